Context: an optimization exercise on an open-source flow, tuned for small area. The choices shown serve that exercise and are no tape-out recipe. Where RTL was checked, it was by simulation tests only, not by an equivalence proof against the original. Runs are listed by start time; runs that overlapped did not see each other's results, and the first one shown may already differ from the original design. Some runs may be left out. An edit can pass the tests and still lose a function that they never use. No functional check of the RTL was part of run 3.

$ cat flow/run.sh
#!/bin/bash
# synth_recipe.tcl (not shown) runs the flow's synth.tcl, then flattens the netlist and writes it again
# the make line also repeats each setting of config.mk as NAME=value (left out here)
make -C /OpenROAD-flow-scripts/flow DESIGN_CONFIG=/design/flow/config.mk WORK_HOME=/design/flow/orfs CLKGATE_MAP_FILE= SYNTH_SCRIPT=/design/flow/synth_recipe.tcl finish
$ cat flow/config.mk
export PLATFORM = sky130hd
export DESIGN_NAME = calc
export DESIGN_NICKNAME = calc
export VERILOG_FILES = /design/flow/design.v
export SDC_FILE = /design/flow/constraint.sdc
export NUM_CORES = 4
export LEC_CHECK = 0
export CAP_MARGIN = 20
export CORE_MARGIN = 2
export CORE_UTILIZATION = 45
export SLEW_MARGIN = 20
$ cat flow/constraint.sdc
create_clock -name core_clock -period 170.0 [get_ports {clk}]
set_input_delay 34.0000 -clock core_clock [delete_from_list [all_inputs] [get_ports {clk}]]
set_output_delay 34.0000 -clock core_clock [all_outputs]
set_load 0.01 [all_outputs]
$ cat flow/design.v
module alu (
	input [1:0] op,
	input  signed [35:0] A,
	input  signed [35:0] B,
	output reg [35:0] Y,
	output reg error,
	input clk,
	input reset
);
parameter add = 0;
parameter sub = 1;
parameter mult = 2;
parameter div = 3;
always@ (posedge(clk)) begin
	if(reset==1'b1) begin
		Y <= 0;
		error <= 0;
	end
	else begin
        case(op)
            add: begin
                Y <= A+B;
				error <= 0;
            end
            sub: begin
                Y <= A-B;
				error <= 0;
            end
            mult: begin
                Y <= A*B;
				error <= 0;
            end
            div: begin
				if(B == 0)begin
					Y <= 0;
					error <= 1;
				end
				else begin
					Y <= A/B;
					error <= 0;
				end
            end
				default: begin
					Y <= 0;
					error <= 1;
				end
        endcase
	end
end
endmodule
module bcd (
	input [35:0] binary,
	output reg [3:0] ones,
	output reg [3:0] tens,
	output reg [3:0] hundreds,
	output reg [3:0] thousands,
	output reg [3:0] tenthousands,
	output reg [3:0] hundredthousands,
	output reg [3:0] millions,
	output reg [3:0] tenmillions,
	output reg [3:0] hundredmillions,
	output reg [3:0] billions
);
integer i;
always @(binary) begin
	ones = 0;
	tens = 0;
	hundreds = 0;
	thousands = 0;
	tenthousands = 0;
	hundredthousands = 0;
	millions = 0;
	tenmillions = 0;
	hundredmillions = 0;
	billions = 0;
	for(i = 35; i>=0; i = i-1) begin
		if(billions >= 5)
			billions = billions+3;
		if(hundredmillions >= 5)
			 hundredmillions = hundredmillions+3;
		if(tenmillions >= 5)
			tenmillions = tenmillions+3;
		if(millions >= 5)
			millions = millions+3;
		if(hundredthousands >= 5)
			hundredthousands = hundredthousands+3;
		if(tenthousands >= 5)
			tenthousands = tenthousands+3;
		if(thousands >= 5)
			thousands = thousands+3;
		if(hundreds >= 5)
			hundreds = hundreds+3;
		if(tens >= 5)
			tens = tens+3;
		if(ones >= 5)
			ones = ones+3;
		billions = billions << 1;
		billions[0] = hundredmillions[3];
		hundredmillions = hundredmillions << 1;
		hundredmillions[0] = tenmillions[3];
		tenmillions = tenmillions << 1;
		tenmillions[0] = millions[3];
		millions = millions << 1;
		millions[0] = hundredthousands[3];
		hundredthousands = hundredthousands << 1;
		hundredthousands[0] = tenthousands[3];
		tenthousands = tenthousands << 1;
		tenthousands[0] = thousands[3];
		thousands = thousands << 1;
		thousands[0] = hundreds[3];
		hundreds = hundreds << 1;
		hundreds[0] = tens[3];
		tens = tens << 1;
		tens[0] = ones[3];
		ones = ones << 1;
		ones[0] = binary[i];
	end
end
endmodule
module stack #(parameter WIDTH = 36, parameter DEPTH = 10) (
	input signed [WIDTH-1:0] d,
	output reg signed [WIDTH-1:0] q1,
	output reg signed [WIDTH-1:0] q2,
	input push,
	input pop,
	output logic [9:0] ptr,
	input reset,
	input clk
);
parameter SCAN = 2'b00;
parameter PUSH = 2'b01;
parameter POP = 2'b10;
logic [1:0] state;
reg [WIDTH - 1:0] mem [0: DEPTH - 1];
integer i;
always @(posedge clk) begin
	if (reset)begin
		ptr <= 0;
		q1 <= 0;
		q2 <= 0;
		for(i = 0; i < DEPTH; i = i+1)
		begin
			mem[i] <= 0;
		end
	end
	else
		if(push == 1'b1)begin
			mem[ptr+1] <= d;
			ptr <= ptr + 1;
		end
		else if(pop && (ptr > 0))begin
			if(ptr == 1)begin  
				q1 <= mem[ptr];
				q2 <= 0;
				ptr <= 0;
			end
			else begin
				q1 <= mem[ptr];
				q2 <= mem[ptr-1];
				ptr <= ptr - 2;
			end
		end
		else if(pop && (ptr < 1)) begin
			q1 <= 0;
			q2 <= 0;
		end
end
endmodule
module display(
	input clk,
	input signed [35:0] binary,
	input disp_en,
	input div0,
	output reg [6:0] sseg_a,
	output reg [9:0] sseg_c,
	output reg neg,
	input reset
);
wire [3:0] d0;
wire [3:0] d1;
wire [3:0] d2;
wire [3:0] d3;
wire [3:0] d4;
wire [3:0] d5;
wire [3:0] d6;
wire [3:0] d7;
wire [3:0] d8;
wire [3:0] d9;
parameter E = 10;
parameter r = 11;
parameter o = 12;
parameter off = 13;
reg [35:0] unsigned_bin;
always @(binary, reset) begin
	if(reset) begin
		unsigned_bin = 0;
		neg = 0;
	end
	else if(binary[35] == 1'b1) begin 
		unsigned_bin = ~binary;
		unsigned_bin = unsigned_bin + 1;
		neg = 1;
	end
	else begin 
		unsigned_bin = binary;
		neg = 0;
	end
end
bcd convert(
	.binary(unsigned_bin),
	.ones(d0),
	.tens(d1),
	.hundreds(d2),
	.thousands(d3),
	.tenthousands(d4),
	.hundredthousands(d5),
	.millions(d6),
	.tenmillions(d7),
	.hundredmillions(d8),
	.billions(d9)
);
reg [3:0] count;
reg clk_div;
parameter divider = 1;
always @ (posedge clk) begin
	if(reset) begin
		count <= 0;
		clk_div <= 0;
	end
	else begin
		if(count < divider)
			count <= count + 1;
		else begin
			count <= 0;
			clk_div <= ~clk_div;
		end
	end
end
reg [3:0] output_dig;
reg [3:0] sel_count;
wire div_tick = !(count < divider) && !clk_div;
always @(posedge clk or posedge reset)begin
	if(reset) begin
		sseg_c <= 10'b1111111110;
		sel_count <= 0;
	end
	else if(div_tick) begin
		sseg_c = {sseg_c[8:0], sseg_c[9]};
		if(sel_count == 9)
			sel_count <= 0;
		else
			sel_count++;
	end
end
always @(*) begin
	if(div0 == 0)begin
		case(sel_count)
			0:
				output_dig = d0;
			1:
				output_dig = d1;
			2:
				output_dig = d2;
			3:
				output_dig = d3;
			4:
				output_dig = d4;
			5:
				output_dig = d5;
			6:
				output_dig = d6;
			7:
				output_dig = d7;
			8:
				output_dig = d8;
			9:
				output_dig = d9;
			default:
				output_dig = 0;
		endcase
	end
	else begin
		case(sel_count)
			0:
				output_dig = r;
			1:
				output_dig = o;
			2:
				output_dig = r;
			3:
				output_dig = r;
			4:
				output_dig = E;
			5:
				output_dig = off;
			6:
				output_dig = off;
			7:
				output_dig = off;
			8:
				output_dig = off;
			9:
				output_dig = off;
			default:
				output_dig = 0;
		endcase
	end
end
always @(output_dig, disp_en) begin
    if(disp_en == 1)begin
        case(output_dig)
            0:
                sseg_a = 7'b1000000;
            1:
                sseg_a = 7'b1111001;
            2:
                sseg_a = 7'b0100100;
            3:
                sseg_a = 7'b0110000;
            4:
                sseg_a = 7'b0011001;
            5:
                sseg_a = 7'b0010010;
            6:
                sseg_a = 7'b0000010;
            7:
                sseg_a = 7'b1111000;
            8:
                sseg_a = 7'b0000000;
            9:
                sseg_a = 7'b0011000;
            E:
                sseg_a = 7'b0000110;
            r:
                sseg_a = 7'b0101111;
            o:
                sseg_a = 7'b0100011;
						off:
								sseg_a = 7'b1111111;
            default:
								sseg_a = 7'b1000000;
        endcase
    end
    else
        sseg_a = 7'b0000000;
end
endmodule
module input_control(
	output logic [3:0] key_col,
	input logic [3:0] key_row,
	output logic ev,
	output logic [3:0] row_o,
	output logic [3:0] col_o,
	input clk,
	input reset
);
logic count_en;
reg [3:0] count;
logic [2:0] state, next;
parameter SCAN = 0, EVENT = 1, WAIT_FOR_RELEASE = 2;
always @ (posedge(clk)) begin 
	if(reset == 1'b1)begin  
		count <= 4'b0111;
		row_o <= 4'b1111;
	end
	else if(count_en == 1'b0) begin
		count <= count;
		row_o <= key_row;
	end
	else begin  
		count <= {count[2:0], count[3]};  
	end
end
assign key_col = count;
always @(posedge clk or posedge reset) begin
	if(reset) begin
		state <= SCAN;
	end
	else
		state <= next;
end
assign count_en = (&key_row);
always @ (posedge clk or posedge reset) begin
	if(reset == 1'b1)begin
		ev <= 0;
		col_o <= 4'b1111;
	end
	else begin
		case (state)
			SCAN: begin
				ev <= 1'b0;
			end
			EVENT: begin
				ev <= 1'b1;
				col_o <= key_col; 
			end
			WAIT_FOR_RELEASE: begin
				ev <= 1'b0;
			end
		endcase
	end
end
always_comb begin
	case(state)
		SCAN: begin
			if(!(&key_row))
				next = EVENT;
			else
				next = SCAN;
		end
		EVENT: begin
			if(reset)
				next = SCAN;
			else
				next = WAIT_FOR_RELEASE;
		end
		WAIT_FOR_RELEASE: begin
			if(&key_row)
				next = SCAN;
			else
				next = WAIT_FOR_RELEASE;
		end
		default:
			next = SCAN;
	endcase
end
endmodule
module main_control (
	input [3:0] col,
	input [3:0] row,
	input ev,
	output reg disp_en,
	output reg valid,
	output reg [35:0] disp,
	output div0,
	input clk,
	input reset
);
parameter plus = 10, minus = 11, mult = 12, div = 13, enter = 14, clr = 15, no_button = 16;
typedef enum{
	SCAN =  0,
	CLEAR = 1,
	PUSH_DIG = 2,
	PUSH_MEM1 = 3,
	PUSH_MEM2 = 4,
	LOAD = 5,
	STORE = 6,
	POP_MEM = 7,
	PUSH_MEM3 = 8,
	WAIT_POP_MEM = 9,
	LOAD2 = 10,
	STORE2 = 11
} state_type;
logic [11:0] state, next;
reg [1:0] operator;
logic signed [35:0] A;
logic signed [35:0] B;
logic signed [35:0] Y;
reg push_digit;
reg pop_digit;
wire [9:0] dig_ptr;
reg push_mem;
reg pop_mem;
wire [9:0] mem_ptr;
wire [3:0] out_dig1;
wire [3:0] out_dig2;
wire [35:0] out_mem1;
wire [35:0] out_mem2;
reg [35:0] in_mem;
reg stack_reset;
reg [1:0] push_count;
wire [8:0] colrow_i;
wire [3:0] state_check;
reg [31:0] digit_i;
assign colrow_i = {col, row};
always @(colrow_i) begin
	case (colrow_i)
		8'b01110111:
			digit_i = 7;
		8'b10110111:
			digit_i = 8;
		8'b11010111:
			digit_i = 9;
		8'b11100111:
			digit_i = plus;
		8'b01111011:
			digit_i = 4;
		8'b10111011:
			digit_i = 5;
		8'b11011011:
			digit_i = 6;
		8'b11101011:
			digit_i = minus;
		8'b01111101:
			digit_i = 1;
		8'b10111101:
			digit_i = 2;
		8'b11011101:
			digit_i = 3;
		8'b11101101:
			digit_i = mult;
		8'b01111110:
			digit_i = clr;
		8'b10111110:
			digit_i = 0;
		8'b11011110:
			digit_i = enter;
		8'b11101110:
			digit_i = div;
		8'b11111111:
			digit_i = no_button;
		default:
			digit_i = 0;
	endcase
end
always @(posedge clk or posedge reset) begin
	if(reset) begin
		state <= 13'b1;  
	end
	else
		state <= next;
end
always_comb begin
	next = '0;  
	case(1'b1)
		state[SCAN] : begin
			if(ev == 1'b1) begin
				if(digit_i < plus)begin  
					next[PUSH_DIG] = 1'b1;
				end
				else if(digit_i == clr) begin
					next[CLEAR] = 1'b1;
				end
				else if(digit_i == enter) begin
					next[PUSH_MEM1] = 1'b1;
				end
				else  
					next[POP_MEM] = 1'b1;
			end
			else
				next[SCAN] = 1'b1;  
		end
		state[CLEAR]: begin
			next[SCAN] = 1'b1;
		end
		state[PUSH_DIG]: begin
			next[SCAN] = 1'b1;
		end
		state[PUSH_MEM1]: begin
			next[PUSH_MEM2] = 1'b1;
		end
		state[PUSH_MEM2]: begin
			next[PUSH_MEM3] = 1'b1;
		end
		state[PUSH_MEM3]: begin
			next[SCAN] = 1'b1;
		end
		state[POP_MEM]: begin
			next[WAIT_POP_MEM] = 1'b1;
		end
		state[WAIT_POP_MEM]: begin
			next[LOAD] = 1'b1;
		end
		state[LOAD]: begin
			next[LOAD2] = 1'b1;
		end
		state[LOAD2]: begin
			next[STORE] = 1'b1;
		end
		state[STORE]: begin
			next[STORE2] = 1'b1;
		end
		state[STORE2]:begin
			next[SCAN] = 1'b1;
		end
		default:
			next[SCAN] = 1'b1;
	endcase
end
always @ (posedge(clk) or posedge reset)
begin
	if(reset == 1'b1)begin
		disp_en <= 0;
		operator <= 0;
		A <= 0;
		B <= 0;
		pop_digit <= 0;
		push_count <= 0;
		pop_mem <= 0;
		stack_reset <= 1;
		push_digit <= 0;
		in_mem <= 0;
		push_mem <= 0;
		disp <= 0;
		valid <= 0;
	end
	else begin
		disp_en <= 1;
		case(1'b1)
			state[SCAN]: begin
				push_mem <= 0;
				push_digit <= 0;
				pop_digit <= 0;
				pop_mem <= 0;
				stack_reset <= 0;
				valid <= 0;
			end
			state[CLEAR]: begin
				stack_reset <= 1;
				disp <= 0;
				valid <= 0;
			end
			state[PUSH_DIG]: begin
				push_digit <= 1;
			end
			state[PUSH_MEM1]: begin
				pop_digit <= 1;
			end
			state[PUSH_MEM2]: begin
				pop_digit <= 1;
			end
			state[PUSH_MEM3]: begin
				pop_digit <= 0;
				in_mem <= out_dig1 + (out_dig2 * 10);
				push_mem <= 1;
			end
			state[POP_MEM]: begin
				pop_mem <= 1;
				operator <= digit_i -10;
			end
			state[WAIT_POP_MEM]: begin
				pop_mem <= 0;
			end
			state[LOAD]: begin
				B <= out_mem1;
				A <= out_mem2;
			end
			state[LOAD2]: begin
			end
			state[STORE]: begin
				in_mem <= Y;
				disp <= Y;
				valid <= 1;
			end
			state[STORE2]: begin
				push_mem <= 1;
			end
			default: begin
				push_mem <= 0;
				pop_mem <= 0;
				push_digit <= 0;
				pop_digit <= 0;
				stack_reset <= 0;
			end
		endcase
	end
end
alu calc(
	.op(operator),
	.A(A),
	.B(B),
	.Y(Y),
	.error(div0),
	.clk(clk),
	.reset(reset)
);
stack #(.WIDTH(4), .DEPTH(10))digit(
	.d(digit_i[3:0]),
	.q1(out_dig1),
	.q2(out_dig2),
	.push(push_digit),
	.pop(pop_digit),
	.ptr(dig_ptr),
	.clk(clk),
	.reset(stack_reset)
);
stack #(.WIDTH(36), .DEPTH(10))memory(
	.d(in_mem),
	.q1(out_mem1),
	.q2(out_mem2),
	.push(push_mem),
	.pop(pop_mem),
	.ptr(mem_ptr),
	.clk(clk),
	.reset(stack_reset)
);
endmodule
module calc (
	output [3:0] col,
	input [3:0] row,
	output [6:0] sseg_A,
	output [9:0] sseg_C,
	output [35:0] value,
  output valid,
	output neg,
	input clk,
	input reset
);
wire ev;
wire [3:0] row_o;
wire [3:0] col_o;
wire [35:0] disp;
wire div0;
input_control input_controller(
	.key_col(col),
	.key_row(row),
	.ev(ev),
	.row_o(row_o),
	.col_o(col_o),
	.clk(clk),
	.reset(reset));
wire disp_en;
main_control main_controller(
	.col(col_o),
	.row(row_o),
	.ev(ev),
	.disp_en(disp_en),
	.disp(disp),
  .valid(valid),
	.div0(div0),
	.clk(clk),
	.reset(reset)
);
display display_controller(
	.binary(disp),
	.disp_en(disp_en),
	.sseg_a(sseg_A),
	.sseg_c(sseg_C),
	.div0(div0),
	.neg(neg),
	.clk(clk),
	.reset(reset)
);
assign value = disp;
endmodule
==> notes.md, run 1 <==
======================================================================================================
Run status                                                            no timing/DRC/antenna violations
Number of rows created at floorplan                                                                195
Buffer cell driving the clock tree root                                                   sky130_fd_sc_hd__clkbuf_16
Fmax achieved                                                                             0.006313 GHz
Pin count of the biggest net entering global routing                                                95
Dominant delay contributor by cell family on the critical path                            compound AO/OA/AOI/OAI gates
Vias per Instance                                                                                6.042
Number of buffer cells added on primary ports                                                       64
Share of the synthesized area in the top cell type                                              0.1509
Finished Layout Cells                                                                           17,826
First-pass GRT wire length                                                                    604.9 mm
Worst Path Max Fanout                                                                               68
Worst-skew pair later-pin latency                                                              0.76 ns
Initial core utilization                                                                        0.4520
Fill cell count                                                                                 26,616
Source of the worst hold timing path                                                      main_controller.memory.q2[11]
Critical Path Sink                                                                        main_controller.calc.Y[31]
Sequential-to-total area share from yosys stat                                                  0.2124
Die X                                                                                         536.0 µm
Origin of the critical flop-to-flop path                                                  main_controller.B[2]
Critical-path cell with the highest stage delay                                           sky130_fd_sc_hd__or3_1
1st-iter DRT viols                                                                               9,270
Post-detailed-route wirelength per cell                                                       22.05 µm
Max Cap Violations                                                                                   0
Floorplan Core Area                                                                        281,800 µm²
Predominant post-synthesis flop cell                                                      sky130_fd_sc_hd__edfxtp_1
Aggregate negative setup slack                                                                    0 ns
Buf/Inv on CP                                                                                       37
Internal reg-to-reg setup slack                                                               11.60 ns
Final cycle utilization of the critical path                                                    0.9317
Launch point of the worst path                                                            main_controller.B[2]
Cell variety after synth                                                                           181
Share of async-settable or async-resettable flops after synthesis                               0.1890
Hold Worst Slack                                                                             0.4596 ns
Synthesis-to-layout area growth                                                                 7.028%
Vias after detailed routing                                                                    107,711
Worst Setup Path Type                                                                          reg2reg
Number of standard cells after synthesis                                                        14,205
HPWL after detailed placement                                                                 284.2 mm
Via count of the first global-routing pass                                                     101,814
Most prevalent standard cell on the critical path                                         sky130_fd_sc_hd__o21a_1
Fraction of the mapped netlist area in compound gates                                           0.1749
Residual DRC count                                                                                   0
Yosys reg bits                                                                                     984
Final hold violation count                                                                           0
Worst Hold Endpoint                                                                       main_controller.A[11]
Post-synthesis simple-gate area fraction                                                        0.1956
Leading area contributor after synthesis                                                  sky130_fd_sc_hd__edfxtp_1
Destination of the worst register-to-register timing path                                 main_controller.calc.Y[31]
Total global routing track utilization                                                          0.2681
Final setup vio count                                                                                0
Fraction of synthesized area in multiplexers                                                    0.1155
Initial DRT Pass Iterations                                                                          7
Fin nets                                                                                        15,838
Cell area after placement                                                                  132,600 µm²
Area of the die                                                                            287,300 µm²
Post-synth design cell area                                                                127,400 µm²
WP data arrival                                                                              158.98 ns
Crit path capture type                                                                            flop
Slew Viols, Final                                                                                    0
Synthesized net count                                                                           16,053
Time the final worst path needs with I/O delays and setup                                    158.40 ns
Clock skew                                                                                  0.04610 ns
Final routed wirelength across all metal layers                                               393.1 mm
Post-synthesis adder-cell area fraction                                                         0.2125
Xor-xnor portion of the synthesized cell area                                                  0.03568
Tightest Hold Check Type                                                                       reg2reg
Most frequent standard cell in the layout excluding fill and tap cells                    sky130_fd_sc_hd__nand2_1
Clock tree sinks                                                                                   984
Die Y                                                                                         536.0 µm
Total instance count after detailed placement                                                   17,622
Dominant combinational cell family by area after synthesis                                 adder cells
Startpoint class of the critical path                                                             flop
Hold-fix buffers, CTS                                                                                0
Post-route ant nets                                                                                  0
Worst Hold Depth                                                                                     2
CTS tree                                                                                           yes
Fraction of final layout cells sized beyond drive strength 1                                    0.1210
Total overflow reported by the global router                                                         0
Critical path data required time                                                             170.58 ns
EDFF count, synth                                                                                  640
Max_slew headroom                                                                               0.1989
Top library cells by usage in the layout, fill and taps aside                             1,722 x sky130_fd_sc_hd__nand2_1, 1,305 x sky130_fd_sc_hd__ha_1, 1,116 x sky130_fd_sc_hd__inv_1, 1,071 x sky130_fd_sc_hd__nor2_1, 700 x sky130_fd_sc_hd__nor3_1
Boundary Pins                                                                                       65
Buffers from clock root to sink, at most                                                             3
Final Wtd Congestion                                                                            0.9439
Largest cells by area after synthesis                                                     sky130_fd_sc_hd__edfxtp_1 15%, sky130_fd_sc_hd__ha_1 13%, sky130_fd_sc_hd__fa_1 8.4%
CTS H-Tree Depth                                                                                     3
TritonCTS buffer count                                                                             102
Setup repair after global routing missed its margin                                              false
Highest cell delay on the worst timing path                                                    0.62 ns
Post-route cell area                                                                       136,300 µm²
Yosys warning total                                                                                  7
Clock transition at the register clock pins on the worst setup and hold paths after CTS        0.06 ns
Transition time of the tightest slew-check pin                                                1.202 ns
Antenna violations before repair                                                                     4
Number of cells on the critical path                                                               904
Worst reg2reg path depth                                                                           778
Mean instance size in the synthesized netlist                                                8.966 µm²
======================================================================================================
## stage by stage
step | setup WS, ns | util
final | 11.60 | 0.4837
after floorplan | 9.938 | -
after detailed placement | 10.08 | 0.4706
after global routing | 0.07779 | 0.4837
after global placement | 11.62 | 0.4706
after CTS | 9.444 | 0.4832
## Yosys cell counts (88+ instances only)
| cell | n |
|---|---|
| sky130_fd_sc_hd__and2_1 | 337 |
| sky130_fd_sc_hd__clkbuf_1 | 471 |
| sky130_fd_sc_hd__o21a_1 | 603 |
| sky130_fd_sc_hd__a21o_1 | 148 |
| sky130_fd_sc_hd__fa_1 | 536 |
| sky130_fd_sc_hd__nand2_1 | 1729 |
| sky130_fd_sc_hd__nand3_1 | 210 |
| sky130_fd_sc_hd__ha_1 | 1306 |
| sky130_fd_sc_hd__dfxtp_1 | 158 |
| sky130_fd_sc_hd__o21ai_0 | 268 |
| sky130_fd_sc_hd__nand2b_1 | 207 |
| sky130_fd_sc_hd__a21oi_1 | 408 |
| sky130_fd_sc_hd__buf_1 | 96 |
| sky130_fd_sc_hd__nor2_1 | 1082 |
| sky130_fd_sc_hd__mux4_2 | 358 |
| sky130_fd_sc_hd__edfxtp_1 | 640 |
| sky130_fd_sc_hd__or2_2 | 101 |
| sky130_fd_sc_hd__o211ai_1 | 97 |
| sky130_fd_sc_hd__nor2b_1 | 101 |
| sky130_fd_sc_hd__and3_1 | 88 |
| sky130_fd_sc_hd__mux2_2 | 337 |
| sky130_fd_sc_hd__xor2_1 | 207 |
| sky130_fd_sc_hd__xnor2_1 | 264 |
| sky130_fd_sc_hd__inv_1 | 1118 |
| sky130_fd_sc_hd__o31ai_1 | 394 |
| sky130_fd_sc_hd__mux2i_1 | 198 |
| sky130_fd_sc_hd__nor3_1 | 701 |
| sky130_fd_sc_hd__a211oi_1 | 93 |
| sky130_fd_sc_hd__dfrtp_1 | 171 |
## registers in the layout, summed over array words and instances, names as in the netlist, 12 cells and up, named ones only
signal and count:
main_controller.memory.mem 576, main_controller.digit.mem 64, main_controller.A 36, main_controller.B 36, main_controller.calc.Y 36, main_controller.disp 36
main_controller.in_mem 36, main_controller.memory.q1 36, main_controller.memory.q2 36, main_controller.state 12
## routing by layer
| metal | track usage | part of all wire | routed length [µm] |
|---|---|---|---|
| met1 | 0.3650 | 0.43 | 170100 |
| met2 | 0.4324 | 0.45 | 177400 |
| met3 | 0.03596 | 0.073 | 28500 |
| met4 | 0.1015 | 0.044 | 17140 |
| met5 | 0 | 0 | 0 |
## what timing repair did
item / CTS / global route
setup buffers: 0 / 5
endpoints found under the setup margin: 0 / 36
gates resized for setup: 0 / 18
## logic make-up after synthesis
logic type	after synthesis
fa+ha+maj	1842
mux	952
compound gates	2997
xor+xnor	495
other cells	2
simple gates	5159
buf+inv	1774
flops	984
## layout make-up
class | instances | area (µm²) | area share
Multi-Input combinational cell | 11448 | 94320 | 0.6919
Sequential cell | 984 | 27090 | 0.1987
Tap cell | 3743 | 4683 | 0.03436
Inverter | 1185 | 4473 | 0.03281
Clock buffer | 142 | 2895 | 0.02124
Timing Repair Buffer | 268 | 2207 | 0.01619
Clock inverter | 51 | 640.6 | 0.004699
Antenna cell | 4 | 10.01 | 0.00007343
Timing Repair inverter | 1 | 5.005 | 0.00003671
Power of run 1 is not shown: the default activity estimate is doubtful for this run.
==> run 2: changes to the inputs <==
==> flow/design.v (replaced) <==
module calc (
	output [3:0] col,
	input [3:0] row,
	output [6:0] sseg_A,
	output [9:0] sseg_C,
	output [35:0] value,
	output valid,
	output neg,
	input clk,
	input reset
);
reg [1:0] ci;             
wire allhi = &row;
always @(posedge clk)
	if (reset) ci <= 2'd3;
	else if (allhi) ci <= ci + 2'd1;
assign col = ~(4'b0001 << ci);
reg held;                 
wire det = !held && !allhi;
always @(posedge clk or posedge reset)
	if (reset) held <= 1'b0;
	else if (det) held <= 1'b1;
	else if (allhi) held <= 1'b0;
reg [3:0] code;
always @(*) begin
	case ({row, ci})
		6'b0111_11: code = 4'd7;
		6'b0111_10: code = 4'd8;
		6'b0111_01: code = 4'd9;
		6'b0111_00: code = 4'd10;
		6'b1011_11: code = 4'd4;
		6'b1011_10: code = 4'd5;
		6'b1011_01: code = 4'd6;
		6'b1011_00: code = 4'd11;
		6'b1101_11: code = 4'd1;
		6'b1101_10: code = 4'd2;
		6'b1101_01: code = 4'd3;
		6'b1101_00: code = 4'd12;
		6'b1110_11: code = 4'd15;
		6'b1110_10: code = 4'd0;
		6'b1110_01: code = 4'd14;
		6'b1110_00: code = 4'd13;
		default:    code = 4'd0;
	endcase
end
reg [1:0] c4;             
reg [3:0] sel;            
wire tick = (c4 == 2'd1);
wire [3:0] seln = (sel == 4'd9) ? 4'd0 : sel + 4'd1;
always @(posedge clk or posedge reset)
	if (reset) begin
		c4 <= 2'd0;
		sel <= 4'd0;
	end else begin
		c4 <= c4 + 2'd1;
		if (tick) sel <= seln;
	end
assign sseg_C = ~(10'b1 << sel);
localparam IDLE = 4'd0, DIG = 4'd1, ENT = 4'd2, PUSH = 4'd3, CLR = 4'd4,
           OPW = 4'd5, OPB = 4'd6, OPPH = 4'd7, XFER = 4'd8, ITER = 4'd9,
           FIN = 4'd10, PREP = 4'd11, CONV = 4'd12, FIN2 = 4'd13, VAL = 4'd14;
reg [3:0] st;
reg [5:0] cnt;
reg [3:0] key;
reg [3:0] ph;             
reg [3:0] spn, spd;       
reg err, sgn;
wire isdiv = (key == 4'd13);
wire ismul = (key == 4'd12);
wire issub = (key == 4'd11);
wire isadd = (key == 4'd10);
wire addsub = isadd | issub;
wire isop = addsub | ismul | isdiv;
reg [36*9-1:0] nr;
reg [4*9-1:0] dr;
wire [35:0] nend = nr[36*9-1 -: 36];
wire [3:0] dend = dr[4*9-1 -: 4];
wire [3:0] dfirst = dr[3:0];
reg [35:0] V, P, Q;
reg xp, xs, sb, selV, selW, selE, inv, cin, vload;
wire [6:0] e1 = (spd >= 4'd1) ? {3'b0, dend} : 7'd0;
wire [3:0] e2 = (spd >= 4'd2) ? dfirst : 4'd0;
wire [6:0] e7 = {e2, 3'b0} + {2'b0, e2, 1'b0} + e1;
wire [35:0] X = ({36{xp}} & P) | ({36{xs}} & {P[34:0], 1'b0}) | {35'b0, sb};
wire [35:0] Y = ({36{selV}} & V) | ({36{selW}} & nend) | {29'b0, {7{selE}} & e7};
wire [35:0] S = X + (Y ^ {36{inv}}) + {35'b0, cin};
wire topn = (ph == spn) || (spn == 4'd0);
wire topd = (ph == spd) || (spd == 4'd0);
wire pushn = (ph == spn + 4'd1);
wire pushd = (ph == spd + 4'd1);
wire first = (cnt == 6'd0);
wire last = (cnt == 6'd35);
wire B35 = (spn >= 4'd1) & nend[35];
wire A35 = (spn >= 4'd2) & nend[35];
wire phok = (sel == 4'd2) && (c4 == (isdiv ? 2'd0 : 2'd2));
always @(*) begin
	xp = 0; xs = 0; sb = 0; selV = 0; selW = 0; selE = 0; inv = 0; cin = 0; vload = 0;
	case (st)
		ENT: selE = 1;
		PUSH: begin
			xp = !isop;
			selV = isop;
		end
		CLR: vload = 1;
		OPW: begin
			selW = (spn >= 4'd1);
			inv = issub | (isdiv & B35);
			cin = inv;
			vload = 1;
		end
		OPB: begin
			if (cnt == 6'd7) begin
				selW = (spn >= 4'd2);
				inv = isdiv & A35;
				cin = inv;
				xp = addsub;
				vload = addsub;
			end else
				xp = 1;
		end
		OPPH: xp = 1;
		XFER: xs = 1;
		ITER: begin
			xs = !first;
			if (isdiv) begin
				sb = Q[35];
				selV = 1;
				inv = first | ~P[35];
				cin = inv;
			end else
				selV = Q[35];
		end
		FIN: begin
			xp = 1;
			vload = ismul;
		end
		PREP: begin
			selV = 1;
			inv = V[35];
			cin = V[35];
		end
		CONV: begin
			xs = 1;
			sb = isdiv & (Q[35] ^ sgn);
		end
		FIN2: begin
			xp = isdiv & !err;
			cin = isdiv & sgn & !err;
			vload = isdiv;
		end
		default: ;
	endcase
end
always @(posedge clk or posedge reset)
	if (reset) begin
		st <= CLR;
		cnt <= 6'd0;
		key <= 4'd0;
		ph <= 4'd1;
		spn <= 4'd0;
		spd <= 4'd0;
		err <= 1'b0;
		sgn <= 1'b0;
	end else begin
		ph <= (ph == 4'd9) ? 4'd1 : ph + 4'd1;
		cnt <= cnt + 6'd1;
		case (st)
			IDLE: begin
				cnt <= 6'd0;
				if (det) begin
					key <= code;
					if (code < 4'd10) st <= DIG;
					else if (code == 4'd14) st <= ENT;
					else if (code == 4'd15) st <= CLR;
					else st <= OPW;
				end
			end
			DIG: if (pushd) begin
				spd <= spd + 4'd1;
				st <= IDLE;
			end
			ENT: if (topd) begin
				spd <= (spd >= 4'd4) ? spd - 4'd4 : 4'd0;
				st <= PUSH;
			end
			PUSH: if (pushn) begin
				spn <= spn + 4'd1;
				st <= IDLE;
			end
			CLR: begin
				spn <= 4'd0;
				spd <= 4'd0;
				if (cnt == 6'd39) st <= IDLE;
			end
			OPW: begin
				cnt <= 6'd0;
				if (topn) begin
					sgn <= isdiv & B35;
					st <= OPB;
				end
			end
			OPB: if (cnt == 6'd7) begin
				sgn <= sgn ^ (isdiv & A35);
				spn <= (spn >= 4'd2) ? spn - 4'd2 : 4'd0;
				st <= OPPH;
			end
			OPPH: begin
				cnt <= 6'd0;
				if (phok) st <= XFER;
			end
			XFER: if (last) begin
				cnt <= 6'd0;
				st <= ITER;
			end
			ITER: if (last) begin
				cnt <= 6'd0;
				st <= isdiv ? CONV : FIN;
			end
			FIN: st <= PREP;
			PREP: begin
				cnt <= 6'd0;
				st <= CONV;
			end
			CONV: begin
				if (first) err <= isdiv & Q[35] & Q[34];
				if (last) st <= FIN2;
			end
			FIN2: st <= VAL;
			VAL: st <= PUSH;
			default: st <= IDLE;
		endcase
	end
wire wrn = (st == PUSH) && pushn;
wire wrd = (st == DIG) && pushd;
always @(posedge clk) begin
	nr <= {nr[36*8-1:0], wrn ? S : nend};
	dr <= {dr[4*8-1:0], wrd ? key : dend};
	P <= S;
	Q <= {Q[34:0], (st == ITER && isdiv) ? ~S[35] : P[35]};
	if (vload) V <= S;
end
assign value = V;
assign neg = V[35];
assign valid = (st == VAL);
reg [39:0] b;
wire conv = (st == CONV);
wire rot = (st == IDLE) || (st == DIG) || (st == ENT) || (st == PUSH) ||
           (st == FIN2) || (st == VAL);
wire binbit = isdiv ? Q[35] : P[35];
reg [39:0] adj;
integer k;
always @(*) begin
	for (k = 0; k < 10; k = k + 1) begin
		if (conv && (b[4*k+3] || (b[4*k+2] && (b[4*k+1] || b[4*k]))))
			adj[4*k +: 4] = b[4*k +: 4] + 4'd3;
		else
			adj[4*k +: 4] = b[4*k +: 4];
	end
end
always @(posedge clk)
	b <= {adj[38:0], conv ? binbit : (rot & b[39])};
reg [3:0] dig;
reg [3:0] tap;
always @(*) begin
	case (seln)
		4'd0, 4'd5: tap = b[3:0];
		4'd1, 4'd6: tap = b[11:8];
		4'd2, 4'd7: tap = b[19:16];
		4'd3, 4'd8: tap = b[27:24];
		default:    tap = b[35:32];
	endcase
end
reg [3:0] ecode;
always @(*) begin
	case (seln)
		4'd0, 4'd2, 4'd3: ecode = 4'd11;
		4'd1: ecode = 4'd12;
		4'd4: ecode = 4'd10;
		default: ecode = 4'd13;
	endcase
end
always @(posedge clk)
	if (tick) dig <= err ? ecode : tap;
reg [6:0] sa;
always @(*) begin
	case (dig)
		4'd0: sa = 7'b1000000;
		4'd1: sa = 7'b1111001;
		4'd2: sa = 7'b0100100;
		4'd3: sa = 7'b0110000;
		4'd4: sa = 7'b0011001;
		4'd5: sa = 7'b0010010;
		4'd6: sa = 7'b0000010;
		4'd7: sa = 7'b1111000;
		4'd8: sa = 7'b0000000;
		4'd9: sa = 7'b0011000;
		4'd10: sa = 7'b0000110;
		4'd11: sa = 7'b0101111;
		4'd12: sa = 7'b0100011;
		4'd13: sa = 7'b1111111;
		default: sa = 7'b1000000;
	endcase
end
assign sseg_A = sa;
endmodule
==> run 2 against run 1 <==
  * Final cell count decreased by 87%
  * Fmax increased to 4.3 times the previous value
  * Sequential cell count decreased by 435
  * Area after synthesis decreased by 85%
  * Clock skew decreased by 0.020 ns
  * Clock-buffer cell count decreased by 63
==> notes.md, run 2 <==
======================================================================================================
Initial DRT Pass Iterations                                                                          5
Buffer cell driving the clock tree root                                                   sky130_fd_sc_hd__clkbuf_16
Number of standard cells after synthesis                                                         1,672
Xor-xnor portion of the synthesized cell area                                                  0.05104
Clock skew                                                                                  0.02603 ns
First-pass GRT wire length                                                                    58.86 mm
Worst Setup Path Type                                                                          reg2out
Crit path capture type                                                                     output port
Share of the synthesized area in the top cell type                                              0.4982
Top library cells by usage in the layout, fill and taps aside                             474 x sky130_fd_sc_hd__dfxtp_1, 117 x sky130_fd_sc_hd__nand2_1, 110 x sky130_fd_sc_hd__o21ai_0, 90 x sky130_fd_sc_hd__ha_1, 81 x sky130_fd_sc_hd__xnor2_1
Core utilization of the finished layout                                                         0.5248
Vias per Instance                                                                                5.120
Area of the die                                                                             43,990 µm²
Post-synthesis adder-cell area fraction                                                        0.06227
Final hold violation count                                                                           0
Final setup vio count                                                                                0
Via count of the first global-routing pass                                                      11,814
Antenna fix cells                                                                                    0
Fraction of synthesized area in multiplexers                                                   0.03390
Die Y                                                                                         209.7 µm
Registers with the most flip-flops                                                        nr x324, b x40
Number of flip-flops in the largest register                                                       324
Residual DRC count                                                                                   0
Hold-fix buffers, CTS                                                                                0
Critical-path cell with the highest stage delay                                           sky130_fd_sc_hd__dfrtp_1
Cells traversed along the worst timing path                                               clkinv_1 > nand2_1 > nor2_1 > clkdlybuf4s50_1
Clock tree sinks                                                                                   549
Cell variety after synth                                                                            73
WP data arrival                                                                                2.58 ns
Most instantiated cells after synthesis                                                   474 x sky130_fd_sc_hd__dfxtp_1, 117 x sky130_fd_sc_hd__nand2_1, 110 x sky130_fd_sc_hd__o21ai_0
Post-route ant nets                                                                                  0
Leading area contributor after synthesis                                                  sky130_fd_sc_hd__dfxtp_1
Final cycle utilization of the critical path                                                    0.2152
Mean instance size in the synthesized netlist                                                11.39 µm²
TritonCTS buffer count                                                                              52
Largest cells by area after synthesis                                                     sky130_fd_sc_hd__dfxtp_1 50%, sky130_fd_sc_hd__edfxtp_1 6.3%, sky130_fd_sc_hd__ha_1 5.9%
Most numerous cell in the Yosys netlist                                                   sky130_fd_sc_hd__dfxtp_1
Slew Viols, Final                                                                                    0
1st-iter DRT viols                                                                                 783
Total global routing track utilization                                                          0.1631
Max_slew headroom                                                                               0.4976
Fraction of final layout cells sized beyond drive strength 1                                   0.09224
CTS tree                                                                                           yes
Dominant delay contributor by cell family on the critical path                            buffers and inverters
Antenna violations before repair                                                                     0
Vias after detailed routing                                                                     11,862
Post-synth design cell area                                                                 19,050 µm²
HPWL after detailed placement                                                                 23.28 mm
Post-synthesis simple-gate area fraction                                                       0.09000
Startpoint class of the critical path                                                             flop
Post-detailed-route wirelength per cell                                                       15.20 µm
Run status                                                            no timing/DRC/antenna violations
Synthesis-to-layout area growth                                                                 15.31%
Max Cap Violations                                                                                   0
Total overflow reported by the global router                                                         0
Worst Path Max Fanout                                                                               21
Die X                                                                                         209.7 µm
Clock transition at the register clock pins on the worst setup and hold paths after CTS        0.06 ns
Fraction of the mapped netlist area in compound gates                                           0.1267
Aggregate negative setup slack                                                                    0 ns
Tightest Hold Check Type                                                                       reg2reg
Transition time of the tightest slew-check pin                                               0.7537 ns
Floorplan Core Area                                                                         41,850 µm²
Sequential-to-total area share from yosys stat                                                  0.6074
Buf/Inv on CP                                                                                        2
EDFF count, synth                                                                                   40
Final Wtd Congestion                                                                            0.8233
Yosys warning total                                                                                  1
Largest reg by FF count                                                                             nr
Yosys reg bits                                                                                     549
Critical path data required time                                                             136.00 ns
Pin count of the biggest net entering global routing                                                44
Number of rows created at floorplan                                                                 75
Predominant post-synthesis flop cell                                                      sky130_fd_sc_hd__dfxtp_1
Initial core utilization                                                                        0.4551
Total of cells resized after clock tree synthesis                                                    0
Fmax achieved                                                                              0.02734 GHz
Buffers from clock root to sink, at most                                                             3
Final routed wirelength across all metal layers                                               35.22 mm
Post-CTS Repair Setup Buffers                                                                        0
Boundary Pins                                                                                       65
Time the final worst path needs with I/O delays and setup                                     36.58 ns
Dominant combinational cell family by area after synthesis                                compound AO/OA/AOI/OAI gates
Number of buffer cells added on primary ports                                                       64
Worst-skew pair later-pin latency                                                              0.60 ns
Most frequent standard cell in the layout excluding fill and tap cells                    sky130_fd_sc_hd__dfxtp_1
Highest cell delay on the worst timing path                                                    0.73 ns
Setup repair after global routing missed its margin                                              false
Fin nets                                                                                         1,834
Synthesized net count                                                                            1,771
Share of async-settable or async-resettable flops after synthesis                              0.06375
CTS H-Tree Depth                                                                                     2
======================================================================================================
run 2: cell count changes after synthesis, moves of 316 or more:
cell                       delta
sky130_fd_sc_hd__a21oi_1    -335
sky130_fd_sc_hd__and2_1     -332
sky130_fd_sc_hd__clkbuf_1   -421
sky130_fd_sc_hd__dfxtp_1    +316
sky130_fd_sc_hd__edfxtp_1   -600
sky130_fd_sc_hd__fa_1       -533
sky130_fd_sc_hd__ha_1      -1216
sky130_fd_sc_hd__inv_1     -1041
sky130_fd_sc_hd__mux4_2     -357
sky130_fd_sc_hd__nand2_1   -1612
sky130_fd_sc_hd__nor2_1    -1012
sky130_fd_sc_hd__nor3_1     -672
sky130_fd_sc_hd__o21a_1     -598
sky130_fd_sc_hd__o31ai_1    -386
run 2: cells by family (layout without fill, tap and decap cells):
| kind of cell | after synthesis | count (layout) |
|---|---|---|
| mux | 57 | 57 |
| xor+xnor | 111 | 111 |
| fa+ha+maj | 93 | 93 |
| compound gates | 368 | 368 |
| simple gates | 352 | 352 |
| flops | 549 | 549 |
| buf+inv | 142 | 248 |
run 2: area by class of cell:
class | instances | area [µm²]
clock inverters | 18 | 136.4
clock buffers | 79 | 1620
well taps | 539 | 674.4
inverters | 78 | 292.8
fillers | 3696 | 19890
flip-flops and latches | 549 | 11570
repair buffers | 73 | 708.2
multi-input cells | 981 | 6962
run 2: path summary, 6_finish.rpt:
path | end | depth (start not counted) | from | slack (ns)
min reg2reg | nr[134] | 0 | nr[98] | 0.30
min | nr[134] | 0 | nr[98] | 0.30
max reg2reg | nr[32] | 21 | spd[0] | 163.84
max in group asynchronous | ph[0] | 3 | reset | 135.78
min in group asynchronous | sel[2] | 3 | reset | 33.82
max | valid | 4 | st[0] | 133.42
run 2: metal layers:
metal,wire length [µm],GRT usage,up-vias
met2,15980,0.2633,219
met3,1333,0.02589,70
met1,16960,0.2199,5613
met4,935,0.06603,0
li1,-,-,5960
met5,0,0,-
run 2: metrics by stage:
stage | area (µm²) | setup WS [ns] | hold slack (ns) | std cells
3_5_place_dp | 20210 | 133.65 | 0.3121 | 2220
5_1_grt | 21960 | 133.30 | 0.3128 | 2317
4_1_cts | 21960 | 133.40 | 0.3048 | 2317
2_1_floorplan | 19050 | 134.34 | 0.3096 | 1672
6_report | 21960 | 133.42 | 0.3039 | 2317
3_3_place_gp | 20210 | 133.77 | 0.3097 | 2220
Power of run 2 is not shown: the default activity estimate is doubtful for this run.
==> run 3: changes to the inputs <==
--- a/flow/design.v
+++ b/flow/design.v
@@ -11,2 +11,39 @@
 );
+wire det;
+wire [3:0] code;
+keyscan u_scan (.clk(clk), .reset(reset), .row(row), .col(col), .det(det), .code(code));
+wire [3:0] sel;
+wire [1:0] c4;
+wire conv, rot, binbit, err;
+display u_disp (.clk(clk), .reset(reset), .conv(conv), .rot(rot), .binbit(binbit),
+	.err(err), .sel(sel), .c4(c4), .sseg_A(sseg_A), .sseg_C(sseg_C));
+wire wrn, wrd;
+wire [35:0] S, nend;
+wire [3:0] key, dend, dfirst;
+nring u_nring (.clk(clk), .wr(wrn), .d(S), .q(nend));
+dring u_dring (.clk(clk), .wr(wrd), .d(key), .q(dend), .q0(dfirst));
+wire xp, xs, sb, selV, selW, selE, inv, cin, vload, qdiv;
+wire [6:0] e7;
+wire [35:0] V;
+wire P35, Q35, Q34;
+datapath u_dp (.clk(clk), .xp(xp), .xs(xs), .sb(sb), .selV(selV), .selW(selW),
+	.selE(selE), .inv(inv), .cin(cin), .vload(vload), .qdiv(qdiv), .e7(e7),
+	.nend(nend), .S(S), .V(V), .P35(P35), .Q35(Q35), .Q34(Q34));
+control u_ctl (.clk(clk), .reset(reset), .det(det), .code(code), .sel(sel), .c4(c4),
+	.nend35(nend[35]), .dend(dend), .dfirst(dfirst), .P35(P35), .Q35(Q35),
+	.Q34(Q34), .V35(V[35]), .S35(S[35]),
+	.xp(xp), .xs(xs), .sb(sb), .selV(selV), .selW(selW), .selE(selE), .inv(inv),
+	.cin(cin), .vload(vload), .qdiv(qdiv), .e7(e7), .wrn(wrn), .wrd(wrd), .key(key),
+	.conv(conv), .rot(rot), .binbit(binbit), .err(err), .valid(valid));
+assign value = V;
+assign neg = V[35];
+endmodule
+module keyscan (
+	input clk,
+	input reset,
+	input [3:0] row,
+	output [3:0] col,
+	output det,
+	output reg [3:0] code
+);
 reg [1:0] ci;             
@@ -18,3 +55,3 @@
 reg held;                 
-wire det = !held && !allhi;
+assign det = !held && !allhi;
 always @(posedge clk or posedge reset)
@@ -23,3 +60,2 @@
 	else if (allhi) held <= 1'b0;
-reg [3:0] code;
 always @(*) begin
@@ -45,4 +81,15 @@
 end
-reg [1:0] c4;             
-reg [3:0] sel;            
+endmodule
+module display (
+	input clk,
+	input reset,
+	input conv,               
+	input rot,                
+	input binbit,
+	input err,
+	output reg [3:0] sel,
+	output reg [1:0] c4,
+	output [6:0] sseg_A,
+	output [9:0] sseg_C
+);
 wire tick = (c4 == 2'd1);
@@ -58,2 +105,143 @@
 assign sseg_C = ~(10'b1 << sel);
+reg [39:0] b;
+reg [39:0] adj;
+integer k;
+always @(*) begin
+	for (k = 0; k < 10; k = k + 1) begin
+		case ({conv, b[4*k +: 4]})
+			5'h15: adj[4*k +: 4] = 4'd8;
+			5'h16: adj[4*k +: 4] = 4'd9;
+			5'h17: adj[4*k +: 4] = 4'd10;
+			5'h18: adj[4*k +: 4] = 4'd11;
+			5'h19: adj[4*k +: 4] = 4'd12;
+			5'h1a: adj[4*k +: 4] = 4'd13;
+			5'h1b: adj[4*k +: 4] = 4'd14;
+			5'h1c: adj[4*k +: 4] = 4'd15;
+			5'h1d: adj[4*k +: 4] = 4'd0;
+			5'h1e: adj[4*k +: 4] = 4'd1;
+			5'h1f: adj[4*k +: 4] = 4'd2;
+			default: adj[4*k +: 4] = b[4*k +: 4];
+		endcase
+	end
+end
+always @(posedge clk)
+	b <= {adj[38:0], conv ? binbit : (rot & b[39])};
+reg [3:0] dig;
+reg [3:0] tap;
+always @(*) begin
+	case (seln)
+		4'd0, 4'd5: tap = b[3:0];
+		4'd1, 4'd6: tap = b[11:8];
+		4'd2, 4'd7: tap = b[19:16];
+		4'd3, 4'd8: tap = b[27:24];
+		default:    tap = b[35:32];
+	endcase
+end
+reg [3:0] ecode;
+always @(*) begin
+	case (seln)
+		4'd0, 4'd2, 4'd3: ecode = 4'd11;
+		4'd1: ecode = 4'd12;
+		4'd4: ecode = 4'd10;
+		default: ecode = 4'd13;
+	endcase
+end
+always @(posedge clk)
+	if (tick) dig <= err ? ecode : tap;
+reg [6:0] sa;
+always @(*) begin
+	case (dig)
+		4'd0: sa = 7'b1000000;
+		4'd1: sa = 7'b1111001;
+		4'd2: sa = 7'b0100100;
+		4'd3: sa = 7'b0110000;
+		4'd4: sa = 7'b0011001;
+		4'd5: sa = 7'b0010010;
+		4'd6: sa = 7'b0000010;
+		4'd7: sa = 7'b1111000;
+		4'd8: sa = 7'b0000000;
+		4'd9: sa = 7'b0011000;
+		4'd10: sa = 7'b0000110;
+		4'd11: sa = 7'b0101111;
+		4'd12: sa = 7'b0100011;
+		4'd13: sa = 7'b1111111;
+		default: sa = 7'b1000000;
+	endcase
+end
+assign sseg_A = sa;
+endmodule
+module nring (
+	input clk,
+	input wr,
+	input [35:0] d,
+	output [35:0] q
+);
+reg [36*9-1:0] r;
+assign q = r[36*9-1 -: 36];
+always @(posedge clk)
+	r <= {r[36*8-1:0], wr ? d : q};
+endmodule
+module dring (
+	input clk,
+	input wr,
+	input [3:0] d,
+	output [3:0] q,
+	output [3:0] q0
+);
+reg [4*9-1:0] r;
+assign q = r[4*9-1 -: 4];
+assign q0 = r[3:0];
+always @(posedge clk)
+	r <= {r[4*8-1:0], wr ? d : q};
+endmodule
+module datapath (
+	input clk,
+	input xp, xs, sb, selV, selW, selE, inv, cin, vload, qdiv,
+	input [6:0] e7,
+	input [35:0] nend,
+	output [35:0] S,
+	output reg [35:0] V,
+	output P35, Q35, Q34
+);
+reg [35:0] P, Q;
+wire [35:0] X = ({36{xp}} & P) | ({36{xs}} & {P[34:0], 1'b0}) | {35'b0, sb};
+wire [35:0] Y = ({36{selV}} & V) | ({36{selW}} & nend) | {29'b0, {7{selE}} & e7};
+wire [35:0] Yx = Y ^ {36{inv}};
+wire [36:0] cy;
+assign cy[0] = cin;
+genvar gi;
+generate
+	for (gi = 0; gi < 36; gi = gi + 1) begin : rca
+		assign S[gi] = X[gi] ^ Yx[gi] ^ cy[gi];
+		assign cy[gi+1] = (X[gi] & Yx[gi]) | (cy[gi] & (X[gi] ^ Yx[gi]));
+	end
+endgenerate
+always @(posedge clk) begin
+	P <= S;
+	Q <= {Q[34:0], qdiv ? ~S[35] : P[35]};
+	if (vload) V <= S;
+end
+assign P35 = P[35];
+assign Q35 = Q[35];
+assign Q34 = Q[34];
+endmodule
+module control (
+	input clk,
+	input reset,
+	input det,
+	input [3:0] code,
+	input [3:0] sel,
+	input [1:0] c4,
+	input nend35,
+	input [3:0] dend, dfirst,
+	input P35, Q35, Q34, V35, S35,
+	output reg xp, xs, sb, selV, selW, selE, inv, cin, vload,
+	output qdiv,
+	output [6:0] e7,
+	output wrn, wrd,
+	output reg [3:0] key,
+	output conv, rot, binbit,
+	output reg err,
+	output valid
+);
 localparam IDLE = 4'd0, DIG = 4'd1, ENT = 4'd2, PUSH = 4'd3, CLR = 4'd4,
@@ -63,6 +251,5 @@
 reg [5:0] cnt;
-reg [3:0] key;
 reg [3:0] ph;             
 reg [3:0] spn, spd;       
-reg err, sgn;
+reg sgn;
 wire isdiv = (key == 4'd13);
@@ -73,15 +260,5 @@
 wire isop = addsub | ismul | isdiv;
-reg [36*9-1:0] nr;
-reg [4*9-1:0] dr;
-wire [35:0] nend = nr[36*9-1 -: 36];
-wire [3:0] dend = dr[4*9-1 -: 4];
-wire [3:0] dfirst = dr[3:0];
-reg [35:0] V, P, Q;
-reg xp, xs, sb, selV, selW, selE, inv, cin, vload;
 wire [6:0] e1 = (spd >= 4'd1) ? {3'b0, dend} : 7'd0;
 wire [3:0] e2 = (spd >= 4'd2) ? dfirst : 4'd0;
-wire [6:0] e7 = {e2, 3'b0} + {2'b0, e2, 1'b0} + e1;
-wire [35:0] X = ({36{xp}} & P) | ({36{xs}} & {P[34:0], 1'b0}) | {35'b0, sb};
-wire [35:0] Y = ({36{selV}} & V) | ({36{selW}} & nend) | {29'b0, {7{selE}} & e7};
-wire [35:0] S = X + (Y ^ {36{inv}}) + {35'b0, cin};
+assign e7 = {e2, 3'b0} + {2'b0, e2, 1'b0} + e1;
 wire topn = (ph == spn) || (spn == 4'd0);
@@ -92,4 +269,4 @@
 wire last = (cnt == 6'd35);
-wire B35 = (spn >= 4'd1) & nend[35];
-wire A35 = (spn >= 4'd2) & nend[35];
+wire B35 = (spn >= 4'd1) & nend35;
+wire A35 = (spn >= 4'd2) & nend35;
 wire phok = (sel == 4'd2) && (c4 == (isdiv ? 2'd0 : 2'd2));
@@ -125,8 +302,8 @@
 			if (isdiv) begin
-				sb = Q[35];
+				sb = Q35;
 				selV = 1;
-				inv = first | ~P[35];
+				inv = first | ~P35;
 				cin = inv;
 			end else
-				selV = Q[35];
+				selV = Q35;
 		end
@@ -138,4 +315,4 @@
 			selV = 1;
-			inv = V[35];
-			cin = V[35];
+			inv = V35;
+			cin = V35;
 		end
@@ -143,3 +320,3 @@
 			xs = 1;
-			sb = isdiv & (Q[35] ^ sgn);
+			sb = isdiv & (Q35 ^ sgn);
 		end
@@ -224,3 +401,3 @@
 			CONV: begin
-				if (first) err <= isdiv & Q[35] & Q[34];
+				if (first) err <= isdiv & Q35 & Q34;
 				if (last) st <= FIN2;
@@ -232,74 +409,10 @@
 	end
-wire wrn = (st == PUSH) && pushn;
-wire wrd = (st == DIG) && pushd;
-always @(posedge clk) begin
-	nr <= {nr[36*8-1:0], wrn ? S : nend};
-	dr <= {dr[4*8-1:0], wrd ? key : dend};
-	P <= S;
-	Q <= {Q[34:0], (st == ITER && isdiv) ? ~S[35] : P[35]};
-	if (vload) V <= S;
-end
-assign value = V;
-assign neg = V[35];
+assign wrn = (st == PUSH) && pushn;
+assign wrd = (st == DIG) && pushd;
+assign qdiv = (st == ITER) && isdiv;
 assign valid = (st == VAL);
-reg [39:0] b;
-wire conv = (st == CONV);
-wire rot = (st == IDLE) || (st == DIG) || (st == ENT) || (st == PUSH) ||
-           (st == FIN2) || (st == VAL);
-wire binbit = isdiv ? Q[35] : P[35];
-reg [39:0] adj;
-integer k;
-always @(*) begin
-	for (k = 0; k < 10; k = k + 1) begin
-		if (conv && (b[4*k+3] || (b[4*k+2] && (b[4*k+1] || b[4*k]))))
-			adj[4*k +: 4] = b[4*k +: 4] + 4'd3;
-		else
-			adj[4*k +: 4] = b[4*k +: 4];
-	end
-end
-always @(posedge clk)
-	b <= {adj[38:0], conv ? binbit : (rot & b[39])};
-reg [3:0] dig;
-reg [3:0] tap;
-always @(*) begin
-	case (seln)
-		4'd0, 4'd5: tap = b[3:0];
-		4'd1, 4'd6: tap = b[11:8];
-		4'd2, 4'd7: tap = b[19:16];
-		4'd3, 4'd8: tap = b[27:24];
-		default:    tap = b[35:32];
-	endcase
-end
-reg [3:0] ecode;
-always @(*) begin
-	case (seln)
-		4'd0, 4'd2, 4'd3: ecode = 4'd11;
-		4'd1: ecode = 4'd12;
-		4'd4: ecode = 4'd10;
-		default: ecode = 4'd13;
-	endcase
-end
-always @(posedge clk)
-	if (tick) dig <= err ? ecode : tap;
-reg [6:0] sa;
-always @(*) begin
-	case (dig)
-		4'd0: sa = 7'b1000000;
-		4'd1: sa = 7'b1111001;
-		4'd2: sa = 7'b0100100;
-		4'd3: sa = 7'b0110000;
-		4'd4: sa = 7'b0011001;
-		4'd5: sa = 7'b0010010;
-		4'd6: sa = 7'b0000010;
-		4'd7: sa = 7'b1111000;
-		4'd8: sa = 7'b0000000;
-		4'd9: sa = 7'b0011000;
-		4'd10: sa = 7'b0000110;
-		4'd11: sa = 7'b0101111;
-		4'd12: sa = 7'b0100011;
-		4'd13: sa = 7'b1111111;
-		default: sa = 7'b1000000;
-	endcase
-end
-assign sseg_A = sa;
+assign conv = (st == CONV);
+assign rot = (st == IDLE) || (st == DIG) || (st == ENT) || (st == PUSH) ||
+             (st == FIN2) || (st == VAL);
+assign binbit = isdiv ? Q35 : P35;
 endmodule
--- a/flow/config.mk
+++ b/flow/config.mk
@@ -9,3 +9,4 @@
 export CORE_MARGIN = 2
-export CORE_UTILIZATION = 45
+export CORE_UTILIZATION = 70
+export CTS_BUF_LIST = sky130_fd_sc_hd__clkbuf_4
 export SLEW_MARGIN = 20
==> run 3 against run 2 <==
  * Highest routed layer is now met5
  * Synthesized cell count fell by 15%
  * Via count fell by 5.4%
  * Global-route usage rose by 13 points
  * Non-clock buffer count fell by 1
  * Utilization rose by 30 points
==> notes.md, run 3 <==
======================================================================================================
Registers with the most flip-flops                                                        u_nring.r x324, u_disp.b x40
Most instantiated cells after synthesis                                                   474 x sky130_fd_sc_hd__dfxtp_1, 112 x sky130_fd_sc_hd__nand2_1, 69 x sky130_fd_sc_hd__inv_1
Worst Hold Depth                                                                                     0
Vias after detailed routing                                                                     11,218
TritonCTS buffer count                                                                             131
Worst reg2reg path depth                                                                            46
Number of cells on the critical path                                                                 4
Post-CTS Repair Setup Buffers                                                                        0
Final cycle utilization of the critical path                                                    0.2150
WP data arrival                                                                                2.55 ns
Final Wtd Congestion                                                                            0.9022
Cell variety after synth                                                                            76
Antenna violations before repair                                                                     2
Highest cell delay on the worst timing path                                                    0.49 ns
Die X                                                                                         162.1 µm
Crit path capture type                                                                     output port
Buffers from clock root to sink, at most                                                             3
Clock skew                                                                                  0.06384 ns
Predominant post-synthesis flop cell                                                      sky130_fd_sc_hd__dfxtp_1
Run status                                                            no timing/DRC/antenna violations
Largest reg by FF count                                                                      u_nring.r
Launch point of the worst path                                                            u_disp.dig[1]
Worst Hold Endpoint                                                                          u_dp.Q[3]
Number of flip-flops in the largest register                                                       324
Total of cells resized after clock tree synthesis                                                    0
Fraction of final layout cells sized beyond drive strength 1                                    0.1443
Dominant delay contributor by cell family on the critical path                            buffers and inverters
Synthesized net count                                                                            1,504
Post-detailed-route wirelength per cell                                                       18.66 µm
Critical-path cell with the highest stage delay                                           sky130_fd_sc_hd__clkdlybuf4s50_1
Share of async-settable or async-resettable flops after synthesis                              0.06375
Worst-skew pair later-pin latency                                                              0.79 ns
Max Cap Violations                                                                                   0
Vias per Instance                                                                                5.623
Most numerous cell in the Yosys netlist                                                   sky130_fd_sc_hd__dfxtp_1
Total overflow reported by the global router                                                         0
Yosys reg bits                                                                                     549
Number of standard cells after synthesis                                                         1,426
Time the final worst path needs with I/O delays and setup                                     36.55 ns
Aggregate negative setup slack                                                                    0 ns
Leading area contributor after synthesis                                                  sky130_fd_sc_hd__dfxtp_1
Boundary Pins                                                                                       65
CTS H-Tree Depth                                                                                     4
Residual DRC count                                                                                   0
Largest cells by area after synthesis                                                     sky130_fd_sc_hd__dfxtp_1 54%, sky130_fd_sc_hd__edfxtp_1 6.9%, sky130_fd_sc_hd__dfrtp_1 4.7%
Via count of the first global-routing pass                                                      11,777
Post-route ant nets                                                                                  0
Final setup vio count                                                                                0
Floorplan Core Area                                                                         24,390 µm²
Fmax achieved                                                                              0.02736 GHz
Mean instance size in the synthesized netlist                                                12.26 µm²
Buffer cell driving the clock tree root                                                   sky130_fd_sc_hd__clkbuf_4
Buf/Inv on CP                                                                                        2
Origin of the critical flop-to-flop path                                                  u_ctl.key[1]
Area of the die                                                                             26,270 µm²
Tightest Hold Check Type                                                                       reg2reg
HPWL after detailed placement                                                                 21.21 mm
Worst Setup Path Type                                                                          reg2out
Yosys warning total                                                                                  6
Total global routing track utilization                                                          0.2955
Number of buffer cells added on primary ports                                                       64
Sequential-to-total area share from yosys stat                                                  0.6615
Hold-fix buffers, CTS                                                                                0
1st-iter DRT viols                                                                               1,042
Clock transition at the register clock pins on the worst setup and hold paths after CTS        0.07 ns
Initial core utilization                                                                        0.7170
Most frequent standard cell in the layout excluding fill and tap cells                    sky130_fd_sc_hd__dfxtp_1
First-pass GRT wire length                                                                    60.73 mm
Slew Viols, Final                                                                                    0
M3 GR Usage                                                                                    0.07150
Initial DRT Pass Iterations                                                                          6
EDFF count, synth                                                                                   40
Source of the worst hold timing path                                                         u_dp.Q[2]
Destination of the worst register-to-register timing path                                 u_nring.r[35]
Worst Path Max Fanout                                                                                6
Max_slew headroom                                                                               0.2363
Internal reg-to-reg setup slack                                                              152.71 ns
Number of rows created at floorplan                                                                 57
Setup repair after global routing missed its margin                                              false
Fin nets                                                                                         1,650
Die Y                                                                                         162.1 µm
Global-route met2 utilization                                                                   0.5081
Most heavily used metal layer in global routing                                                   met2
Synthesis-to-layout area growth                                                                 15.17%
Final hold violation count                                                                           0
Met1 global-route usage                                                                         0.3601
Startpoint class of the critical path                                                             flop
Pin count of the biggest net entering global routing                                                46
Transition time of the tightest slew-check pin                                                1.146 ns
Final routed wirelength across all metal layers                                               37.22 mm
Share of the synthesized area in the top cell type                                              0.5426
Critical path data required time                                                             136.00 ns
Post-synth design cell area                                                                 17,490 µm²
Top library cells by usage in the layout, fill and taps aside                             474 x sky130_fd_sc_hd__dfxtp_1, 196 x sky130_fd_sc_hd__clkbuf_4, 112 x sky130_fd_sc_hd__nand2_1, 69 x sky130_fd_sc_hd__inv_1, 67 x sky130_fd_sc_hd__xnor2_1
Clock tree sinks                                                                                   549
Cells traversed along the worst timing path                                               inv_1 > ha_1 > mux4_2 > clkdlybuf4s50_1
CTS tree                                                                                           yes
======================================================================================================
## run 3: cell count changes in the layout (fill, tap and decap cells not counted), moves of 34 or more
| cell | before | now |
|---|---|---|
| sky130_fd_sc_hd__clkbuf_16 | 58 | 0 |
| sky130_fd_sc_hd__o21ai_1 | 1 | 43 |
| sky130_fd_sc_hd__clkbuf_4 | 0 | 196 |
| sky130_fd_sc_hd__fa_1 | 3 | 37 |
| sky130_fd_sc_hd__mux2_2 | 50 | 7 |
| sky130_fd_sc_hd__o21ai_0 | 110 | 55 |
| sky130_fd_sc_hd__ha_1 | 90 | 35 |
## run 3: worst register-to-register path, delay by kind of cell (launching register included)
| family | cells | cell delay (ns) |
|---|---|---|
| AO/OA/AOI/OAI | 3 | 0.73 |
| XOR/XNOR | 2 | 0.61 |
| adder cells (fa/ha/maj) | 35 | 13.54 |
| buffers and inverters | 2 | 0.55 |
| flip-flops | 1 | 0.49 |
| multiplexers | 1 | 0.26 |
| AND/OR/NAND/NOR | 3 | 1.01 |
## run 3: stage by stage
stage | cell area (µm²) | std cells | hold slack, ns | util | setup WS, ns
floorplan | 17490 | 1426 | 0.3096 | - | 134.48
global placement | 18400 | 1763 | 0.3097 | 0.7543 | 133.87
detailed placement | 18400 | 1763 | 0.3121 | 0.7543 | 133.80
CTS | 20140 | 1994 | 0.2838 | 0.8257 | 133.40
global route | 20140 | 1995 | 0.2899 | 0.8258 | 133.32
finish | 20140 | 1995 | 0.2955 | 0.8258 | 133.45
## run 3: kinds of logic after synthesis
logic type,share of synthesized area
mux,0.01331
buf+inv,0.02819
simple gates,0.07548
flops,0.6615
compound gates,0.1143
fa+ha+maj,0.06739
xor+xnor,0.03985
## run 3: metal layers
layer / routed length, µm / share of wire
met1: 15150 / 0.41
met3: 2094 / 0.056
met4: 1140 / 0.031
met2: 18820 / 0.51
met5: 13 / 0.00035
## run 3: how the worst max path moves through the flow
| stage | endpoint | slack (ns) |
|---|---|---|
| CTS | sseg_A[0] | 133.40 |
| global placement | u_ctl.st[1] | 133.87 |
| global route | valid | 133.32 |
| finish | sseg_A[0] | 133.45 |
| detailed placement | u_ctl.st[1] | 133.80 |
| floorplan | u_ctl.st[1] | 134.48 |
## run 3: layout make-up
class                           count  area, µm²
Antenna cell                        1      2.502
Clock buffer                      196       1471
Clock inverter                     35      269.0
Fill cell                        1351       4249
Inverter                           70      262.8
Multi-Input combinational cell    748       5461
Sequential cell                   549      11570
Tap cell                          324      405.4
Timing Repair Buffer               72      700.7
Power of run 3 is not shown: the default activity estimate is doubtful for this run.
==> run 4: changes to the inputs <==
==> flow/design.v (replaced) <==
module calc (
	output [3:0] col,
	input [3:0] row,
	output [6:0] sseg_A,
	output [9:0] sseg_C,
	output [35:0] value,
	output valid,
	output neg,
	input clk,
	input reset
);
wire det;
wire [3:0] code;
keyscan u_scan (.clk(clk), .reset(reset), .row(row), .col(col), .det(det), .code(code));
wire [3:0] sel;
wire [1:0] c4;
wire conv, rot, qin, err, setu;
wire Q35, Q34;
display u_disp (.clk(clk), .reset(reset), .conv(conv), .rot(rot), .qin(qin),
	.err(err), .setu(setu), .sel(sel), .c4(c4), .q35(Q35), .q34(Q34),
	.sseg_A(sseg_A), .sseg_C(sseg_C));
wire wrn, wrd;
wire [35:0] S, nend;
wire [3:0] key, dend, dfirst;
nring u_nring (.clk(clk), .wr(wrn), .d(S), .q(nend));
dring u_dring (.clk(clk), .wr(wrd), .d(key), .q(dend), .q0(dfirst));
wire xp, xs, sb, selV, selW, selE, inv, cin, vload;
wire [6:0] e7;
wire [35:0] V;
wire P35;
datapath u_dp (.clk(clk), .xp(xp), .xs(xs), .sb(sb), .selV(selV), .selW(selW),
	.selE(selE), .inv(inv), .cin(cin), .vload(vload), .e7(e7),
	.nend(nend), .S(S), .V(V), .P35(P35));
control u_ctl (.clk(clk), .reset(reset), .det(det), .code(code), .sel(sel), .c4(c4),
	.nend35(nend[35]), .dend(dend), .dfirst(dfirst), .P35(P35), .Q35(Q35),
	.Q34(Q34), .V35(V[35]), .S35(S[35]),
	.xp(xp), .xs(xs), .sb(sb), .selV(selV), .selW(selW), .selE(selE), .inv(inv),
	.cin(cin), .vload(vload), .e7(e7), .wrn(wrn), .wrd(wrd), .key(key),
	.conv(conv), .rot(rot), .qin(qin), .setu(setu), .err(err), .valid(valid));
assign value = V;
assign neg = V[35];
endmodule
module keyscan (
	input clk,
	input reset,
	input [3:0] row,
	output [3:0] col,
	output det,
	output reg [3:0] code
);
reg [1:0] ci;             
wire allhi = &row;
always @(posedge clk)
	if (reset) ci <= 2'd3;
	else if (allhi) ci <= ci + 2'd1;
assign col = ~(4'b0001 << ci);
reg held;                 
assign det = !held && !allhi;
always @(posedge clk)
	if (det) held <= 1'b1;
	else if (allhi) held <= 1'b0;
wire [1:0] ri = {~row[3] | ~row[2], ~row[3] | ~row[1]};
always @(*) begin
	case ({ri, ci})
		4'b11_11: code = 4'd7;
		4'b11_10: code = 4'd8;
		4'b11_01: code = 4'd9;
		4'b11_00: code = 4'd10;
		4'b10_11: code = 4'd4;
		4'b10_10: code = 4'd5;
		4'b10_01: code = 4'd6;
		4'b10_00: code = 4'd11;
		4'b01_11: code = 4'd1;
		4'b01_10: code = 4'd2;
		4'b01_01: code = 4'd3;
		4'b01_00: code = 4'd12;
		4'b00_11: code = 4'd15;
		4'b00_10: code = 4'd0;
		4'b00_01: code = 4'd14;
		default:  code = 4'd13;
	endcase
end
endmodule
module display (
	input clk,
	input reset,
	input conv,               
	input rot,                
	input qin,
	input err,
	input setu,               
	output reg [3:0] sel,
	output reg [1:0] c4,
	output q35, q34,
	output [6:0] sseg_A,
	output [9:0] sseg_C
);
wire tick = ~c4[1] & c4[0];
always @(posedge clk or posedge reset)
	if (reset) begin
		c4 <= 2'd0;
		sel <= 4'd0;
	end else begin
		c4 <= c4 + 2'd1;
		if (tick) sel <= (sel == 4'd9) ? 4'd0 : sel + 4'd1;
	end
wire [3:0] s = sel;
assign sseg_C[0] = ~(~s[3] & ~s[2] & ~s[1] & ~s[0]);
assign sseg_C[1] = ~(~s[3] & ~s[2] & ~s[1] & s[0]);
assign sseg_C[2] = ~(~s[2] & s[1] & ~s[0]);
assign sseg_C[3] = ~(~s[2] & s[1] & s[0]);
assign sseg_C[4] = ~(s[2] & ~s[1] & ~s[0]);
assign sseg_C[5] = ~(s[2] & ~s[1] & s[0]);
assign sseg_C[6] = ~(s[2] & s[1] & ~s[0]);
assign sseg_C[7] = ~(s[2] & s[1] & s[0]);
assign sseg_C[8] = ~(s[3] & ~s[0]);
assign sseg_C[9] = ~(s[3] & s[0]);
reg [39:0] b;
wire [39:0] a;
genvar gk;
generate
	for (gk = 0; gk < 10; gk = gk + 1) begin : adjd
		wire [3:0] d = b[4*gk +: 4];
		wire t = d[1] | d[0];
		wire g = conv & (d[3] | (d[2] & t));
		assign a[4*gk]   = d[0] ^ g;
		assign a[4*gk+1] = d[1] ^ (g & ~d[0]);
		assign a[4*gk+2] = d[2] ^ (g & t);
		if (gk == 9)
			assign a[4*gk+3] = d[3] ^ (g & d[2] & t);
		else
			assign a[4*gk+3] = d[3] | g;
	end
endgenerate
always @(posedge clk)
	b <= {a[38:0], rot ? b[39] : qin};
assign q35 = b[35];
assign q34 = b[34];
reg [2:0] u;
always @(posedge clk)
	if (setu) begin
		case (sel)
			4'd0: u <= 3'd1;
			4'd2: u <= 3'd2;
			4'd4: u <= 3'd3;
			4'd6: u <= 3'd4;
			default: u <= 3'd0;
		endcase
	end else if (tick)
		u <= (u == 3'd4) ? 3'd0 : u + 3'd1;
reg [3:0] dig;
reg [3:0] tap;
always @(*) begin
	case (u)
		3'd0: tap = b[6:3];
		3'd1: tap = b[14:11];
		3'd2: tap = b[22:19];
		3'd3: tap = b[30:27];
		default: tap = b[38:35];
	endcase
end
reg [3:0] ecode;
always @(*) begin
	case (sel)
		4'd9, 4'd1, 4'd2: ecode = 4'd11;
		4'd0: ecode = 4'd12;
		4'd3: ecode = 4'd10;
		default: ecode = 4'd13;
	endcase
end
always @(posedge clk)
	if (tick) dig <= err ? ecode : tap;
reg [6:0] sa;
always @(*) begin
	case (dig)
		4'd0: sa = 7'b1000000;
		4'd1: sa = 7'b1111001;
		4'd2: sa = 7'b0100100;
		4'd3: sa = 7'b0110000;
		4'd4: sa = 7'b0011001;
		4'd5: sa = 7'b0010010;
		4'd6: sa = 7'b0000010;
		4'd7: sa = 7'b1111000;
		4'd8: sa = 7'b0000000;
		4'd9: sa = 7'b0011000;
		4'd10: sa = 7'b0000110;
		4'd11: sa = 7'b0101111;
		4'd12: sa = 7'b0100011;
		4'd13: sa = 7'b1111111;
		default: sa = 7'b1000000;
	endcase
end
assign sseg_A = sa;
endmodule
module nring (
	input clk,
	input wr,
	input [35:0] d,
	output [35:0] q
);
reg [36*9-1:0] r;
assign q = r[36*9-1 -: 36];
always @(posedge clk)
	r <= {r[36*8-1:0], wr ? d : q};
endmodule
module dring (
	input clk,
	input wr,
	input [3:0] d,
	output [3:0] q,
	output [3:0] q0
);
reg [4*9-1:0] r;
assign q = r[4*9-1 -: 4];
assign q0 = r[3:0];
always @(posedge clk)
	r <= {r[4*8-1:0], wr ? d : q};
endmodule
module datapath (
	input clk,
	input xp, xs, sb, selV, selW, selE, inv, cin, vload,
	input [6:0] e7,
	input [35:0] nend,
	output [35:0] S,
	output reg [35:0] V,
	output P35
);
reg [35:0] P;
wire [35:0] X = ({36{xp}} & P) | ({36{xs}} & {P[34:0], 1'b0}) | {35'b0, sb};
wire [35:0] Y = ({36{selV}} & V) | ({36{selW}} & nend) | {29'b0, {7{selE}} & e7};
wire [35:0] Yx = Y ^ {36{inv}};
wire [36:0] cy;
assign cy[0] = cin;
genvar gi;
generate
	for (gi = 0; gi < 36; gi = gi + 1) begin : rca
		assign S[gi] = X[gi] ^ Yx[gi] ^ cy[gi];
		assign cy[gi+1] = (X[gi] & Yx[gi]) | (cy[gi] & (X[gi] ^ Yx[gi]));
	end
endgenerate
always @(posedge clk) begin
	P <= S;
	if (vload) V <= S;
end
assign P35 = P[35];
endmodule
module control (
	input clk,
	input reset,
	input det,
	input [3:0] code,
	input [3:0] sel,
	input [1:0] c4,
	input nend35,
	input [3:0] dend, dfirst,
	input P35, Q35, Q34, V35, S35,
	output reg xp, xs, sb, selV, selW, selE, inv, cin, vload,
	output [6:0] e7,
	output wrn, wrd,
	output reg [3:0] key,
	output conv, rot, qin, setu,
	output reg err,
	output valid
);
localparam IDLE = 4'd0, DIG = 4'd1, ENT = 4'd2, PUSH = 4'd3, CLR = 4'd4,
           OPW = 4'd5, OPB = 4'd6, ALGN = 4'd7, XFER = 4'd8, ITER = 4'd9,
           FIN = 4'd10, PREP = 4'd11, CONV = 4'd12, FIN2 = 4'd13, VAL = 4'd14,
           BACK = 4'd15;
reg [3:0] st;
reg [5:0] cnt;
reg [3:0] ph;             
reg [3:0] spn, spd;       
reg sgn;
wire isdiv = (key == 4'd13);
wire ismul = (key == 4'd12);
wire issub = (key == 4'd11);
wire isadd = (key == 4'd10);
wire addsub = isadd | issub;
wire isop = addsub | ismul | isdiv;
wire [6:0] e1 = (spd >= 4'd1) ? {3'b0, dend} : 7'd0;
wire [3:0] e2 = (spd >= 4'd2) ? dfirst : 4'd0;
assign e7 = {e2, 3'b0} + {2'b0, e2, 1'b0} + e1;
wire zn = (spn == 4'd0);
wire zd = (spd == 4'd0);
wire topn = (ph == {spn[3] | zn, spn[2:1], spn[0] | zn});
wire topd = (ph == {spd[3] | zd, spd[2:1], spd[0] | zd});
reg pushn, pushd;
always @(posedge clk) begin
	pushn <= topn;
	pushd <= topd;
end
wire first = (cnt == 6'd0);
wire last = (cnt == 6'd35);
wire B35 = (spn >= 4'd1) & nend35;
wire A35 = (spn >= 4'd2) & nend35;
wire phok = (c4 == 2'd1) && sel[0] && (cnt >= 6'd2);
always @(*) begin
	xp = 0; xs = 0; sb = 0; selV = 0; selW = 0; selE = 0; inv = 0; cin = 0; vload = 0;
	case (st)
		ENT: selE = 1;
		PUSH: begin
			xp = !isop;
			selV = isop;
		end
		CLR: vload = 1;
		OPW: begin
			selW = (spn >= 4'd1);
			inv = issub | (isdiv & B35);
			cin = inv;
			vload = 1;
		end
		OPB: begin
			if (cnt == 6'd7) begin
				selW = (spn >= 4'd2);
				inv = isdiv & A35;
				cin = inv;
				xp = addsub;
				vload = addsub;
			end else
				xp = 1;
		end
		ALGN: xp = 1;
		XFER: xs = 1;
		ITER: begin
			xs = !first;
			if (isdiv) begin
				sb = Q35;
				selV = 1;
				inv = first | ~P35;
				cin = inv;
			end else
				selV = Q35;
		end
		FIN: begin
			xp = 1;
			vload = ismul;
		end
		PREP: begin
			selV = 1;
			inv = V35;
			cin = V35;
		end
		CONV: xs = 1;
		BACK: begin
			xs = (cnt < 6'd36);
			xp = !xs;
			sb = xs & (Q35 ^ sgn);
		end
		FIN2: begin
			xp = isdiv & !err;
			cin = isdiv & sgn & !err;
			vload = isdiv;
		end
		default: ;
	endcase
end
always @(posedge clk or posedge reset)
	if (reset) begin
		st <= CLR;
		cnt <= 6'd0;
		ph <= 4'd1;
		err <= 1'b0;
	end else begin
		ph <= (ph == 4'd9) ? 4'd1 : ph + 4'd1;
		cnt <= cnt + 6'd1;
		case (st)
			IDLE: begin
				cnt <= 6'd0;
				if (det) begin
					if (code < 4'd10) st <= DIG;
					else if (code == 4'd14) st <= ENT;
					else if (code == 4'd15) st <= CLR;
					else st <= OPW;
				end
			end
			DIG: if (pushd) st <= IDLE;
			ENT: if (topd) st <= PUSH;
			PUSH: if (pushn) st <= IDLE;
			CLR: if (cnt == 6'd39) st <= IDLE;
			OPW: begin
				cnt <= 6'd0;
				if (topn) st <= OPB;
			end
			OPB: if (cnt == 6'd7) begin
				cnt <= 6'd0;
				st <= XFER;
			end
			XFER: if (last) begin
				cnt <= 6'd0;
				st <= ITER;
			end
			ITER: if (last) begin
				cnt <= 6'd0;
				st <= isdiv ? BACK : FIN;
			end
			BACK: begin
				if (first) err <= Q35 & Q34;
				if (cnt == 6'd39) st <= FIN2;
			end
			FIN2: st <= PREP;
			FIN: begin
				err <= 1'b0;
				st <= PREP;
			end
			PREP: begin
				cnt <= 6'd0;
				st <= ALGN;
			end
			ALGN: if (phok) begin
				cnt <= 6'd0;
				st <= CONV;
			end
			CONV: if (last) st <= VAL;
			VAL: st <= PUSH;
			default: st <= IDLE;
		endcase
	end
always @(posedge clk) begin
	if (st == IDLE && det) key <= code;
	if (st == CLR) begin
		spn <= 4'd0;
		spd <= 4'd0;
	end
	if (st == DIG && pushd) spd <= spd + 4'd1;
	if (st == ENT && topd) spd <= (spd >= 4'd4) ? spd - 4'd4 : 4'd0;
	if (st == PUSH && pushn) spn <= spn + 4'd1;
	if (st == OPW && topn) sgn <= isdiv & B35;
	if (st == OPB && cnt == 6'd7) begin
		sgn <= sgn ^ (isdiv & A35);
		spn <= (spn >= 4'd2) ? spn - 4'd2 : 4'd0;
	end
end
assign wrn = (st == PUSH) && pushn;
assign wrd = (st == DIG) && pushd;
assign valid = (st == VAL);
assign conv = (st == CONV);
assign rot = (st == IDLE) || (st == DIG) || (st == ENT) || (st == PUSH) ||
             (st == VAL);
assign qin = (st == CONV || st == XFER) ? P35 :
             (st == ITER && isdiv) ? ~S35 : 1'b0;
assign setu = conv && last;
endmodule
==> flow/flow/run.sh (new file) <==
#!/bin/bash
# Layout flow: the standard flow (standard.sh) with three changes to how the
# layout is built:
#  - ABC maps the logic with an area-oriented script (abc_area.script beside
#    this file) in place of ORFS's; the registers are mapped before ABC runs, so
#    they are the standard synthesis's;
#  - ports are buffered with the smallest buffer;
#  - the clock tree uses small clock buffers in larger sink clusters, without
#    dummy loads.
# The make output goes to standard.log; ORFS keeps each step's log in orfs/logs.
set -euo pipefail
here=$(pwd)
rm -rf "$here/scripts"
cp -r "$FLOW_HOME/scripts" "$here/scripts"
cp "$here/flow/abc_area.script" "$here/scripts/abc_area.script"
bash standard.sh \
	"SCRIPTS_DIR=$here/scripts" \
	"ABC_AREA=1" \
	"CTS_ARGS=-sink_clustering_enable -repair_clock_nets -dont_use_dummy_load -buf_list sky130_fd_sc_hd__clkbuf_4 -sink_clustering_size 10 -sink_clustering_max_diameter 40" \
	"BUFFER_PORTS_ARGS=-buffer_cell sky130_fd_sc_hd__buf_1" \
	finish > standard.log 2>&1
==> flow/flow/abc_area.script (new file) <==
strash
&get -n
&fraig -x
&put
scorr
dc2
strash
&get -n
&dch -f
&nf -R 1000
&put
==> flow/standard.sh (new file) <==
#!/bin/bash
# synth_recipe.tcl (not shown) runs the flow's synth.tcl, then flattens the netlist and writes it again
# the make line also repeats each setting of config.mk as NAME=value (left out here)
make -C /OpenROAD-flow-scripts/flow DESIGN_CONFIG=/design/flow/config.mk WORK_HOME=/design/flow/orfs CLKGATE_MAP_FILE= SYNTH_SCRIPT=/design/flow/synth_recipe.tcl "${@:-finish}"
--- a/flow/config.mk
+++ b/flow/config.mk
@@ -9,4 +9,3 @@
 export CORE_MARGIN = 2
-export CORE_UTILIZATION = 70
-export CTS_BUF_LIST = sky130_fd_sc_hd__clkbuf_4
+export CORE_UTILIZATION = 75
 export SLEW_MARGIN = 20
removed: flow/run.sh
==> run 4 against run 3 <==
  * Largest cell class unchanged
  * Synthesized cell count shrank 10%
  * Non-clock buffer count up 1
  * Fmax is 1.4% higher
  * Area after synthesis down 7.1%
  * Clock-buffer cell count fell by 136
==> notes.md, run 4 <==
======================================================================================================
Run status                                                            no timing/DRC/antenna violations
Worst Path Max Fanout                                                                               15
First-pass GRT wire length                                                                    52.31 mm
Hold-fix buffers, CTS                                                                                0
Worst reg2reg path depth                                                                            47
Number of buffer cells added on primary ports                                                       64
Worst Hold Endpoint                                                                       u_nring.r[217]
Cells traversed along the worst timing path                                               clkinv_1 > nand2_1 > nor2_1 > buf_1
Sequential-to-total area share from yosys stat                                                  0.6793
Yosys warning total                                                                                  6
Aggregate negative setup slack                                                                    0 ns
Destination of the worst register-to-register timing path                                  u_disp.b[0]
Registers with the most flip-flops                                                        u_nring.r x324, u_disp.b x40
Buf/Inv on CP                                                                                        2
1st-iter DRT viols                                                                                 579
Startpoint class of the critical path                                                             flop
Critical path data required time                                                             136.00 ns
Number of rows created at floorplan                                                                 53
CTS H-Tree Depth                                                                                     2
Final Wtd Congestion                                                                            0.9217
Synthesized net count                                                                            1,376
WP data arrival                                                                                2.05 ns
Dominant delay contributor by cell family on the critical path                              flip-flops
Fmax achieved                                                                              0.02774 GHz
Post-route ant nets                                                                                  0
Buffers from clock root to sink, at most                                                             3
Post-synth design cell area                                                                 16,250 µm²
Worst Setup Path Type                                                                          reg2out
Total global routing track utilization                                                          0.2990
Final hold violation count                                                                           0
Area of the die                                                                             22,860 µm²
Most numerous cell in the Yosys netlist                                                   sky130_fd_sc_hd__dfxtp_1
Via count of the first global-routing pass                                                      10,189
Mean instance size in the synthesized netlist                                                12.65 µm²
Setup repair after global routing missed its margin                                              false
Buffer cell driving the clock tree root                                                   sky130_fd_sc_hd__clkbuf_4
Synthesis-to-layout area growth                                                                 6.861%
Total overflow reported by the global router                                                         0
Share of the synthesized area in the top cell type                                              0.5434
Max_slew headroom                                                                               0.4489
Most instantiated cells after synthesis                                                   441 x sky130_fd_sc_hd__dfxtp_1, 104 x sky130_fd_sc_hd__nand2_1, 93 x sky130_fd_sc_hd__clkinv_1
Cell variety after synth                                                                            51
Vias after detailed routing                                                                      9,922
Pin count of the biggest net entering global routing                                                71
Antenna violations before repair                                                                     1
Vias per Instance                                                                                5.864
Source of the worst hold timing path                                                      u_nring.r[181]
Yosys reg bits                                                                                     518
Die X                                                                                         151.2 µm
Final setup vio count                                                                                0
Slew Viols, Final                                                                                    0
Leading area contributor after synthesis                                                  sky130_fd_sc_hd__dfxtp_1
Crit path capture type                                                                     output port
Post-CTS Repair Setup Buffers                                                                        0
Transition time of the tightest slew-check pin                                               0.8191 ns
Origin of the critical flop-to-flop path                                                  u_ctl.cnt[1]
Internal reg-to-reg setup slack                                                              152.40 ns
Time the final worst path needs with I/O delays and setup                                     36.05 ns
HPWL after detailed placement                                                                 21.33 mm
Tightest Hold Check Type                                                                       reg2reg
Top library cells by usage in the layout, fill and taps aside                             441 x sky130_fd_sc_hd__dfxtp_1, 103 x sky130_fd_sc_hd__nand2_1, 93 x sky130_fd_sc_hd__clkinv_1, 66 x sky130_fd_sc_hd__a22oi_1, 66 x sky130_fd_sc_hd__o21ai_0
Number of flip-flops in the largest register                                                       324
Final routed wirelength across all metal layers                                               32.90 mm
Clock transition at the register clock pins on the worst setup and hold paths after CTS        0.10 ns
TritonCTS buffer count                                                                              60
Predominant post-synthesis flop cell                                                      sky130_fd_sc_hd__dfxtp_1
Critical-path cell with the highest stage delay                                           sky130_fd_sc_hd__dfrtp_1
Post-detailed-route wirelength per cell                                                       19.44 µm
Final cycle utilization of the critical path                                                    0.2121
Worst-skew pair later-pin latency                                                              0.77 ns
Boundary Pins                                                                                       65
Initial core utilization                                                                        0.7681
Total of cells resized after clock tree synthesis                                                    0
Most frequent standard cell in the layout excluding fill and tap cells                    sky130_fd_sc_hd__dfxtp_1
Residual DRC count                                                                                   0
Max Cap Violations                                                                                   0
Floorplan Core Area                                                                         21,150 µm²
Worst Setup Slack, final                                                                     133.95 ns
Fin nets                                                                                         1,510
Clock tree sinks                                                                                   518
Initial DRT Pass Iterations                                                                          5
Worst slack at placement                                                                     133.97 ns
Die Y                                                                                         151.2 µm
Clock skew                                                                                   0.1473 ns
EDFF count, synth                                                                                   56
Fraction of final layout cells sized beyond drive strength 1                                   0.05297
Worst Hold Depth                                                                                     0
Highest cell delay on the worst timing path                                                    0.67 ns
Largest cells by area after synthesis                                                     sky130_fd_sc_hd__dfxtp_1 54%, sky130_fd_sc_hd__edfxtp_1 10%, sky130_fd_sc_hd__fa_1 4.6%
CTS tree                                                                                           yes
Largest reg by FF count                                                                      u_nring.r
Share of async-settable or async-resettable flops after synthesis                              0.04054
Number of standard cells after synthesis                                                         1,284
======================================================================================================
## run 4: per-layer routing
metal  vias to the layer above  wire, µm  track usage
met5                         -         0            0
met1                      4809     13550       0.3765
met2                       389     16270       0.5043
met3                        84      1888      0.05602
met4                         0      1194       0.1388
li1                       4640         -            -
## run 4: final cells by class
class,count,area (µm²)
Antenna cell,1,2.502
Multi-Input combinational cell,672,4871
Tap cell,275,344.1
Fill cell,1165,3791
Clock buffer,60,450.4
Inverter,93,349.1
Timing Repair Buffer,73,307.8
Sequential cell,518,11040
## run 4: worst max-delay path by stage
stage          depth (start not counted)          start           to  slack [ns]
5_1_grt                                4  u_disp.dig[0]    sseg_A[3]      133.78
4_1_cts                                4  u_disp.dig[0]    sseg_A[3]      133.91
2_1_floorplan                          8         row[2]  u_ctl.st[3]      134.35
3_3_place_gp                           9         row[2]  u_ctl.st[3]      134.04
3_5_place_dp                           9         row[2]  u_ctl.st[3]      133.97
6_report                               4    u_ctl.st[0]        valid      133.95
## run 4: through the flow
step           hold WS (ns)  instance area, µm²  instances    util
6_report             0.2505               17360       1692  0.8208
5_1_grt              0.2459               17360       1692  0.8208
4_1_cts              0.2489               17360       1691  0.8207
3_5_place_dp         0.3121               16910       1631  0.7994
3_3_place_gp         0.3101               16910       1631  0.7994
2_1_floorplan        0.3096               16250       1284       -
## run 4: kinds of logic after synthesis
family          synth area share
flops                     0.6793
simple gates             0.07993
compound gates           0.09418
buf+inv                  0.02195
fa+ha+maj                0.08332
xor+xnor                 0.03719
mux                     0.004081
## run 4: worst reg2reg max path, delay by kind of cell, from the launching register on
| family | cells | cell delay, ns |
|---|---|---|
| and+or+nand+nor | 4 | 0.97 |
| buffers and inverters | 2 | 0.43 |
| AOI/OAI and AO/OA | 2 | 0.54 |
| DFF | 1 | 0.46 |
| adders and majority gates | 36 | 14.43 |
| xor gates and xnor gates | 3 | 0.69 |
Power of run 4 is not shown: the default activity estimate is doubtful for this run.
==> run 5: changes to the inputs <==
--- a/flow/design.v
+++ b/flow/design.v
@@ -23,5 +23,5 @@
 wire [35:0] S, nend;
-wire [3:0] key, dend, dfirst;
+wire [3:0] dwd, dend, dfirst;
 nring u_nring (.clk(clk), .wr(wrn), .d(S), .q(nend));
-dring u_dring (.clk(clk), .wr(wrd), .d(key), .q(dend), .q0(dfirst));
+dring u_dring (.clk(clk), .wr(wrd), .d(dwd), .q(dend), .q0(dfirst));
 wire xp, xs, sb, selV, selW, selE, inv, cin, vload;
@@ -37,3 +37,3 @@
 	.xp(xp), .xs(xs), .sb(sb), .selV(selV), .selW(selW), .selE(selE), .inv(inv),
-	.cin(cin), .vload(vload), .e7(e7), .wrn(wrn), .wrd(wrd), .key(key),
+	.cin(cin), .vload(vload), .e7(e7), .wrn(wrn), .wrd(wrd), .dwd(dwd),
 	.conv(conv), .rot(rot), .qin(qin), .setu(setu), .err(err), .valid(valid));
@@ -259,3 +259,3 @@
 	output wrn, wrd,
-	output reg [3:0] key,
+	output [3:0] dwd,
 	output conv, rot, qin, setu,
@@ -264,10 +264,9 @@
 );
-localparam IDLE = 4'd0, DIG = 4'd1, ENT = 4'd2, PUSH = 4'd3, CLR = 4'd4,
-           OPW = 4'd5, OPB = 4'd6, ALGN = 4'd7, XFER = 4'd8, ITER = 4'd9,
-           FIN = 4'd10, PREP = 4'd11, CONV = 4'd12, FIN2 = 4'd13, VAL = 4'd14,
-           BACK = 4'd15;
+localparam IDLE = 4'd0, DIG = 4'd1, ENT = 4'd2, ENTZ = 4'd3, PUSH = 4'd4, CLR = 4'd5,
+           OPW = 4'd6, OPB = 4'd7, XFER = 4'd8, ITER = 4'd9, FIN = 4'd10, PREP = 4'd11,
+           BACK = 4'd12, ALGN = 4'd13, CONV = 4'd14, VAL = 4'd15;
 reg [3:0] st;
 reg [5:0] cnt;
-reg [3:0] ph;             
-reg [3:0] spn, spd;       
+reg [3:0] key;
+reg [3:0] rn, rd;
 reg sgn;
@@ -279,19 +278,19 @@
 wire isop = addsub | ismul | isdiv;
-wire [6:0] e1 = (spd >= 4'd1) ? {3'b0, dend} : 7'd0;
-wire [3:0] e2 = (spd >= 4'd2) ? dfirst : 4'd0;
-assign e7 = {e2, 3'b0} + {2'b0, e2, 1'b0} + e1;
-wire zn = (spn == 4'd0);
-wire zd = (spd == 4'd0);
-wire topn = (ph == {spn[3] | zn, spn[2:1], spn[0] | zn});
-wire topd = (ph == {spd[3] | zd, spd[2:1], spd[0] | zd});
-reg pushn, pushd;
-always @(posedge clk) begin
-	pushn <= topn;
-	pushd <= topd;
-end
+assign e7 = {dfirst, 3'b0} + {2'b0, dfirst, 1'b0} + {3'b0, dend};
+wire rn0 = (rn == 4'd0);
+wire rn1 = (rn == 4'd1);
+wire rd0 = (rd == 4'd0);
+wire rd1 = (rd == 4'd1);
 wire first = (cnt == 6'd0);
 wire last = (cnt == 6'd35);
-wire B35 = (spn >= 4'd1) & nend35;
-wire A35 = (spn >= 4'd2) & nend35;
 wire phok = (c4 == 2'd1) && sel[0] && (cnt >= 6'd2);
+wire holdn = (st == PUSH && !isop && rn1) || (st == XFER && cnt < 6'd8);
+wire holdd = (st == DIG && rd1) || (st == ENTZ && cnt < 6'd5);
+always @(posedge clk) begin
+	if (!holdn) rn <= (rn == 4'd8) ? 4'd0 : rn + 4'd1;
+	if (!holdd) rd <= (rd == 4'd8) ? 4'd0 : rd + 4'd1;
+	if (st == IDLE && det) key <= code;
+	if (st == OPW && rn0) sgn <= isdiv & nend35;
+	if (st == OPB && cnt == 6'd7) sgn <= sgn ^ (isdiv & nend35);
+end
 always @(*) begin
@@ -300,5 +299,6 @@
 		ENT: selE = 1;
+		ENTZ: xp = 1;
 		PUSH: begin
 			xp = !isop;
-			selV = isop;
+			selV = isop & rn0;
 		end
@@ -306,4 +306,4 @@
 		OPW: begin
-			selW = (spn >= 4'd1);
-			inv = issub | (isdiv & B35);
+			selW = 1;
+			inv = issub | (isdiv & nend35);
 			cin = inv;
@@ -313,4 +313,4 @@
 			if (cnt == 6'd7) begin
-				selW = (spn >= 4'd2);
-				inv = isdiv & A35;
+				selW = 1;
+				inv = isdiv & nend35;
 				cin = inv;
@@ -334,4 +334,5 @@
 		FIN: begin
-			xp = 1;
-			vload = ismul;
+			xp = !(isdiv & err);
+			cin = isdiv & sgn & !err;
+			vload = ismul | isdiv;
 		end
@@ -344,10 +345,4 @@
 		BACK: begin
-			xs = (cnt < 6'd36);
-			xp = !xs;
-			sb = xs & (Q35 ^ sgn);
-		end
-		FIN2: begin
-			xp = isdiv & !err;
-			cin = isdiv & sgn & !err;
-			vload = isdiv;
+			xs = 1;
+			sb = Q35 ^ sgn;
 		end
@@ -360,6 +355,4 @@
 		cnt <= 6'd0;
-		ph <= 4'd1;
 		err <= 1'b0;
 	end else begin
-		ph <= (ph == 4'd9) ? 4'd1 : ph + 4'd1;
 		cnt <= cnt + 6'd1;
@@ -375,5 +368,9 @@
 			end
-			DIG: if (pushd) st <= IDLE;
-			ENT: if (topd) st <= PUSH;
-			PUSH: if (pushn) st <= IDLE;
+			DIG: if (rd1) st <= IDLE;
+			ENT: begin
+				cnt <= 6'd0;
+				if (rd0) st <= ENTZ;
+			end
+			ENTZ: if (cnt == 6'd7) st <= PUSH;
+			PUSH: if (rn1) st <= IDLE;
 			CLR: if (cnt == 6'd39) st <= IDLE;
@@ -381,3 +378,3 @@
 				cnt <= 6'd0;
-				if (topn) st <= OPB;
+				if (rn0) st <= OPB;
 			end
@@ -393,3 +390,7 @@
 				cnt <= 6'd0;
-				st <= isdiv ? BACK : FIN;
+				if (isdiv) st <= BACK;
+				else begin
+					err <= 1'b0;
+					st <= FIN;
+				end
 			end
@@ -397,9 +398,5 @@
 				if (first) err <= Q35 & Q34;
-				if (cnt == 6'd39) st <= FIN2;
-			end
-			FIN2: st <= PREP;
-			FIN: begin
-				err <= 1'b0;
-				st <= PREP;
+				if (last) st <= FIN;
 			end
+			FIN: st <= PREP;
 			PREP: begin
@@ -413,3 +410,3 @@
 			CONV: if (last) st <= VAL;
-			VAL: st <= PUSH;
+			VAL: if (rn == 4'd8) st <= PUSH;
 			default: st <= IDLE;
@@ -417,23 +414,10 @@
 	end
-always @(posedge clk) begin
-	if (st == IDLE && det) key <= code;
-	if (st == CLR) begin
-		spn <= 4'd0;
-		spd <= 4'd0;
-	end
-	if (st == DIG && pushd) spd <= spd + 4'd1;
-	if (st == ENT && topd) spd <= (spd >= 4'd4) ? spd - 4'd4 : 4'd0;
-	if (st == PUSH && pushn) spn <= spn + 4'd1;
-	if (st == OPW && topn) sgn <= isdiv & B35;
-	if (st == OPB && cnt == 6'd7) begin
-		sgn <= sgn ^ (isdiv & A35);
-		spn <= (spn >= 4'd2) ? spn - 4'd2 : 4'd0;
-	end
-end
-assign wrn = (st == PUSH) && pushn;
-assign wrd = (st == DIG) && pushd;
+assign wrd = (st == DIG && rd1) || (st == ENT && rd0) ||
+             (st == ENTZ && cnt >= 6'd5) || (st == CLR);
+assign dwd = (st == DIG) ? key : 4'd0;
+assign wrn = (st == PUSH && (rn1 || (isop && rn0))) || (st == CLR);
 assign valid = (st == VAL);
 assign conv = (st == CONV);
-assign rot = (st == IDLE) || (st == DIG) || (st == ENT) || (st == PUSH) ||
-             (st == VAL);
+assign rot = (st == IDLE) || (st == DIG) || (st == ENT) || (st == ENTZ) ||
+             (st == PUSH) || (st == VAL);
 assign qin = (st == CONV || st == XFER) ? P35 :
==> run 5 against run 4 <==
  * First-iteration DRC count up 13%
  * Area after synthesis down 3.1%
  * Routed wire length fell by 9.2%
  * Via count is 6.2% lower
  * Utilization fell by 1.1 points
  * Clock skew decreased by 0.052 ns
==> notes.md, run 5 <==
======================================================================================================
Run status                                                            no timing/DRC/antenna violations
Hold-fix buffers, CTS                                                                                0
Aggregate negative setup slack                                                                    0 ns
Final setup vio count                                                                                0
Most numerous cell in the Yosys netlist                                                   sky130_fd_sc_hd__dfxtp_1
Worst-skew pair later-pin latency                                                              0.73 ns
Total global routing track utilization                                                          0.2789
Tightest Hold Check Type                                                                       reg2reg
Most instantiated cells after synthesis                                                   439 x sky130_fd_sc_hd__dfxtp_1, 92 x sky130_fd_sc_hd__clkinv_1, 81 x sky130_fd_sc_hd__nor2_1
Worst slack at placement                                                                     134.12 ns
Yosys warning total                                                                                  6
Max Cap Violations                                                                                   0
Vias per Instance                                                                                5.676
Most frequent standard cell in the layout excluding fill and tap cells                    sky130_fd_sc_hd__dfxtp_1
Top library cells by usage in the layout, fill and taps aside                             439 x sky130_fd_sc_hd__dfxtp_1, 92 x sky130_fd_sc_hd__clkinv_1, 81 x sky130_fd_sc_hd__nor2_1, 75 x sky130_fd_sc_hd__nand2_1, 74 x sky130_fd_sc_hd__a21oi_1
Crit path capture type                                                                     output port
Worst Setup Path Type                                                                          reg2out
Post-route ant nets                                                                                  0
Leading area contributor after synthesis                                                  sky130_fd_sc_hd__dfxtp_1
Floorplan Core Area                                                                         20,820 µm²
Total overflow reported by the global router                                                         0
Final routed wirelength across all metal layers                                               29.86 mm
Fmax achieved                                                                              0.02771 GHz
Transition time of the tightest slew-check pin                                               0.8386 ns
Cell area after placement                                                                   16,410 µm²
1st-iter DRT viols                                                                                 653
Synthesis-to-layout area growth                                                                 7.105%
Post-synth design cell area                                                                 15,740 µm²
Worst Setup Slack, final                                                                     133.92 ns
Time the final worst path needs with I/O delays and setup                                     36.08 ns
Die X                                                                                         148.9 µm
Boundary Pins                                                                                       65
Area of combinational cells with multiple inputs                                              4511 µm²
Pin count of the biggest net entering global routing                                                43
Fraction of final layout cells sized beyond drive strength 1                                   0.05282
Startpoint class of the critical path                                                             flop
Final hold violation count                                                                           0
Largest reg by FF count                                                                      u_nring.r
Die Y                                                                                         148.9 µm
Clock tree sinks                                                                                   512
Slew Viols, Final                                                                                    0
Largest cells by area after synthesis                                                     sky130_fd_sc_hd__dfxtp_1 56%, sky130_fd_sc_hd__edfxtp_1 11%, sky130_fd_sc_hd__fa_1 4.7%
Vias after detailed routing                                                                      9,303
Fill cell count                                                                                  1,162
Final cycle utilization of the critical path                                                    0.2123
Cell variety after synth                                                                            52
Number of buffer cells added on primary ports                                                       64
Synthesized net count                                                                            1,316
Mean instance size in the synthesized netlist                                                12.79 µm²
TritonCTS buffer count                                                                              58
First-pass GRT wire length                                                                    48.59 mm
WP data arrival                                                                                2.08 ns
Post-CTS Repair Setup Buffers                                                                        0
Total of cells resized after clock tree synthesis                                                    0
Initial DRT Pass Iterations                                                                          6
HPWL after detailed placement                                                                 20.16 mm
Yosys reg bits                                                                                     512
Area of the die                                                                             22,170 µm²
Share of the synthesized area in the top cell type                                              0.5582
CTS tree                                                                                           yes
Sequential-to-total area share from yosys stat                                                  0.6922
Area of all sequential standard cells                                                       10,900 µm²
Setup repair after global routing missed its margin                                              false
Via count of the first global-routing pass                                                       9,700
Post-detailed-route wirelength per cell                                                       18.22 µm
CTS H-Tree Depth                                                                                     2
Number of rows created at floorplan                                                                 53
Predominant post-synthesis flop cell                                                      sky130_fd_sc_hd__dfxtp_1
Clock transition at the register clock pins on the worst setup and hold paths after CTS        0.10 ns
Post-route cell area                                                                        16,860 µm²
Buffer cell driving the clock tree root                                                   sky130_fd_sc_hd__clkbuf_4
Clock skew                                                                                  0.09572 ns
Final Wtd Congestion                                                                            0.9268
Worst Path Max Fanout                                                                               14
Buffers from clock root to sink, at most                                                             3
Residual DRC count                                                                                   0
Critical path data required time                                                             136.00 ns
EDFF count, synth                                                                                   56
Initial core utilization                                                                        0.7561
Fin nets                                                                                         1,450
Number of standard cells after synthesis                                                         1,231
Share of async-settable or async-resettable flops after synthesis                              0.03320
Antenna violations before repair                                                                     2
Registers with the most flip-flops                                                        u_nring.r x324, u_disp.b x40
Number of flip-flops in the largest register                                                       324
Max_slew headroom                                                                               0.4409
======================================================================================================
[run 5: changes by cell type in the layout (fill, tap and decap cells not counted), sizes merged, moves of 4 or more]
cell | previous run | this run
nor2b | 12 | 6
xor2 | 23 | 16
o21ai | 68 | 30
and2 | 13 | 2
nor2 | 56 | 81
a21oi | 39 | 74
nor3 | 10 | 14
ha | 49 | 42
dfrtp | 19 | 15
nand2 | 104 | 75
[run 5: path summary, 6_finish.rpt]
kind | startpoint | cells after the start | endpoint | slack [ns]
worst max-delay path | u_ctl.st[0] | 3 | valid | 133.92
worst min-delay path | u_nring.r[250] | 0 | u_nring.r[286] | 0.30
worst max register to register | u_ctl.st[0] | 46 | u_nring.r[35] | 152.57
worst min register to register | u_nring.r[250] | 0 | u_nring.r[286] | 0.30
max in group asynchronous | reset | 2 | u_disp.sel[2] | 136.27
min in group asynchronous | reset | 2 | u_ctl.cnt[0] | 33.31
[run 5: layout make-up]
cell class | count | area share
clock buffers | 58 | 0.02582
diodes | 1 | 0.0001484
repair buffers | 75 | 0.01937
flip-flops and latches | 512 | 0.6463
inverters | 92 | 0.02048
well taps | 275 | 0.02041
multi-input cells | 626 | 0.2675
[run 5: metrics by stage]
| step | instances | hold slack, ns | util |
|---|---|---|---|
| 2_1_floorplan | 1231 | 0.3096 | - |
| 3_3_place_gp | 1579 | 0.3098 | 0.7882 |
| 3_5_place_dp | 1579 | 0.3121 | 0.7882 |
| 4_1_cts | 1637 | 0.3009 | 0.8092 |
| 5_1_grt | 1639 | 0.3001 | 0.8098 |
| 6_report | 1639 | 0.2983 | 0.8098 |
[run 5: cell families after synthesis]
| kind of cell | after synthesis | synth area share |
|---|---|---|
| DFF | 512 | 0.6922 |
| adders and majority gates | 79 | 0.08043 |
| AOI/OAI and AO/OA | 235 | 0.09728 |
| muxes | 2 | 0.001430 |
| buffers and inverters | 93 | 0.02241 |
| and+or+nand+nor | 250 | 0.07288 |
| xor gates and xnor gates | 60 | 0.03338 |
[run 5: per-layer routing]
metal	track usage	vias to the layer above	part of all wire
met5	0	-	0
met4	0.1071	0	0.032
met3	0.05168	90	0.059
met2	0.4719	291	0.49
met1	0.3611	4455	0.42
li1	-	4467	-
[run 5: critical path, stage by stage, from the launching register on]
cell	delay, ns
sky130_fd_sc_hd__dfstp_2	0.68
sky130_fd_sc_hd__nand2_1	0.19
sky130_fd_sc_hd__nor2_1	0.26
sky130_fd_sc_hd__buf_1	0.24
Power of run 5 is not shown: the default activity estimate is doubtful for this run.
==> run 6: changes to the inputs <==
--- a/flow/design.v
+++ b/flow/design.v
@@ -13,3 +13,5 @@
 wire [3:0] code;
-keyscan u_scan (.clk(clk), .reset(reset), .row(row), .col(col), .det(det), .code(code));
+wire idle;
+keyscan u_scan (.clk(clk), .reset(reset), .row(row), .take(idle), .col(col), .det(det),
+	.code(code));
 wire [3:0] sel;
@@ -26,4 +28,5 @@
 dring u_dring (.clk(clk), .wr(wrd), .d(dwd), .q(dend), .q0(dfirst));
-wire xp, xs, sb, selV, selW, selE, inv, cin, vload;
-wire [6:0] e7;
+wire xp, xs, sb, selV, selW, inv, cin, vload;
+wire selE8, selE2, selE1;
+wire [3:0] dend_c, dfirst_c;
 wire [35:0] V;
@@ -31,3 +34,4 @@
 datapath u_dp (.clk(clk), .xp(xp), .xs(xs), .sb(sb), .selV(selV), .selW(selW),
-	.selE(selE), .inv(inv), .cin(cin), .vload(vload), .e7(e7),
+	.selE8(selE8), .selE2(selE2), .selE1(selE1), .dend(dend), .dfirst(dfirst),
+	.inv(inv), .cin(cin), .vload(vload),
 	.nend(nend), .S(S), .V(V), .P35(P35));
@@ -36,5 +40,6 @@
 	.Q34(Q34), .V35(V[35]), .S35(S[35]),
-	.xp(xp), .xs(xs), .sb(sb), .selV(selV), .selW(selW), .selE(selE), .inv(inv),
-	.cin(cin), .vload(vload), .e7(e7), .wrn(wrn), .wrd(wrd), .dwd(dwd),
-	.conv(conv), .rot(rot), .qin(qin), .setu(setu), .err(err), .valid(valid));
+	.xp(xp), .xs(xs), .sb(sb), .selV(selV), .selW(selW), .selE8(selE8), .selE2(selE2),
+	.selE1(selE1), .inv(inv), .cin(cin), .vload(vload), .wrn(wrn), .wrd(wrd), .dwd(dwd),
+	.conv(conv), .rot(rot), .qin(qin), .setu(setu), .err(err), .valid(valid),
+	.idle(idle));
 assign value = V;
@@ -46,2 +51,3 @@
 	input [3:0] row,
+	input take,               
 	output [3:0] col,
@@ -58,4 +64,5 @@
 assign det = !held && !allhi;
-always @(posedge clk)
-	if (det) held <= 1'b1;
+always @(posedge clk or posedge reset)
+	if (reset) held <= 1'b0;
+	else if (det && take) held <= 1'b1;
 	else if (allhi) held <= 1'b0;
@@ -220,4 +227,5 @@
 	input clk,
-	input xp, xs, sb, selV, selW, selE, inv, cin, vload,
-	input [6:0] e7,
+	input xp, xs, sb, selV, selW, inv, cin, vload,
+	input selE8, selE2, selE1,      
+	input [3:0] dend, dfirst,
 	input [35:0] nend,
@@ -229,3 +237,5 @@
 wire [35:0] X = ({36{xp}} & P) | ({36{xs}} & {P[34:0], 1'b0}) | {35'b0, sb};
-wire [35:0] Y = ({36{selV}} & V) | ({36{selW}} & nend) | {29'b0, {7{selE}} & e7};
+wire [6:0] E = ({7{selE8}} & {dend, 3'b0}) | ({7{selE2}} & {2'b0, dfirst, 1'b0}) |
+               ({7{selE1}} & {3'b0, dfirst});
+wire [35:0] Y = ({36{selV}} & V) | ({36{selW}} & nend) | {29'b0, E};
 wire [35:0] Yx = Y ^ {36{inv}};
@@ -256,4 +266,3 @@
 	input P35, Q35, Q34, V35, S35,
-	output reg xp, xs, sb, selV, selW, selE, inv, cin, vload,
-	output [6:0] e7,
+	output reg xp, xs, sb, selV, selW, selE8, selE2, selE1, inv, cin, vload,
 	output wrn, wrd,
@@ -262,3 +271,4 @@
 	output reg err,
-	output valid
+	output valid,
+	output idle
 );
@@ -278,3 +288,2 @@
 wire isop = addsub | ismul | isdiv;
-assign e7 = {dfirst, 3'b0} + {2'b0, dfirst, 1'b0} + {3'b0, dend};
 wire rn0 = (rn == 4'd0);
@@ -282,2 +291,3 @@
 wire rd0 = (rd == 4'd0);
+wire rd8 = (rd == 4'd8);
 wire rd1 = (rd == 4'd1);
@@ -287,3 +297,3 @@
 wire holdn = (st == PUSH && !isop && rn1) || (st == XFER && cnt < 6'd8);
-wire holdd = (st == DIG && rd1) || (st == ENTZ && cnt < 6'd5);
+wire holdd = (st == DIG && rd1) || (st == ENTZ && cnt >= 6'd1 && cnt < 6'd6);
 always @(posedge clk) begin
@@ -296,6 +306,11 @@
 always @(*) begin
-	xp = 0; xs = 0; sb = 0; selV = 0; selW = 0; selE = 0; inv = 0; cin = 0; vload = 0;
+	xp = 0; xs = 0; sb = 0; selV = 0; selW = 0; selE8 = 0; selE2 = 0; selE1 = 0;
+	inv = 0; cin = 0; vload = 0;
 	case (st)
-		ENT: selE = 1;
-		ENTZ: xp = 1;
+		ENT: selE8 = 1;
+		ENTZ: begin
+			xp = 1;
+			selE2 = (cnt == 6'd0);
+			selE1 = (cnt == 6'd1);
+		end
 		PUSH: begin
@@ -354,3 +369,3 @@
 		st <= CLR;
-		cnt <= 6'd0;
+		cnt <= 6'd31;
 		err <= 1'b0;
@@ -371,5 +386,5 @@
 				cnt <= 6'd0;
-				if (rd0) st <= ENTZ;
+				if (rd8) st <= ENTZ;
 			end
-			ENTZ: if (cnt == 6'd7) st <= PUSH;
+			ENTZ: if (cnt == 6'd9) st <= PUSH;
 			PUSH: if (rn1) st <= IDLE;
@@ -414,4 +429,3 @@
 	end
-assign wrd = (st == DIG && rd1) || (st == ENT && rd0) ||
-             (st == ENTZ && cnt >= 6'd5) || (st == CLR);
+assign wrd = (st == DIG && rd1) || (st == ENTZ && cnt >= 6'd6) || (st == CLR);
 assign dwd = (st == DIG) ? key : 4'd0;
@@ -419,5 +433,10 @@
 assign valid = (st == VAL);
+assign idle = (st == IDLE);
 assign conv = (st == CONV);
-assign rot = (st == IDLE) || (st == DIG) || (st == ENT) || (st == ENTZ) ||
-             (st == PUSH) || (st == VAL);
+reg bok;
+always @(posedge clk or posedge reset)
+	if (reset) bok <= 1'b0;
+	else if (sel == 4'd0 && c4 == 2'd3) bok <= 1'b1;
+assign rot = bok && ((st == IDLE) || (st == DIG) || (st == ENT) || (st == ENTZ) ||
+             (st == PUSH) || (st == VAL));
 assign qin = (st == CONV || st == XFER) ? P35 :
==> run 6 against run 5 <==
  * Non-clock buffer count decreased by 1
  * Die area is 0.31% lower
  * Sequential share of layout area up 0.48 points
  * Synthesized cell count decreased by 0.41%
  * Final cell count decreased by 0.67%
  * Via count grew 1.8%
  * Sequential cell count rose by 1
  * Worst setup slack gained 0.081 ns
  * Hold slack improved by 0.010 ns
  * Critical path type unchanged
  * Largest cell class unchanged
  * Highest routed layer unchanged
==> notes.md, run 6 <==
======================================================================================================
Number of standard cells after synthesis                                                         1,226
Top library cells by usage in the layout, fill and taps aside                             438 x sky130_fd_sc_hd__dfxtp_1, 85 x sky130_fd_sc_hd__clkinv_1, 85 x sky130_fd_sc_hd__nor2_1, 77 x sky130_fd_sc_hd__nand2_1, 76 x sky130_fd_sc_hd__a21oi_1
Slew Viols, Final                                                                                    0
Total instance count after detailed placement                                                    1,567
Floorplan Core Area                                                                         20,360 µm²
Predominant post-synthesis flop cell                                                      sky130_fd_sc_hd__dfxtp_1
Number of flip-flops in the largest register                                                       324
Worst-skew pair later-pin latency                                                              0.70 ns
Die Y                                                                                         148.7 µm
Via count of the first global-routing pass                                                       9,782
Setup repair after global routing missed its margin                                              false
Total of cells resized after clock tree synthesis                                                    0
TritonCTS buffer count                                                                              58
Max Cap Violations                                                                                   0
1st-iter DRT viols                                                                                 755
Share of the synthesized area in the top cell type                                              0.5587
Final setup vio count                                                                                0
Boundary Pins                                                                                       65
HPWL after detailed placement                                                                 20.60 mm
Most frequent standard cell in the layout excluding fill and tap cells                    sky130_fd_sc_hd__dfxtp_1
Total global routing track utilization                                                          0.2902
Yosys warning total                                                                                  6
Residual DRC count                                                                                   0
Final hold violation count                                                                           0
Antenna violations before repair                                                                     1
Share of async-settable or async-resettable flops after synthesis                              0.03704
Synthesis-to-layout area growth                                                                 7.016%
Worst Setup Path Type                                                                          reg2out
Hold-fix buffers, CTS                                                                                0
Mean instance size in the synthesized netlist                                                12.80 µm²
Time the final worst path needs with I/O delays and setup                                     36.00 ns
Finished Layout Cells                                                                            1,628
Max_slew headroom                                                                               0.4866
Cells traversed along the worst timing path                                               clkinv_1 > ha_1 > o21bai_1 > a21oi_1 > a21o_1 > buf_1
Number of rows created at floorplan                                                                 52
EDFF count, synth                                                                                   56
Highest cell delay on the worst timing path                                                    0.41 ns
Registers with the most flip-flops                                                        u_nring.r x324, u_disp.b x40
Final cycle utilization of the critical path                                                    0.2118
Critical path data required time                                                             136.00 ns
First-pass GRT wire length                                                                    49.91 mm
Crit path capture type                                                                     output port
Fmax achieved                                                                              0.02778 GHz
Yosys reg bits                                                                                     513
Number of buffer cells added on primary ports                                                       64
Total overflow reported by the global router                                                         0
CTS tree                                                                                           yes
Final Wtd Congestion                                                                            0.9377
Leading area contributor after synthesis                                                  sky130_fd_sc_hd__dfxtp_1
Buffers from clock root to sink, at most                                                             3
Most instantiated cells after synthesis                                                   438 x sky130_fd_sc_hd__dfxtp_1, 85 x sky130_fd_sc_hd__clkinv_1, 85 x sky130_fd_sc_hd__nor2_1
Pin count of the biggest net entering global routing                                                45
Largest cells by area after synthesis                                                     sky130_fd_sc_hd__dfxtp_1 56%, sky130_fd_sc_hd__edfxtp_1 11%, sky130_fd_sc_hd__fa_1 4.5%
Post-synth design cell area                                                                 15,690 µm²
Worst Path Max Fanout                                                                                4
Clock tree sinks                                                                                   513
Post-route ant nets                                                                                  0
Initial core utilization                                                                        0.7706
CTS H-Tree Depth                                                                                     2
Aggregate negative setup slack                                                                    0 ns
Die X                                                                                         148.7 µm
Sequential-to-total area share from yosys stat                                                  0.6967
Clock transition at the register clock pins on the worst setup and hold paths after CTS        0.12 ns
Clock skew                                                                                  0.05808 ns
Final routed wirelength across all metal layers                                               31.01 mm
Area of the die                                                                             22,100 µm²
Critical-path cell with the highest stage delay                                           sky130_fd_sc_hd__edfxtp_1
Startpoint class of the critical path                                                             flop
Transition time of the tightest slew-check pin                                               0.7653 ns
Initial DRT Pass Iterations                                                                          5
Cell variety after synth                                                                            52
Fraction of final layout cells sized beyond drive strength 1                                   0.05748
Tightest Hold Check Type                                                                       reg2reg
WP data arrival                                                                                2.00 ns
Synthesized net count                                                                            1,303
Vias after detailed routing                                                                      9,470
Post-detailed-route wirelength per cell                                                       19.05 µm
Fin nets                                                                                         1,436
Vias per Instance                                                                                5.817
Largest reg by FF count                                                                      u_nring.r
Buffer cell driving the clock tree root                                                   sky130_fd_sc_hd__clkbuf_4
Post-CTS Repair Setup Buffers                                                                        0
Most numerous cell in the Yosys netlist                                                   sky130_fd_sc_hd__dfxtp_1
Run status                                                            no timing/DRC/antenna violations
======================================================================================================
==> run 6: cell count changes after synthesis, moves of 3 or more <==
cell                       before  now
sky130_fd_sc_hd__a21o_1        14   10
sky130_fd_sc_hd__and2_0         2    5
sky130_fd_sc_hd__clkinv_1      92   85
sky130_fd_sc_hd__dfrtp_1       15   12
sky130_fd_sc_hd__dfstp_2        2    7
sky130_fd_sc_hd__ha_1          42   36
sky130_fd_sc_hd__nand3_1       18   14
sky130_fd_sc_hd__nor2_1        81   85
sky130_fd_sc_hd__nor2b_1        6   10
sky130_fd_sc_hd__nor3_1        14   10
sky130_fd_sc_hd__xnor2_1       44   37
sky130_fd_sc_hd__xor2_1        16   22
==> run 6: logic make-up (layout without fill, tap and decap cells) <==
kind of cell,Yosys count,count (layout),synth area share
buf+inv,86,217,0.02081
mux,3,3,0.002152
fa+ha+maj,71,71,0.07335
xor+xnor,59,59,0.03293
flops,513,513,0.6967
compound gates,233,233,0.09639
simple gates,261,261,0.07765
other cells,0,1,0
==> run 6: critical path: cells and delay by family, from the launching register on <==
| kind | cells | cell delay [ns] |
|---|---|---|
| AOI/OAI and AO/OA | 3 | 0.44 |
| DFF | 1 | 0.41 |
| buffers and inverters | 2 | 0.25 |
| adders and majority gates | 1 | 0.23 |
==> run 6: final cells by class <==
class                           instances  area [µm²]
Sequential cell                       513       10930
Multi-Input combinational cell        627        4447
Fill cell                            1118        3570
Clock buffer                           58       435.4
Tap cell                              270       337.8
Timing Repair Buffer                   74       319.1
Inverter                               85       319.1
Antenna cell                            1       2.502
==> run 6: path summary, 6_finish.rpt <==
check	startpoint	slack [ns]	endpoint	cells after the start
worst min-delay path	u_nring.r[228]	0.31	u_nring.r[264]	0
max in group asynchronous	reset	136.20	u_ctl.err	2
worst min register to register	u_nring.r[228]	0.31	u_nring.r[264]	0
min in group asynchronous	reset	33.39	u_scan.held	2
worst max register to register	u_ctl.st[2]	153.22	u_nring.r[35]	46
worst max-delay path	u_disp.dig[1]	134.00	sseg_A[3]	6
==> run 6: layer usage <==
| metal | part of all wire | vias up | track usage |
|---|---|---|---|
| li1 | - | 4449 | - |
| met1 | 0.42 | 4572 | 0.3832 |
| met2 | 0.49 | 363 | 0.4838 |
| met3 | 0.059 | 86 | 0.05429 |
| met4 | 0.031 | 0 | 0.1105 |
| met5 | 0 | - | 0 |
==> run 6: per-stage QoR <==
stage               hold WS [ns]  setup WS, ns  instance area, µm²    util
floorplan                 0.3096        134.74               15690       -
global placement          0.3098        134.47               16340  0.8023
detailed placement        0.3121        134.32               16340  0.8023
CTS                       0.3082        133.97               16770  0.8237
global route              0.3151        133.89               16790  0.8247
finish                    0.3086        134.00               16790  0.8247
Power of run 6 is not shown: the default activity estimate is doubtful for this run.
==> run 7: changes to the inputs <==
--- a/flow/flow/run.sh
+++ b/flow/flow/run.sh
@@ -4,4 +4,5 @@
 #  - ABC maps the logic with an area-oriented script (abc_area.script beside
-#    this file) in place of ORFS's; the registers are mapped before ABC runs, so
-#    they are the standard synthesis's;
+#    this file) in place of ORFS's, and Yosys extracts only full adders before
+#    it (no half adders); the registers are mapped before either runs, so they
+#    are the standard synthesis's;
 #  - ports are buffered with the smallest buffer;
@@ -15,2 +16,5 @@
 cp "$here/flow/abc_area.script" "$here/scripts/abc_area.script"
+# extract only full adders (the ALU's adder); leave other logic to ABC
+sed -i 's/^  extract_fa {\*}\[dont_use_extract_fa_args\]$/  extract_fa -fa/' "$here/scripts/synth.tcl"
+grep -q '^  extract_fa -fa$' "$here/scripts/synth.tcl"
 bash standard.sh \
==> run 7 against run 6 <==
  * Sequential cell count unchanged
  * Via count down 4.0%
  * Critical path type unchanged
  * Register-to-register slack got worse by 0.54 ns
  * Fmax hardly changed
  * Routed wire length decreased by 4.9%
  * Critical path depth decreased by 3
  * Utilization is 1.3 points lower
  * Still clean
  * Hold slack worse by 0.069 ns
  * Clock skew rose by 0.079 ns
  * Highest routed layer unchanged
  * Die area decreased by 2.9%
  * Largest cell class unchanged
  * Final cell count down 3.9%
  * Area after synthesis fell by 3.0%
==> notes.md, run 7 <==
======================================================================================================
Final Wtd Congestion                                                                            0.8997
Startpoint class of the critical path                                                             flop
Share of the synthesized area in the top cell type                                              0.5759
Final routed wirelength across all metal layers                                               29.48 mm
Largest reg by FF count                                                                      u_nring.r
Most heavily used metal layer in global routing                                                   met2
EDFF count, synth                                                                                   56
WP data arrival                                                                                2.00 ns
Predominant post-synthesis flop cell                                                      sky130_fd_sc_hd__dfxtp_1
Origin of the critical flop-to-flop path                                                   u_ctl.st[2]
Synthesis-to-layout area growth                                                                 7.249%
Core utilization of the finished layout                                                         0.8122
Total of cells resized after clock tree synthesis                                                    0
Most instantiated cells after synthesis                                                   438 x sky130_fd_sc_hd__dfxtp_1, 100 x sky130_fd_sc_hd__nor2_1, 73 x sky130_fd_sc_hd__a22oi_1
Residual DRC count                                                                                   0
Registers with the most flip-flops                                                        u_nring.r x324, u_disp.b x40
Post-synth design cell area                                                                 15,220 µm²
Worst Setup Path Type                                                                          reg2out
Cell variety after synth                                                                            54
Slew Viols, Final                                                                                    0
Final hold violation count                                                                           0
Die X                                                                                         146.5 µm
Worst Path Max Fanout                                                                               12
Mean instance size in the synthesized netlist                                                13.12 µm²
Clock skew                                                                                   0.1367 ns
CTS tree                                                                                           yes
Leading area contributor after synthesis                                                  sky130_fd_sc_hd__dfxtp_1
Post-detailed-route wirelength per cell                                                       18.84 µm
Initial DRT Pass Iterations                                                                          5
Most numerous cell in the Yosys netlist                                                   sky130_fd_sc_hd__dfxtp_1
Transition time of the tightest slew-check pin                                               0.8190 ns
Crit path capture type                                                                     output port
Total overflow reported by the global router                                                         0
Area of the die                                                                             21,450 µm²
Antenna violations before repair                                                                     3
First-pass GRT wire length                                                                    47.78 mm
Fmax achieved                                                                              0.02778 GHz
Launch point of the worst path                                                             u_ctl.st[0]
HPWL after detailed placement                                                                 19.13 mm
Global-route met2 utilization                                                                   0.4670
Pin count of the biggest net entering global routing                                                57
Buffers from clock root to sink, at most                                                             3
Max Cap Violations                                                                                   0
Share of async-settable or async-resettable flops after synthesis                              0.03704
Number of buffer cells added on primary ports                                                       64
Worst reg2reg path depth                                                                            48
Number of rows created at floorplan                                                                 52
Met1 global-route usage                                                                         0.3801
Vias after detailed routing                                                                      9,095
Run status                                                            no timing/DRC/antenna violations
Sequential-to-total area share from yosys stat                                                  0.7182
Hold-fix buffers, CTS                                                                                0
1st-iter DRT viols                                                                                 650
Number of standard cells after synthesis                                                         1,160
Final cycle utilization of the critical path                                                    0.2118
Yosys warning total                                                                                  6
Post-CTS Repair Setup Buffers                                                                        0
Clock tree sinks                                                                                   513
Buffer cell driving the clock tree root                                                   sky130_fd_sc_hd__clkbuf_4
Destination of the worst register-to-register timing path                                 u_nring.r[35]
Post-route ant nets                                                                                  0
Number of flip-flops in the largest register                                                       324
Synthesized net count                                                                            1,201
Internal reg-to-reg setup slack                                                              152.68 ns
Die Y                                                                                         146.5 µm
Initial core utilization                                                                        0.7573
Largest cells by area after synthesis                                                     sky130_fd_sc_hd__dfxtp_1 58%, sky130_fd_sc_hd__edfxtp_1 11%, sky130_fd_sc_hd__fa_1 4.6%
Critical Path Sink                                                                               valid
Yosys reg bits                                                                                     513
Final setup vio count                                                                                0
Total global routing track utilization                                                          0.2827
Fin nets                                                                                         1,335
Critical path data required time                                                             136.00 ns
Setup repair after global routing missed its margin                                              false
Time the final worst path needs with I/O delays and setup                                     36.00 ns
Aggregate negative setup slack                                                                    0 ns
Vias per Instance                                                                                5.812
CTS H-Tree Depth                                                                                     2
Tightest Hold Check Type                                                                       reg2reg
Floorplan Core Area                                                                         20,100 µm²
Cell area after placement                                                                   15,880 µm²
Finished Layout Cells                                                                            1,565
Max_slew headroom                                                                               0.4490
Fraction of final layout cells sized beyond drive strength 1                                   0.06037
Most frequent standard cell in the layout excluding fill and tap cells                    sky130_fd_sc_hd__dfxtp_1
Boundary Pins                                                                                       65
Clock transition at the register clock pins on the worst setup and hold paths after CTS        0.10 ns
Top library cells by usage in the layout, fill and taps aside                             438 x sky130_fd_sc_hd__dfxtp_1, 99 x sky130_fd_sc_hd__nor2_1, 73 x sky130_fd_sc_hd__a22oi_1, 65 x sky130_fd_sc_hd__a21oi_1, 64 x sky130_fd_sc_hd__buf_1
Worst-skew pair later-pin latency                                                              0.73 ns
M3 GR Usage                                                                                    0.05250
Via count of the first global-routing pass                                                       9,281
TritonCTS buffer count                                                                              58
Total instance count after detailed placement                                                    1,503
Post-route cell area                                                                        16,330 µm²
======================================================================================================
## run 7: through the flow
| step | hold WS, ns | setup WS, ns |
|---|---|---|
| 6_report | 0.2394 | 134.00 |
| 5_1_grt | 0.2473 | 133.84 |
| 4_1_cts | 0.2616 | 133.95 |
| 3_5_place_dp | 0.3121 | 134.09 |
| 3_3_place_gp | 0.3100 | 134.15 |
| 2_1_floorplan | 0.3096 | 134.47 |
## run 7: how the worst min path moves through the flow
stage,cells after the start,slack [ns],end,start
4_1_cts,0,0.26,u_dring.r[10],u_dring.r[6]
6_report,0,0.24,u_dring.r[10],u_dring.r[6]
3_3_place_gp,0,0.31,u_nring.r[226],u_nring.r[190]
5_1_grt,0,0.25,u_dring.r[10],u_dring.r[6]
2_1_floorplan,0,0.31,u_dring.r[10],u_dring.r[6]
3_5_place_dp,0,0.31,u_nring.r[297],u_nring.r[261]
## run 7: logic make-up (layout without fill, tap and decap cells)
logic type / count (synthesis) / in the layout / synth area share
flops: 513 / 513 / 0.7182
simple gates: 259 / 259 / 0.07890
compound gates: 228 / 228 / 0.09961
xor+xnor: 74 / 74 / 0.04257
buf+inv: 47 / 179 / 0.01183
fa+ha+maj: 35 / 35 / 0.04602
mux: 4 / 4 / 0.002876
other cells: 0 / 3 / 0
## run 7: metal layers
metal / part of all wire / vias up
li1: - / 4282
met1: 0.43 / 4401
met2: 0.48 / 347
met3: 0.066 / 65
met4: 0.024 / 0
met5: 0 / -
## run 7: final cells by class
type	count	area (µm²)
flip-flops and latches	513	10930
multi-input cells	600	4114
fillers	1098	3776
clock buffers	58	435.4
well taps	270	337.8
repair buffers	75	326.6
inverters	46	172.7
diodes	3	7.507
## run 7: worst max-delay path, cell delays in order (launching register included)
cell                      delay [ns]
sky130_fd_sc_hd__dfstp_2        0.66
sky130_fd_sc_hd__nand2_1        0.20
sky130_fd_sc_hd__nor2_1         0.24
sky130_fd_sc_hd__buf_1          0.21
Power of run 7 is not shown: the default activity estimate is doubtful for this run.
==> run 8: changes to the inputs <==
--- a/flow/design.v
+++ b/flow/design.v
@@ -207,6 +207,6 @@
 );
-reg [36*9-1:0] r;
-assign q = r[36*9-1 -: 36];
+reg [36*8-1:0] r;
+assign q = r[36*8-1 -: 36];
 always @(posedge clk)
-	r <= {r[36*8-1:0], wr ? d : q};
+	r <= {r[36*7-1:0], wr ? d : q};
 endmodule
@@ -275,4 +275,4 @@
 localparam IDLE = 4'd0, DIG = 4'd1, ENT = 4'd2, ENTZ = 4'd3, PUSH = 4'd4, CLR = 4'd5,
-           OPW = 4'd6, OPB = 4'd7, XFER = 4'd8, ITER = 4'd9, FIN = 4'd10, PREP = 4'd11,
-           BACK = 4'd12, ALGN = 4'd13, CONV = 4'd14, VAL = 4'd15;
+           OPA = 4'd6, OPW = 4'd7, XFER = 4'd8, ITER = 4'd9, FIN = 4'd10, BACK = 4'd11,
+           ALGN = 4'd12, CONV = 4'd13, VAL = 4'd14, TOS = 4'd15;
 reg [3:0] st;
@@ -280,4 +280,6 @@
 reg [3:0] key;
-reg [3:0] rn, rd;
+reg [2:0] rn;
+reg [3:0] rd;
 reg sgn;
+reg tv;                   
 wire isdiv = (key == 4'd13);
@@ -287,8 +289,7 @@
 wire addsub = isadd | issub;
-wire isop = addsub | ismul | isdiv;
-wire rn0 = (rn == 4'd0);
-wire rn1 = (rn == 4'd1);
+wire rn0 = (rn == 3'd0);
+wire rn1 = (rn == 3'd1);
 wire rd0 = (rd == 4'd0);
-wire rd8 = (rd == 4'd8);
 wire rd1 = (rd == 4'd1);
+wire rd8 = (rd == 4'd8);
 wire first = (cnt == 6'd0);
@@ -296,10 +297,12 @@
 wire phok = (c4 == 2'd1) && sel[0] && (cnt >= 6'd2);
-wire holdn = (st == PUSH && !isop && rn1) || (st == XFER && cnt < 6'd8);
+wire holdn = (st == PUSH && rn1) || (st == XFER && cnt < 6'd7);
 wire holdd = (st == DIG && rd1) || (st == ENTZ && cnt >= 6'd1 && cnt < 6'd6);
 always @(posedge clk) begin
-	if (!holdn) rn <= (rn == 4'd8) ? 4'd0 : rn + 4'd1;
+	if (!holdn) rn <= rn + 3'd1;
 	if (!holdd) rd <= (rd == 4'd8) ? 4'd0 : rd + 4'd1;
 	if (st == IDLE && det) key <= code;
-	if (st == OPW && rn0) sgn <= isdiv & nend35;
-	if (st == OPB && cnt == 6'd7) sgn <= sgn ^ (isdiv & nend35);
+	if (st == OPA && cnt == 6'd1) sgn <= isdiv & V35;
+	if (st == OPW && rn0) sgn <= sgn ^ (isdiv & nend35);
+	if (st == CLR) tv <= 1'b0;
+	if (st == ENT || st == TOS) tv <= 1'b1;
 end
@@ -309,2 +312,3 @@
 	case (st)
+		IDLE, DIG, PUSH, VAL: xp = 1;
 		ENT: selE8 = 1;
@@ -315,15 +319,17 @@
 		end
-		PUSH: begin
-			xp = !isop;
-			selV = isop & rn0;
-		end
 		CLR: vload = 1;
-		OPW: begin
-			selW = 1;
-			inv = issub | (isdiv & nend35);
-			cin = inv;
-			vload = 1;
+		OPA: begin
+			if (first) begin
+				xp = 1;
+				vload = 1;
+			end else if (isdiv | issub) begin
+				selV = 1;
+				inv = issub | V35;
+				cin = inv;
+				vload = isdiv;
+			end else
+				xp = 1;
 		end
-		OPB: begin
-			if (cnt == 6'd7) begin
+		OPW: begin
+			if (rn0) begin
 				selW = 1;
@@ -336,3 +342,2 @@
 		end
-		ALGN: xp = 1;
 		XFER: xs = 1;
@@ -349,11 +354,13 @@
 		FIN: begin
-			xp = !(isdiv & err);
-			cin = isdiv & sgn & !err;
-			vload = ismul | isdiv;
-		end
-		PREP: begin
-			selV = 1;
-			inv = V35;
-			cin = V35;
+			if (first) begin
+				xp = !(isdiv & err);
+				cin = isdiv & sgn & !err;
+				vload = ismul | isdiv;
+			end else begin
+				selV = 1;
+				inv = V35;
+				cin = V35;
+			end
 		end
+		ALGN: xp = 1;
 		CONV: xs = 1;
@@ -363,2 +370,3 @@
 		end
+		TOS: selV = 1;
 		default: ;
@@ -378,5 +386,5 @@
 					if (code < 4'd10) st <= DIG;
-					else if (code == 4'd14) st <= ENT;
+					else if (code == 4'd14) st <= tv ? PUSH : ENT;
 					else if (code == 4'd15) st <= CLR;
-					else st <= OPW;
+					else st <= OPA;
 				end
@@ -384,2 +392,3 @@
 			DIG: if (rd1) st <= IDLE;
+			PUSH: if (rn1) st <= ENT;
 			ENT: begin
@@ -388,12 +397,8 @@
 			end
-			ENTZ: if (cnt == 6'd9) st <= PUSH;
-			PUSH: if (rn1) st <= IDLE;
+			ENTZ: if (cnt == 6'd9) st <= IDLE;
 			CLR: if (cnt == 6'd39) st <= IDLE;
+			OPA: if (cnt == 6'd1) st <= OPW;
 			OPW: begin
 				cnt <= 6'd0;
-				if (rn0) st <= OPB;
-			end
-			OPB: if (cnt == 6'd7) begin
-				cnt <= 6'd0;
-				st <= XFER;
+				if (rn0) st <= XFER;
 			end
@@ -413,6 +418,8 @@
 				if (first) err <= Q35 & Q34;
-				if (last) st <= FIN;
+				if (last) begin
+					cnt <= 6'd0;
+					st <= FIN;
+				end
 			end
-			FIN: st <= PREP;
-			PREP: begin
+			FIN: if (cnt == 6'd1) begin
 				cnt <= 6'd0;
@@ -425,3 +432,4 @@
 			CONV: if (last) st <= VAL;
-			VAL: if (rn == 4'd8) st <= PUSH;
+			VAL: if (rn1) st <= TOS;
+			TOS: st <= IDLE;
 			default: st <= IDLE;
@@ -431,3 +439,3 @@
 assign dwd = (st == DIG) ? key : 4'd0;
-assign wrn = (st == PUSH && (rn1 || (isop && rn0))) || (st == CLR);
+assign wrn = ((st == PUSH || st == VAL) && rn1) || (st == CLR);
 assign valid = (st == VAL);
@@ -440,3 +448,3 @@
 assign rot = bok && ((st == IDLE) || (st == DIG) || (st == ENT) || (st == ENTZ) ||
-             (st == PUSH) || (st == VAL));
+             (st == PUSH) || (st == VAL) || (st == TOS));
 assign qin = (st == CONV || st == XFER) ? P35 :
--- a/flow/flow/run.sh
+++ b/flow/flow/run.sh
@@ -22,3 +22,3 @@
 	"ABC_AREA=1" \
-	"CTS_ARGS=-sink_clustering_enable -repair_clock_nets -dont_use_dummy_load -buf_list sky130_fd_sc_hd__clkbuf_4 -sink_clustering_size 10 -sink_clustering_max_diameter 40" \
+	"CTS_ARGS=-sink_clustering_enable -repair_clock_nets -dont_use_dummy_load -buf_list sky130_fd_sc_hd__clkbuf_4 -sink_clustering_size 8 -sink_clustering_max_diameter 40" \
 	"BUFFER_PORTS_ARGS=-buffer_cell sky130_fd_sc_hd__buf_1" \
==> run 8 against run 7 <==
  * Utilization increased by 2.3 points
  * Register-to-register slack got worse by 0.51 ns
  * Sequential cell count decreased by 36
  * Worst setup slack better by 0.014 ns
  * Clock-buffer cell count increased by 12
  * Final cell count is 2.3% lower
  * Routed wire length up 10%
  * First-iteration DRC count grew 6.5%
  * Critical path type unchanged
==> notes.md, run 8 <==
======================================================================================================
Hold-fix buffers, CTS                                                                                0
Yosys warning total                                                                                  6
Final Wtd Congestion                                                                            0.9125
Tightest Hold Check Type                                                                       reg2reg
Xor-xnor portion of the synthesized cell area                                                  0.04583
Via count of the first global-routing pass                                                       9,554
Met1 global-route usage                                                                         0.3943
Most instantiated cells after synthesis                                                   403 x sky130_fd_sc_hd__dfxtp_1, 102 x sky130_fd_sc_hd__nor2_1, 68 x sky130_fd_sc_hd__a21oi_1
Number of flip-flops in the largest register                                                       288
Yosys reg bits                                                                                     477
Run status                                                            no timing/DRC/antenna violations
Critical-path cell with the highest stage delay                                           sky130_fd_sc_hd__edfxtp_1
Slew Viols, Final                                                                                    0
CTS tree                                                                                           yes
Source of the worst hold timing path                                                      u_nring.r[101]
Area of combinational cells with multiple inputs                                              4170 µm²
Antenna violations before repair                                                                     2
Largest cells by area after synthesis                                                     sky130_fd_sc_hd__dfxtp_1 56%, sky130_fd_sc_hd__edfxtp_1 11%, sky130_fd_sc_hd__fa_1 4.8%
Most numerous cell in the Yosys netlist                                                   sky130_fd_sc_hd__dfxtp_1
Final hold violation count                                                                           0
Aggregate negative setup slack                                                                    0 ns
Destination of the worst register-to-register timing path                                 u_nring.r[35]
Fraction of final layout cells sized beyond drive strength 1                                   0.07261
Crit path capture type                                                                     output port
Number of rows created at floorplan                                                                 50
WP data arrival                                                                                1.99 ns
Vias per Instance                                                                                5.994
Post-synth design cell area                                                                 14,530 µm²
Initial core utilization                                                                        0.7714
Number of standard cells after synthesis                                                         1,125
Clock transition at the register clock pins on the worst setup and hold paths after CTS        0.09 ns
Synthesis-to-layout area growth                                                                 8.209%
Area of the die                                                                             20,500 µm²
Clock skew                                                                                   0.1008 ns
M3 GR Usage                                                                                    0.07914
Pin count of the biggest net entering global routing                                                70
EDFF count, synth                                                                                   55
Synthesized net count                                                                            1,166
Share of async-settable or async-resettable flops after synthesis                              0.03983
Cell variety after synth                                                                            55
Leading area contributor after synthesis                                                  sky130_fd_sc_hd__dfxtp_1
Origin of the critical flop-to-flop path                                                   u_ctl.st[0]
Registers with the most flip-flops                                                        u_nring.r x288, u_disp.b x40
Post-CTS Repair Setup Buffers                                                                        0
TritonCTS buffer count                                                                              70
Startpoint class of the critical path                                                             flop
Max_slew headroom                                                                               0.2477
Final cycle utilization of the critical path                                                    0.2117
Total global routing track utilization                                                          0.3272
Post-synthesis adder-cell area fraction                                                        0.04824
Worst reg2reg path depth                                                                            49
First-pass GRT wire length                                                                    50.57 mm
Worst Path Max Fanout                                                                                8
Number of buffer cells added on primary ports                                                       64
Post-route ant nets                                                                                  0
Mean instance size in the synthesized netlist                                                12.91 µm²
Transition time of the tightest slew-check pin                                                1.118 ns
Final routed wirelength across all metal layers                                               32.42 mm
Total overflow reported by the global router                                                         0
Share of the synthesized area in the top cell type                                              0.5554
Final setup vio count                                                                                0
Die Y                                                                                         143.2 µm
Initial DRT Pass Iterations                                                                          5
Highest cell delay on the worst timing path                                                    0.52 ns
Worst-skew pair later-pin latency                                                              0.73 ns
Buffers from clock root to sink, at most                                                             3
Worst Hold Endpoint                                                                       u_nring.r[137]
Vias after detailed routing                                                                      9,165
Post-detailed-route wirelength per cell                                                       21.20 µm
Fin nets                                                                                         1,310
CTS H-Tree Depth                                                                                     3
Buffer cell driving the clock tree root                                                   sky130_fd_sc_hd__clkbuf_4
Time the final worst path needs with I/O delays and setup                                     35.99 ns
Largest reg by FF count                                                                      u_nring.r
Area of all sequential standard cells                                                       10,200 µm²
Boundary Pins                                                                                       65
Post-synthesis simple-gate area fraction                                                       0.08468
Dominant combinational cell family by area after synthesis                                compound AO/OA/AOI/OAI gates
Internal reg-to-reg setup slack                                                              152.17 ns
Clock tree sinks                                                                                   477
HPWL after detailed placement                                                                 19.80 mm
Fmax achieved                                                                              0.02779 GHz
Cells traversed along the worst timing path                                               xor2_1 > clkinv_1 > nor3_1 > buf_1
Critical path data required time                                                             136.00 ns
Total of cells resized after clock tree synthesis                                                    0
Global-route met2 utilization                                                                   0.5575
Top library cells by usage in the layout, fill and taps aside                             403 x sky130_fd_sc_hd__dfxtp_1, 101 x sky130_fd_sc_hd__nor2_1, 70 x sky130_fd_sc_hd__clkbuf_4, 67 x sky130_fd_sc_hd__a22oi_1, 66 x sky130_fd_sc_hd__a21oi_1
Max Cap Violations                                                                                   0
Worst Hold Depth                                                                                     0
Fill cell count                                                                                    936
Most frequent standard cell in the layout excluding fill and tap cells                    sky130_fd_sc_hd__dfxtp_1
Fraction of synthesized area in multiplexers                                                  0.002326
Fraction of the mapped netlist area in compound gates                                           0.1035
Setup repair after global routing missed its margin                                              false
Most heavily used metal layer in global routing                                                   met2
Predominant post-synthesis flop cell                                                      sky130_fd_sc_hd__dfxtp_1
Sequential-to-total area share from yosys stat                                                  0.7025
1st-iter DRT viols                                                                                 692
Worst Setup Path Type                                                                          reg2out
Floorplan Core Area                                                                         18,830 µm²
Residual DRC count                                                                                   0
Die X                                                                                         143.2 µm
======================================================================================================
run 8: cell count changes after synthesis, sizes merged, moves of 4 or more:
| cell | previous run | this run |
|---|---|---|
| xnor2 | 21 | 55 |
| nor4 | 5 | 9 |
| nand2 | 61 | 53 |
| a22oi | 73 | 67 |
| a21o | 5 | 0 |
| dfxtp | 438 | 403 |
| xor2 | 53 | 21 |
run 8: logic make-up after synthesis:
family / count (synthesis)
AOI/OAI and AO/OA: 224
xor gates and xnor gates: 76
adders and majority gates: 35
buffers and inverters: 49
DFF: 477
muxes: 3
and+or+nand+nor: 261
run 8: worst max-delay path by stage:
stage,start,end
2_1_floorplan,row[2],u_ctl.st[2]
3_3_place_gp,row[2],u_ctl.st[2]
3_5_place_dp,row[3],u_ctl.st[2]
4_1_cts,u_disp.dig[1],sseg_A[2]
5_1_grt,u_ctl.st[2],valid
6_report,u_disp.dig[1],sseg_A[2]
run 8: area by class of cell:
| type | instances | area share |
|---|---|---|
| Antenna cell | 2 | 0.0003184 |
| Clock buffer | 70 | 0.03343 |
| Inverter | 48 | 0.01146 |
| Multi-Input combinational cell | 599 | 0.2653 |
| Sequential cell | 477 | 0.6492 |
| Tap cell | 260 | 0.02070 |
| Timing Repair Buffer | 73 | 0.01958 |
run 8: critical path, delay by kind of cell (launching register included):
| family | cells | cell delay (ns) |
|---|---|---|
| AND/OR/NAND/NOR | 1 | 0.19 |
| XOR/XNOR | 1 | 0.35 |
| flip-flops | 1 | 0.52 |
| buffers and inverters | 2 | 0.29 |
run 8: per-stage QoR:
step	cells	utilization	hold WS (ns)	instance area [µm²]	setup WS, ns
finish	1529	0.8347	0.2959	15720	134.01
global route	1528	0.8346	0.3077	15720	133.91
CTS	1527	0.8344	0.2977	15710	134.00
detailed placement	1457	0.8065	0.3121	15190	134.31
global placement	1457	0.8065	0.3097	15190	134.40
floorplan	1125	-	0.3096	14530	134.64
run 8: routing by layer:
| layer | vias to the layer above | share of wire |
|---|---|---|
| met3 | 98 | 0.067 |
| met4 | 0 | 0.035 |
| met1 | 4471 | 0.39 |
| met5 | - | 0 |
| met2 | 403 | 0.51 |
| li1 | 4193 | - |
Power of run 8 is not shown: the default activity estimate is doubtful for this run.
==> run 9: changes to the inputs <==
--- a/flow/design.v
+++ b/flow/design.v
@@ -300,4 +300,9 @@
 always @(posedge clk) begin
-	if (!holdn) rn <= rn + 3'd1;
-	if (!holdd) rd <= (rd == 4'd8) ? 4'd0 : rd + 4'd1;
+	if (st == CLR) begin
+		rn <= 3'd0;
+		rd <= 4'd0;
+	end else begin
+		if (!holdn) rn <= rn + 3'd1;
+		if (!holdd) rd <= (rd == 4'd8) ? 4'd0 : rd + 4'd1;
+	end
 	if (st == IDLE && det) key <= code;
--- a/flow/flow/run.sh
+++ b/flow/flow/run.sh
@@ -22,3 +22,3 @@
 	"ABC_AREA=1" \
-	"CTS_ARGS=-sink_clustering_enable -repair_clock_nets -dont_use_dummy_load -buf_list sky130_fd_sc_hd__clkbuf_4 -sink_clustering_size 8 -sink_clustering_max_diameter 40" \
+	"CTS_ARGS=-sink_clustering_enable -repair_clock_nets -dont_use_dummy_load -buf_list sky130_fd_sc_hd__clkbuf_4 -sink_clustering_size 10 -sink_clustering_max_diameter 40" \
 	"BUFFER_PORTS_ARGS=-buffer_cell sky130_fd_sc_hd__buf_1" \
==> run 9 against run 8 <==
  * Sequential cell count unchanged
  * Critical path depth increased by 2
  * Global-route usage is 1.2 points lower
  * Clock skew is 0.053 ns higher
  * Fmax increased by 0.13%
  * Final area down 0.82%
  * Routed wire length shrank 4.1%
  * Register-to-register slack worse by 0.03 ns
  * Worst setup slack improved by 0.048 ns
  * Sequential share of layout area is 0.088 points higher
  * Hold slack got worse by 0.027 ns
  * Largest cell class unchanged
==> notes.md, run 9 <==
======================================================================================================
Number of rows created at floorplan                                                                 50
Initial DRT Pass Iterations                                                                          5
Vias after detailed routing                                                                      9,166
Tightest Hold Check Type                                                                       reg2reg
HPWL after detailed placement                                                                 19.10 mm
Top library cells by usage in the layout, fill and taps aside                             410 x sky130_fd_sc_hd__dfxtp_1, 101 x sky130_fd_sc_hd__nor2_1, 75 x sky130_fd_sc_hd__a21oi_1, 70 x sky130_fd_sc_hd__a22oi_1, 64 x sky130_fd_sc_hd__buf_1
Crit path capture type                                                                     output port
Slew Viols, Final                                                                                    0
Worst Path Max Fanout                                                                                7
Initial core utilization                                                                        0.7707
Cell area after placement                                                                   15,160 µm²
Buffer cell driving the clock tree root                                                   sky130_fd_sc_hd__clkbuf_4
Post-detailed-route wirelength per cell                                                       20.27 µm
Registers with the most flip-flops                                                        u_nring.r x288, u_disp.b x40
Yosys reg bits                                                                                     477
Boundary Pins                                                                                       65
Time the final worst path needs with I/O delays and setup                                     35.94 ns
Setup repair after global routing missed its margin                                              false
Hold-fix buffers, CTS                                                                                0
Predominant post-synthesis flop cell                                                      sky130_fd_sc_hd__dfxtp_1
Post-CTS Repair Setup Buffers                                                                        0
Final routed wirelength across all metal layers                                               31.09 mm
Fin nets                                                                                         1,316
Worst Hold Endpoint                                                                       u_nring.r[284]
Total overflow reported by the global router                                                         0
First-pass GRT wire length                                                                    49.27 mm
Synthesis-to-layout area growth                                                                 7.414%
Clock tree sinks                                                                                   477
Startpoint class of the critical path                                                             flop
Worst slack at placement                                                                     134.34 ns
Largest reg by FF count                                                                      u_nring.r
Clock skew                                                                                   0.1542 ns
Source of the worst hold timing path                                                      u_nring.r[248]
Run status                                                            no timing/DRC/antenna violations
Post-synth design cell area                                                                 14,510 µm²
Most instantiated cells after synthesis                                                   410 x sky130_fd_sc_hd__dfxtp_1, 101 x sky130_fd_sc_hd__nor2_1, 77 x sky130_fd_sc_hd__a21oi_1
Max_slew headroom                                                                               0.2658
EDFF count, synth                                                                                   48
Transition time of the tightest slew-check pin                                                1.097 ns
Total global routing track utilization                                                          0.3150
Yosys warning total                                                                                  6
Final hold violation count                                                                           0
Final setup vio count                                                                                0
CTS tree                                                                                           yes
Worst Setup Path Type                                                                          reg2out
Number of flip-flops in the largest register                                                       288
Largest cells by area after synthesis                                                     sky130_fd_sc_hd__dfxtp_1 57%, sky130_fd_sc_hd__edfxtp_1 9.9%, sky130_fd_sc_hd__fa_1 4.8%
Internal reg-to-reg setup slack                                                              152.14 ns
Max Cap Violations                                                                                   0
Aggregate negative setup slack                                                                    0 ns
Number of buffer cells added on primary ports                                                       64
Buffers from clock root to sink, at most                                                             3
Antenna violations before repair                                                                     1
Post-route ant nets                                                                                  0
TritonCTS buffer count                                                                              57
Total of cells resized after clock tree synthesis                                                    0
Most numerous cell in the Yosys netlist                                                   sky130_fd_sc_hd__dfxtp_1
Post-route cell area                                                                        15,590 µm²
Origin of the critical flop-to-flop path                                                  u_ctl.cnt[3]
Most frequent standard cell in the layout excluding fill and tap cells                    sky130_fd_sc_hd__dfxtp_1
Final cycle utilization of the critical path                                                    0.2114
Share of async-settable or async-resettable flops after synthesis                              0.03983
Pin count of the biggest net entering global routing                                                70
Critical path data required time                                                             136.00 ns
Leading area contributor after synthesis                                                  sky130_fd_sc_hd__dfxtp_1
1st-iter DRT viols                                                                                 564
Worst Setup Slack, final                                                                     134.06 ns
Vias per Instance                                                                                5.975
Die Y                                                                                         143.1 µm
WP data arrival                                                                                1.94 ns
Share of the synthesized area in the top cell type                                              0.5656
Via count of the first global-routing pass                                                       9,522
Destination of the worst register-to-register timing path                                 u_nring.r[35]
Fraction of final layout cells sized beyond drive strength 1                                   0.05970
Fmax achieved                                                                              0.02783 GHz
Number of standard cells after synthesis                                                         1,145
Synthesized net count                                                                            1,186
Sequential-to-total area share from yosys stat                                                  0.6982
Final Wtd Congestion                                                                            0.8977
Clock transition at the register clock pins on the worst setup and hold paths after CTS        0.11 ns
Die X                                                                                         143.1 µm
Worst-skew pair later-pin latency                                                              0.74 ns
Floorplan Core Area                                                                         18,830 µm²
Worst reg2reg path depth                                                                            48
Area of the die                                                                             20,480 µm²
Worst Hold Depth                                                                                     0
Hold Worst Slack                                                                             0.2692 ns
Residual DRC count                                                                                   0
Mean instance size in the synthesized netlist                                                12.67 µm²
Cell variety after synth                                                                            52
CTS H-Tree Depth                                                                                     2
======================================================================================================
[run 9: cell types whose count changed in the layout (fill, tap and decap cells not counted), moves of 4 or more]
cell,delta
sky130_fd_sc_hd__and3_1,+6
sky130_fd_sc_hd__o21ai_0,+10
sky130_fd_sc_hd__nor4_1,-4
sky130_fd_sc_hd__nand2_1,+6
sky130_fd_sc_hd__dfxtp_1,+7
sky130_fd_sc_hd__clkbuf_4,-13
sky130_fd_sc_hd__edfxtp_1,-7
sky130_fd_sc_hd__a21oi_1,+9
[run 9: per-stage QoR]
| stage | instances | util |
|---|---|---|
| after CTS | 1533 | 0.8277 |
| after floorplan | 1145 | - |
| after global placement | 1476 | 0.8050 |
| after global routing | 1534 | 0.8278 |
| final | 1534 | 0.8278 |
| after detailed placement | 1476 | 0.8050 |
[run 9: worst max-delay path, stage by stage, from the launching register on]
cell,delay [ns]
sky130_fd_sc_hd__edfxtp_1,0.50
sky130_fd_sc_hd__clkinv_1,0.19
sky130_fd_sc_hd__a21oi_1,0.14
sky130_fd_sc_hd__nor2_1,0.06
sky130_fd_sc_hd__xor2_1,0.14
sky130_fd_sc_hd__a21oi_1,0.11
sky130_fd_sc_hd__buf_1,0.16
[run 9: worst max path at each step]
| stage | startpoint | end | slack (ns) | cells after the start |
|---|---|---|---|---|
| floorplan | row[1] | u_ctl.st[3] | 134.67 | 5 |
| global placement | row[2] | u_ctl.st[3] | 134.42 | 6 |
| detailed placement | row[2] | u_ctl.st[3] | 134.34 | 6 |
| CTS | u_disp.dig[1] | sseg_A[3] | 134.04 | 6 |
| global route | u_disp.dig[1] | sseg_A[3] | 133.86 | 6 |
| finish | u_disp.dig[1] | sseg_A[3] | 134.06 | 6 |
[run 9: per-layer routing]
layer | vias up | global-route usage | part of all wire
li1 | 4225 | - | -
met1 | 4381 | 0.4037 | 0.39
met2 | 450 | 0.5276 | 0.49
met3 | 110 | 0.05701 | 0.074
met4 | 0 | 0.1417 | 0.039
met5 | - | 0 | 0
[run 9: kinds of logic after synthesis]
group                    count (synthesis)  share of synthesized area
AO/OA/AOI/OAI                          241                     0.1080
AND/OR/NAND/NOR                        267                    0.08578
adder cells (fa/ha/maj)                 35                    0.04828
XOR/XNOR                                74                    0.04466
multiplexers                             3                   0.002328
buffers and inverters                   48                    0.01267
flip-flops                             477                     0.6982
[run 9: final cells by class]
class                   count  area (µm²)
fillers                   986        3242
clock buffers              57       427.9
inverters                  47       176.4
diodes                      1       2.502
repair buffers             72       300.3
flip-flops and latches    477       10130
multi-input cells         620        4223
well taps                 260       325.3
Power of run 9 is not shown: the default activity estimate is doubtful for this run.
==> run 10: changes to the inputs <==
--- a/flow/design.v
+++ b/flow/design.v
@@ -283,3 +283,2 @@
 reg sgn;
-reg tv;                   
 wire isdiv = (key == 4'd13);
@@ -310,4 +309,2 @@
 	if (st == OPW && rn0) sgn <= sgn ^ (isdiv & nend35);
-	if (st == CLR) tv <= 1'b0;
-	if (st == ENT || st == TOS) tv <= 1'b1;
 end
@@ -391,3 +388,3 @@
 					if (code < 4'd10) st <= DIG;
-					else if (code == 4'd14) st <= tv ? PUSH : ENT;
+					else if (code == 4'd14) st <= PUSH;
 					else if (code == 4'd15) st <= CLR;
==> run 10 against run 9 <==
  * Still clean
  * Clock skew decreased by 0.055 ns
  * Clock-buffer cell count is 2 lower
  * Utilization is 0.26 points lower
  * Die area is 0.40% lower
  * First-iteration DRC count is 10% higher
  * Sequential share of layout area up 0.075 points
  * Critical path depth shrank 3
  * Hold slack better by 0.0012 ns
  * Routed wire length decreased by 9.0%
  * Worst setup slack worse by 0.070 ns
  * Synthesized cell count fell by 1.5%
  * Highest routed layer unchanged
==> notes.md, run 10 <==
======================================================================================================
Fmax achieved                                                                              0.02777 GHz
Hold-fix buffers, CTS                                                                                0
Worst reg2reg path depth                                                                            49
Share of async-settable or async-resettable flops after synthesis                              0.03992
First-pass GRT wire length                                                                    45.00 mm
Slew Viols, Final                                                                                    0
Final cycle utilization of the critical path                                                    0.2118
Final routed wirelength across all metal layers                                               28.31 mm
Fraction of final layout cells sized beyond drive strength 1                                   0.06295
Initial core utilization                                                                        0.7676
Top library cells by usage in the layout, fill and taps aside                             409 x sky130_fd_sc_hd__dfxtp_1, 97 x sky130_fd_sc_hd__nor2_1, 73 x sky130_fd_sc_hd__a21oi_1, 70 x sky130_fd_sc_hd__a22oi_1, 64 x sky130_fd_sc_hd__buf_1
Aggregate negative setup slack                                                                    0 ns
Yosys warning total                                                                                  6
Cell area after placement                                                                   15,120 µm²
Worst Hold Depth                                                                                     0
Residual DRC count                                                                                   0
Total of cells resized after clock tree synthesis                                                    0
Tightest Hold Check Type                                                                       reg2reg
Source of the worst hold timing path                                                      u_nring.r[100]
TritonCTS buffer count                                                                              55
Post-synth design cell area                                                                 14,450 µm²
WP data arrival                                                                                2.01 ns
Fill cell count                                                                                    984
Number of rows created at floorplan                                                                 50
Total global routing track utilization                                                          0.2837
Synthesis-to-layout area growth                                                                 7.514%
Worst Path Max Fanout                                                                               16
Antenna violations before repair                                                                     2
Share of the synthesized area in the top cell type                                              0.5665
Vias per Instance                                                                                5.837
Die Y                                                                                         142.8 µm
Final Wtd Congestion                                                                            0.9410
Boundary Pins                                                                                       65
Max_slew headroom                                                                               0.4601
Hold Worst Slack                                                                             0.2704 ns
Most frequent standard cell in the layout excluding fill and tap cells                    sky130_fd_sc_hd__dfxtp_1
Cell variety after synth                                                                            51
Max Cap Violations                                                                                   0
Predominant post-synthesis flop cell                                                      sky130_fd_sc_hd__dfxtp_1
Most instantiated cells after synthesis                                                   409 x sky130_fd_sc_hd__dfxtp_1, 98 x sky130_fd_sc_hd__nor2_1, 74 x sky130_fd_sc_hd__a21oi_1
Largest reg by FF count                                                                      u_nring.r
Initial DRT Pass Iterations                                                                          5
Setup repair after global routing missed its margin                                              false
HPWL after detailed placement                                                                 18.22 mm
CTS tree                                                                                           yes
Die X                                                                                         142.8 µm
Critical path data required time                                                             136.00 ns
Crit path capture type                                                                     output port
Total overflow reported by the global router                                                         0
Clock skew                                                                                  0.09925 ns
Number of buffer cells added on primary ports                                                       64
Origin of the critical flop-to-flop path                                                   u_ctl.st[2]
Mean instance size in the synthesized netlist                                                12.81 µm²
Post-CTS Repair Setup Buffers                                                                        0
Leading area contributor after synthesis                                                  sky130_fd_sc_hd__dfxtp_1
Post-route ant nets                                                                                  0
Destination of the worst register-to-register timing path                                 u_nring.r[35]
Clock transition at the register clock pins on the worst setup and hold paths after CTS        0.10 ns
Clock tree sinks                                                                                   476
Number of flip-flops in the largest register                                                       288
Transition time of the tightest slew-check pin                                               0.8099 ns
Post-detailed-route wirelength per cell                                                       18.66 µm
Largest cells by area after synthesis                                                     sky130_fd_sc_hd__dfxtp_1 57%, sky130_fd_sc_hd__edfxtp_1 10%, sky130_fd_sc_hd__fa_1 4.8%
Sequential-to-total area share from yosys stat                                                  0.6997
Synthesized net count                                                                            1,169
Area of the die                                                                             20,400 µm²
CTS H-Tree Depth                                                                                     2
Fin nets                                                                                         1,298
Area of combinational cells with multiple inputs                                              4222 µm²
Time the final worst path needs with I/O delays and setup                                     36.01 ns
Buffer cell driving the clock tree root                                                   sky130_fd_sc_hd__clkbuf_4
Core utilization of the finished layout                                                         0.8252
Floorplan Core Area                                                                         18,830 µm²
Worst Hold Endpoint                                                                       u_nring.r[136]
Worst Setup Path Type                                                                          reg2out
Final hold violation count                                                                           0
Startpoint class of the critical path                                                             flop
Most numerous cell in the Yosys netlist                                                   sky130_fd_sc_hd__dfxtp_1
Via count of the first global-routing pass                                                       9,024
Pin count of the biggest net entering global routing                                                70
Final setup vio count                                                                                0
Worst-skew pair later-pin latency                                                              0.70 ns
EDFF count, synth                                                                                   48
Buffers from clock root to sink, at most                                                             3
1st-iter DRT viols                                                                                 623
Post-route cell area                                                                        15,540 µm²
Run status                                                            no timing/DRC/antenna violations
Area of all sequential standard cells                                                       10,110 µm²
Registers with the most flip-flops                                                        u_nring.r x288, u_disp.b x40
Number of standard cells after synthesis                                                         1,128
Vias after detailed routing                                                                      8,855
Yosys reg bits                                                                                     476
Internal reg-to-reg setup slack                                                              152.73 ns
======================================================================================================
[run 10: cell count changes after synthesis, sizes merged, moves of 3 or more]
cell and change:
nand2 -12, clkinv -6, nor2b +5, xnor2 -5, a31oi +4, o31ai -4
a21oi -3, a221oi +3, nor2 -3, o21a -3, or2 +3
[run 10: per-layer routing]
metal | GRT usage | part of all wire | vias to the layer above
met4 | 0.1016 | 0.022 | 0
met1 | 0.3764 | 0.43 | 4281
met3 | 0.05701 | 0.063 | 55
li1 | - | - | 4185
met2 | 0.4704 | 0.49 | 334
met5 | 0 | 0 | -
[run 10: worst max-delay path, cell delays in order (launching register included)]
cell and delay [ns]:
sky130_fd_sc_hd__dfstp_2 0.68, sky130_fd_sc_hd__nand2b_1 0.34, sky130_fd_sc_hd__nor2_1 0.12, sky130_fd_sc_hd__buf_1 0.17
[run 10: worst max-delay path by stage]
stage,to,cells after the start,slack [ns],startpoint
floorplan,u_ctl.st[2],7,134.67,row[1]
global placement,u_ctl.st[2],8,134.40,row[3]
detailed placement,u_ctl.st[2],8,134.28,row[3]
CTS,valid,3,133.97,u_ctl.st[0]
global route,valid,3,133.80,u_ctl.st[0]
finish,valid,3,133.99,u_ctl.st[0]
[run 10: final cells by class]
| class | instances | share of cell area |
|---|---|---|
| sequential | 476 | 0.6508 |
| multi-input combinational | 610 | 0.2717 |
| clock buffer | 55 | 0.02657 |
| tap | 260 | 0.02093 |
| timing repair buffer | 73 | 0.01981 |
| inverter | 41 | 0.009903 |
| antenna | 2 | 0.0003221 |
[run 10: per-stage QoR]
step	instances	setup slack, ns
6_report	1517	133.99
5_1_grt	1516	133.80
4_1_cts	1515	133.97
3_5_place_dp	1460	134.28
3_3_place_gp	1460	134.40
2_1_floorplan	1128	134.67
[run 10: logic make-up after synthesis]
| kind of cell | synth area share |
|---|---|
| AO/OA/AOI/OAI | 0.1105 |
| XOR/XNOR | 0.04181 |
| adder cells (fa/ha/maj) | 0.04848 |
| buffers and inverters | 0.01117 |
| flip-flops | 0.6997 |
| multiplexers | 0.003116 |
| AND/OR/NAND/NOR | 0.08527 |
Power of run 10 is not shown: the default activity estimate is doubtful for this run.

[port drivers added, routing unchanged]
The flow's constraints put no driver on any port. The routed layouts listed below were extracted and timed again, unchanged, in two steps. Step 1, drivers: a clkbuf_16 drives clk and a buf_2 each remaining input, both assumed. Step 2 times the ports against the registers' clock, not the clock port: input delays grow and output delays shrink by t, the midpoint of the rising clock arrivals with the driver on. Slacks: ideal ports / drivers / drivers and shift; pairs: ideal ports / drivers.
run | t, ns | slack for setup (ns) | worst setup path after step 2 | clock arrival spread, ns | pins driven straight from the clock port
run 1 | 0.824 | 11.605 / 11.605 / 11.605 | register to register | 0.058 / 0.057 | 1
run 2 | 0.643 | 133.420 / 133.369 / 133.593 | input to register | 0.032 / 0.032 | 1
run 3 | 0.798 | 133.451 / 133.407 / 133.735 | input to register | 0.066 / 0.065 | 1
run 4 | 0.746 | 133.950 / 133.904 / 133.847 | input to register | 0.147 / 0.147 | 1
run 5 | 0.720 | 133.916 / 133.875 / 134.041 | input to register | 0.096 / 0.096 | 1
run 6 | 0.722 | 133.997 / 133.952 / 134.219 | input to register | 0.059 / 0.060 | 1
run 7 | 0.704 | 133.999 / 133.959 / 133.969 | input to register | 0.137 / 0.138 | 1
run 8 | 0.720 | 134.013 / 133.970 / 134.219 | input to register | 0.102 / 0.102 | 1
run 9 | 0.701 | 134.061 / 134.019 / 134.326 | input to register | 0.155 / 0.154 | 1
run 10 | 0.693 | 133.991 / 133.950 / 134.270 | input to register | 0.099 / 0.099 | 1
After both steps setup and hold are still met in every run listed. For run 4, which loses most, drivers alone change the setup slack by -0.046 ns; drivers and shift together by -0.103 ns.
